This design comes from an exercise in tuning for small area on the open sky130 flow, not from production work.
RTL that was checked went through simulation tests only; none was proved equivalent to the original.
Runs are listed by start time; runs that overlapped did not see each other's results, and the first one shown may already differ from the original design.
The series may have gaps, and a smaller design here may also do less where the tests do not look.
For runs 4 to 9 and 18, only the layout was checked, not whether the RTL still works.
The clock cells of runs 10 and 12 to 18 come from the design's own scripts or RTL, not from TritonCTS.
No driver is modelled on the clock port, so clock power and skew are understated where the tree is cut down; a real chip needs a root buffer or a tree.
No activity file was given, so power comes from the tool's default toggle rates.

`run.sh`:
```
#!/bin/bash
# synth_recipe.tcl (not shown) runs the flow's synth.tcl, then flattens the netlist and writes it again
# the make line also repeats each setting of config.mk as NAME=value (left out here)
make -C /OpenROAD-flow-scripts/flow DESIGN_CONFIG=/design/flow/config.mk WORK_HOME=/design/flow/orfs CLKGATE_MAP_FILE= SYNTH_SCRIPT=/design/flow/synth_recipe.tcl finish
```
`config.mk`:
```
export PLATFORM = sky130hd
export DESIGN_NAME = i2s_to_tdm
export DESIGN_NICKNAME = i2s_to_tdm
export VERILOG_FILES = /design/flow/design.v
export SDC_FILE = /design/flow/constraint.sdc
export NUM_CORES = 4
export LEC_CHECK = 0
export CAP_MARGIN = 20
export CORE_MARGIN = 2
export CORE_UTILIZATION = 40
export SLEW_MARGIN = 20
```
`design.v`:
```
module i2s_rx
#(
	parameter G_BITS = 16
)(
	input wire in_mclk,
	input wire in_reset,
	input wire in_sclk,
	input wire in_fclk,
	input wire in_din,
	output logic [G_BITS-1 : 0] out_frame_left,
	output logic [G_BITS-1 : 0] out_frame_right,
	output logic out_frame_strobe
);
	logic [G_BITS-1 : 0] frame_left;
	logic [G_BITS-1 : 0] frame_right;
	logic sclk;
	logic fclk;
	logic din;
	logic sclk_q;
	logic fclk_internal;
	logic fclk_internal_q;
	enum logic [1:0] {IDLE, LEFT, RIGHT} state;
	int index;
	always_ff @ (posedge in_mclk) begin
		sclk <= in_sclk;
		fclk <= in_fclk;
		din <= in_din;
		out_frame_strobe <= 0;   
		sclk_q <= sclk;
		if (sclk_q == 0 && sclk == 1) begin
			fclk_internal <= fclk;
		end
		fclk_internal_q <= fclk_internal;
		if (state == IDLE) begin
			if (fclk_internal_q == 1 && fclk_internal == 0) begin
				index <= G_BITS;
				state <= LEFT;
			end
		end else if (state == LEFT) begin
			if (sclk_q == 0 && sclk == 1) begin
				if (index > 0) begin
					index <= index-1;
					frame_left[index-1] <= din;
				end
			end
			if (fclk_internal_q == 0 && fclk_internal == 1) begin
				index <= G_BITS;
				state <= RIGHT;
			end
		end else if (state == RIGHT) begin
			if (sclk_q == 0 && sclk == 1) begin
				if (index > 0) begin
					index <= index-1;
					frame_right[index-1] <= din;
				end
			end
			if (fclk_internal_q == 1 && fclk_internal == 0) begin
				index <= G_BITS;
				state <= LEFT;
				out_frame_left <= frame_left;
				out_frame_right <= frame_right;
				out_frame_strobe <= 1;
				frame_left <= 0;
				frame_right <= 0;
			end
		end
		if (in_reset) begin
			state <= IDLE;
			out_frame_left <= 0;
			out_frame_right <= 0;
			frame_left <= 0;
			frame_right <= 0;
			out_frame_strobe <= 0;
			sclk <= 0;
			fclk <= 0;
			sclk_q <= 0;
			fclk_internal <= 0;
			fclk_internal_q <= 0;
		end
	end
endmodule
module tdm_tx
#(
	parameter G_BITS = 16
)(
	input wire in_mclk,
	input wire in_reset,
	input wire [G_BITS-1 : 0] in_frame_1,
	input wire [G_BITS-1 : 0] in_frame_2,
	input wire in_frame_strobe,
	output logic out_sclk,
	output logic out_fclk,
	output logic out_dout
);
	logic [2*G_BITS-1 : 0] frame;
	logic sclk;
	logic sclk_q;
	logic frame_strobe_internal;
	logic [G_BITS-1 : 0] frame_1;
	logic [G_BITS-1 : 0] frame_2;
	always_ff @(posedge in_mclk) begin
		sclk <= ~sclk;
		out_sclk <= sclk;
		sclk_q <= sclk;
		if (in_frame_strobe == 1) begin
			frame_strobe_internal <= 1;
			frame_1 <= in_frame_1;
			frame_2 <= in_frame_2;
		end
		if (sclk_q == 1 && sclk == 0) begin
			if (frame_strobe_internal == 1) begin
				frame_strobe_internal <= 0;
				out_fclk <= 1;
				out_dout <= 0;
				frame <= {frame_1, frame_2};
			end else begin
				out_fclk <= 0;
				out_dout <= frame[2*G_BITS-1];
				frame <= frame << 1;
			end
		end
		if (in_reset) begin
			frame <= 0;
			sclk <= 0;
			sclk_q <= 0;
			out_fclk <= 0;
			out_sclk <= 0;
			out_dout <= 0;
			frame_strobe_internal <= 0;
		end
	end
endmodule
module i2s_to_tdm
#(
	parameter G_BITS = 16
)(
	input wire in_mclk,
	input wire in_reset,
	input wire in_sclk,
	input wire in_fclk,
	input wire in_din,
	output wire out_sclk,
	output wire out_fclk,
	output wire out_dout
);
	logic [G_BITS-1 : 0] frame_left;
	logic [G_BITS-1 : 0] frame_right;
	logic frame_strobe;
	i2s_rx
	#(
		.G_BITS(G_BITS)
	)
	i2s (
		.in_mclk(in_mclk),
		.in_reset(in_reset),
		.in_sclk(in_sclk),
		.in_fclk(in_fclk),
		.in_din(in_din),
		.out_frame_left(frame_left),
		.out_frame_right(frame_right),
		.out_frame_strobe(frame_strobe)
	);
	tdm_tx
	#(
		.G_BITS(G_BITS)
	)
	tdm (
		.in_mclk(in_mclk),
		.in_reset(in_reset),
		.in_frame_1(frame_left),
		.in_frame_2(frame_right),
		.in_frame_strobe(frame_strobe),
		.out_sclk(out_sclk),
		.out_fclk(out_fclk),
		.out_dout(out_dout)
	);
endmodule
```
`constraint.sdc`:
```
create_clock -name core_clock -period 81.38 [get_ports {in_mclk}]
set_input_delay 16.2760 -clock core_clock [delete_from_list [all_inputs] [get_ports {in_mclk}]]
set_output_delay 16.2760 -clock core_clock [all_outputs]
set_load 0.01 [all_outputs]
```
==> impl_metrics.yaml, run 1 <==
clock_network:
  cts.clk_slew.worst_paths_ns: 0.07
  cts_max_level: 4
  ctsLongestPathBuffers: 2
  clkLatencyLatePin_ns: 0.44
  numCtsBuffers: 17
  cts_hold_buffers: 0
  cts_root_buf: "clkbuf_16"
  cts_resized: 0
  postCtsSetupBuffers: 0
  cts_tree: "yes"
  cts_sinks: 174
grt:
  grt_usage_pct: 19.2
  first_global_vias: 7519
  grt_max_degree: 80
  grt_pass1_wl_um: 38900
  overflow: 0
  antenna_found_initial: 0
setup_path:
  crit_arrival_ns: 18.21
  cpPeakStageDelay_ns: 0.86
  path_cells: "buf_2 > nor3_2 > and2_1 > nand4_1 > nand3_1"
  regToRegSetupSlack_ns: 75.34
  cp.required_ns: 81.75
  crit_fanout: 18
  worst-setup-path-type: "input port to flop"
  slowest_stage: "nor3_2"
  start_kind: "input port"
  cp-end-kind: "flop"
synth:
  synth_edf_count: 64
  synth.distinct_cells: 74
  synth_cells: 1104
  syn_avg_cell_area_um2: 8.65
  synth_ff_type: "dfxtp_1"
  netlist_area_um2: 9540
  ys_warn_count: 2
  ys_async_sr_fraction_pct: 0
  synth_seq_cells: 174
  seq_area_frac_synth_pct: 43.2
timing:
  slew_headroom_pct: 28.7
  min_period_ns: 17.84
  setup_tns_ns: 0
  max_freq_ghz: 0.0561
  setup_ws_ns: 63.54
  final_max_slew_viol_count: 0
  setup_violations: 0
  rsz0062_at_grt: "false"
  finClkSkew_ns: 0.0203
  worst-slew-pin-transition_ns: 1.07
  layout_worst_path_cycle_share_pct: 21.9
  hold_viol: 0
power:
  total_power_uw: 185
  peakVddDrop_v: 0.0000165
  powerDensity_nw_per_um2: 17.7
  p_leak_uw: 0.00317
placed_design:
  hpwl_um: 15400
  place.gp.congestion: 0.869
  pre_cts_ws_ns: 63.13
  portBuffers: 7
final_layout:
  nets: 1067
  drive_gt1_share_pct: 8.67
  fill_cells: 2317
  syn2layout_area_growth_pct: 9.37
  insertedDiodeCount: 0
detailed_routing:
  routed_wl_um: 23100
  dr_total_vias: 7890
  drc: 0
  ant_nets: 0
  drt_iter0_markers: 636
  routedWlPerCell_um: 16.6
  drtPass1Iterations: 5
  viasPerCell: 5.67
die:
  dieArea_um2: 25100
  core_um2: 23500
  die_h_um: 158
  ioPinCount: 8
  die_w_um: 158
  rows: 56
  initial_core_util_pct: 40.7
run_status:
  status: "timing/DRC/antenna clean"
flow_run:
  drv_cap: 0
hold_path:
  min_path_type: "flop to flop"
## report_power, final
group	leakage, uW	internal [uW]	switching, uW	total, uW
registers	0.00148	91.0	1.47	92.5
logic	0.00139	2.82	4.86	7.68
clock network	0.000293	42.2	42.3	84.5
## per-stage QoR
| step | instances | utilization [%] | cell area, um^2 | hold WS (ns) |
|---|---|---|---|---|
| 2_1_floorplan | 1104 | - | 9540 | 0.401 |
| 3_3_place_gp | 1359 | 41.7 | 9800 | 0.412 |
| 3_5_place_dp | 1359 | 41.8 | 9800 | 0.416 |
| 4_1_cts | 1391 | 44.4 | 10400 | 0.431 |
| 5_1_grt | 1392 | 44.5 | 10400 | 0.440 |
| 6_report | 1392 | 44.5 | 10400 | 0.433 |
## registers in the layout, indices dropped and copies added, names as in the netlist, 2 cells and up
name	flops
i2s.out_frame_left	16
i2s.state	2
i2s.frame_left	16
i2s.out_frame_right	16
i2s.index	32
tdm.frame	32
tdm.frame_1	16
i2s.frame_right	16
tdm.frame_2	16
## cell type report
class	instances	area, um^2	area share (%)
multi-input cells	832	5050	48.4
flip-flops and latches	174	4130	39.5
clock buffers	17	425	4.08
well taps	319	399	3.82
repair buffers	23	205	1.97
clock inverters	15	185	1.77
inverters	12	45.0	0.431
## cell usage after synthesis, types with 12 or more instances
| cell | number | area share [%] |
|---|---|---|
| a211oi_1 | 36 | 2.8 |
| a21oi_1 | 62 | 3.3 |
| a31o_2 | 19 | 1.7 |
| a31oi_1 | 20 | 1.3 |
| and2_1 | 19 | 1.2 |
| buf_2 | 13 | 0.68 |
| clkbuf_1 | 60 | 2.4 |
| dfxtp_1 | 110 | 23 |
| edfxtp_1 | 64 | 20 |
| inv_1 | 12 | 0.47 |
| mux2i_1 | 36 | 3.8 |
| nand2_1 | 166 | 6.5 |
| nand3_1 | 44 | 2.3 |
| nand4_1 | 33 | 2.2 |
| nor2_1 | 84 | 3.3 |
| nor2b_1 | 13 | 0.85 |
| nor3_1 | 40 | 2.1 |
| nor4_1 | 25 | 1.6 |
| o21ai_0 | 26 | 1.4 |
| or3_1 | 21 | 1.4 |
| or4_1 | 16 | 1.3 |
| xnor2_1 | 40 | 3.7 |
| xor2_1 | 16 | 1.5 |
## cell families after synthesis
| logic type | share of synthesized area, % |
|---|---|
| compound gates | 16.2 |
| flops | 43.2 |
| mux | 3.78 |
| simple gates | 27.1 |
| buf+inv | 4.27 |
| xor+xnor | 5.14 |
| fa+ha+maj | 0.262 |
## layer usage
layer	wire length, um	global-route usage (%)	up-vias
li1	-	-	3981
met1	10900	26.0	3696
met2	10900	32.0	180
met3	883	2.37	33
met4	408	5.62	0
met5	0	0	-
## critical path: cells and delay by family
family	cells	cell delay, ns
buf+inv	1	0.14
simple gates	4	1.78
## placed cells by master, fill, tap and decap left out, types with 33 or more instances in the layout
cell type,Yosys,final
nor2_1,84,83
mux2i_1,36,36
dfxtp_1,110,109
edfxtp_1,64,64
nand4_1,33,33
nand3_1,44,44
nor3_1,40,39
nand2_1,166,166
a211oi_1,36,36
xnor2_1,40,40
a21oi_1,62,61
## final timing paths
kind	startpoint	end	cells past startpoint
min reg2reg	i2s.out_frame_right[14]$_SDFFE_PP0P_	tdm.frame_2[14]$_DFFE_PP_	0
max reg2reg	i2s.index[0]$_SDFFCE_PP0P_	i2s.frame_right[10]$_SDFFE_PP0P_	13
max	in_reset	i2s.frame_left[7]$_SDFFE_PP0P_	5
min	i2s.out_frame_right[14]$_SDFFE_PP0P_	tdm.frame_2[14]$_DFFE_PP_	0
==> run 2, diff against run 1 <==
==> design.v (replaced) <==
module i2s_rx
#(
	parameter G_BITS = 16
)(
	input wire in_mclk,
	input wire in_reset,
	input wire in_sclk,
	input wire in_fclk,
	input wire in_din,
	output wire [2*G_BITS-1 : 0] out_data,
	output wire out_load,
	output reg  out_strobe
);
	reg sclk, sclk_q, fclk, din;
	reg fclk_int, fclk_int_q;
	reg active;
	reg [4:0] cnt;
	reg [G_BITS-1 : 0] left;
	reg [G_BITS-1 : 0] right;
	wire rise  = ~sclk_q & sclk;
	wire fedge = fclk_int ^ fclk_int_q;
	wire ffall = fclk_int_q & ~fclk_int;
	wire load  = active & ffall;
	wire wr    = rise & active & ~cnt[4];
	wire clr   = load | ~active;
	assign out_load = load;
	assign out_data = {left, right};
	integer k;
	always @(posedge in_mclk) begin
		sclk <= in_sclk & ~in_reset;
		sclk_q <= sclk;
		fclk <= in_fclk;
		din <= in_din;
		if (in_reset) begin
			fclk_int <= 1'b0;
			fclk_int_q <= 1'b0;
		end else begin
			if (rise)
				fclk_int <= fclk;
			fclk_int_q <= fclk_int;
		end
		active <= ~in_reset & (active | ffall);
		out_strobe <= ~in_reset & load;
		if (fedge)
			cnt <= 5'd0;
		else if (wr)
			cnt <= cnt + 5'd1;
		for (k = 0; k < G_BITS; k = k + 1) begin
			if (wr && cnt[3:0] == G_BITS-1-k) begin
				if (fclk_int_q)
					right[k] <= din;
				else
					left[k] <= din;
			end else if (clr) begin
				left[k] <= 1'b0;
				right[k] <= 1'b0;
			end
		end
	end
endmodule
module tdm_tx
#(
	parameter G_BITS = 16
)(
	input wire in_mclk,
	input wire in_reset,
	input wire [2*G_BITS-1 : 0] in_data,
	input wire in_load,
	input wire in_strobe,
	output reg out_sclk,
	output reg out_fclk,
	output reg out_dout
);
	reg [2*G_BITS-1 : 0] frame;
	reg sclk;
	reg pending;    
	reg zero;       
	reg saved;      
	wire fall = out_sclk;
	always @(posedge in_mclk) begin
		sclk <= ~in_reset & ~sclk;
		out_sclk <= ~in_reset & sclk;
		saved <= frame[2*G_BITS-1];
		if (in_load)
			frame <= in_data;
		else if (fall & ~pending & ~in_strobe)
			frame <= {frame[2*G_BITS-2 : 0], 1'b0};
		pending <= ~in_reset & (in_strobe | (pending & ~fall));
		zero <= in_reset | (zero & ~in_strobe);
		if (in_reset) begin
			out_fclk <= 1'b0;
			out_dout <= 1'b0;
		end else if (fall) begin
			out_fclk <= pending;
			out_dout <= ~pending & ~zero & (in_strobe ? saved : frame[2*G_BITS-1]);
		end
	end
endmodule
module i2s_to_tdm
#(
	parameter G_BITS = 16
)(
	input wire in_mclk,
	input wire in_reset,
	input wire in_sclk,
	input wire in_fclk,
	input wire in_din,
	output wire out_sclk,
	output wire out_fclk,
	output wire out_dout
);
	wire [2*G_BITS-1 : 0] data;
	wire load;
	wire strobe;
	i2s_rx
	#(
		.G_BITS(G_BITS)
	)
	i2s (
		.in_mclk(in_mclk),
		.in_reset(in_reset),
		.in_sclk(in_sclk),
		.in_fclk(in_fclk),
		.in_din(in_din),
		.out_data(data),
		.out_load(load),
		.out_strobe(strobe)
	);
	tdm_tx
	#(
		.G_BITS(G_BITS)
	)
	tdm (
		.in_mclk(in_mclk),
		.in_reset(in_reset),
		.in_data(data),
		.in_load(load),
		.in_strobe(strobe),
		.out_sclk(out_sclk),
		.out_fclk(out_fclk),
		.out_dout(out_dout)
	);
endmodule
==> impl_metrics.yaml, run 2 <==
final_layout:
  nets: 278
  final_cell_mix: "64 x edfxtp_1, 39 x a31oi_1, 31 x mux2_2, 25 x nor2_1, 20 x dfxtp_1"
  layout_commonest_cell: "edfxtp_1"
  syn2layout_area_growth_pct: 9.42
  insertedDiodeCount: 0
  largest_reg_flops: 32
  largestRegisters: "tdm.frame x32, i2s.left x16, i2s.right x16"
  finalNonFillerCells: 380
  top_register: "tdm.frame"
  drive_gt1_share_pct: 19.1
flow_run:
  drv_cap: 0
clock_network:
  cts_hold_buffers: 0
  numCtsBuffers: 9
  cts_resized: 0
  ctsLongestPathBuffers: 2
  cts_root_buf: "clkbuf_8"
  cts_tree: "yes"
  cts_sinks: 84
  cts_max_level: 3
  clkLatencyLatePin_ns: 0.35
  cts.clk_slew.worst_paths_ns: 0.08
  postCtsSetupBuffers: 0
synth:
  synth_cells: 265
  synth_top_area_cell: "edfxtp_1"
  synth_ff_type: "edfxtp_1"
  seq_area_frac_synth_pct: 64.7
  synth_common_cells: "64 x edfxtp_1, 39 x a31oi_1, 31 x mux2_2"
  ys_warn_count: 2
  synth_edf_count: 64
  synth_top_area_share_pct: 53.6
  synth_seq_cells: 84
  synthTopCellsByArea: "edfxtp_1 54%, dfxtp_1 11%, mux2_2 9.7%"
  ys_async_sr_fraction_pct: 0
  netlist_area_um2: 3590
  synth.distinct_cells: 29
  synth.most_common_cell: "edfxtp_1"
  syn_avg_cell_area_um2: 13.5
placed_design:
  portBuffers: 7
  pre_cts_ws_ns: 64.13
  place.gp.congestion: 0.773
  hpwl_um: 4070
  dp.cells: 364
power:
  total_power_uw: 80.8
  p_leak_uw: 0.00141
  powerDensity_nw_per_um2: 20.6
  peakVddDrop_v: 0.00000864
hold_path:
  min_path_type: "flop to flop"
  hold_start: "i2s.sclk$_DFF_P_"
detailed_routing:
  drc: 0
  routed_wl_um: 6290
  routedWlPerCell_um: 16.5
  drtPass1Iterations: 5
  ant_nets: 0
  viasPerCell: 5.38
  dr_total_vias: 2043
  drt_iter0_markers: 94
timing:
  final_max_slew_viol_count: 0
  holdWs_ns: 0.395
  max_freq_ghz: 0.0568
  setup_violations: 0
  worst-slew-pin-transition_ns: 0.715
  hold_viol: 0
  rsz0062_at_grt: "false"
  min_period_ns: 17.62
  setup_ws_ns: 63.76
  setup_tns_ns: 0
  finClkSkew_ns: 0.00828
  slew_headroom_pct: 52.3
  layout_worst_path_cycle_share_pct: 21.6
setup_path:
  slowest_stage: "clkdlybuf4s50_1"
  worst-setup-path-type: "flop to primary output"
  timing.rr.start: "i2s.fclk_int_q$_SDFF_PP0_"
  crit_fanout: 5
  crit_path_start: "tdm.out_sclk$_DFF_P_"
  start_kind: "flop"
  regToRegSetupSlack_ns: 79.07
  cpPeakStageDelay_ns: 0.58
  cp.required_ns: 65.10
  cp-end-kind: "primary output"
  path_cells: "clkdlybuf4s50_1"
  crit_arrival_ns: 1.34
  path_buf_inv: 1
  critPathTopFamily: "buffers and inverters"
run_status:
  status: "timing/DRC/antenna clean"
grt:
  overflow: 0
  grt_usage_pct: 14.0
  grt_max_degree: 34
  first_global_vias: 2047
  grt_pass1_wl_um: 10300
  antenna_found_initial: 0
die:
  rows: 34
  die_h_um: 98.7
  initial_core_util_pct: 41.1
  dieArea_um2: 9740
  ioPinCount: 8
  core_um2: 8720
  die_w_um: 98.7
[run 2: cells by family (layout without fill, tap and decap cells)]
family	count (synthesis)	after routing	synth area share, %
AOI/OAI and AO/OA	44	44	7.78
xor gates and xnor gates	1	1	0.244
adders and majority gates	6	6	2.09
buffers and inverters	24	31	3.31
DFF	84	84	64.7
muxes	43	43	13.1
and+or+nand+nor	63	63	8.76
[run 2: final timing paths]
| kind | to | cells past startpoint |
|---|---|---|
| worst max-delay path | out_sclk | 1 |
| worst min-delay path | i2s.sclk_q$_DFF_P_ | 0 |
| worst max register to register | tdm.frame[0]$_SDFFCE_PN0P_ | 5 |
| worst min register to register | i2s.sclk_q$_DFF_P_ | 0 |
[run 2: layout make-up]
cell class / instances / area [um^2]
clock buffer: 13 / 195
clock inverter: 3 / 15.0
fill: 776 / 4800
inverter: 6 / 22.5
multi-input combinational: 157 / 1150
sequential: 84 / 2320
tap: 108 / 135
timing repair buffer: 9 / 85.1
[run 2: metrics by stage]
stage	utilization (%)	cell area (um^2)
final	45.0	3930
after global routing	45.0	3930
after CTS	45.0	3930
after detailed placement	42.6	3710
after global placement	42.6	3710
after floorplan	-	3590
[run 2: power breakdown]
part | internal, uW | total, uW | switching, uW
Combinational | 1.31 | 3.03 | 1.72
Sequential | 47.3 | 48.0 | 0.649
Clock | 15.8 | 29.8 | 13.9
Total | 64.5 | 80.8 | 16.3
[run 2: per-layer routing]
metal / GRT usage, % / wire (um) / vias up
met5: 0 / 0 / -
met4: 8.01 / 136 / 0
met3: 3.48 / 400 / 12
met2: 21.8 / 3020 / 57
met1: 18.0 / 2730 / 983
li1: - / - / 991
==> run 3, diff against run 2 <==
--- a/design.v
+++ b/design.v
@@ -15,16 +15,18 @@
 	reg fclk_int, fclk_int_q;
 	reg active;
 	reg [4:0] cnt;
-	reg [G_BITS-1 : 0] left;
-	reg [G_BITS-1 : 0] right;
+	reg [2*G_BITS-1 : 0] data;    
 	wire rise  = ~sclk_q & sclk;
 	wire fedge = fclk_int ^ fclk_int_q;
 	wire ffall = fclk_int_q & ~fclk_int;
 	wire load  = active & ffall;
 	wire wr    = rise & active & ~cnt[4];
-	wire clr   = load | ~active;
-	assign out_load = load;
-	assign out_data = {left, right};
+	wire clr   = load | ~active | in_reset;
+	assign out_load = clr;
+	assign out_data = data;
+	wire [2*G_BITS-1 : 0] sel = {{(2*G_BITS-1){1'b0}}, wr} << {~fclk_int_q, ~cnt[3:0]};
+	wire [2*G_BITS-1 : 0] we = sel | {(2*G_BITS){clr}};
+	wire wd = din & ~clr;
 	integer k;
 	always @(posedge in_mclk) begin
 		sclk <= in_sclk & ~in_reset;
@@ -45,17 +47,9 @@
 			cnt <= 5'd0;
 		else if (wr)
 			cnt <= cnt + 5'd1;
-		for (k = 0; k < G_BITS; k = k + 1) begin
-			if (wr && cnt[3:0] == G_BITS-1-k) begin
-				if (fclk_int_q)
-					right[k] <= din;
-				else
-					left[k] <= din;
-			end else if (clr) begin
-				left[k] <= 1'b0;
-				right[k] <= 1'b0;
-			end
-		end
+		for (k = 0; k < 2*G_BITS; k = k + 1)
+			if (we[k])
+				data[k] <= wd;
 	end
 endmodule
 module tdm_tx
@@ -74,7 +68,6 @@
 	reg [2*G_BITS-1 : 0] frame;
 	reg sclk;
 	reg pending;    
-	reg zero;       
 	reg saved;      
 	wire fall = out_sclk;
 	always @(posedge in_mclk) begin
@@ -86,13 +79,12 @@
 		else if (fall & ~pending & ~in_strobe)
 			frame <= {frame[2*G_BITS-2 : 0], 1'b0};
 		pending <= ~in_reset & (in_strobe | (pending & ~fall));
-		zero <= in_reset | (zero & ~in_strobe);
 		if (in_reset) begin
 			out_fclk <= 1'b0;
 			out_dout <= 1'b0;
 		end else if (fall) begin
 			out_fclk <= pending;
-			out_dout <= ~pending & ~zero & (in_strobe ? saved : frame[2*G_BITS-1]);
+			out_dout <= ~pending & saved;
 		end
 	end
 endmodule
==> impl_metrics.yaml, run 3 <==
synth:
  synth_seq_cells: 83
  netlist_area_um2: 3260
  synth_ff_type: "edfxtp_1"
  syn_avg_cell_area_um2: 15.2
  synthTopCellsByArea: "edfxtp_1 59%, dfxtp_1 12%, mux2_2 10%"
  synth_cells: 214
  synth.distinct_cells: 29
  synth_edf_count: 64
  ys_async_sr_fraction_pct: 0
  synth_top_area_cell: "edfxtp_1"
  seq_area_frac_synth_pct: 70.6
  synth.most_common_cell: "edfxtp_1"
  synth_top_area_share_pct: 58.9
  ys_warn_count: 2
  synth_common_cells: "64 x edfxtp_1, 29 x mux2_2, 19 x dfxtp_1, 19 x o21ai_1, 14 x o21ai_0"
detailed_routing:
  drc: 0
  ant_nets: 0
  routedWlPerCell_um: 14.6
  routed_wl_um: 4850
  dr_total_vias: 1665
  viasPerCell: 5.03
  drt_iter0_markers: 140
  drtPass1Iterations: 4
final_layout:
  insertedDiodeCount: 0
  fill_cells: 696
  drive_gt1_share_pct: 21.8
  layout_commonest_cell: "edfxtp_1"
  final_cell_mix: "64 x edfxtp_1, 29 x mux2_2, 19 x o21ai_1, 19 x dfxtp_1, 14 x o21ai_0"
  nets: 231
  syn2layout_area_growth_pct: 11.2
  largestRegisters: "i2s.data x32, tdm.frame x32, i2s.cnt x5"
power:
  peakVddDrop_v: 0.0000129
  power.switching_uw: 16.0
  pwr-share-comb_pct: 2.5
  power.share.clock_pct: 39.1
  powerDensity_nw_per_um2: 22.3
  swShare_pct: 19.8
  pwr-share-seq_pct: 58.4
  p_leak_uw: 0.00140
  p_int_uw: 64.9
setup_path:
  start_kind: "input port"
  crit_arrival_ns: 18.61
  slowest_stage: "and2_1"
  regToRegSetupSlack_ns: 78.73
  timing.rr.start: "i2s.fclk_int_q$_SDFF_PP0_"
  rr_worst_depth: 4
  cp.required_ns: 81.39
  cpPeakStageDelay_ns: 0.87
  crit_path_start: "in_reset"
  rr_endpoint: "i2s.data[3]$_DFFE_PP_"
  crit_fanout: 66
  worst-setup-path-type: "input port to flop"
  path_buf_inv: 2
  path_cells: "clkdlybuf4s50_1 > nor3b_4 > buf_4 > and2_1"
  cp-end-kind: "flop"
  critPathTopFamily: "buffers and inverters"
clock_network:
  cts_root_buf: "clkbuf_8"
  cts_resized: 0
  cts.clk_slew.worst_paths_ns: 0.08
  cts_tree: "yes"
  cts_sinks: 83
  cts_max_level: 3
  postCtsSetupBuffers: 0
  cts_hold_buffers: 0
  ctsLongestPathBuffers: 2
  clkLatencyLatePin_ns: 0.35
  numCtsBuffers: 9
hold_path:
  min_path_type: "flop to flop"
  holdPathEnd: "tdm.saved$_DFF_P_"
  hold_start: "tdm.frame[31]$_DFFE_PP_"
  hold_path_depth: 0
grt:
  use_met3_pct: 4.33
  grt_busiest_layer: "met2"
  grt_usage_pct: 12.5
  first_global_vias: 1671
  overflow: 0
  use_met1_pct: 16.6
  antenna_found_initial: 0
  grt_max_degree: 67
  grt_pass1_wl_um: 8360
  met2_usage_pct: 18.8
timing:
  setup_tns_ns: 0
  worst-slew-pin-transition_ns: 0.970
  layout_worst_path_cycle_share_pct: 22.9
  final_max_slew_viol_count: 0
  holdWs_ns: 0.377
  setup_ws_ns: 62.78
  max_freq_ghz: 0.0538
  hold_viol: 0
  rsz0062_at_grt: "false"
  slew_headroom_pct: 35.4
  setup_violations: 0
  finClkSkew_ns: 0.00715
  min_period_ns: 18.60
placed_design:
  portBuffers: 7
  hpwl_um: 2810
  place.gp.congestion: 0.705
  pre_cts_ws_ns: 62.41
run_status:
  status: "timing/DRC/antenna clean"
die:
  dieArea_um2: 8900
  core_um2: 7810
  rows: 32
  initial_core_util_pct: 41.8
  ioPinCount: 8
  die_h_um: 94.3
  die_w_um: 94.3
flow_run:
  drv_cap: 0
[run 3: worst max-delay path by stage]
stage	to	depth (start not counted)	slack, ns
floorplan	tdm.frame[0]$_SDFFCE_PP0P_	5	63.38
global placement	i2s.data[10]$_DFFE_PP_	4	62.45
detailed placement	i2s.data[0]$_DFFE_PP_	4	62.41
CTS	i2s.data[31]$_DFFE_PP_	4	62.76
global route	i2s.data[3]$_DFFE_PP_	4	62.55
finish	i2s.data[3]$_DFFE_PP_	4	62.78
[run 3: through the flow]
step	power [uW]	instance area (um^2)	util (%)	cells
2_1_floorplan	49.6	3260	-	214
3_3_place_gp	50.2	3410	43.7	315
3_5_place_dp	50.3	3410	43.7	315
4_1_cts	82.0	3630	46.5	331
5_1_grt	84.0	3630	46.5	331
6_report	80.9	3630	46.5	331
[run 3: cell families after synthesis]
kind of cell / count (synthesis) / synth area share [%]
AO/OA/AOI/OAI: 36 / 5.60
XOR/XNOR: 1 / 0.268
adder cells (fa/ha/maj): 2 / 0.767
buffers and inverters: 12 / 2.76
flip-flops: 83 / 70.6
multiplexers: 36 / 12.2
AND/OR/NAND/NOR: 44 / 7.82
[run 3: cell type report]
cell class	instances	area [um^2]	area share [%]
sequential	83	2300	63.4
multi-input combinational	119	891	24.6
tap	102	128	3.52
clock buffer	9	124	3.41
clock inverter	7	91.3	2.52
timing repair buffer	9	85.1	2.34
inverter	2	7.51	0.207
[run 3: power by group through the flow]
stage	Clock [uW]	Combinational, uW	Sequential [uW]
floorplan	0	1.54	48.0
global placement	0	1.99	48.2
detailed placement	0	2.02	48.2
CTS	32.7	2.04	47.3
global route	34.3	2.26	47.4
finish	31.6	2.00	47.2
[run 3: metal layers]
metal / up-vias / wire length [um]
met5: - / 0
met4: 0 / 46
met3: 6 / 160
met2: 24 / 2240
met1: 816 / 2400
li1: 819 / -
==> run 4, diff against run 3 <==
--- a/design.v
+++ b/design.v
@@ -21,12 +21,13 @@
 	wire ffall = fclk_int_q & ~fclk_int;
 	wire load  = active & ffall;
 	wire wr    = rise & active & ~cnt[4];
-	wire clr   = load | ~active | in_reset;
-	assign out_load = clr;
+	wire clr   = out_strobe | ~active | in_reset;
+	wire hand  = out_strobe | ~active;
+	assign out_load = hand;
 	assign out_data = data;
 	wire [2*G_BITS-1 : 0] sel = {{(2*G_BITS-1){1'b0}}, wr} << {~fclk_int_q, ~cnt[3:0]};
 	wire [2*G_BITS-1 : 0] we = sel | {(2*G_BITS){clr}};
-	wire wd = din & ~clr;
+	wire wd = din & wr;
 	integer k;
 	always @(posedge in_mclk) begin
 		sclk <= in_sclk & ~in_reset;
@@ -49,7 +50,7 @@
 			cnt <= cnt + 5'd1;
 		for (k = 0; k < 2*G_BITS; k = k + 1)
 			if (we[k])
-				data[k] <= wd;
+				data[k] <= (k == 2*G_BITS-1) ? wd : wd & ~clr;
 	end
 endmodule
 module tdm_tx
@@ -68,15 +69,13 @@
 	reg [2*G_BITS-1 : 0] frame;
 	reg sclk;
 	reg pending;    
-	reg saved;      
 	wire fall = out_sclk;
 	always @(posedge in_mclk) begin
 		sclk <= ~in_reset & ~sclk;
 		out_sclk <= ~in_reset & sclk;
-		saved <= frame[2*G_BITS-1];
 		if (in_load)
 			frame <= in_data;
-		else if (fall & ~pending & ~in_strobe)
+		else if (fall & ~pending)
 			frame <= {frame[2*G_BITS-2 : 0], 1'b0};
 		pending <= ~in_reset & (in_strobe | (pending & ~fall));
 		if (in_reset) begin
@@ -84,7 +83,7 @@
 			out_dout <= 1'b0;
 		end else if (fall) begin
 			out_fclk <= pending;
-			out_dout <= ~pending & saved;
+			out_dout <= ~pending & frame[2*G_BITS-1];
 		end
 	end
 endmodule
--- a/config.mk
+++ b/config.mk
@@ -8,4 +8,6 @@
 export CAP_MARGIN = 20
 export CORE_MARGIN = 2
 export CORE_UTILIZATION = 40
+export CTS_CLUSTER_DIAMETER = 500
+export CTS_CLUSTER_SIZE = 100
 export SLEW_MARGIN = 20
==> impl_metrics.yaml, run 4 <==
run_status:
  status: "timing/DRC/antenna clean"
final_layout:
  insertedDiodeCount: 0
  stdcell_area_um2: 3570
  finalNonFillerCells: 332
  final_cell_mix: "64 x edfxtp_1, 31 x mux2_2, 22 x o21ai_0, 18 x dfxtp_1, 11 x o21ai_1"
  layout_commonest_cell: "edfxtp_1"
  largestRegisters: "i2s.data x32, tdm.frame x32, i2s.cnt x5"
  fin_util_pct: 45.7
  nets: 232
  drive_gt1_share_pct: 20.9
  syn2layout_area_growth_pct: 9.61
die:
  die_h_um: 94.2
  rows: 32
  dieArea_um2: 8880
  ioPinCount: 8
  die_w_um: 94.2
  initial_core_util_pct: 41.7
  core_um2: 7810
power:
  swShare_pct: 20.1
  power.share.clock_pct: 36.4
  pwr-share-seq_pct: 60.9
  powerDensity_nw_per_um2: 21.4
  power.switching_uw: 15.4
  pwr-share-comb_pct: 2.7
  peakVddDrop_v: 0.00000983
  p_int_uw: 61.1
  p_leak_uw: 0.00139
synth:
  ys_async_sr_fraction_pct: 0
  synth_seq_cells: 82
  ys_warn_count: 2
  synth_top_area_share_pct: 59.0
  synth.distinct_cells: 29
  synth_edf_count: 64
  syn_avg_cell_area_um2: 15.1
  synth_common_cells: "64 x edfxtp_1, 31 x mux2_2, 23 x o21ai_0"
  seq_area_frac_synth_pct: 70.1
  synth_ff_type: "edfxtp_1"
  netlist_area_um2: 3260
  synth_top_area_cell: "edfxtp_1"
  synth_cells: 215
  synthTopCellsByArea: "edfxtp_1 59%, dfxtp_1 11%, mux2_2 11%"
  synth.most_common_cell: "edfxtp_1"
detailed_routing:
  dr_total_vias: 1656
  routedWlPerCell_um: 14.1
  drtPass1Iterations: 4
  drt_iter0_markers: 87
  routed_wl_um: 4690
  drc: 0
  ant_nets: 0
  viasPerCell: 4.99
setup_path:
  start_kind: "input port"
  crit_fanout: 33
  worst-setup-path-type: "input port to flop"
  crit_arrival_ns: 18.15
  cp.required_ns: 81.40
  regToRegSetupSlack_ns: 78.99
  cp-end-kind: "flop"
timing:
  layout_worst_path_cycle_share_pct: 22.3
  final_max_slew_viol_count: 0
  setup_tns_ns: 0
  slew_headroom_pct: 42.4
  setup_violations: 0
  min_period_ns: 18.14
  finClkSkew_ns: 0.0121
  hold_viol: 0
  max_freq_ghz: 0.0551
  worst-slew-pin-transition_ns: 0.864
  rsz0062_at_grt: "false"
clock_network:
  cts_resized: 0
  cts_root_buf: "clkbuf_8"
  numCtsBuffers: 9
  cts_hold_buffers: 0
  ctsLongestPathBuffers: 2
  cts_sinks: 82
  clkLatencyLatePin_ns: 0.34
  cts_max_level: 3
  cts.clk_slew.worst_paths_ns: 0.07
  postCtsSetupBuffers: 0
  cts_tree: "yes"
flow_run:
  drv_cap: 0
placed_design:
  portBuffers: 7
  hpwl_um: 2750
  dp.cells: 316
  place_area_um2: 3390
  place.gp.congestion: 0.697
grt:
  first_global_vias: 1564
  grt_max_degree: 35
  overflow: 0
  grt_usage_pct: 12.0
  grt_pass1_wl_um: 7890
  antenna_found_initial: 0
hold_path:
  min_path_type: "flop to flop"
## run 4: cell types whose count changed after synthesis, moves of 2 or more
cell	previous run	this run
buf_2	0	2
clkbuf_1	3	1
mux2_1	2	0
mux2_2	29	31
nand2_1	8	10
nand4_1	2	0
o21ai_0	14	23
o21ai_1	19	11
or3b_1	0	2
or3b_2	2	0
## run 4: final timing paths
path	from	endpoint	cells past startpoint
max	in_reset	i2s.data[7]$_DFFE_PP_	3
min	i2s.sclk$_DFF_P_	i2s.sclk_q$_DFF_P_	0
min reg2reg	i2s.sclk$_DFF_P_	i2s.sclk_q$_DFF_P_	0
max reg2reg	i2s.active$_DFF_P_	i2s.data[7]$_DFFE_PP_	4
## run 4: stage by stage
step	power, uW	hold WS, ns	worst slack [ns]
after floorplan	49.0	0.364	64.10
after global placement	49.6	0.376	62.91
after detailed placement	49.6	0.383	62.86
after CTS	77.2	0.397	63.21
after global routing	79.4	0.414	63.03
final	76.5	0.394	63.24
## run 4: power by group through the flow
stage	Sequential (uW)	Clock, uW	Combinational (uW)
3_3_place_gp	47.5	0	2.05
6_report	46.6	27.9	2.03
3_5_place_dp	47.5	0	2.08
4_1_cts	46.6	28.5	2.08
2_1_floorplan	47.4	0	1.64
5_1_grt	46.8	30.3	2.30
## run 4: cell type report
class                   count  area, um^2
repair buffers              9        85.1
fillers                   726        4240
multi-input cells         121         888
flip-flops and latches     82        2280
clock buffers              12         135
well taps                 102         128
clock inverters             4        42.5
inverters                   2        7.51
## run 4: logic make-up after synthesis
| family | after synthesis | share of synthesized area [%] |
|---|---|---|
| AO/OA/AOI/OAI | 36 | 5.53 |
| buffers and inverters | 12 | 2.73 |
| adder cells (fa/ha/maj) | 2 | 0.769 |
| AND/OR/NAND/NOR | 46 | 8.34 |
| XOR/XNOR | 1 | 0.269 |
| multiplexers | 36 | 12.3 |
| flip-flops | 82 | 70.1 |
## run 4: critical path: stages
cell and delay, ns:
clkdlybuf4s50_1 0.59, and2b_4 0.52, and2_1 0.75
## run 4: per-layer routing
layer,routed length (um),up-vias,track usage [%],share of wire (%)
met3,155,6,3.13,3.3
li1,-,822,-,-
met5,0,-,0,0
met1,2400,799,18.0,51
met4,79,0,6.64,1.7
met2,2060,29,15.7,44
==> run 5, diff against run 4 <==
--- a/config.mk
+++ b/config.mk
@@ -8,6 +8,7 @@
 export CAP_MARGIN = 20
 export CORE_MARGIN = 2
 export CORE_UTILIZATION = 40
+export CTS_BUF_LIST = sky130_fd_sc_hd__clkbuf_8
 export CTS_CLUSTER_DIAMETER = 500
 export CTS_CLUSTER_SIZE = 100
 export SLEW_MARGIN = 20
==> impl_metrics.yaml, run 5 <==
clock_network:
  numCtsBuffers: 9
  ctsLongestPathBuffers: 2
  clkLatencyLatePin_ns: 0.34
  cts_sinks: 82
  cts.clk_slew.worst_paths_ns: 0.07
  cts_tree: "yes"
  cts_hold_buffers: 0
  cts_max_level: 3
  cts_resized: 0
  cts_root_buf: "clkbuf_8"
  postCtsSetupBuffers: 0
synth:
  synth_cells: 215
  synth_common_cells: "64 x edfxtp_1, 31 x mux2_2, 23 x o21ai_0"
  synth.distinct_cells: 29
  ys_async_sr_fraction_pct: 0
  syn_avg_cell_area_um2: 15.1
  ys_warn_count: 2
  synth_top_area_cell: "edfxtp_1"
  synth_seq_cells: 82
  synth_top_area_share_pct: 59.0
  seq_area_frac_synth_pct: 70.1
  synthTopCellsByArea: "edfxtp_1 59%, dfxtp_1 11%, mux2_2 11%"
  synth.most_common_cell: "edfxtp_1"
  synth_ff_type: "edfxtp_1"
  netlist_area_um2: 3260
  synth_edf_count: 64
detailed_routing:
  drt_iter0_markers: 85
  drtPass1Iterations: 4
  dr_total_vias: 1652
  routedWlPerCell_um: 14.1
  viasPerCell: 4.98
  ant_nets: 0
  routed_wl_um: 4680
  drc: 0
setup_path:
  worst-setup-path-type: "input port to flop"
  rr_worst_depth: 4
  regToRegSetupSlack_ns: 78.99
  rr_endpoint: "i2s.data[7]$_DFFE_PP_"
  timing.rr.start: "i2s.active$_DFF_P_"
  crit_arrival_ns: 18.15
  cp-end-kind: "flop"
  crit_path_end: "i2s.data[7]$_DFFE_PP_"
  start_kind: "input port"
  crit_fanout: 33
  crit_path_start: "in_reset"
  cp.required_ns: 81.40
hold_path:
  hold_start: "i2s.sclk$_DFF_P_"
  min_path_type: "flop to flop"
flow_run:
  drv_cap: 0
timing:
  slew_headroom_pct: 42.4
  rsz0062_at_grt: "false"
  max_freq_ghz: 0.0551
  setup_violations: 0
  hold_viol: 0
  worst-slew-pin-transition_ns: 0.864
  setup_tns_ns: 0
  layout_worst_path_cycle_share_pct: 22.3
  min_period_ns: 18.13
  finClkSkew_ns: 0.0119
  final_max_slew_viol_count: 0
power:
  powerDensity_nw_per_um2: 21.3
  pwr-share-seq_pct: 61.2
  power.switching_uw: 15.4
  p_int_uw: 60.7
  power.share.clock_pct: 36.1
  p_leak_uw: 0.00140
  peakVddDrop_v: 0.00000983
  pwr-share-comb_pct: 2.7
  swShare_pct: 20.3
die:
  dieArea_um2: 8880
  initial_core_util_pct: 41.7
  ioPinCount: 8
  core_um2: 7810
  die_h_um: 94.2
  die_w_um: 94.2
  rows: 32
final_layout:
  drive_gt1_share_pct: 20.9
  nets: 232
  syn2layout_area_growth_pct: 9.61
  finalNonFillerCells: 332
  insertedDiodeCount: 0
  layout_commonest_cell: "edfxtp_1"
  largestRegisters: "i2s.data x32, tdm.frame x32, i2s.cnt x5"
  fill_cells: 726
  fin_util_pct: 45.7
  final_cell_mix: "64 x edfxtp_1, 31 x mux2_2, 22 x o21ai_0, 18 x dfxtp_1, 11 x o21ai_1"
  stdcell_area_um2: 3570
grt:
  grt_usage_pct: 12.0
  grt_pass1_wl_um: 7890
  first_global_vias: 1564
  grt_max_degree: 35
  antenna_found_initial: 0
  overflow: 0
placed_design:
  hpwl_um: 2750
  dp.cells: 316
  portBuffers: 7
  place_area_um2: 3390
  place.gp.congestion: 0.697
run_status:
  status: "timing/DRC/antenna clean"
==> run 5: cell types whose count changed in the layout (fill, tap and decap cells not counted) <==
cell      delta
inv_1        +3
clkbuf_1     -3
==> run 5: logic make-up (layout without fill, tap and decap cells) <==
family / after synthesis / in the layout / share of synthesized area, %
and+or+nand+nor: 46 / 46 / 8.34
AOI/OAI and AO/OA: 36 / 36 / 5.53
adders and majority gates: 2 / 2 / 0.769
xor gates and xnor gates: 1 / 1 / 0.269
buffers and inverters: 12 / 27 / 2.73
muxes: 36 / 36 / 12.3
DFF: 82 / 82 / 70.1
==> run 5: cell type report <==
cell class | count | area [um^2] | area share [%]
flip-flops and latches | 82 | 2280 | 64.0
repair buffers | 9 | 85.1 | 2.38
multi-input cells | 121 | 888 | 24.9
clock buffers | 9 | 124 | 3.47
well taps | 102 | 128 | 3.58
inverters | 2 | 7.51 | 0.210
clock inverters | 7 | 53.8 | 1.51
==> run 5: through the flow <==
step	hold WS, ns	worst slack (ns)	power, uW
after floorplan	0.364	64.10	49.0
after global placement	0.376	62.91	49.6
after detailed placement	0.383	62.86	49.6
after CTS	0.397	63.21	76.9
after global routing	0.415	63.03	79.0
final	0.394	63.25	76.1
==> run 5: routing by layer <==
layer | up-vias | share of wire, % | track usage (%)
li1 | 824 | - | -
met1 | 788 | 51 | 18.0
met2 | 32 | 43 | 15.7
met3 | 8 | 3.7 | 3.13
met4 | 0 | 2.1 | 6.64
met5 | - | 0 | 0
==> run 5: worst min-delay path by stage <==
| stage | to | cells past startpoint |
|---|---|---|
| CTS | i2s.sclk_q$_DFF_P_ | 0 |
| detailed placement | i2s.sclk_q$_DFF_P_ | 0 |
| finish | i2s.sclk_q$_DFF_P_ | 0 |
| floorplan | i2s.sclk_q$_DFF_P_ | 0 |
| global route | i2s.sclk_q$_DFF_P_ | 0 |
| global placement | i2s.sclk_q$_DFF_P_ | 0 |
==> run 5: worst max-delay path: stages <==
cell and delay [ns]:
clkdlybuf4s50_1 0.59, and2b_4 0.52, and2_1 0.75
==> run 5: power by group through the flow <==
stage | clock network [uW] | logic [uW] | registers (uW)
global route | 30.0 | 2.30 | 46.8
floorplan | 0 | 1.64 | 47.4
global placement | 0 | 2.05 | 47.5
finish | 27.5 | 2.03 | 46.6
detailed placement | 0 | 2.08 | 47.5
CTS | 28.2 | 2.08 | 46.6
==> run 6, diff against run 5 <==
==> flow/run.sh (new file) <==
#!/bin/bash
# Own flow: the standard layout (unchanged synthesis, floorplan, power grid
# and tap cells), with these changes:
#  - clock tree synthesis without dummy loads,
#  - port buffers of the smallest buffer,
#  - the buffers ABC put in during synthesis removed before placement.
# Every tool's output goes to the ORFS logs under orfs/logs; make's own
# output goes to standard.log here.
set -euo pipefail
export CTS_ARGS="-sink_clustering_enable -repair_clock_nets -dont_use_dummy_load"
export BUFFER_PORTS_ARGS="-buffer_cell sky130_fd_sc_hd__buf_1"
export REMOVE_ABC_BUFFERS=1
bash standard.sh "CTS_ARGS=$CTS_ARGS" "BUFFER_PORTS_ARGS=$BUFFER_PORTS_ARGS" \
	"REMOVE_ABC_BUFFERS=$REMOVE_ABC_BUFFERS" finish > standard.log 2>&1
==> standard.sh (new file) <==
#!/bin/bash
# synth_recipe.tcl (not shown) runs the flow's synth.tcl, then flattens the netlist and writes it again
# the make line also repeats each setting of config.mk as NAME=value (left out here)
make -C /OpenROAD-flow-scripts/flow DESIGN_CONFIG=/design/flow/config.mk WORK_HOME=/design/flow/orfs CLKGATE_MAP_FILE= SYNTH_SCRIPT=/design/flow/synth_recipe.tcl "${@:-finish}"
--- a/config.mk
+++ b/config.mk
@@ -8,7 +8,4 @@
 export CAP_MARGIN = 20
 export CORE_MARGIN = 2
 export CORE_UTILIZATION = 40
-export CTS_BUF_LIST = sky130_fd_sc_hd__clkbuf_8
-export CTS_CLUSTER_DIAMETER = 500
-export CTS_CLUSTER_SIZE = 100
 export SLEW_MARGIN = 20
removed: run.sh
==> impl_metrics.yaml, run 6 <==
run_status:
  status: "timing/DRC/antenna clean"
synth:
  synth_top_area_share_pct: 59.0
  synth_edf_count: 64
  synth_ff_type: "edfxtp_1"
  synth_top_family_by_area: "multiplexers"
  syn_avg_cell_area_um2: 15.1
  synthAdderAreaFrac_pct: 0.769
  synthMuxAreaShare_pct: 12.3
  netlist_area_um2: 3260
  seq_area_frac_synth_pct: 70.1
  synth_common_cells: "64 x edfxtp_1, 31 x mux2_2, 23 x o21ai_0"
  synth-simple-area-share_pct: 8.34
  ys_async_sr_fraction_pct: 0
  synthXorXnorAreaFrac_pct: 0.269
  synth_seq_cells: 82
  synth_top_area_cell: "edfxtp_1"
  synth.most_common_cell: "edfxtp_1"
  ys_warn_count: 2
  synth.distinct_cells: 29
  synthTopCellsByArea: "edfxtp_1 59%, dfxtp_1 11%, mux2_2 11%"
  synth_compound_area_share_pct: 5.53
  synth_cells: 215
grt:
  grt_pass1_wl_um: 7960
  first_global_vias: 1611
  grt_max_degree: 35
  antenna_found_initial: 0
  overflow: 0
  grt_usage_pct: 12.3
setup_path:
  timing.rr.start: "i2s.active$_DFF_P_"
  cp.required_ns: 81.39
  crit_path_start: "in_reset"
  worst-setup-path-type: "input port to flop"
  cp-end-kind: "flop"
  regToRegSetupSlack_ns: 78.94
  crit_arrival_ns: 17.75
  start_kind: "input port"
  crit_fanout: 33
timing:
  setup_tns_ns: 0
  setup_ws_ns: 63.64
  final_max_slew_viol_count: 0
  worst-slew-pin-transition_ns: 0.885
  layout_worst_path_cycle_share_pct: 21.8
  hold_viol: 0
  setup_violations: 0
  rsz0062_at_grt: "false"
  max_freq_ghz: 0.0564
  finClkSkew_ns: 0.0128
  slew_headroom_pct: 41.0
  min_period_ns: 17.74
clock_network:
  cts_sinks: 82
  clkLatencyLatePin_ns: 0.34
  cts_resized: 0
  cts.clk_slew.worst_paths_ns: 0.06
  cts_max_level: 3
  ctsLongestPathBuffers: 2
  postCtsSetupBuffers: 0
  cts_root_buf: "clkbuf_8"
  numCtsBuffers: 9
  cts_tree: "yes"
  cts_hold_buffers: 0
detailed_routing:
  ant_nets: 0
  drtPass1Iterations: 4
  routedWlPerCell_um: 14.3
  drt_iter0_markers: 77
  viasPerCell: 5.07
  routed_wl_um: 4650
  met3_wirelength_um: 145
  dr_total_vias: 1647
  met1_length_um: 2270
  highest_layer: "met4"
  wl_met2_um: 2120
  drc: 0
final_layout:
  fin_util_pct: 44.5
  final_cell_mix: "64 x edfxtp_1, 31 x mux2_2, 22 x o21ai_0, 18 x dfxtp_1, 11 x o21ai_1"
  drive_gt1_share_pct: 20.6
  insertedDiodeCount: 0
  largestRegisters: "i2s.data x32, tdm.frame x32, i2s.cnt x5"
  nets: 232
  layout_commonest_cell: "edfxtp_1"
  syn2layout_area_growth_pct: 6.61
die:
  initial_core_util_pct: 41.7
  rows: 32
  die_h_um: 94.2
  core_um2: 7810
  dieArea_um2: 8880
  die_w_um: 94.2
  ioPinCount: 8
power:
  p_leak_uw: 0.00135
  peakVddDrop_v: 0.00000954
  powerDensity_nw_per_um2: 20.3
placed_design:
  pre_cts_ws_ns: 63.25
  place.gp.congestion: 0.720
  portBuffers: 7
  hpwl_um: 2870
hold_path:
  min_path_type: "flop to flop"
  hold_start: "i2s.sclk$_DFF_P_"
flow_run:
  drv_cap: 0
run 6: final cells by class:
class,count,area [um^2]
Timing Repair Buffer,9,41.3
Sequential cell,82,2280
Clock buffer,9,124
Tap cell,102,128
Fill cell,722,4340
Inverter,2,7.51
Multi-Input combinational cell,121,888
run 6: where the power goes:
part,total (uW),internal [uW],switching (uW)
logic,1.88,0.856,1.03
clock network,22.0,9.89,12.1
registers,46.6,46.1,0.509
run 6: cells by family after synthesis:
family                   after synthesis
buffers and inverters                 12
XOR/XNOR                               1
flip-flops                            82
AND/OR/NAND/NOR                       46
adder cells (fa/ha/maj)                2
multiplexers                          36
AO/OA/AOI/OAI                         36
run 6: worst max-delay path: stages:
cell and delay [ns]:
buf_1 0.20, and2b_4 0.49, and2_1 0.76
run 6: final timing paths:
kind | to | cells after the start
setup / recovery | i2s.data[5]$_DFFE_PP_ | 3
hold / removal | i2s.sclk_q$_DFF_P_ | 0
setup reg to reg | i2s.data[5]$_DFFE_PP_ | 4
hold reg to reg | i2s.sclk_q$_DFF_P_ | 0
run 6: per-layer routing:
layer  GRT usage [%]  vias up
met5               0        -
met4            8.33        0
met3            2.65        8
met2            18.0       21
met1            16.3      804
li1                -      814
run 6: through the flow:
step	power [uW]	instance area, um^2	hold WS [ns]	instances
after global routing	73.4	3470	0.405	325
after global placement	49.4	3350	0.380	316
after detailed placement	49.5	3350	0.386	316
final	70.5	3470	0.395	325
after floorplan	48.8	3170	0.364	205
after CTS	71.3	3470	0.389	325
==> run 7, diff against run 6 <==
--- a/flow/run.sh
+++ b/flow/run.sh
@@ -7,7 +7,7 @@
 # Every tool's output goes to the ORFS logs under orfs/logs; make's own
 # output goes to standard.log here.
 set -euo pipefail
-export CTS_ARGS="-sink_clustering_enable -repair_clock_nets -dont_use_dummy_load"
+export CTS_ARGS="-sink_clustering_enable -repair_clock_nets -dont_use_dummy_load -sink_clustering_size 100 -sink_clustering_max_diameter 1000 -buf_list sky130_fd_sc_hd__clkbuf_16"
 export BUFFER_PORTS_ARGS="-buffer_cell sky130_fd_sc_hd__buf_1"
 export REMOVE_ABC_BUFFERS=1
 bash standard.sh "CTS_ARGS=$CTS_ARGS" "BUFFER_PORTS_ARGS=$BUFFER_PORTS_ARGS" \
==> impl_metrics.yaml, run 7 <==
run_status:
  status: "timing/DRC/antenna clean"
placed_design:
  dp.cells: 316
  place.gp.congestion: 0.720
  pre_cts_ws_ns: 63.25
  hpwl_um: 2870
  portBuffers: 7
power:
  total_power_uw: 81.1
  p_leak_uw: 0.00139
  powerDensity_nw_per_um2: 22.7
  peakVddDrop_v: 0.0000102
synth:
  synth.distinct_cells: 29
  synthXorXnorAreaFrac_pct: 0.269
  seq_area_frac_synth_pct: 70.1
  synth_ff_type: "edfxtp_1"
  syn_avg_cell_area_um2: 15.1
  synth_common_cells: "64 x edfxtp_1, 31 x mux2_2, 23 x o21ai_0"
  synthAdderAreaFrac_pct: 0.769
  synth_compound_area_share_pct: 5.53
  synth.most_common_cell: "edfxtp_1"
  netlist_area_um2: 3260
  synth_cells: 215
  synth_top_area_share_pct: 59.0
  synth-simple-area-share_pct: 8.34
  synth_top_area_cell: "edfxtp_1"
  synth_top_family_by_area: "multiplexers"
  synthMuxAreaShare_pct: 12.3
  ys_async_sr_fraction_pct: 0
  synth_edf_count: 64
  synthTopCellsByArea: "edfxtp_1 59%, dfxtp_1 11%, mux2_2 11%"
  ys_warn_count: 2
  synth_seq_cells: 82
timing:
  setup_tns_ns: 0
  setup_violations: 0
  rsz0062_at_grt: "false"
  hold_viol: 0
  max_freq_ghz: 0.0563
  worst-slew-pin-transition_ns: 0.886
  final_max_slew_viol_count: 0
  layout_worst_path_cycle_share_pct: 21.8
  slew_headroom_pct: 41.0
  setup_ws_ns: 63.62
  min_period_ns: 17.76
  finClkSkew_ns: 0.0107
setup_path:
  cp-end-kind: "flop"
  crit_arrival_ns: 17.75
  worst-setup-path-type: "input port to flop"
  critPathTopFamily: "simple AND/OR/NAND/NOR gates"
  slowest_stage: "and2_1"
  path_buf_inv: 1
  start_kind: "input port"
  cpPeakStageDelay_ns: 0.76
  cp.required_ns: 81.37
  crit_fanout: 33
  path_cells: "buf_1 > and2b_4 > and2_1"
final_layout:
  largestRegisters: "i2s.data x32, tdm.frame x32, i2s.cnt x5"
  final_cell_mix: "64 x edfxtp_1, 31 x mux2_2, 22 x o21ai_0, 18 x dfxtp_1, 11 x o21ai_1"
  syn2layout_area_growth_pct: 9.72
  finalNonFillerCells: 325
  drive_gt1_share_pct: 20.6
  layout_commonest_cell: "edfxtp_1"
  fill_cells: 711
  insertedDiodeCount: 0
  fin_util_pct: 45.8
  nets: 232
die:
  ioPinCount: 8
  die_h_um: 94.2
  dieArea_um2: 8880
  core_um2: 7810
  die_w_um: 94.2
  initial_core_util_pct: 41.7
  rows: 32
clock_network:
  numCtsBuffers: 9
  clkLatencyLatePin_ns: 0.32
  cts_max_level: 3
  postCtsSetupBuffers: 0
  cts_root_buf: "clkbuf_16"
  cts_hold_buffers: 0
  cts_sinks: 82
  cts_resized: 0
  cts.clk_slew.worst_paths_ns: 0.05
  ctsLongestPathBuffers: 2
  cts_tree: "yes"
detailed_routing:
  routed_wl_um: 4670
  drtPass1Iterations: 4
  wl_met2_um: 2130
  dr_total_vias: 1645
  highest_layer: "met4"
  ant_nets: 0
  viasPerCell: 5.06
  drc: 0
  routedWlPerCell_um: 14.4
  met3_wirelength_um: 112
  drt_iter0_markers: 53
  met1_length_um: 2310
grt:
  grt_pass1_wl_um: 8010
  grt_max_degree: 35
  overflow: 0
  first_global_vias: 1616
  grt_usage_pct: 12.3
  antenna_found_initial: 0
hold_path:
  min_path_type: "flop to flop"
flow_run:
  drv_cap: 0
## run 7: cell count changes in the layout (fill, tap and decap cells not counted)
cell,change
clkbuf_16,+9
clkbuf_8,-9
## run 7: routing by layer
metal / GRT usage, % / vias to the layer above
li1: - / 821
met1: 16.3 / 791
met2: 18.0 / 24
met3: 2.89 / 9
met4: 8.33 / 0
met5: 0 / -
## run 7: final cells by class
| cell class | instances | area [um^2] | share of cell area, % |
|---|---|---|---|
| repair buffers | 9 | 41.3 | 1.16 |
| clock buffers | 9 | 225 | 6.30 |
| flip-flops and latches | 82 | 2280 | 63.9 |
| multi-input cells | 121 | 888 | 24.9 |
| inverters | 2 | 7.51 | 0.210 |
| well taps | 102 | 128 | 3.57 |
## run 7: final timing paths
kind / from / cells past startpoint / end / slack, ns
max reg2reg: i2s.active$_DFF_P_ / 4 / i2s.data[0]$_DFFE_PP_ / 78.94
max: in_reset / 3 / i2s.data[0]$_DFFE_PP_ / 63.62
min: i2s.sclk$_DFF_P_ / 0 / i2s.sclk_q$_DFF_P_ / 0.39
min reg2reg: i2s.sclk$_DFF_P_ / 0 / i2s.sclk_q$_DFF_P_ / 0.39
## run 7: cell families after synthesis
family,after synthesis
flops,82
mux,36
compound gates,36
simple gates,46
buf+inv,12
xor+xnor,1
fa+ha+maj,2
## run 7: per-stage QoR
| step | instance area, um^2 | hold slack (ns) |
|---|---|---|
| 3_5_place_dp | 3350 | 0.386 |
| 6_report | 3570 | 0.392 |
| 5_1_grt | 3570 | 0.403 |
| 2_1_floorplan | 3170 | 0.364 |
| 3_3_place_gp | 3350 | 0.380 |
| 4_1_cts | 3570 | 0.387 |
## run 7: power by group
group | total [uW] | switching [uW] | internal [uW]
sequential | 46.7 | 0.509 | 46.2
combinational | 1.89 | 1.03 | 0.856
clock | 32.5 | 13.1 | 19.4
total | 81.1 | 14.7 | 66.4
==> run 8, diff against run 7 <==
--- a/flow/run.sh
+++ b/flow/run.sh
@@ -7,7 +7,7 @@
 # Every tool's output goes to the ORFS logs under orfs/logs; make's own
 # output goes to standard.log here.
 set -euo pipefail
-export CTS_ARGS="-sink_clustering_enable -repair_clock_nets -dont_use_dummy_load -sink_clustering_size 100 -sink_clustering_max_diameter 1000 -buf_list sky130_fd_sc_hd__clkbuf_16"
+export CTS_ARGS="-sink_clustering_enable -repair_clock_nets -dont_use_dummy_load -buf_list sky130_fd_sc_hd__clkbuf_4 -root_buf sky130_fd_sc_hd__clkbuf_4"
 export BUFFER_PORTS_ARGS="-buffer_cell sky130_fd_sc_hd__buf_1"
 export REMOVE_ABC_BUFFERS=1
 bash standard.sh "CTS_ARGS=$CTS_ARGS" "BUFFER_PORTS_ARGS=$BUFFER_PORTS_ARGS" \
==> impl_metrics.yaml, run 8 <==
synth:
  ys_warn_count: 2
  ys_async_sr_fraction_pct: 0
  synthTopCellsByArea: "edfxtp_1 59%, dfxtp_1 11%, mux2_2 11%"
  netlist_area_um2: 3260
  synth.most_common_cell: "edfxtp_1"
  synth_common_cells: "64 x edfxtp_1, 31 x mux2_2, 23 x o21ai_0"
  synth_cells: 215
  seq_area_frac_synth_pct: 70.1
  syn_avg_cell_area_um2: 15.1
  synth_ff_type: "edfxtp_1"
  synth_top_area_cell: "edfxtp_1"
  synth.distinct_cells: 29
  synth_top_area_share_pct: 59.0
  synth_edf_count: 64
  synth_seq_cells: 82
timing:
  rsz0062_at_grt: "false"
  max_freq_ghz: 0.0565
  setup_tns_ns: 0
  worst-slew-pin-transition_ns: 0.899
  final_max_slew_viol_count: 0
  hold_viol: 0
  slew_headroom_pct: 40.1
  setup_violations: 0
  layout_worst_path_cycle_share_pct: 21.7
  min_period_ns: 17.69
  finClkSkew_ns: 0.0264
final_layout:
  syn2layout_area_growth_pct: 4.88
  fill_cells: 733
  nets: 232
  insertedDiodeCount: 0
  final_cell_mix: "64 x edfxtp_1, 31 x mux2_2, 22 x o21ai_0, 18 x dfxtp_1, 11 x o21ai_1"
  largestRegisters: "i2s.data x32, tdm.frame x32, i2s.cnt x5"
  stdcell_area_um2: 3410
  layout_commonest_cell: "edfxtp_1"
  seq_area_um2: 2280
  drive_gt1_share_pct: 20.6
  multi_input_area_um2: 888
power:
  peakVddDrop_v: 0.00000852
  powerDensity_nw_per_um2: 19.1
  p_leak_uw: 0.00132
setup_path:
  regToRegSetupSlack_ns: 78.90
  crit_path_start: "in_reset"
  rr_worst_depth: 4
  critPathTopFamily: "simple AND/OR/NAND/NOR gates"
  worst-setup-path-type: "input port to flop"
  crit_fanout: 33
  slowest_stage: "and2_1"
  timing.rr.start: "i2s.active$_DFF_P_"
  crit_path_end: "i2s.data[0]$_DFFE_PP_"
  crit_arrival_ns: 17.76
  cp.required_ns: 81.45
  cp.depth: 3
  cpPeakStageDelay_ns: 0.77
  rr_endpoint: "i2s.data[0]$_DFFE_PP_"
  cp-end-kind: "flop"
  path_buf_inv: 1
  path_cells: "buf_1 > and2b_4 > and2_1"
  start_kind: "input port"
grt:
  first_global_vias: 1611
  antenna_found_initial: 0
  grt_usage_pct: 12.2
  grt_max_degree: 35
  overflow: 0
  grt_pass1_wl_um: 7910
detailed_routing:
  routedWlPerCell_um: 14.4
  viasPerCell: 5.07
  dr_total_vias: 1648
  ant_nets: 0
  drt_iter0_markers: 66
  drtPass1Iterations: 4
  routed_wl_um: 4680
  drc: 0
clock_network:
  postCtsSetupBuffers: 0
  cts_hold_buffers: 0
  ctsLongestPathBuffers: 2
  cts.clk_slew.worst_paths_ns: 0.10
  cts_resized: 0
  cts_sinks: 82
  clkLatencyLatePin_ns: 0.41
  cts_tree: "yes"
  cts_max_level: 3
  cts_root_buf: "clkbuf_4"
  numCtsBuffers: 9
placed_design:
  place.gp.congestion: 0.720
  place_area_um2: 3350
  portBuffers: 7
  hpwl_um: 2870
die:
  dieArea_um2: 8880
  initial_core_util_pct: 41.7
  core_um2: 7810
  rows: 32
  ioPinCount: 8
  die_w_um: 94.2
  die_h_um: 94.2
flow_run:
  drv_cap: 0
hold_path:
  min_path_type: "flop to flop"
run_status:
  status: "timing/DRC/antenna clean"
## run 8: cell count changes in the layout (fill, tap and decap cells not counted)
cell | previous run | this run
clkbuf_16 | 9 | 0
clkbuf_4 | 0 | 9
## run 8: power breakdown
part | switching (uW) | leakage [uW] | internal (uW) | total, uW
logic | 1.03 | 0.000354 | 0.856 | 1.89
registers | 0.508 | 0.000927 | 46.1 | 46.6
clock network | 11.5 | 0.0000414 | 5.16 | 16.6
## run 8: routing by layer
| layer | GRT usage (%) | wire [um] | vias up |
|---|---|---|---|
| li1 | - | - | 820 |
| met1 | 16.2 | 2320 | 796 |
| met2 | 17.9 | 2100 | 20 |
| met3 | 2.65 | 125 | 12 |
| met4 | 7.97 | 137 | 0 |
| met5 | 0 | 0 | - |
## run 8: how the worst min path moves through the flow
stage                           from  cells past startpoint  slack (ns)            endpoint
floorplan           i2s.sclk$_DFF_P_                      0        0.36  i2s.sclk_q$_DFF_P_
global placement    i2s.sclk$_DFF_P_                      0        0.38  i2s.sclk_q$_DFF_P_
detailed placement  i2s.sclk$_DFF_P_                      0        0.39  i2s.sclk_q$_DFF_P_
CTS                 i2s.sclk$_DFF_P_                      0        0.39  i2s.sclk_q$_DFF_P_
global route        i2s.sclk$_DFF_P_                      0        0.41  i2s.sclk_q$_DFF_P_
finish              i2s.sclk$_DFF_P_                      0        0.40  i2s.sclk_q$_DFF_P_
## run 8: cell type report
| class | count | share of cell area [%] |
|---|---|---|
| tap | 102 | 3.74 |
| multi-input combinational | 121 | 26.0 |
| clock buffer | 9 | 1.98 |
| inverter | 2 | 0.220 |
| sequential | 82 | 66.8 |
| timing repair buffer | 9 | 1.21 |
## run 8: cell families (layout without fill, tap and decap cells)
kind of cell | Yosys count | after routing | synth area share [%]
flip-flops | 82 | 82 | 70.1
AND/OR/NAND/NOR | 46 | 46 | 8.34
AO/OA/AOI/OAI | 36 | 36 | 5.53
multiplexers | 36 | 36 | 12.3
buffers and inverters | 12 | 20 | 2.73
adder cells (fa/ha/maj) | 2 | 2 | 0.769
XOR/XNOR | 1 | 1 | 0.269
## run 8: per-stage QoR
stage | worst slack (ns) | std cells | hold slack (ns) | total power, uW | util, %
floorplan | 63.95 | 205 | 0.364 | 48.8 | -
global placement | 63.32 | 316 | 0.380 | 49.4 | 42.9
detailed placement | 63.25 | 316 | 0.386 | 49.5 | 42.9
CTS | 63.67 | 325 | 0.394 | 66.0 | 43.7
global route | 63.45 | 325 | 0.411 | 67.9 | 43.7
finish | 63.69 | 325 | 0.399 | 65.1 | 43.7
## run 8: worst reg2reg max path: cells and delay by family (launching register included)
family | cells | cell delay, ns
simple gates | 3 | 1.35
flops | 1 | 0.42
buf+inv | 1 | 0.37
==> run 9, diff against run 8 <==
--- a/flow/run.sh
+++ b/flow/run.sh
@@ -7,7 +7,7 @@
 # Every tool's output goes to the ORFS logs under orfs/logs; make's own
 # output goes to standard.log here.
 set -euo pipefail
-export CTS_ARGS="-sink_clustering_enable -repair_clock_nets -dont_use_dummy_load -buf_list sky130_fd_sc_hd__clkbuf_4 -root_buf sky130_fd_sc_hd__clkbuf_4"
+export CTS_ARGS="-sink_clustering_enable -repair_clock_nets -dont_use_dummy_load -buf_list sky130_fd_sc_hd__clkbuf_4 -root_buf sky130_fd_sc_hd__clkbuf_4 -sink_clustering_size 8"
 export BUFFER_PORTS_ARGS="-buffer_cell sky130_fd_sc_hd__buf_1"
 export REMOVE_ABC_BUFFERS=1
 bash standard.sh "CTS_ARGS=$CTS_ARGS" "BUFFER_PORTS_ARGS=$BUFFER_PORTS_ARGS" \
==> impl_metrics.yaml, run 9 <==
power:
  peakVddDrop_v: 0.00000852
  powerDensity_nw_per_um2: 19.1
  p_int_uw: 52.1
  pwr-share-seq_pct: 71.6
  power.share.clock_pct: 25.5
  pwr-share-comb_pct: 2.9
  p_leak_uw: 0.00132
  power.switching_uw: 13.0
  swShare_pct: 20.0
timing:
  setup_ws_ns: 63.69
  max_freq_ghz: 0.0565
  setup_violations: 0
  rsz0062_at_grt: "false"
  layout_worst_path_cycle_share_pct: 21.7
  final_max_slew_viol_count: 0
  finClkSkew_ns: 0.0264
  min_period_ns: 17.69
  hold_viol: 0
  slew_headroom_pct: 40.1
  worst-slew-pin-transition_ns: 0.899
  setup_tns_ns: 0
synth:
  synth_common_cells: "64 x edfxtp_1, 31 x mux2_2, 23 x o21ai_0"
  synth.distinct_cells: 29
  synth_seq_cells: 82
  synth_compound_area_share_pct: 5.53
  syn_avg_cell_area_um2: 15.1
  synth_top_area_cell: "edfxtp_1"
  synth.most_common_cell: "edfxtp_1"
  synthXorXnorAreaFrac_pct: 0.269
  synthTopCellsByArea: "edfxtp_1 59%, dfxtp_1 11%, mux2_2 11%"
  netlist_area_um2: 3260
  synth_top_area_share_pct: 59.0
  ys_warn_count: 2
  ys_async_sr_fraction_pct: 0
  synth_cells: 215
  synth-simple-area-share_pct: 8.34
  synth_edf_count: 64
  synth_top_family_by_area: "multiplexers"
  synth_ff_type: "edfxtp_1"
  seq_area_frac_synth_pct: 70.1
  synthAdderAreaFrac_pct: 0.769
  synthMuxAreaShare_pct: 12.3
setup_path:
  critPathTopFamily: "simple AND/OR/NAND/NOR gates"
  crit_fanout: 33
  cp.required_ns: 81.45
  cpPeakStageDelay_ns: 0.77
  start_kind: "input port"
  rr_worst_depth: 4
  crit_path_start: "in_reset"
  crit_arrival_ns: 17.76
  timing.rr.start: "i2s.active$_DFF_P_"
  slowest_stage: "and2_1"
  cp.depth: 3
  worst-setup-path-type: "input port to flop"
  path_cells: "buf_1 > and2b_4 > and2_1"
  path_buf_inv: 1
  cp-end-kind: "flop"
detailed_routing:
  ant_nets: 0
  drt_iter0_markers: 66
  viasPerCell: 5.07
  drtPass1Iterations: 4
  drc: 0
  routedWlPerCell_um: 14.4
  dr_total_vias: 1648
  routed_wl_um: 4680
grt:
  overflow: 0
  first_global_vias: 1611
  grt_usage_pct: 12.2
  antenna_found_initial: 0
  grt_max_degree: 35
  grt_pass1_wl_um: 7910
clock_network:
  cts_root_buf: "clkbuf_4"
  cts_sinks: 82
  cts_max_level: 3
  clkLatencyLatePin_ns: 0.41
  postCtsSetupBuffers: 0
  cts.clk_slew.worst_paths_ns: 0.10
  cts_tree: "yes"
  cts_hold_buffers: 0
  numCtsBuffers: 9
  cts_resized: 0
  ctsLongestPathBuffers: 2
die:
  ioPinCount: 8
  core_um2: 7810
  dieArea_um2: 8880
  die_h_um: 94.2
  initial_core_util_pct: 41.7
  die_w_um: 94.2
  rows: 32
final_layout:
  finalNonFillerCells: 325
  stdcell_area_um2: 3410
  seq_area_um2: 2280
  multi_input_area_um2: 888
  insertedDiodeCount: 0
  fill_cells: 733
  syn2layout_area_growth_pct: 4.88
  largestRegisters: "i2s.data x32, tdm.frame x32, i2s.cnt x5"
  drive_gt1_share_pct: 20.6
  nets: 232
  layout_commonest_cell: "edfxtp_1"
  final_cell_mix: "64 x edfxtp_1, 31 x mux2_2, 22 x o21ai_0, 18 x dfxtp_1, 11 x o21ai_1"
placed_design:
  portBuffers: 7
  pre_cts_ws_ns: 63.25
  dp.cells: 316
  place.gp.congestion: 0.720
  place_area_um2: 3350
  hpwl_um: 2870
hold_path:
  hold_path_depth: 0
  min_path_type: "flop to flop"
  hold_start: "i2s.sclk$_DFF_P_"
run_status:
  status: "timing/DRC/antenna clean"
flow_run:
  drv_cap: 0
run 9: cell counts after synthesis:
Identical to the previous run, type by type.
run 9: cell families after synthesis:
logic type	count (synthesis)
AOI/OAI and AO/OA	36
xor gates and xnor gates	1
adders and majority gates	2
buffers and inverters	12
DFF	82
muxes	36
and+or+nand+nor	46
run 9: final cells by class:
cell class              instances  area share, %
flip-flops and latches         82           66.8
multi-input cells             121           26.0
well taps                     102           3.74
clock buffers                   9           1.98
repair buffers                  9           1.21
inverters                       2          0.220
run 9: path summary, 6_finish.rpt:
path,to,slack (ns)
max,i2s.data[0]$_DFFE_PP_,63.69
min,i2s.sclk_q$_DFF_P_,0.40
max reg2reg,i2s.data[0]$_DFFE_PP_,78.90
min reg2reg,i2s.sclk_q$_DFF_P_,0.40
run 9: per-stage QoR:
step           hold WS, ns  utilization (%)  power [uW]
6_report             0.399             43.7        65.1
3_5_place_dp         0.386             42.9        49.5
4_1_cts              0.394             43.7        66.0
2_1_floorplan        0.364                -        48.8
3_3_place_gp         0.380             42.9        49.4
5_1_grt              0.411             43.7        67.9
run 9: routing by layer:
layer / GRT usage, % / up-vias / wire length (um) / share of wire [%]
met4: 7.97 / 0 / 137 / 2.9
met3: 2.65 / 12 / 125 / 2.7
met1: 16.2 / 796 / 2320 / 49
met5: 0 / - / 0 / 0
li1: - / 820 / - / -
met2: 17.9 / 20 / 2100 / 45
run 9: power groups by stage:
stage / Combinational (uW) / Clock (uW) / Sequential, uW
after floorplan: 1.41 / 0 / 47.4
after global placement: 1.88 / 0 / 47.5
after detailed placement: 1.93 / 0 / 47.6
after CTS: 1.93 / 17.4 / 46.6
after global routing: 2.15 / 19.0 / 46.7
final: 1.89 / 16.6 / 46.6
==> run 10, diff against run 9 <==
--- a/design.v
+++ b/design.v
@@ -50,7 +50,7 @@
 			cnt <= cnt + 5'd1;
 		for (k = 0; k < 2*G_BITS; k = k + 1)
 			if (we[k])
-				data[k] <= (k == 2*G_BITS-1) ? wd : wd & ~clr;
+				data[k] <= ((k == 2*G_BITS-1) ? wd : wd & ~clr) ^ k[0] ^ 1'b1;
 	end
 endmodule
 module tdm_tx
@@ -70,20 +70,20 @@
 	reg sclk;
 	reg pending;    
 	wire fall = out_sclk;
+	wire shift = fall & ~pending & ~in_load;
 	always @(posedge in_mclk) begin
 		sclk <= ~in_reset & ~sclk;
 		out_sclk <= ~in_reset & sclk;
-		if (in_load)
-			frame <= in_data;
-		else if (fall & ~pending)
-			frame <= {frame[2*G_BITS-2 : 0], 1'b0};
+		if (in_load | shift)
+			frame <= ~((~{(2*G_BITS){in_load}} | in_data)
+			         & (~{(2*G_BITS){shift}} | {frame[2*G_BITS-2 : 0], 1'b1}));
 		pending <= ~in_reset & (in_strobe | (pending & ~fall));
 		if (in_reset) begin
 			out_fclk <= 1'b0;
 			out_dout <= 1'b0;
 		end else if (fall) begin
 			out_fclk <= pending;
-			out_dout <= ~pending & frame[2*G_BITS-1];
+			out_dout <= ~pending & ~frame[2*G_BITS-1];
 		end
 	end
 endmodule
==> flow/run.sh (replaced) <==
#!/bin/bash
# Own flow: the standard layout (unchanged synthesis, floorplan, power grid
# and tap cells, placement, routing), with these changes:
#  - port buffers of the smallest buffer,
#  - the buffers ABC put in during synthesis removed before placement,
#  - the clock tree rebuilt after clock tree synthesis by flow/clock_tree.tcl:
#    CLOCK_GROUPS buffers of type CLOCK_BUF fed by the clock port, each
#    driving the flip-flops of one part of the core.
# Every tool's output goes to the ORFS logs under orfs/logs; make's own
# output goes to standard.log here.
set -euo pipefail
export CTS_ARGS="-sink_clustering_enable -repair_clock_nets -dont_use_dummy_load"
export BUFFER_PORTS_ARGS="-buffer_cell sky130_fd_sc_hd__buf_1"
export REMOVE_ABC_BUFFERS=1
export POST_CTS_TCL="$PWD/flow/clock_tree.tcl"
export CLOCK_GROUPS=4
export CLOCK_BUF=sky130_fd_sc_hd__clkbuf_8
bash standard.sh "CTS_ARGS=$CTS_ARGS" "BUFFER_PORTS_ARGS=$BUFFER_PORTS_ARGS" \
	"REMOVE_ABC_BUFFERS=$REMOVE_ABC_BUFFERS" "POST_CTS_TCL=$POST_CTS_TCL" finish > standard.log 2>&1
==> flow/clock_tree.tcl (new file) <==
# Rebuild the clock tree after ORFS's clock tree synthesis (POST_CTS_TCL hook):
# remove the buffers it inserted, split the flip-flops into CLOCK_GROUPS
# groups of about equal size by recursive bisection of their locations, and
# drive each group with one CLOCK_BUF buffer at the group's centroid, fed
# straight from the clock port. Then legalise the placement again.
set clk_port_net in_mclk
set ngroups $::env(CLOCK_GROUPS)
set bufname $::env(CLOCK_BUF)

set db [ord::get_db]
set block [ord::get_db_block]
set root [$block findNet $clk_port_net]

# walk the existing tree from the clock port: buffers and their nets, and sinks
set sinks {}
set tree_insts {}
set tree_nets {}
set todo [list $root]
while {[llength $todo]} {
  set net [lindex $todo 0]
  set todo [lrange $todo 1 end]
  foreach it [$net getITerms] {
    if {![$it isInputSignal] && [$it getIoType] ne "INPUT"} { continue }
    set inst [$it getInst]
    set m [[$inst getMaster] getName]
    if {[string match "*clkbuf*" $m] || [string match "*__buf_*" $m] || [string match "*clkinv*" $m]} {
      if {[string match "*clkinv*" $m]} { error "inverter $m in the clock tree" }
      lappend tree_insts $inst
      foreach ot [$inst getITerms] {
        if {[$ot isOutputSignal]} {
          set on [$ot getNet]
          if {$on ne "NULL" && $on ne ""} { lappend tree_nets $on; lappend todo $on }
        }
      }
    } else {
      lappend sinks $it
    }
  }
}
puts "clock_tree: [llength $sinks] sinks, removing [llength $tree_insts] buffers"

foreach it $sinks { $it disconnect }
foreach inst $tree_insts { odb::dbInst_destroy $inst }
foreach net $tree_nets { odb::dbNet_destroy $net }

proc sink_xy {it} {
  set b [[$it getInst] getBBox]
  return [list [expr {([$b xMin] + [$b xMax]) / 2}] [expr {([$b yMin] + [$b yMax]) / 2}]]
}

# recursive bisection into k groups along the longer side
proc bisect {items k} {
  if {$k <= 1} { return [list $items] }
  set pts {}
  set xs {}; set ys {}
  foreach it $items {
    lassign [sink_xy $it] x y
    lappend pts [list $it $x $y]
    lappend xs $x; lappend ys $y
  }
  set xs [lsort -integer $xs]; set ys [lsort -integer $ys]
  set w [expr {[lindex $xs end] - [lindex $xs 0]}]
  set h [expr {[lindex $ys end] - [lindex $ys 0]}]
  set idx [expr {$w >= $h ? 1 : 2}]
  set pts [lsort -integer -index $idx $pts]
  set k1 [expr {$k / 2}]
  set n1 [expr {int(round(double([llength $pts]) * $k1 / $k))}]
  set a {}; set b {}
  set i 0
  foreach p $pts {
    if {$i < $n1} { lappend a [lindex $p 0] } else { lappend b [lindex $p 0] }
    incr i
  }
  return [concat [bisect $a $k1] [bisect $b [expr {$k - $k1}]]]
}

set master [$db findMaster $bufname]
set groups [bisect $sinks $ngroups]
set gi 0
foreach g $groups {
  set sx 0; set sy 0
  foreach it $g { lassign [sink_xy $it] x y; incr sx $x; incr sy $y }
  set n [llength $g]
  set cx [expr {$sx / $n}]; set cy [expr {$sy / $n}]
  set inst [odb::dbInst_create $block $master "clkbuf_grp_$gi"]
  set net [odb::dbNet_create $block "clknet_grp_$gi"]
  $net setSigType CLOCK
  [$inst findITerm A] connect $root
  [$inst findITerm X] connect $net
  foreach it $g { $it connect $net }
  $inst setLocation $cx $cy
  $inst setPlacementStatus PLACED
  puts "clock_tree: group $gi: $n sinks, buffer at ($cx, $cy)"
  incr gi
}

detailed_placement
check_placement -verbose
estimate_parasitics -placement
report_clock_skew
set worst 0
foreach it $sinks {
  set iname [[$it getInst] getName]
  if {[catch {set s [get_property [get_pins "$iname/CLK"] slew_max]}]} { continue }
  if {$s > $worst} { set worst $s }
}
puts "clock_tree: worst estimated flip-flop clock slew $worst"
==> impl_metrics.yaml, run 10 <==
die:
  initial_core_util_pct: 41.0
  die_w_um: 92.6
  core_um2: 7650
  rows: 32
  ioPinCount: 8
  die_h_um: 92.6
  dieArea_um2: 8570
setup_path:
  crit_fanout: 34
  worst-setup-path-type: "input port to flop"
  cpPeakStageDelay_ns: 0.52
  timing.rr.start: "i2s.active$_DFF_P_"
  cp.required_ns: 81.17
  path_cells: "buf_1 > and2b_4 > nand2_1"
  critPathTopFamily: "simple AND/OR/NAND/NOR gates"
  path_buf_inv: 1
  rr_endpoint: "i2s.data[0]$_DFFE_PP_"
  start_kind: "input port"
  regToRegSetupSlack_ns: 79.29
  rr_worst_depth: 4
  cp-end-kind: "flop"
  crit_arrival_ns: 17.41
  slowest_stage: "and2b_4"
detailed_routing:
  drc: 0
  routed_wl_um: 4800
  viasPerCell: 5.27
  drtPass1Iterations: 4
  dr_total_vias: 1681
  routedWlPerCell_um: 15.0
  drt_iter0_markers: 141
  ant_nets: 0
synth:
  synth_top_area_cell: "edfxtp_1"
  synth_edf_count: 64
  netlist_area_um2: 3140
  ys_warn_count: 2
  synth_common_cells: "64 x edfxtp_1, 32 x o21ai_1, 31 x o22ai_1"
  synth_cells: 218
  synth.most_common_cell: "edfxtp_1"
  synth_top_area_share_pct: 61.2
  syn_avg_cell_area_um2: 14.4
  seq_area_frac_synth_pct: 72.7
  synth_seq_cells: 82
  synthTopCellsByArea: "edfxtp_1 61%, dfxtp_1 11%, o22ai_1 6.2%"
  synth_ff_type: "edfxtp_1"
  synth.distinct_cells: 33
  ys_async_sr_fraction_pct: 0
timing:
  layout_worst_path_cycle_share_pct: 21.7
  hold_viol: 0
  final_max_slew_viol_count: 0
  worst-slew-pin-transition_ns: 0.629
  setup_tns_ns: 0
  finClkSkew_ns: 0.00943
  max_freq_ghz: 0.0568
  slew_headroom_pct: 57.9
  min_period_ns: 17.62
  rsz0062_at_grt: "false"
  setup_violations: 0
final_layout:
  nets: 226
  stdcell_area_um2: 3280
  drive_gt1_share_pct: 6.91
  insertedDiodeCount: 0
  fin_util_pct: 42.9
  fill_cells: 697
  final_cell_mix: "64 x edfxtp_1, 32 x o21ai_1, 31 x o22ai_1, 18 x dfxtp_1, 11 x nor2_1"
  syn2layout_area_growth_pct: 4.63
  layout_commonest_cell: "edfxtp_1"
  seq_area_um2: 2280
  largestRegisters: "i2s.data x32, tdm.frame x32, i2s.cnt x5"
  multi_input_area_um2: 769
grt:
  overflow: 0
  grt_pass1_wl_um: 7870
  grt_usage_pct: 12.0
  grt_max_degree: 36
  first_global_vias: 1607
  antenna_found_initial: 0
power:
  peakVddDrop_v: 0.00000828
  powerDensity_nw_per_um2: 19.0
  p_leak_uw: 0.00112
hold_path:
  holdPathEnd: "i2s.sclk_q$_DFF_P_"
  hold_path_depth: 0
  min_path_type: "flop to flop"
  hold_start: "i2s.sclk$_DFF_P_"
flow_run:
  drv_cap: 0
run_status:
  status: "timing/DRC/antenna clean"
clock_network:
  clkLatencyLatePin_ns: 0.17
  cts.clk_slew.worst_paths_ns: 0.11
  cts_sinks: 82
placed_design:
  hpwl_um: 2990
  place_area_um2: 3230
  place.gp.congestion: 0.721
  portBuffers: 7
## run 10: metal layers
metal / GRT usage, % / share of wire, % / vias up
li1: - / - / 826
met1: 17.0 / 49 / 837
met2: 17.9 / 46 / 13
met3: 3.66 / 2.8 / 5
met4: 3.36 / 1.3 / 0
met5: 0 / 0 / -
## run 10: cell families (layout without fill, tap and decap cells)
| family | after synthesis | after routing | synth area share, % |
|---|---|---|---|
| buffers and inverters | 16 | 15 | 2.95 |
| XOR/XNOR | 1 | 1 | 0.279 |
| multiplexers | 5 | 5 | 1.59 |
| flip-flops | 82 | 82 | 72.7 |
| adder cells (fa/ha/maj) | 2 | 2 | 0.797 |
| AND/OR/NAND/NOR | 45 | 45 | 9.73 |
| AO/OA/AOI/OAI | 67 | 67 | 11.9 |
## run 10: cell type report
| cell class | instances | area share (%) |
|---|---|---|
| multi-input combinational | 120 | 23.4 |
| tap | 102 | 3.89 |
| buffer | 4 | 1.68 |
| timing repair buffer | 9 | 1.26 |
| inverter | 2 | 0.229 |
| sequential | 82 | 69.5 |
## run 10: where the power goes
part           leakage [uW]  switching [uW]  internal, uW
clock             0.0000288            9.46          4.61
combinational      0.000298            1.04         0.757
sequential         0.000796           0.594          45.8
total               0.00112            11.1          51.2
## run 10: worst max path at each step
stage                     slack (ns)  startpoint                endpoint  cells past startpoint
after floorplan                64.17    in_reset   i2s.data[0]$_DFFE_PP_                      2
after global placement         63.65    in_reset  i2s.data[10]$_DFFE_PP_                      3
after detailed placement       63.53    in_reset  i2s.data[10]$_DFFE_PP_                      3
after global routing           63.61    in_reset  i2s.data[14]$_DFFE_PP_                      3
final                          63.76    in_reset   i2s.data[0]$_DFFE_PP_                      3
## run 10: stage by stage
| step | power (uW) | setup WS, ns | cells | hold WS (ns) |
|---|---|---|---|---|
| after floorplan | 48.5 | 64.17 | 204 | 0.345 |
| after global placement | 49.1 | 63.65 | 315 | 0.357 |
| after detailed placement | 49.2 | 63.53 | 315 | 0.363 |
| after global routing | 64.4 | 63.61 | 319 | 0.392 |
| final | 62.3 | 63.76 | 319 | 0.377 |
==> run 11, diff against run 10 <==
==> flow/run.sh (replaced) <==
#!/bin/bash
# Own flow: the standard layout (unchanged synthesis, floorplan, power grid
# and tap cells, placement, routing), with these changes:
#  - port buffers of the smallest buffer,
#  - the buffers ABC put in during synthesis removed before placement,
#  - the clock tree rebuilt after clock tree synthesis by flow/clock_tree.tcl:
#    the first of CLOCK_TREES (groups, buffer cell; smallest area first)
#    whose worst clock-pin slew is estimated at most CLOCK_SLEW_TARGET_PS,
#    each buffer driving the flip-flops of one part of the core.
# Every tool's output goes to the ORFS logs under orfs/logs; make's own
# output goes to standard.log here.
set -euo pipefail
export CTS_ARGS="-sink_clustering_enable -repair_clock_nets -dont_use_dummy_load"
export BUFFER_PORTS_ARGS="-buffer_cell sky130_fd_sc_hd__buf_1"
export REMOVE_ABC_BUFFERS=1
export POST_CTS_TCL="$PWD/flow/clock_tree.tcl"
export CLOCK_TREES="{2 sky130_fd_sc_hd__clkbuf_16} {4 sky130_fd_sc_hd__clkbuf_8} {5 sky130_fd_sc_hd__clkbuf_8} {3 sky130_fd_sc_hd__clkbuf_16} {6 sky130_fd_sc_hd__clkbuf_8} {7 sky130_fd_sc_hd__clkbuf_8} {4 sky130_fd_sc_hd__clkbuf_16} {8 sky130_fd_sc_hd__clkbuf_8} {10 sky130_fd_sc_hd__clkbuf_8} {12 sky130_fd_sc_hd__clkbuf_8}"
export CLOCK_ROOT_BUF=sky130_fd_sc_hd__clkbuf_4
export CLOCK_SLEW_TARGET_PS=110
bash standard.sh "CTS_ARGS=$CTS_ARGS" "BUFFER_PORTS_ARGS=$BUFFER_PORTS_ARGS" \
	"REMOVE_ABC_BUFFERS=$REMOVE_ABC_BUFFERS" "POST_CTS_TCL=$POST_CTS_TCL" finish > standard.log 2>&1
==> flow/clock_tree.tcl (replaced) <==
set clk_port_net in_mclk
set trees $::env(CLOCK_TREES)
set root_cell $::env(CLOCK_ROOT_BUF)
set target [expr {$::env(CLOCK_SLEW_TARGET_PS) * 1e-12}]

set db [ord::get_db]
set block [ord::get_db_block]
set root [$block findNet $clk_port_net]

# walk the existing tree from the clock port: buffers and their nets, and sinks
set sinks {}
set tree_insts {}
set tree_nets {}
set todo [list $root]
while {[llength $todo]} {
  set net [lindex $todo 0]
  set todo [lrange $todo 1 end]
  foreach it [$net getITerms] {
    if {![$it isInputSignal]} { continue }
    set inst [$it getInst]
    set m [[$inst getMaster] getName]
    if {[string match "*clkbuf*" $m] || [string match "*__buf_*" $m]} {
      lappend tree_insts $inst
      foreach ot [$inst getITerms] {
        if {[$ot isOutputSignal]} {
          set on [$ot getNet]
          if {$on ne "NULL" && $on ne ""} { lappend tree_nets $on; lappend todo $on }
        }
      }
    } elseif {[string match "*inv*" $m]} {
      error "inverter $m in the clock tree"
    } else {
      lappend sinks $it
    }
  }
}
puts "clock_tree: [llength $sinks] sinks, removing [llength $tree_insts] buffers"
foreach it $sinks { $it disconnect }
foreach inst $tree_insts { odb::dbInst_destroy $inst }
foreach net $tree_nets { odb::dbNet_destroy $net }

proc sink_xy {it} {
  set b [[$it getInst] getBBox]
  return [list [expr {([$b xMin] + [$b xMax]) / 2}] [expr {([$b yMin] + [$b yMax]) / 2}]]
}

# recursive bisection into k groups along the longer side
proc bisect {items k} {
  if {$k <= 1} { return [list $items] }
  set pts {}
  set xs {}; set ys {}
  foreach it $items {
    lassign [sink_xy $it] x y
    lappend pts [list $it $x $y]
    lappend xs $x; lappend ys $y
  }
  set xs [lsort -integer $xs]; set ys [lsort -integer $ys]
  set w [expr {[lindex $xs end] - [lindex $xs 0]}]
  set h [expr {[lindex $ys end] - [lindex $ys 0]}]
  set idx [expr {$w >= $h ? 1 : 2}]
  set pts [lsort -integer -index $idx $pts]
  set k1 [expr {$k / 2}]
  set n1 [expr {int(round(double([llength $pts]) * $k1 / $k))}]
  set a {}; set b {}
  set i 0
  foreach p $pts {
    if {$i < $n1} { lappend a [lindex $p 0] } else { lappend b [lindex $p 0] }
    incr i
  }
  return [concat [bisect $a $k1] [bisect $b [expr {$k - $k1}]]]
}

proc centroid {its} {
  set sx 0; set sy 0
  foreach it $its { lassign [sink_xy $it] x y; incr sx $x; incr sy $y }
  set n [llength $its]
  return [list [expr {$sx / $n}] [expr {$sy / $n}]]
}

proc add_buf {cell name in_net out_name x y} {
  set inst [odb::dbInst_create [ord::get_db_block] [[ord::get_db] findMaster $cell] $name]
  set net [odb::dbNet_create [ord::get_db_block] $out_name]
  $net setSigType CLOCK
  [$inst findITerm A] connect $in_net
  [$inst findITerm X] connect $net
  $inst setLocation $x $y
  $inst setPlacementStatus PLACED
  return [list $inst $net]
}

proc worst_clk_slew {sinks} {
  estimate_parasitics -placement
  set worst 0
  foreach it $sinks {
    set iname [[$it getInst] getName]
    if {[catch {set s [get_property [get_pins "$iname/CLK"] slew_max]}]} { return 1 }
    if {$s > $worst} { set worst $s }
  }
  return $worst
}

set done 0
foreach tree $trees {
  lassign $tree k cell
  set made_insts {}; set made_nets {}
  set feed $root
  if {$k > 4} {
    lassign [centroid $sinks] cx cy
    lassign [add_buf $root_cell clkbuf_root $root clknet_root $cx $cy] inst net
    lappend made_insts $inst; lappend made_nets $net
    set feed $net
  }
  set gi 0
  foreach g [bisect $sinks $k] {
    lassign [centroid $g] cx cy
    lassign [add_buf $cell clkbuf_grp_$gi $feed clknet_grp_$gi $cx $cy] inst net
    lappend made_insts $inst; lappend made_nets $net
    foreach it $g { $it connect $net }
    puts "clock_tree: $k x $cell: group $gi: [llength $g] sinks, buffer at ($cx, $cy)"
    incr gi
  }
  set w [worst_clk_slew $sinks]
  puts "clock_tree: $k x $cell: worst estimated flip-flop clock slew [expr {$w * 1e12}] ps"
  if {$w <= $target} { set done 1; break }
  foreach it $sinks { $it disconnect }
  foreach inst $made_insts { odb::dbInst_destroy $inst }
  foreach net $made_nets { odb::dbNet_destroy $net }
}
if {!$done} { error "clock_tree: no tree in CLOCK_TREES meets the slew target" }

detailed_placement
check_placement -verbose
puts "clock_tree: after legalisation: worst estimated flip-flop clock slew [expr {[worst_clk_slew $sinks] * 1e12}] ps"
report_clock_skew
==> impl_metrics.yaml, run 11 <==
synth:
  synth_cells: 218
  ys_async_sr_fraction_pct: 0
  synthTopCellsByArea: "edfxtp_1 61%, dfxtp_1 11%, o22ai_1 6.2%"
  synth_seq_cells: 82
  netlist_area_um2: 3140
  synth.most_common_cell: "edfxtp_1"
  syn_avg_cell_area_um2: 14.4
  seq_area_frac_synth_pct: 72.7
  synth_common_cells: "64 x edfxtp_1, 32 x o21ai_1, 31 x o22ai_1"
  synth_top_area_cell: "edfxtp_1"
  synth_top_area_share_pct: 61.2
  synth_edf_count: 64
  synth.distinct_cells: 33
  ys_warn_count: 2
  synth_ff_type: "edfxtp_1"
run_status:
  error: "Error: cts.tcl, 90 clock_tree: no tree in CLOCK_TREES meets the slew target"
  stop_stage: "clock tree synthesis (4_1_cts)"
  status: "aborted with a tool error"
die:
  rows: 32
  die_h_um: 92.6
  initial_core_util_pct: 41.0
  ioPinCount: 8
  die_w_um: 92.6
placed_design:
  portBuffers: 7
  hpwl_um: 2990
  place.gp.congestion: 0.721
clock_network:
  cts_sinks: 82
## run 11: cell counts after synthesis
Identical to the previous run, type by type.
## run 11: how the worst min path moves through the flow
stage,slack [ns],to
after global placement,0.36,i2s.sclk_q$_DFF_P_
after detailed placement,0.36,i2s.sclk_q$_DFF_P_
after floorplan,0.34,i2s.sclk_q$_DFF_P_
## run 11: cells by family after synthesis
| logic type | synth area share, % |
|---|---|
| AO/OA/AOI/OAI | 11.9 |
| XOR/XNOR | 0.279 |
| adder cells (fa/ha/maj) | 0.797 |
| buffers and inverters | 2.95 |
| flip-flops | 72.7 |
| multiplexers | 1.59 |
| AND/OR/NAND/NOR | 9.73 |
## run 11: stage by stage
| stage | hold slack [ns] | worst slack [ns] | util (%) | area (um^2) | instances |
|---|---|---|---|---|---|
| 2_1_floorplan | 0.345 | 64.17 | - | 3050 | 204 |
| 3_3_place_gp | 0.357 | 63.65 | 42.2 | 3230 | 315 |
| 3_5_place_dp | 0.363 | 63.53 | 42.2 | 3230 | 315 |
## run 11: power by group through the flow
stage | clock [uW] | sequential, uW | combinational [uW]
global placement | 0 | 47.4 | 1.77
detailed placement | 0 | 47.4 | 1.83
floorplan | 0 | 47.2 | 1.31
==> run 12, diff against run 11 <==
--- a/flow/run.sh
+++ b/flow/run.sh
@@ -14,7 +14,7 @@
 export BUFFER_PORTS_ARGS="-buffer_cell sky130_fd_sc_hd__buf_1"
 export REMOVE_ABC_BUFFERS=1
 export POST_CTS_TCL="$PWD/flow/clock_tree.tcl"
-export CLOCK_TREES="{2 sky130_fd_sc_hd__clkbuf_16} {4 sky130_fd_sc_hd__clkbuf_8} {5 sky130_fd_sc_hd__clkbuf_8} {3 sky130_fd_sc_hd__clkbuf_16} {6 sky130_fd_sc_hd__clkbuf_8} {7 sky130_fd_sc_hd__clkbuf_8} {4 sky130_fd_sc_hd__clkbuf_16} {8 sky130_fd_sc_hd__clkbuf_8} {10 sky130_fd_sc_hd__clkbuf_8} {12 sky130_fd_sc_hd__clkbuf_8}"
+export CLOCK_TREES="{2 sky130_fd_sc_hd__clkbuf_16} {4 sky130_fd_sc_hd__clkbuf_8} {3 sky130_fd_sc_hd__clkbuf_16} {5 sky130_fd_sc_hd__clkbuf_8} {6 sky130_fd_sc_hd__clkbuf_8} {4 sky130_fd_sc_hd__clkbuf_16} {7 sky130_fd_sc_hd__clkbuf_8} {8 sky130_fd_sc_hd__clkbuf_8} {10 sky130_fd_sc_hd__clkbuf_8} {12 sky130_fd_sc_hd__clkbuf_8}"
 export CLOCK_ROOT_BUF=sky130_fd_sc_hd__clkbuf_4
 export CLOCK_SLEW_TARGET_PS=110
 bash standard.sh "CTS_ARGS=$CTS_ARGS" "BUFFER_PORTS_ARGS=$BUFFER_PORTS_ARGS" \
--- a/flow/clock_tree.tcl
+++ b/flow/clock_tree.tcl
@@ -1,7 +1,8 @@
 set clk_port_net in_mclk
 set trees $::env(CLOCK_TREES)
 set root_cell $::env(CLOCK_ROOT_BUF)
-set target [expr {$::env(CLOCK_SLEW_TARGET_PS) * 1e-12}]
+# slews come in ns
+set target [expr {$::env(CLOCK_SLEW_TARGET_PS) * 1e-3}]
 
 set db [ord::get_db]
 set block [ord::get_db_block]
@@ -93,7 +94,7 @@
   set worst 0
   foreach it $sinks {
     set iname [[$it getInst] getName]
-    if {[catch {set s [get_property [get_pins "$iname/CLK"] slew_max]}]} { return 1 }
+    if {[catch {set s [get_property [get_pins "$iname/CLK"] slew_max]}]} { return 1e9 }
     if {$s > $worst} { set worst $s }
   }
   return $worst
@@ -120,7 +121,7 @@
     incr gi
   }
   set w [worst_clk_slew $sinks]
-  puts "clock_tree: $k x $cell: worst estimated flip-flop clock slew [expr {$w * 1e12}] ps"
+  puts "clock_tree: $k x $cell: worst estimated flip-flop clock slew [expr {$w * 1e3}] ps"
   if {$w <= $target} { set done 1; break }
   foreach it $sinks { $it disconnect }
   foreach inst $made_insts { odb::dbInst_destroy $inst }
@@ -130,5 +131,5 @@
 
 detailed_placement
 check_placement -verbose
-puts "clock_tree: after legalisation: worst estimated flip-flop clock slew [expr {[worst_clk_slew $sinks] * 1e12}] ps"
+puts "clock_tree: after legalisation: worst estimated flip-flop clock slew [expr {[worst_clk_slew $sinks] * 1e3}] ps"
 report_clock_skew
==> impl_metrics.yaml, run 12 <==
run_status:
  status: "timing/DRC/antenna clean"
detailed_routing:
  dr_total_vias: 1671
  ant_nets: 0
  routedWlPerCell_um: 15.1
  drt_iter0_markers: 190
  viasPerCell: 5.25
  drc: 0
  routed_wl_um: 4790
  drtPass1Iterations: 4
placed_design:
  place.gp.congestion: 0.721
  dp.cells: 315
  portBuffers: 7
  hpwl_um: 2990
  place_area_um2: 3230
die:
  die_w_um: 92.6
  initial_core_util_pct: 41.0
  die_h_um: 92.6
  rows: 32
  ioPinCount: 8
  dieArea_um2: 8570
  core_um2: 7650
timing:
  min_period_ns: 17.63
  setup_violations: 0
  finClkSkew_ns: 0.0100
  worst-slew-pin-transition_ns: 0.644
  slew_headroom_pct: 56.9
  layout_worst_path_cycle_share_pct: 21.7
  setup_tns_ns: 0
  hold_viol: 0
  final_max_slew_viol_count: 0
  rsz0062_at_grt: "false"
  max_freq_ghz: 0.0567
final_layout:
  drive_gt1_share_pct: 6.48
  syn2layout_area_growth_pct: 5.26
  layout_commonest_cell: "edfxtp_1"
  nets: 225
  largestRegisters: "i2s.data x32, tdm.frame x32, i2s.cnt x5"
  stdcell_area_um2: 3300
  final_cell_mix: "64 x edfxtp_1, 32 x o21ai_1, 31 x o22ai_1, 18 x dfxtp_1, 11 x nor2_1"
  fill_cells: 689
  finalNonFillerCells: 318
  fin_util_pct: 43.2
  insertedDiodeCount: 0
grt:
  grt_pass1_wl_um: 7890
  grt_busiest_layer: "met2"
  use_met1_pct: 17.2
  use_met3_pct: 1.95
  met2_usage_pct: 18.1
  overflow: 0
  grt_max_degree: 36
  antenna_found_initial: 0
  first_global_vias: 1591
  grt_usage_pct: 11.8
power:
  pwr-share-comb_pct: 2.8
  power.switching_uw: 11.4
  power.share.clock_pct: 25.6
  total_power_uw: 64.8
  p_int_uw: 53.4
  pwr-share-seq_pct: 71.6
  p_leak_uw: 0.00113
  powerDensity_nw_per_um2: 19.6
  swShare_pct: 17.6
  peakVddDrop_v: 0.0000129
synth:
  netlist_area_um2: 3140
  synth_top_area_share_pct: 61.2
  synth_common_cells: "64 x edfxtp_1, 32 x o21ai_1, 31 x o22ai_1"
  seq_area_frac_synth_pct: 72.7
  synth_edf_count: 64
  synthTopCellsByArea: "edfxtp_1 61%, dfxtp_1 11%, o22ai_1 6.2%"
  synth_top_area_cell: "edfxtp_1"
  ys_warn_count: 2
  synth_seq_cells: 82
  syn_avg_cell_area_um2: 14.4
  ys_async_sr_fraction_pct: 0
  synth.most_common_cell: "edfxtp_1"
  synth_cells: 218
  synth_ff_type: "edfxtp_1"
  synth.distinct_cells: 33
setup_path:
  cpPeakStageDelay_ns: 0.52
  crit_fanout: 34
  worst-setup-path-type: "input port to flop"
  critPathTopFamily: "simple AND/OR/NAND/NOR gates"
  rr_worst_depth: 4
  slowest_stage: "and2b_4"
  regToRegSetupSlack_ns: 79.30
  crit_arrival_ns: 17.41
  cp-end-kind: "flop"
  path_cells: "buf_1 > and2b_4 > nand2_1"
  path_buf_inv: 1
  rr_endpoint: "i2s.data[0]$_DFFE_PP_"
  timing.rr.start: "i2s.active$_DFF_P_"
  start_kind: "input port"
  cp.required_ns: 81.16
clock_network:
  cts_sinks: 82
  clkLatencyLatePin_ns: 0.17
  cts.clk_slew.worst_paths_ns: 0.10
hold_path:
  hold_start: "i2s.sclk$_DFF_P_"
  holdPathEnd: "i2s.sclk_q$_DFF_P_"
  min_path_type: "flop to flop"
  hold_path_depth: 0
flow_run:
  drv_cap: 0
-- run 12: power by group through the flow --
stage	clock network (uW)	registers, uW	logic [uW]
final	16.6	46.4	1.80
after global routing	18.3	46.5	2.02
after detailed placement	0	47.4	1.83
after global placement	0	47.4	1.77
after floorplan	0	47.2	1.31
-- run 12: per-layer routing --
layer | wire length [um] | vias up
met1 | 2400 | 825
met4 | 63 | 0
li1 | - | 828
met2 | 2240 | 13
met3 | 86 | 5
met5 | 0 | -
-- run 12: per-stage QoR --
step | hold slack, ns | setup slack (ns)
after floorplan | 0.345 | 64.17
after global placement | 0.357 | 63.65
after detailed placement | 0.363 | 63.53
after global routing | 0.390 | 63.60
final | 0.376 | 63.75
-- run 12: area by class of cell --
cell class	instances	area (um^2)	area share (%)
Buffer	3	75.1	2.27
Sequential cell	82	2280	69.1
Tap cell	102	128	3.86
Inverter	2	7.51	0.227
Multi-Input combinational cell	120	769	23.3
Timing Repair Buffer	9	41.3	1.25
-- run 12: worst max path at each step --
stage	cells past startpoint	slack [ns]	endpoint	start
global placement	3	63.65	i2s.data[10]$_DFFE_PP_	in_reset
floorplan	2	64.17	i2s.data[0]$_DFFE_PP_	in_reset
finish	3	63.75	i2s.data[0]$_DFFE_PP_	in_reset
global route	3	63.60	i2s.data[14]$_DFFE_PP_	in_reset
detailed placement	3	63.53	i2s.data[10]$_DFFE_PP_	in_reset
-- run 12: cells by family (layout without fill, tap and decap cells) --
logic type | after synthesis | after routing | synth area share [%]
buf+inv | 16 | 14 | 2.95
flops | 82 | 82 | 72.7
simple gates | 45 | 45 | 9.73
compound gates | 67 | 67 | 11.9
xor+xnor | 1 | 1 | 0.279
fa+ha+maj | 2 | 2 | 0.797
mux | 5 | 5 | 1.59
==> run 13, diff against run 12 <==
--- a/flow/run.sh
+++ b/flow/run.sh
@@ -2,7 +2,9 @@
 # Own flow: the standard layout (unchanged synthesis, floorplan, power grid
 # and tap cells, placement, routing), with these changes:
 #  - port buffers of the smallest buffer,
-#  - the buffers ABC put in during synthesis removed before placement,
+#  - the buffers ABC put in during synthesis removed before placement, and
+#    every other combinational cell given its smallest drive strength
+#    (flow/downsize.tcl); placement's repair then sizes up what it must,
 #  - the clock tree rebuilt after clock tree synthesis by flow/clock_tree.tcl:
 #    the first of CLOCK_TREES (groups, buffer cell; smallest area first)
 #    whose worst clock-pin slew is estimated at most CLOCK_SLEW_TARGET_PS,
@@ -14,8 +16,10 @@
 export BUFFER_PORTS_ARGS="-buffer_cell sky130_fd_sc_hd__buf_1"
 export REMOVE_ABC_BUFFERS=1
 export POST_CTS_TCL="$PWD/flow/clock_tree.tcl"
+export POST_FLOORPLAN_TCL="$PWD/flow/downsize.tcl"
 export CLOCK_TREES="{2 sky130_fd_sc_hd__clkbuf_16} {4 sky130_fd_sc_hd__clkbuf_8} {3 sky130_fd_sc_hd__clkbuf_16} {5 sky130_fd_sc_hd__clkbuf_8} {6 sky130_fd_sc_hd__clkbuf_8} {4 sky130_fd_sc_hd__clkbuf_16} {7 sky130_fd_sc_hd__clkbuf_8} {8 sky130_fd_sc_hd__clkbuf_8} {10 sky130_fd_sc_hd__clkbuf_8} {12 sky130_fd_sc_hd__clkbuf_8}"
 export CLOCK_ROOT_BUF=sky130_fd_sc_hd__clkbuf_4
 export CLOCK_SLEW_TARGET_PS=110
 bash standard.sh "CTS_ARGS=$CTS_ARGS" "BUFFER_PORTS_ARGS=$BUFFER_PORTS_ARGS" \
-	"REMOVE_ABC_BUFFERS=$REMOVE_ABC_BUFFERS" "POST_CTS_TCL=$POST_CTS_TCL" finish > standard.log 2>&1
+	"REMOVE_ABC_BUFFERS=$REMOVE_ABC_BUFFERS" "POST_CTS_TCL=$POST_CTS_TCL" \
+	"POST_FLOORPLAN_TCL=$POST_FLOORPLAN_TCL" finish > standard.log 2>&1
==> flow/downsize.tcl (new file) <==
# POST_FLOORPLAN hook: give every combinational cell the smallest drive
# strength of its kind (synthesis sizes cells for speed the design does not
# need); placement's repair_design then sizes up or buffers only the nets
# that break the slew and capacitance limits. Flip-flops keep their cells.
set db [ord::get_db]
set block [ord::get_db_block]
set n 0
foreach inst [$block getInsts] {
  set m [$inst getMaster]
  set name [$m getName]
  if {![regexp {^(sky130_fd_sc_hd__[a-z0-9]+)_([0-9]+)$} $name -> base size]} { continue }
  if {[regexp {__(df|edf|sdf|sedf|dl|tap|fill|decap|conb|diode)} $name]} { continue }
  set best $m
  foreach s {0 1 2} {
    set c [$db findMaster ${base}_$s]
    if {$c eq "NULL" || $c eq ""} { continue }
    if {[catch {set dont [$c isDontUse]}]} { set dont 0 }
    if {$dont} { continue }
    if {[$c getWidth] < [$best getWidth]} { set best $c }
  }
  if {$best ne $m} {
    $inst swapMaster $best
    incr n
  }
}
puts "downsize: $n cells given a smaller drive strength"
==> impl_metrics.yaml, run 13 <==
run_status:
  status: "timing/DRC/antenna clean"
synth:
  synth_cells: 218
  synthMuxAreaShare_pct: 1.59
  synthTopCellsByArea: "edfxtp_1 61%, dfxtp_1 11%, o22ai_1 6.2%"
  ys_warn_count: 2
  synthAdderAreaFrac_pct: 0.797
  synth_edf_count: 64
  synthXorXnorAreaFrac_pct: 0.279
  synth.distinct_cells: 33
  synth_top_area_cell: "edfxtp_1"
  synth_ff_type: "edfxtp_1"
  synth_common_cells: "64 x edfxtp_1, 32 x o21ai_1, 31 x o22ai_1"
  synth_top_area_share_pct: 61.2
  syn_avg_cell_area_um2: 14.4
  ys_async_sr_fraction_pct: 0
  netlist_area_um2: 3140
  synth_seq_cells: 82
  synth-simple-area-share_pct: 9.73
  synth_compound_area_share_pct: 11.9
  synth_top_family_by_area: "compound AO/OA/AOI/OAI gates"
  synth.most_common_cell: "edfxtp_1"
  seq_area_frac_synth_pct: 72.7
final_layout:
  largestRegisters: "i2s.data x32, tdm.frame x32, i2s.cnt x5"
  drive_gt1_share_pct: 3.69
  fill_cells: 728
  multi_input_area_um2: 721
  seq_area_um2: 2280
  syn2layout_area_growth_pct: 4.07
  final_cell_mix: "64 x edfxtp_1, 32 x o21ai_1, 31 x o22ai_1, 18 x dfxtp_1, 11 x nor2_1"
  nets: 226
  fin_util_pct: 42.7
  layout_commonest_cell: "edfxtp_1"
  insertedDiodeCount: 0
detailed_routing:
  ant_nets: 0
  routed_wl_um: 4950
  drt_iter0_markers: 68
  routedWlPerCell_um: 15.5
  drc: 0
  dr_total_vias: 1641
  viasPerCell: 5.14
  drtPass1Iterations: 4
timing:
  final_max_slew_viol_count: 0
  holdWs_ns: 0.374
  min_period_ns: 18.05
  layout_worst_path_cycle_share_pct: 22.2
  slew_headroom_pct: 44.5
  max_freq_ghz: 0.0554
  setup_tns_ns: 0
  setup_violations: 0
  finClkSkew_ns: 0.0149
  hold_viol: 0
  rsz0062_at_grt: "false"
  worst-slew-pin-transition_ns: 0.833
  setup_ws_ns: 63.33
grt:
  overflow: 0
  grt_max_degree: 36
  first_global_vias: 1655
  grt_usage_pct: 12.6
  antenna_found_initial: 0
  grt_pass1_wl_um: 8280
power:
  powerDensity_nw_per_um2: 19.8
  peakVddDrop_v: 0.0000114
  total_power_uw: 64.7
  p_leak_uw: 0.00106
setup_path:
  cp-end-kind: "flop"
  worst-setup-path-type: "input port to flop"
  start_kind: "input port"
  crit_arrival_ns: 17.81
  cp.required_ns: 81.14
  crit_fanout: 34
die:
  dieArea_um2: 8570
  ioPinCount: 8
  core_um2: 7650
  initial_core_util_pct: 41.0
  rows: 32
  die_h_um: 92.6
  die_w_um: 92.6
hold_path:
  min_path_type: "flop to flop"
clock_network:
  cts.clk_slew.worst_paths_ns: 0.11
  clkLatencyLatePin_ns: 0.17
  cts_sinks: 82
placed_design:
  portBuffers: 7
  pre_cts_ws_ns: 63.10
  place.gp.congestion: 0.697
  hpwl_um: 3200
flow_run:
  drv_cap: 0
[run 13: cell counts after synthesis]
Identical to the previous run, type by type.
[run 13: final timing paths]
path / start / end / slack (ns) / cells after the start
worst max-delay path: in_reset / i2s.data[18]$_DFFE_PP_ / 63.33 / 3
worst min-delay path: i2s.sclk$_DFF_P_ / i2s.sclk_q$_DFF_P_ / 0.37 / 0
worst max register to register: i2s.active$_DFF_P_ / i2s.data[16]$_DFFE_PP_ / 78.87 / 4
worst min register to register: i2s.sclk$_DFF_P_ / i2s.sclk_q$_DFF_P_ / 0.37 / 0
[run 13: critical path, stage by stage]
cell and delay [ns]:
buf_1 0.20, and2b_1 0.81, nand2_1 0.52
[run 13: per-layer routing]
layer / GRT usage (%) / wire (um)
met5: 0 / 0
met4: 3.36 / 51
met3: 2.69 / 93
met2: 20.3 / 2350
met1: 17.4 / 2460
[run 13: cells by family (layout without fill, tap and decap cells)]
family,Yosys count,after routing
AOI/OAI and AO/OA,67,67
xor gates and xnor gates,1,1
adders and majority gates,2,2
buffers and inverters,16,15
DFF,82,82
muxes,5,5
and+or+nand+nor,45,45
[run 13: stage by stage]
step           area [um^2]  instances
2_1_floorplan         3050        204
3_3_place_gp          3180        315
3_5_place_dp          3190        316
5_1_grt               3270        319
6_report              3270        319
[run 13: area by class of cell]
type | count | area share [%]
plain buffers | 3 | 2.30
flip-flops and latches | 82 | 69.9
repair buffers | 10 | 1.61
inverters | 2 | 0.230
multi-input cells | 120 | 22.1
well taps | 102 | 3.91
[run 13: where the power goes]
part / internal (uW) / total [uW] / switching [uW]
combinational: 0.714 / 1.73 / 1.01
clock: 6.81 / 16.6 / 9.80
sequential: 45.8 / 46.3 / 0.506
total: 53.4 / 64.7 / 11.3
==> run 14, diff against run 13 <==
--- a/config.mk
+++ b/config.mk
@@ -5,7 +5,7 @@
 export SDC_FILE = /design/flow/constraint.sdc
 export NUM_CORES = 4
 export LEC_CHECK = 0
-export CAP_MARGIN = 20
+export CAP_MARGIN = 0
 export CORE_MARGIN = 2
 export CORE_UTILIZATION = 40
-export SLEW_MARGIN = 20
+export SLEW_MARGIN = 0
==> impl_metrics.yaml, run 14 <==
run_status:
  status: "timing/DRC/antenna clean"
synth:
  synth_cells: 218
  synth.most_common_cell: "edfxtp_1"
  synth_top_area_cell: "edfxtp_1"
  synth_edf_count: 64
  netlist_area_um2: 3140
  ys_warn_count: 2
  synth_top_area_share_pct: 61.2
  synthTopCellsByArea: "edfxtp_1 61%, dfxtp_1 11%, o22ai_1 6.2%"
  synth_common_cells: "64 x edfxtp_1, 32 x o21ai_1, 31 x o22ai_1"
  synth.distinct_cells: 33
  synth_seq_cells: 82
  syn_avg_cell_area_um2: 14.4
  ys_async_sr_fraction_pct: 0
  synth_ff_type: "edfxtp_1"
  seq_area_frac_synth_pct: 72.7
die:
  initial_core_util_pct: 41.0
  core_um2: 7650
  die_h_um: 92.6
  die_w_um: 92.6
  dieArea_um2: 8570
  rows: 32
  ioPinCount: 8
power:
  power.switching_uw: 11.3
  total_power_uw: 64.7
  pwr-share-seq_pct: 71.6
  p_leak_uw: 0.00105
  pwr-share-comb_pct: 2.7
  p_int_uw: 53.3
  powerDensity_nw_per_um2: 19.9
  peakVddDrop_v: 0.0000124
  power.share.clock_pct: 25.7
  swShare_pct: 17.5
clock_network:
  clkLatencyLatePin_ns: 0.17
  cts_sinks: 82
  cts.clk_slew.worst_paths_ns: 0.10
setup_path:
  regToRegSetupSlack_ns: 78.92
  cp-end-kind: "flop"
  timing.rr.start: "i2s.active$_DFF_P_"
  rr_endpoint: "i2s.data[16]$_DFFE_PP_"
  crit_path_start: "in_reset"
  cp.required_ns: 81.16
  crit_arrival_ns: 17.77
  rr_worst_depth: 4
  crit_path_end: "i2s.data[16]$_DFFE_PP_"
  crit_fanout: 34
  start_kind: "input port"
  worst-setup-path-type: "input port to flop"
detailed_routing:
  drtPass1Iterations: 4
  routed_wl_um: 4890
  viasPerCell: 5.21
  routedWlPerCell_um: 15.4
  drt_iter0_markers: 93
  ant_nets: 0
  dr_total_vias: 1656
  drc: 0
timing:
  worst-slew-pin-transition_ns: 1.09
  layout_worst_path_cycle_share_pct: 22.1
  min_period_ns: 17.99
  setup_violations: 0
  max_freq_ghz: 0.0556
  finClkSkew_ns: 0.00882
  hold_viol: 0
  slew_headroom_pct: 26.8
  setup_tns_ns: 0
  setup_ws_ns: 63.39
  final_max_slew_viol_count: 0
  rsz0062_at_grt: "false"
final_layout:
  layout_commonest_cell: "edfxtp_1"
  syn2layout_area_growth_pct: 3.71
  drive_gt1_share_pct: 3.24
  fin_util_pct: 42.6
  nets: 225
  finalNonFillerCells: 318
  insertedDiodeCount: 0
  final_cell_mix: "64 x edfxtp_1, 32 x o21ai_1, 31 x o22ai_1, 18 x dfxtp_1, 11 x nor2_1"
  largestRegisters: "i2s.data x32, tdm.frame x32, i2s.cnt x5"
grt:
  antenna_found_initial: 0
  grt_usage_pct: 12.3
  first_global_vias: 1592
  overflow: 0
  grt_pass1_wl_um: 8100
  grt_max_degree: 36
placed_design:
  dp.cells: 315
  hpwl_um: 3150
  pre_cts_ws_ns: 63.14
  place.gp.congestion: 0.697
  portBuffers: 7
hold_path:
  min_path_type: "flop to flop"
flow_run:
  drv_cap: 0
run 14: cell counts after synthesis:
Identical to the previous run, type by type.
run 14: worst min-delay path by stage:
stage,start,depth (start not counted),end
3_3_place_gp,i2s.sclk$_DFF_P_,0,i2s.sclk_q$_DFF_P_
3_5_place_dp,i2s.sclk$_DFF_P_,0,i2s.sclk_q$_DFF_P_
5_1_grt,i2s.sclk$_DFF_P_,0,i2s.sclk_q$_DFF_P_
6_report,i2s.sclk$_DFF_P_,0,i2s.sclk_q$_DFF_P_
2_1_floorplan,i2s.sclk$_DFF_P_,0,i2s.sclk_q$_DFF_P_
run 14: cells by family (layout without fill, tap and decap cells):
| family | count (synthesis) | after routing | synth area share (%) |
|---|---|---|---|
| adders and majority gates | 2 | 2 | 0.797 |
| muxes | 5 | 5 | 1.59 |
| and+or+nand+nor | 45 | 45 | 9.73 |
| xor gates and xnor gates | 1 | 1 | 0.279 |
| AOI/OAI and AO/OA | 67 | 67 | 11.9 |
| buffers and inverters | 16 | 14 | 2.95 |
| DFF | 82 | 82 | 72.7 |
run 14: layout make-up:
cell class	instances	area (um^2)
sequential	82	2280
inverter	2	7.51
tap	102	128
multi-input combinational	120	721
timing repair buffer	9	41.3
fill	718	4390
buffer	3	75.1
run 14: per-layer routing:
| layer | track usage [%] | vias up | wire length (um) |
|---|---|---|---|
| met3 | 2.69 | 4 | 166 |
| li1 | - | 832 | - |
| met1 | 16.6 | 797 | 2310 |
| met2 | 19.9 | 23 | 2350 |
| met5 | 0 | - | 0 |
| met4 | 3.73 | 0 | 68 |
run 14: power groups by stage:
| stage | logic, uW | registers, uW | clock network (uW) |
|---|---|---|---|
| floorplan | 1.31 | 47.2 | 0 |
| global placement | 1.70 | 47.3 | 0 |
| detailed placement | 1.75 | 47.3 | 0 |
| global route | 1.96 | 46.5 | 18.3 |
| finish | 1.72 | 46.3 | 16.6 |
run 14: worst max-delay path: stages:
cell and delay (ns):
buf_1 0.20, and2b_1 0.79, nand2_1 0.50
run 14: metrics by stage:
step	hold WS, ns	cell area [um^2]
after floorplan	0.345	3050
after global placement	0.358	3180
after detailed placement	0.367	3180
after global routing	0.384	3250
final	0.371	3250
==> run 15, diff against run 14 <==
--- a/config.mk
+++ b/config.mk
@@ -7,5 +7,5 @@
 export LEC_CHECK = 0
 export CAP_MARGIN = 0
 export CORE_MARGIN = 2
-export CORE_UTILIZATION = 40
+export CORE_UTILIZATION = 65
 export SLEW_MARGIN = 0
==> impl_metrics.yaml, run 15 <==
grt:
  overflow: 0
  grt_max_degree: 36
  grt_usage_pct: 19.5
  antenna_found_initial: 0
  first_global_vias: 1622
  grt_pass1_wl_um: 7810
timing:
  setup_violations: 0
  min_period_ns: 18.01
  final_max_slew_viol_count: 0
  rsz0062_at_grt: "false"
  hold_viol: 0
  setup_tns_ns: 0
  worst-slew-pin-transition_ns: 1.09
  setup_ws_ns: 63.37
  finClkSkew_ns: 0.00676
  max_freq_ghz: 0.0555
  holdWs_ns: 0.373
  slew_headroom_pct: 27.4
  layout_worst_path_cycle_share_pct: 22.1
placed_design:
  portBuffers: 7
  pre_cts_ws_ns: 63.18
  hpwl_um: 3080
  place_area_um2: 3120
  place.gp.congestion: 0.830
detailed_routing:
  viasPerCell: 6.14
  drc: 0
  drtPass1Iterations: 5
  drt_iter0_markers: 131
  routedWlPerCell_um: 17.3
  ant_nets: 0
  routed_wl_um: 4670
  dr_total_vias: 1659
final_layout:
  layout_commonest_cell: "edfxtp_1"
  insertedDiodeCount: 0
  nets: 225
  stdcell_area_um2: 3190
  fin_util_pct: 68.1
  largestRegisters: "i2s.data x32, tdm.frame x32, i2s.cnt x5"
  multi_input_area_um2: 721
  syn2layout_area_growth_pct: 1.79
  seq_area_um2: 2280
  fill_cells: 343
  final_cell_mix: "64 x edfxtp_1, 32 x o21ai_1, 31 x o22ai_1, 18 x dfxtp_1, 11 x nor2_1"
  drive_gt1_share_pct: 3.24
synth:
  synth_compound_area_share_pct: 11.9
  seq_area_frac_synth_pct: 72.7
  synth_edf_count: 64
  synth.most_common_cell: "edfxtp_1"
  synth_ff_type: "edfxtp_1"
  ys_async_sr_fraction_pct: 0
  synth_top_family_by_area: "compound AO/OA/AOI/OAI gates"
  synth_top_area_share_pct: 61.2
  synthMuxAreaShare_pct: 1.59
  synth_top_area_cell: "edfxtp_1"
  synth-simple-area-share_pct: 9.73
  ys_warn_count: 2
  synthAdderAreaFrac_pct: 0.797
  netlist_area_um2: 3140
  synth.distinct_cells: 33
  synth_common_cells: "64 x edfxtp_1, 32 x o21ai_1, 31 x o22ai_1"
  synth_cells: 218
  synthTopCellsByArea: "edfxtp_1 61%, dfxtp_1 11%, o22ai_1 6.2%"
  syn_avg_cell_area_um2: 14.4
  synth_seq_cells: 82
  synthXorXnorAreaFrac_pct: 0.279
power:
  p_int_uw: 53.3
  powerDensity_nw_per_um2: 20.1
  peakVddDrop_v: 0.0000148
  power.switching_uw: 10.8
  p_leak_uw: 0.00105
  pwr-share-seq_pct: 72.3
  power.share.clock_pct: 25.0
  swShare_pct: 16.8
  pwr-share-comb_pct: 2.7
clock_network:
  cts.clk_slew.worst_paths_ns: 0.10
  clkLatencyLatePin_ns: 0.16
  cts_sinks: 82
setup_path:
  cp.required_ns: 81.15
  crit_fanout: 34
  crit_arrival_ns: 17.77
  cp-end-kind: "flop"
  start_kind: "input port"
  regToRegSetupSlack_ns: 78.89
  worst-setup-path-type: "input port to flop"
die:
  core_um2: 4690
  initial_core_util_pct: 66.9
  die_w_um: 73.5
  die_h_um: 73.5
  dieArea_um2: 5400
  rows: 25
  ioPinCount: 8
run_status:
  status: "timing/DRC/antenna clean"
flow_run:
  drv_cap: 0
hold_path:
  min_path_type: "flop to flop"
[run 15: stage by stage]
step / std cells / total power (uW)
floorplan: 204 / 48.5
global placement: 267 / 48.9
detailed placement: 267 / 49.1
global route: 270 / 65.8
finish: 270 / 64.1
[run 15: cells by family after synthesis]
logic type,count (synthesis)
compound gates,67
xor+xnor,1
fa+ha+maj,2
buf+inv,16
flops,82
mux,5
simple gates,45
[run 15: layout make-up]
cell class	count	area share, %
timing repair buffer	9	1.29
inverter	2	0.235
multi-input combinational	120	22.6
sequential	82	71.4
tap	54	2.12
buffer	3	2.35
[run 15: critical path, stage by stage]
cell	delay, ns
buf_1	0.18
and2b_1	0.81
nand2_1	0.50
[run 15: power groups by stage]
stage | clock network (uW) | registers, uW | logic [uW]
after floorplan | 0 | 47.2 | 1.31
after global placement | 0 | 47.3 | 1.64
after detailed placement | 0 | 47.3 | 1.75
after global routing | 17.4 | 46.5 | 1.97
final | 16.1 | 46.3 | 1.72
[run 15: path summary, 6_finish.rpt]
path,from,end,cells after the start
worst min-delay path,i2s.sclk$_DFF_P_,i2s.sclk_q$_DFF_P_,0
worst max register to register,i2s.active$_DFF_P_,i2s.data[16]$_DFFE_PP_,4
worst max-delay path,in_reset,i2s.data[22]$_DFFE_PP_,3
worst min register to register,i2s.sclk$_DFF_P_,i2s.sclk_q$_DFF_P_,0
[run 15: routing by layer]
metal	track usage [%]	vias to the layer above	part of all wire, %
met5	0	-	0
met4	6.06	0	1.3
met3	3.29	6	3.6
met2	32.4	32	51
met1	26.4	788	44
li1	-	833	-
==> run 16, diff against run 15 <==
--- a/flow/run.sh
+++ b/flow/run.sh
@@ -19,7 +19,7 @@
 export POST_FLOORPLAN_TCL="$PWD/flow/downsize.tcl"
 export CLOCK_TREES="{2 sky130_fd_sc_hd__clkbuf_16} {4 sky130_fd_sc_hd__clkbuf_8} {3 sky130_fd_sc_hd__clkbuf_16} {5 sky130_fd_sc_hd__clkbuf_8} {6 sky130_fd_sc_hd__clkbuf_8} {4 sky130_fd_sc_hd__clkbuf_16} {7 sky130_fd_sc_hd__clkbuf_8} {8 sky130_fd_sc_hd__clkbuf_8} {10 sky130_fd_sc_hd__clkbuf_8} {12 sky130_fd_sc_hd__clkbuf_8}"
 export CLOCK_ROOT_BUF=sky130_fd_sc_hd__clkbuf_4
-export CLOCK_SLEW_TARGET_PS=110
+export CLOCK_SLEW_TARGET_PS=115
 bash standard.sh "CTS_ARGS=$CTS_ARGS" "BUFFER_PORTS_ARGS=$BUFFER_PORTS_ARGS" \
 	"REMOVE_ABC_BUFFERS=$REMOVE_ABC_BUFFERS" "POST_CTS_TCL=$POST_CTS_TCL" \
 	"POST_FLOORPLAN_TCL=$POST_FLOORPLAN_TCL" finish > standard.log 2>&1
--- a/config.mk
+++ b/config.mk
@@ -7,5 +7,5 @@
 export LEC_CHECK = 0
 export CAP_MARGIN = 0
 export CORE_MARGIN = 2
-export CORE_UTILIZATION = 65
+export CORE_UTILIZATION = 85
 export SLEW_MARGIN = 0
==> impl_metrics.yaml, run 16 <==
final_layout:
  syn2layout_area_growth_pct: 0.917
  nets: 226
  final_cell_mix: "64 x edfxtp_1, 32 x o21ai_1, 31 x o22ai_1, 18 x dfxtp_1, 11 x nor2_1"
  drive_gt1_share_pct: 3.69
  largestRegisters: "i2s.data x32, tdm.frame x32, i2s.cnt x5"
  layout_commonest_cell: "edfxtp_1"
  fin_util_pct: 87.8
  insertedDiodeCount: 0
grt:
  grt_pass1_wl_um: 9000
  overflow: 0
  grt_max_degree: 36
  grt_usage_pct: 29.4
  antenna_found_initial: 0
  first_global_vias: 1841
timing:
  setup_violations: 0
  slew_headroom_pct: 24.9
  worst-slew-pin-transition_ns: 1.12
  setup_ws_ns: 63.30
  max_freq_ghz: 0.0553
  holdWs_ns: 0.403
  finClkSkew_ns: 0.00417
  setup_tns_ns: 0
  layout_worst_path_cycle_share_pct: 22.2
  final_max_slew_viol_count: 0
  rsz0062_at_grt: "false"
  min_period_ns: 18.08
  hold_viol: 0
hold_path:
  holdPathEnd: "i2s.sclk_q$_DFF_P_"
  hold_path_depth: 0
  min_path_type: "flop to flop"
  hold_start: "i2s.sclk$_DFF_P_"
run_status:
  status: "timing/DRC/antenna clean"
die:
  core_um2: 3610
  initial_core_util_pct: 87.0
  die_w_um: 64.8
  rows: 22
  die_h_um: 64.8
  dieArea_um2: 4190
  ioPinCount: 8
setup_path:
  crit_arrival_ns: 17.86
  timing.rr.start: "i2s.active$_DFF_P_"
  cp-end-kind: "flop"
  rr_worst_depth: 4
  regToRegSetupSlack_ns: 78.76
  start_kind: "input port"
  rr_endpoint: "i2s.data[12]$_DFFE_PP_"
  worst-setup-path-type: "input port to flop"
  crit_fanout: 34
  cp.required_ns: 81.15
synth:
  synth_top_area_cell: "edfxtp_1"
  seq_area_frac_synth_pct: 72.7
  ys_async_sr_fraction_pct: 0
  synth.most_common_cell: "edfxtp_1"
  synth_ff_type: "edfxtp_1"
  syn_avg_cell_area_um2: 14.4
  synth_seq_cells: 82
  synth.distinct_cells: 33
  ys_warn_count: 2
  synth_common_cells: "64 x edfxtp_1, 32 x o21ai_1, 31 x o22ai_1"
  synth_cells: 218
  synth_edf_count: 64
  synthTopCellsByArea: "edfxtp_1 61%, dfxtp_1 11%, o22ai_1 6.2%"
  synth_top_area_share_pct: 61.2
  netlist_area_um2: 3140
detailed_routing:
  routed_wl_um: 5520
  drt_iter0_markers: 276
  drc: 0
  drtPass1Iterations: 5
  dr_total_vias: 1859
  viasPerCell: 7.02
  routedWlPerCell_um: 20.8
  ant_nets: 0
clock_network:
  clkLatencyLatePin_ns: 0.17
  cts_sinks: 82
  cts.clk_slew.worst_paths_ns: 0.11
placed_design:
  place.gp.congestion: 0.797
  pre_cts_ws_ns: 63.14
  hpwl_um: 3260
  portBuffers: 7
power:
  powerDensity_nw_per_um2: 19.6
  p_leak_uw: 0.00104
  peakVddDrop_v: 0.0000187
flow_run:
  drv_cap: 0
run 16: cell count changes in the layout (fill, tap and decap cells not counted), sizes merged:
cell / delta
clkbuf: +1
run 16: metal layers:
| layer | part of all wire (%) | track usage, % | vias up |
|---|---|---|---|
| met1 | 37 | 40.8 | 880 |
| met3 | 8.6 | 4.51 | 18 |
| met5 | 0 | 0 | - |
| li1 | - | - | 833 |
| met2 | 51 | 47.7 | 128 |
| met4 | 2.6 | 12.2 | 0 |
run 16: through the flow:
stage	total power, uW	instances	area, um^2
finish	62.1	265	3170
global route	63.3	265	3170
detailed placement	49.1	261	3110
global placement	48.9	261	3110
floorplan	48.5	204	3050
run 16: cells by family after synthesis:
| logic type | count (synthesis) | share of synthesized area, % |
|---|---|---|
| adders and majority gates | 2 | 0.797 |
| and+or+nand+nor | 45 | 9.73 |
| AOI/OAI and AO/OA | 67 | 11.9 |
| xor gates and xnor gates | 1 | 0.279 |
| buffers and inverters | 16 | 2.95 |
| muxes | 5 | 1.59 |
| DFF | 82 | 72.7 |
run 16: cell type report:
class | count | area [um^2]
inverters | 2 | 7.51
multi-input cells | 120 | 721
fillers | 137 | 439
well taps | 48 | 60.1
repair buffers | 9 | 41.3
flip-flops and latches | 82 | 2280
plain buffers | 4 | 55.1
run 16: where the power goes:
part / total, uW / internal [uW] / leakage (uW) / switching (uW)
Combinational: 1.82 / 0.713 / 0.000218 / 1.10
Clock: 13.9 / 4.60 / 0.0000288 / 9.25
Sequential: 46.4 / 45.8 / 0.000796 / 0.563
Total: 62.1 / 51.1 / 0.00104 / 10.9
run 16: critical path, stage by stage:
cell     delay [ns]
buf_1          0.20
and2b_1        0.85
nand2_1        0.52
run 16: how the worst max path moves through the flow:
| stage | from | end | slack (ns) | depth (start not counted) |
|---|---|---|---|---|
| global route | in_reset | i2s.data[12]$_DFFE_PP_ | 63.03 | 3 |
| global placement | in_reset | i2s.data[10]$_DFFE_PP_ | 63.38 | 3 |
| floorplan | in_reset | i2s.data[0]$_DFFE_PP_ | 64.17 | 2 |
| finish | in_reset | i2s.data[12]$_DFFE_PP_ | 63.30 | 3 |
| detailed placement | in_reset | i2s.data[10]$_DFFE_PP_ | 63.14 | 3 |
==> run 17, diff against run 16 <==
--- a/config.mk
+++ b/config.mk
@@ -8,4 +8,6 @@
 export CAP_MARGIN = 0
 export CORE_MARGIN = 2
 export CORE_UTILIZATION = 85
+export GPL_ROUTABILITY_DRIVEN = 0
+export GPL_TIMING_DRIVEN = 0
 export SLEW_MARGIN = 0
==> impl_metrics.yaml, run 17 <==
run_status:
  status: "timing/DRC/antenna clean"
grt:
  grt_usage_pct: 35.2
  first_global_vias: 1820
  grt_pass1_wl_um: 10400
  antenna_found_initial: 0
  overflow: 0
  grt_max_degree: 35
timing:
  layout_worst_path_cycle_share_pct: 22.4
  setup_violations: 0
  slew_headroom_pct: 15.0
  worst-slew-pin-transition_ns: 1.27
  max_freq_ghz: 0.0548
  setup_tns_ns: 0
  min_period_ns: 18.23
  final_max_slew_viol_count: 0
  rsz0062_at_grt: "false"
  finClkSkew_ns: 0.00643
  holdWs_ns: 0.384
  hold_viol: 0
synth:
  synthXorXnorAreaFrac_pct: 0.279
  ys_warn_count: 2
  synth_cells: 218
  synth_common_cells: "64 x edfxtp_1, 32 x o21ai_1, 31 x o22ai_1"
  synth_top_area_cell: "edfxtp_1"
  synth_compound_area_share_pct: 11.9
  seq_area_frac_synth_pct: 72.7
  synthMuxAreaShare_pct: 1.59
  synthAdderAreaFrac_pct: 0.797
  synthTopCellsByArea: "edfxtp_1 61%, dfxtp_1 11%, o22ai_1 6.2%"
  synth_edf_count: 64
  syn_avg_cell_area_um2: 14.4
  synth_ff_type: "edfxtp_1"
  synth-simple-area-share_pct: 9.73
  synth_seq_cells: 82
  synth.distinct_cells: 33
  synth_top_area_share_pct: 61.2
  synth.most_common_cell: "edfxtp_1"
  synth_top_family_by_area: "compound AO/OA/AOI/OAI gates"
  netlist_area_um2: 3140
  ys_async_sr_fraction_pct: 0
power:
  power.switching_uw: 11.1
  powerDensity_nw_per_um2: 19.5
  pwr-share-comb_pct: 3.3
  p_int_uw: 51.2
  swShare_pct: 17.7
  pwr-share-seq_pct: 74.6
  peakVddDrop_v: 0.0000204
  power.share.clock_pct: 22.1
  p_leak_uw: 0.00105
die:
  die_w_um: 64.8
  rows: 22
  core_um2: 3610
  initial_core_util_pct: 87.0
  ioPinCount: 8
  dieArea_um2: 4190
  die_h_um: 64.8
clock_network:
  cts_sinks: 82
  cts.clk_slew.worst_paths_ns: 0.11
  clkLatencyLatePin_ns: 0.17
setup_path:
  cp-end-kind: "flop"
  critPathTopFamily: "simple AND/OR/NAND/NOR gates"
  start_kind: "input port"
  path_buf_inv: 1
  cp.required_ns: 81.13
  slowest_stage: "and2b_1"
  worst-setup-path-type: "input port to flop"
  crit_arrival_ns: 17.98
  path_cells: "buf_1 > and2b_1 > nand2_1"
  cpPeakStageDelay_ns: 0.90
  crit_fanout: 34
placed_design:
  portBuffers: 7
  place_area_um2: 3140
  hpwl_um: 3570
flow_run:
  drv_cap: 0
detailed_routing:
  ant_nets: 0
  routedWlPerCell_um: 25.3
  dr_total_vias: 1926
  routed_wl_um: 6700
  drtPass1Iterations: 5
  drt_iter0_markers: 451
  drc: 0
  viasPerCell: 7.27
final_layout:
  final_cell_mix: "64 x edfxtp_1, 32 x o21ai_1, 31 x o22ai_1, 18 x dfxtp_1, 11 x nor2_1"
  largestRegisters: "i2s.data x32, tdm.frame x32, i2s.cnt x5"
  nets: 226
  syn2layout_area_growth_pct: 1.79
  insertedDiodeCount: 0
  stdcell_area_um2: 3190
  layout_commonest_cell: "edfxtp_1"
  fill_cells: 129
  drive_gt1_share_pct: 3.69
hold_path:
  min_path_type: "flop to flop"
[run 17: cell families (layout without fill, tap and decap cells)]
logic type / count (synthesis) / after routing
buffers and inverters: 16 / 15
AND/OR/NAND/NOR: 45 / 45
AO/OA/AOI/OAI: 67 / 67
adder cells (fa/ha/maj): 2 / 2
XOR/XNOR: 1 / 1
multiplexers: 5 / 5
flip-flops: 82 / 82
[run 17: per-stage QoR]
step | cells | worst slack, ns | power, uW | utilization [%]
floorplan | 204 | 64.17 | 48.5 | -
global placement | 259 | 63.19 | 48.9 | 85.7
detailed placement | 261 | 63.09 | 49.3 | 87.1
global route | 265 | 63.03 | 63.5 | 88.6
finish | 265 | 63.15 | 62.3 | 88.6
[run 17: metal layers]
layer | track usage [%] | routed length (um)
met2 | 55.2 | 3270
met5 | 0 | 0
met1 | 51.3 | 2500
met3 | 6.25 | 676
met4 | 12.2 | 249
[run 17: worst paths after layout]
check / start / endpoint / slack (ns) / cells past startpoint
max: in_reset / i2s.data[30]$_DFFE_PP_ / 63.15 / 3
min: i2s.sclk$_DFF_P_ / i2s.sclk_q$_DFF_P_ / 0.38 / 0
max reg2reg: i2s.active$_DFF_P_ / tdm.frame[30]$_DFFE_PP_ / 78.52 / 4
min reg2reg: i2s.sclk$_DFF_P_ / i2s.sclk_q$_DFF_P_ / 0.38 / 0
[run 17: power by group through the flow]
stage               combinational, uW  sequential [uW]  clock, uW
floorplan                        1.31             47.2          0
global placement                 1.58             47.3          0
detailed placement               1.94             47.3          0
global route                     2.20             46.5       14.7
finish                           2.05             46.5       13.8
[run 17: cell type report]
class	instances	area [um^2]	area share, %
multi-input cells	120	721	22.6
flip-flops and latches	82	2280	71.4
plain buffers	4	55.1	1.72
well taps	48	60.1	1.88
inverters	2	7.51	0.235
repair buffers	9	68.8	2.15
==> run 18, diff against run 17 <==
--- a/design.v
+++ b/design.v
@@ -13,14 +13,14 @@
 );
 	reg sclk, sclk_q, fclk, din;
 	reg fclk_int, fclk_int_q;
-	reg active;
 	reg [4:0] cnt;
+	wire active = ~(cnt[4] & cnt[0]);
 	reg [2*G_BITS-1 : 0] data;    
 	wire rise  = ~sclk_q & sclk;
 	wire fedge = fclk_int ^ fclk_int_q;
 	wire ffall = fclk_int_q & ~fclk_int;
 	wire load  = active & ffall;
-	wire wr    = rise & active & ~cnt[4];
+	wire wr    = rise & ~cnt[4];
 	wire clr   = out_strobe | ~active | in_reset;
 	wire hand  = out_strobe | ~active;
 	assign out_load = hand;
@@ -42,9 +42,11 @@
 				fclk_int <= fclk;
 			fclk_int_q <= fclk_int;
 		end
-		active <= ~in_reset & (active | ffall);
 		out_strobe <= ~in_reset & load;
-		if (fedge)
+		if (in_reset) begin
+			cnt[4] <= 1'b1;
+			cnt[0] <= 1'b1;
+		end else if (ffall | (fedge & active))
 			cnt <= 5'd0;
 		else if (wr)
 			cnt <= cnt + 5'd1;
--- a/config.mk
+++ b/config.mk
@@ -8,6 +8,4 @@
 export CAP_MARGIN = 0
 export CORE_MARGIN = 2
 export CORE_UTILIZATION = 85
-export GPL_ROUTABILITY_DRIVEN = 0
-export GPL_TIMING_DRIVEN = 0
 export SLEW_MARGIN = 0
==> impl_metrics.yaml, run 18 <==
run_status:
  status: "timing/DRC/antenna clean"
final_layout:
  multi_input_area_um2: 706
  nets: 222
  syn2layout_area_growth_pct: 1.28
  drive_gt1_share_pct: 4.69
  insertedDiodeCount: 0
  seq_area_um2: 2290
  fill_cells: 124
  largestRegisters: "i2s.data x32, tdm.frame x32, i2s.cnt x5"
  fin_util_pct: 87.8
  final_cell_mix: "67 x edfxtp_1, 32 x o21ai_0, 31 x o22ai_1, 14 x dfxtp_1, 9 x nor2_1"
  layout_commonest_cell: "edfxtp_1"
setup_path:
  timing.rr.start: "i2s.cnt[0]$_SDFFE_PP1P_"
  slowest_stage: "and2b_1"
  rr_worst_depth: 4
  cp-end-kind: "flop"
  regToRegSetupSlack_ns: 78.59
  crit_arrival_ns: 17.94
  path_cells: "buf_1 > and2b_1 > nand2_1"
  start_kind: "input port"
  worst-setup-path-type: "input port to flop"
  rr_endpoint: "i2s.data[28]$_DFFE_PP_"
  cpPeakStageDelay_ns: 0.84
  cp.required_ns: 81.13
  crit_fanout: 34
power:
  powerDensity_nw_per_um2: 21.3
  peakVddDrop_v: 0.0000202
  p_leak_uw: 0.000997
timing:
  worst-slew-pin-transition_ns: 1.22
  slew_headroom_pct: 18.6
  finClkSkew_ns: 0.00633
  setup_violations: 0
  final_max_slew_viol_count: 0
  max_freq_ghz: 0.0550
  rsz0062_at_grt: "false"
  setup_tns_ns: 0
  hold_viol: 0
  min_period_ns: 18.19
  layout_worst_path_cycle_share_pct: 22.4
synth:
  synth_seq_cells: 81
  ys_async_sr_fraction_pct: 0
  synthTopCellsByArea: "edfxtp_1 64%, dfxtp_1 9.0%, o22ai_1 6.2%"
  netlist_area_um2: 3130
  synth.most_common_cell: "edfxtp_1"
  synth_ff_type: "edfxtp_1"
  ys_warn_count: 2
  synth_top_area_share_pct: 64.4
  synth_edf_count: 67
  synth_top_area_cell: "edfxtp_1"
  seq_area_frac_synth_pct: 73.3
  synth.distinct_cells: 31
  synth_common_cells: "67 x edfxtp_1, 31 x o22ai_1, 25 x o21ai_0"
  syn_avg_cell_area_um2: 14.6
  synth_cells: 214
detailed_routing:
  drc: 0
  drtPass1Iterations: 5
  dr_total_vias: 1894
  drt_iter0_markers: 364
  routedWlPerCell_um: 23.7
  routed_wl_um: 6180
  ant_nets: 0
  viasPerCell: 7.26
hold_path:
  holdPathEnd: "i2s.sclk_q$_DFF_P_"
  min_path_type: "flop to flop"
  hold_path_depth: 0
  hold_start: "i2s.sclk$_DFF_P_"
flow_run:
  drv_cap: 0
die:
  rows: 22
  ioPinCount: 8
  core_um2: 3610
  dieArea_um2: 4180
  die_h_um: 64.6
  die_w_um: 64.6
  initial_core_util_pct: 86.7
clock_network:
  cts.clk_slew.worst_paths_ns: 0.11
  cts_sinks: 81
  clkLatencyLatePin_ns: 0.17
placed_design:
  portBuffers: 7
  place.gp.congestion: 0.793
  hpwl_um: 3260
grt:
  grt_usage_pct: 33.0
  overflow: 0
  first_global_vias: 1845
  grt_max_degree: 36
  antenna_found_initial: 0
  grt_pass1_wl_um: 9830
run 18: cell count changes in the layout (fill, tap and decap cells not counted), sizes merged, moves of 3 or more:
cell / delta
a21oi: +3
dfxtp: -4
edfxtp: +3
mux2i: -3
nand2: -5
nand2b: -3
run 18: worst max path at each step:
stage | startpoint | endpoint | slack [ns] | cells after the start
3_3_place_gp | in_reset | i2s.data[10]$_DFFE_PP_ | 63.37 | 3
5_1_grt | in_reset | i2s.data[12]$_DFFE_PP_ | 62.99 | 3
2_1_floorplan | in_reset | i2s.data[0]$_DFFE_PP_ | 63.73 | 2
3_5_place_dp | in_reset | i2s.data[12]$_DFFE_PP_ | 63.18 | 3
6_report | in_reset | i2s.data[28]$_DFFE_PP_ | 63.19 | 3
run 18: layout make-up:
| type | instances | share of cell area, % |
|---|---|---|
| Buffer | 4 | 1.74 |
| Inverter | 3 | 0.356 |
| Multi-Input combinational cell | 116 | 22.3 |
| Sequential cell | 81 | 72.4 |
| Tap cell | 48 | 1.90 |
| Timing Repair Buffer | 9 | 1.30 |
run 18: worst max-delay path, delay by kind of cell:
family	cells	cell delay (ns)
buf+inv	1	0.23
simple gates	2	1.42
run 18: through the flow:
stage / power (uW) / hold WS, ns / instance area, um^2 / worst slack [ns] / instances
3_5_place_dp: 54.3 / 0.374 / 3110 / 63.18 / 257
5_1_grt: 69.1 / 0.403 / 3170 / 62.99 / 261
2_1_floorplan: 52.8 / 0.350 / 3040 / 63.73 / 200
3_3_place_gp: 53.8 / 0.360 / 3110 / 63.37 / 257
6_report: 67.3 / 0.386 / 3170 / 63.19 / 261
run 18: cells by family after synthesis:
| logic type | share of synthesized area, % |
|---|---|
| multiplexers | 0.641 |
| adder cells (fa/ha/maj) | 0.801 |
| flip-flops | 73.3 |
| AND/OR/NAND/NOR | 6.81 |
| buffers and inverters | 3.12 |
| XOR/XNOR | 0.841 |
| AO/OA/AOI/OAI | 14.5 |
run 18: metal layers:
layer  vias to the layer above  wire length, um  global-route usage, %  share of wire (%)
met5                         -                0                      0                  0
met4                         0              117                   12.8                1.9
met3                        11              573                   5.56                9.3
met2                       139             3170                   53.1                 51
met1                       911             2320                   46.5                 38
li1                        833                -                      -                  -
run 18: where the power goes:
part	leakage (uW)	switching (uW)	internal [uW]	total [uW]
clock	0.0000288	8.93	4.59	13.5
sequential	0.000789	1.32	48.0	49.4
combinational	0.000179	2.92	1.52	4.44
total	0.000997	13.2	54.1	67.3

-- separate check: timing with driven ports --
The results above use ideal ports. As a check the final layouts listed here were re-extracted and re-timed, cells and wires unchanged. Step 1 assumes that a clkbuf_16 drives the clock port and a buf_2 every other input. Step 2 also shifts input and output timing later by t, the mid clock arrival at the registers, as if the neighbouring blocks saw the same clock. a / b / c = ideal ports / drivers / drivers and shift; a / b = the first two.
run | shift t [ns] | setup slack, ns | worst register clock-pin slew, ns | worst slew at a driven data input, ns
run 1 | 0.478 | 63.544 / 63.565 / 63.087 | 0.08 / 0.08 | 0.03
run 2 | 0.377 | 63.762 / 63.730 / 64.107 | 0.08 / 0.08 | 0.03
run 3 | 0.370 | 62.782 / 62.789 / 62.419 | 0.08 / 0.08 | 0.03
run 4 | 0.366 | 63.244 / 63.251 / 62.885 | 0.09 / 0.09 | 0.03
run 5 | 0.365 | 63.246 / 63.253 / 62.888 | 0.09 / 0.09 | 0.03
run 6 | 0.363 | 63.644 / 63.651 / 63.288 | 0.08 / 0.08 | 0.03
run 7 | 0.352 | 63.623 / 63.634 / 63.282 | 0.06 / 0.06 | 0.03
run 8 | 0.425 | 63.691 / 63.695 / 63.270 | 0.12 / 0.12 | 0.03
run 9 | 0.425 | 63.691 / 63.695 / 63.270 | 0.12 / 0.12 | 0.03
run 10 | 0.227 | 63.760 / 63.801 / 63.574 | 0.12 / 0.12 | 0.03
run 12 | 0.221 | 63.746 / 63.788 / 63.568 | 0.10 / 0.10 | 0.03
run 13 | 0.224 | 63.335 / 63.378 / 63.154 | 0.11 / 0.11 | 0.03
run 14 | 0.226 | 63.389 / 63.433 / 63.207 | 0.10 / 0.10 | 0.03
run 15 | 0.217 | 63.375 / 63.416 / 63.199 | 0.10 / 0.10 | 0.03
run 16 | 0.216 | 63.296 / 63.320 / 63.104 | 0.11 / 0.11 | 0.03
run 17 | 0.222 | 63.148 / 63.174 / 62.952 | 0.11 / 0.11 | 0.04
run 18 | 0.220 | 63.188 / 63.225 / 63.005 | 0.11 / 0.11 | 0.04
After both steps every run listed still meets setup and hold. For run 1, which loses most, drivers alone change the setup slack by +0.021 ns; drivers and shift together by -0.457 ns.
